Source: an optimization exercise on an open RTL-to-GDS flow (aim: small area). Production flows keep margins and buffers that such runs may drop. The RTL was checked by simulation tests, not by an equivalence proof against the original design. Runs are listed by start time; runs that overlapped did not see each other's results, and the first one shown may already differ from the original design. Some runs may be left out. An edit can pass the tests and still lose a function that they never use. Power figures rest on the tool's default switching activity, not on a simulated workload.

## design/flow/design.v

```verilog
`timescale 1ns / 1ps
module fifo_control
    #(
        parameter ADDR_WIDTH = 3
    )
    (
        input   clk,
        input   reset,
        input   r_en,
        input   w_en,
        output  empty,
        output  full,
        output  [ADDR_WIDTH - 1: 0] w_addr,
        output  [ADDR_WIDTH - 1: 0] r_addr
    );
    reg  [ADDR_WIDTH: 0] w_ptr_reg;
    reg  [ADDR_WIDTH: 0] r_ptr_reg;
    always @(posedge clk) begin
        if (reset)
            w_ptr_reg <= 0;
        else if (w_en & !full)
            w_ptr_reg <= w_ptr_reg + 1'b1;
    end
    always @(posedge clk) begin
        if (reset)
            r_ptr_reg <= 0;
        else if (r_en & !empty)
            r_ptr_reg <= r_ptr_reg + 1'b1;
    end
    assign empty  = (r_ptr_reg == w_ptr_reg);
    assign full   = (w_ptr_reg[ADDR_WIDTH-1:0] == r_ptr_reg[ADDR_WIDTH-1:0]) &
                    (w_ptr_reg[ADDR_WIDTH] ^ r_ptr_reg[ADDR_WIDTH]);
    assign w_addr = w_ptr_reg[ADDR_WIDTH-1:0];
    assign r_addr = r_ptr_reg[ADDR_WIDTH-1:0];
endmodule
`timescale 1ns / 1ps
module fifo_dual_port_ram_simple
    #(
        parameter DATA_WIDTH = 384,
        parameter ADDR_WIDTH = 3
    )
    (
        input                        clk,
        input                        w_en,
        input                        reset,
        input   [ADDR_WIDTH - 1 : 0] w_addr,
        input   [ADDR_WIDTH - 1 : 0] r_addr,
        input   [DATA_WIDTH - 1 : 0] w_data,
        output  [DATA_WIDTH  -1 : 0] r_data
    );
    reg [DATA_WIDTH - 1: 0] mem [0: 2**ADDR_WIDTH - 1];
    assign r_data = mem[r_addr];
    integer i;
    always @(posedge clk) begin
        if (reset) begin
            for (i = 0; i < 2**ADDR_WIDTH; i = i + 1)
                mem[i] <= 'd0;
        end else if (w_en)
            mem[w_addr] <= w_data;
    end
endmodule
`timescale 1ns / 1ps
module fifo_syn_depth8
    #(
        parameter DATA_WIDTH = 384,
        parameter ADDR_WIDTH = 3
    )
    (
        input   clk,
        input   reset,
        input   w_en,
        input   r_en,
        input   [DATA_WIDTH - 1: 0] w_data,
        output  empty,
        output  full,
        output  [DATA_WIDTH -1: 0] r_data
    );
    wire [ADDR_WIDTH - 1: 0] w_addr;
    wire [ADDR_WIDTH - 1: 0] r_addr;
    fifo_dual_port_ram_simple #(
        .DATA_WIDTH(DATA_WIDTH),
        .ADDR_WIDTH(ADDR_WIDTH)
        )
    fifo_dual_port_ram_instance(
        .clk     (clk),
        .reset   (reset),
        .w_en    (w_en & ~full),
        .w_addr  (w_addr),
        .r_addr  (r_addr),
        .w_data  (w_data),
        .r_data  (r_data)
        );
    fifo_control #(
        .ADDR_WIDTH(ADDR_WIDTH)
        )
    fifo_control_instance(
        .clk     (clk),
        .reset   (reset),
        .r_en    (r_en),
        .w_en    (w_en),
        .empty   (empty),
        .full    (full),
        .w_addr  (w_addr),
        .r_addr  (r_addr)
        );
endmodule
`timescale 1ns / 1ps
module osu_gen_data(
        input           clk,
        input           rst,
        input           enable,
        output [7:0]    p1_base,     
        output          p1_hdr,      
        output          p1_zero,     
        output [7:0]    p2_base,
        output          p2_hdr,
        output          p2_zero
    );
    reg [1:0] count_packet;
    reg [7:0] payload_count_byte;
    reg       osu_valid;
    reg [1:0] gen_count;             
    always @(posedge clk) begin
        if (rst) begin
            count_packet       <= 2'd0;
            payload_count_byte <= 8'hff;
            osu_valid          <= 1'b0;
            gen_count          <= 2'd0;
        end else begin
            osu_valid <= enable;
            if (enable) begin
                count_packet       <= count_packet + 2'd1;
                payload_count_byte <= payload_count_byte + ((count_packet == 2'd0) ? 8'd41 : 8'd48);
                if (gen_count != 2'd3)
                    gen_count <= gen_count + 2'd1;
            end
        end
    end
    wire [1:0] cp1 = osu_valid ? count_packet - 2'd1 : count_packet;
    assign p1_base = osu_valid ? payload_count_byte - ((count_packet == 2'd1) ? 8'd41 : 8'd48)
                               : payload_count_byte;
    assign p1_hdr  = (cp1 == 2'd1);
    assign p2_hdr  = (cp1 == 2'd2);
    assign p2_base = p1_base - (p1_hdr ? 8'd41 : 8'd48);
    assign p1_zero = osu_valid ? (gen_count <= 2'd1) : (gen_count == 2'd0);
    assign p2_zero = osu_valid ? (gen_count <= 2'd2) : (gen_count <= 2'd1);
endmodule
`timescale 1ns / 1ps
module odu_gen_data(
        input           clk,
        input           rst,
        input           enable,
        output [30:0]   word_out,
        output          valid_gen_out,
        output [1:0]    mfas_out        
        );
    localparam [3:0]
        STATE_IDLE          = 4'd0,
        STATE_OSU_WAIT      = 4'd1,
        STATE_OVERHEAR_ROW1 = 4'd2,
        STATE_PAYLOAD_ROW1  = 4'd3,
        STATE_END_ROW1      = 4'd4,
        STATE_OVERHEAR_ROW2 = 4'd5,
        STATE_PAYLOAD_ROW2  = 4'd6,
        STATE_END_ROW2      = 4'd7,
        STATE_OVERHEAR_ROW3 = 4'd8,
        STATE_PAYLOAD_ROW3  = 4'd9,
        STATE_END_ROW3      = 4'd10;
    reg [3:0]   state_reg;
    reg [6:0]   osu_count_reg;
    reg         osu_gen_enable_reg;
    reg         valid_gen_out_reg;
    reg [3:0]   odu_row_count_reg;
    reg [30:0]  word_reg;
    wire [7:0]  p1_base, p2_base;
    wire        p1_hdr, p1_zero, p2_hdr, p2_zero;
    osu_gen_data osu_gen_data_instance(
        .clk     (clk),
        .rst     (rst),
        .enable  (osu_gen_enable_reg & enable),
        .p1_base (p1_base),
        .p1_hdr  (p1_hdr),
        .p1_zero (p1_zero),
        .p2_base (p2_base),
        .p2_hdr  (p2_hdr),
        .p2_zero (p2_zero)
    );
    function [9:0] pchunk;
        input [7:0] base;
        input       hdr;
        input       zero;
        input [1:0] c;
        begin
            pchunk[9:8] = zero ? 2'd0 : ((c == 2'd2) && hdr) ? 2'd2 : 2'd1;
            pchunk[7:0] = {base[7:4] - {2'b00, c}, base[3:0]};
        end
    endfunction
    wire [9:0] p1c1 = pchunk(p1_base, p1_hdr, p1_zero, 2'd1);
    wire [9:0] p1c2 = pchunk(p1_base, p1_hdr, p1_zero, 2'd2);
    wire [9:0] p2c0 = pchunk(p2_base, p2_hdr, p2_zero, 2'd0);
    wire [9:0] p2c1 = pchunk(p2_base, p2_hdr, p2_zero, 2'd1);
    wire [9:0] p2c2 = pchunk(p2_base, p2_hdr, p2_zero, 2'd2);
    wire [9:0] hdr  = {2'd3, 4'd0, odu_row_count_reg};
    wire [9:0] stuf = {2'd3, 8'd0};
    reg [30:0] word_next;
    reg [3:0]  state_next;
    reg [6:0]  osu_count_next;
    reg        osu_gen_enable_next;
    reg        valid_next;
    reg [3:0]  row_next;
    always @* begin
        state_next          = state_reg;
        osu_count_next      = osu_count_reg;
        osu_gen_enable_next = osu_gen_enable_reg;
        valid_next          = 1'b1;
        row_next            = odu_row_count_reg;
        word_next           = word_reg;
        case (state_reg)
            STATE_IDLE: begin
                state_next          = STATE_OSU_WAIT;
                osu_gen_enable_next = 1'b1;
                osu_count_next      = 7'd0;
                valid_next          = 1'b0;
                row_next            = 4'd0;
                word_next           = {1'b1, 30'd0};
            end
            STATE_OSU_WAIT: begin
                state_next = STATE_OVERHEAR_ROW1;
                valid_next = 1'b0;
            end
            STATE_OVERHEAR_ROW1: begin
                state_next     = STATE_PAYLOAD_ROW1;
                osu_count_next = osu_count_reg + 7'd1;
                row_next       = odu_row_count_reg + 4'd1;
                word_next      = {1'b0, hdr[9:8], p1c2[9:8], p1c1[9:8], hdr[7:0], p1c2[7:0], p1c1[7:0]};
            end
            STATE_PAYLOAD_ROW1: begin
                osu_count_next = osu_count_reg + 7'd1;
                word_next      = {1'b0, p2c0[9:8], p1c2[9:8], p1c1[9:8], p2c0[7:0], p1c2[7:0], p1c1[7:0]};
                if (osu_count_reg == 7'd78) state_next = STATE_END_ROW1;
            end
            STATE_END_ROW1: begin
                osu_count_next = 7'd0;
                state_next     = STATE_OVERHEAR_ROW2;
                word_next      = {1'b0, p2c0[9:8], p1c2[9:8], stuf[9:8], p2c0[7:0], p1c2[7:0], stuf[7:0]};
            end
            STATE_OVERHEAR_ROW2: begin
                state_next     = STATE_PAYLOAD_ROW2;
                osu_count_next = osu_count_reg + 7'd1;
                row_next       = odu_row_count_reg + 4'd1;
                word_next      = {1'b0, hdr[9:8], p2c1[9:8], p2c0[9:8], hdr[7:0], p2c1[7:0], p2c0[7:0]};
            end
            STATE_PAYLOAD_ROW2: begin
                osu_count_next = osu_count_reg + 7'd1;
                word_next      = {1'b0, p2c2[9:8], p2c1[9:8], p2c0[9:8], p2c2[7:0], p2c1[7:0], p2c0[7:0]};
                if (osu_count_reg == 7'd78) begin
                    state_next          = STATE_END_ROW2;
                    osu_gen_enable_next = 1'b1;
                end
                if (osu_count_reg == 7'd77)
                    osu_gen_enable_next = 1'b0;
            end
            STATE_END_ROW2: begin
                osu_gen_enable_next = 1'b1;
                osu_count_next      = 7'd0;
                state_next          = STATE_OVERHEAR_ROW3;
                word_next           = {1'b0, p1c2[9:8], p1c1[9:8], stuf[9:8], p1c2[7:0], p1c1[7:0], stuf[7:0]};
            end
            STATE_OVERHEAR_ROW3: begin
                state_next     = STATE_PAYLOAD_ROW3;
                osu_count_next = osu_count_reg + 7'd1;
                row_next       = odu_row_count_reg + 4'd1;
                word_next      = {1'b0, hdr[9:8], p2c0[9:8], p1c2[9:8], hdr[7:0], p2c0[7:0], p1c2[7:0]};
            end
            STATE_PAYLOAD_ROW3: begin
                osu_gen_enable_next = 1'b1;
                osu_count_next      = osu_count_reg + 7'd1;
                word_next           = {1'b0, p2c1[9:8], p2c0[9:8], p1c2[9:8], p2c1[7:0], p2c0[7:0], p1c2[7:0]};
                if (osu_count_reg == 7'd78) begin
                    state_next          = STATE_END_ROW3;
                    osu_gen_enable_next = 1'b0;
                end
            end
            STATE_END_ROW3: begin
                osu_gen_enable_next = 1'b1;
                osu_count_next      = 7'd0;
                state_next          = STATE_OVERHEAR_ROW1;
                word_next           = {1'b0, p2c1[9:8], p2c0[9:8], stuf[9:8], p2c1[7:0], p2c0[7:0], stuf[7:0]};
            end
            default: begin
                state_next = STATE_IDLE;
                valid_next = valid_gen_out_reg;
            end
        endcase
    end
    always @(posedge clk) begin
        if (rst) begin
            word_reg           <= 31'd0;
            valid_gen_out_reg  <= 1'b0;
            state_reg          <= STATE_IDLE;
            osu_count_reg      <= 7'd0;
            osu_gen_enable_reg <= 1'b0;
            odu_row_count_reg  <= 4'd0;
        end else if (enable) begin
            word_reg           <= word_next;
            valid_gen_out_reg  <= valid_next;
            state_reg          <= state_next;
            osu_count_reg      <= osu_count_next;
            osu_gen_enable_reg <= osu_gen_enable_next;
            odu_row_count_reg  <= (odu_row_count_reg == 4'd12) ? 4'd0 : row_next;
        end else
            valid_gen_out_reg  <= 1'b0;
    end
    wire [3:0] row_sub_1 = odu_row_count_reg - 4'd1;
    assign mfas_out      = {row_sub_1[3], ~row_sub_1[3] & row_sub_1[2]};
    assign word_out      = word_reg;
    assign valid_gen_out = valid_gen_out_reg;
endmodule
module odu_word_decode(
        input  [30:0]  word,
        output [383:0] data,
        output         frame_start,
        output         row_start
        );
    wire       ones = word[30];
    wire [1:0] m2 = word[29:28], m1 = word[27:26], m0 = word[25:24];
    wire [7:0] b2 = word[23:16], b1 = word[15:8], b0 = word[7:0];
    function [7:0] mfas_of;
        input [1:0] r;
        case (r)
            2'd0: mfas_of = 8'h00;
            2'd1: mfas_of = 8'h40;
            2'd2: mfas_of = 8'h80;
            default: mfas_of = 8'hff;
        endcase
    endfunction
    genvar j;
    generate
        for (j = 0; j < 16; j = j + 1) begin : g_byte
            wire [7:0] v2 = b2 - j;
            wire [7:0] v1 = b1 - j;
            wire [7:0] v0 = b0 - j;
            wire [3:0] n2 = {2'b00, b2[1:0]} + 4'd1;
            wire [7:0] h2 = (j == 1 && b2[1:0] == 2'd0) ? mfas_of(b2[3:2]) : {n2, n2};
            assign data[256 + 8*j +: 8] = ones ? 8'hff :
                                          (m2 == 2'd1 || (m2 == 2'd2 && j < 9)) ? v2 :
                                          (m2 == 2'd3) ? h2 : 8'h00;
            assign data[128 + 8*j +: 8] = ones ? 8'hff :
                                          (m1 == 2'd1 || (m1 == 2'd2 && j < 9)) ? v1 : 8'h00;
            assign data[8*j +: 8]       = ones ? 8'hff :
                                          (m0 == 2'd1 || (m0 == 2'd2 && j < 9)) ? v0 :
                                          (m0 == 2'd3) ? 8'h99 : 8'h00;
        end
    endgenerate
    assign row_start   = ~ones & (m2 == 2'd3);
    assign frame_start = row_start & (b2[1:0] == 2'd0);
endmodule
`timescale 1ns / 1ps
module odu_count_reg(
        input   clk,
        input   rst,
        input   enable_chid,
        input   chid_type,
        output  enable_gen_data
    );
    reg [16:0] value_count_reg;
    assign enable_gen_data = chid_type ? (value_count_reg >= 17'd9373)
                                       : (value_count_reg >= 17'd74984);
    always @(posedge clk) begin
        if (rst)
            value_count_reg <= 17'd0;
        else if (enable_chid) begin
            if (enable_gen_data)
                value_count_reg <= value_count_reg - (chid_type ? 17'd9373 : 17'd74984);
            else
                value_count_reg <= value_count_reg + (chid_type ? 17'd7 : 17'd9);
        end
    end
endmodule
`timescale 1ns / 1ps
module odu_count_gen_fifo(
    input           clk,
    input           rst,
    input           enable_chid,
    input           type_chid,
    input           fifo_read_enable,
    output          fifo_empty,
    output [394:0]  fifo_data_out,
    output [383:0]  data_chid,
    output          data_valid_chid
    );
    wire         enable_gen_data;
    wire [30:0]  word;
    wire         valid;
    wire [1:0]   mfas;
    wire [33:0]  fifo_entry;        
    wire         empty;
    odu_count_reg odu_count_reg_instance(
        .clk             (clk),
        .rst             (rst),
        .enable_chid     (enable_chid),
        .chid_type       (type_chid),
        .enable_gen_data (enable_gen_data)
    );
    odu_gen_data odu_gen_data_instance(
        .clk           (clk),
        .rst           (rst),
        .enable        (enable_gen_data),
        .word_out      (word),
        .valid_gen_out (valid),
        .mfas_out      (mfas)
    );
    fifo_syn_depth8 #(
        .DATA_WIDTH(34),
        .ADDR_WIDTH(1)
        )
    fifo_syn_depth8_instace (
        .clk    (clk),
        .reset  (rst),
        .w_en   (valid),
        .r_en   (fifo_read_enable & ~empty),
        .w_data ({valid, mfas, word}),
        .empty  (empty),
        .full   (),
        .r_data (fifo_entry)
        );
    wire fifo_frame_start, fifo_row_start;
    odu_word_decode data_decode(
        .word        (word),
        .data        (data_chid),
        .frame_start (),
        .row_start   ()
    );
    odu_word_decode fifo_decode(
        .word        (fifo_entry[30:0]),
        .data        (fifo_data_out[393:10]),
        .frame_start (fifo_frame_start),
        .row_start   (fifo_row_start)
    );
    assign fifo_data_out[394]   = fifo_entry[33];
    assign fifo_data_out[9]     = fifo_frame_start;
    assign fifo_data_out[8]     = fifo_row_start;
    assign fifo_data_out[7:0]   = {fifo_entry[32:31], 6'd0};
    assign fifo_empty           = empty;
    assign data_valid_chid      = valid;
endmodule
```

## design/flow/run.sh

```bash
#!/bin/bash
# synth_recipe.tcl (not shown) runs the flow's synth.tcl, then flattens the netlist and writes it again
# the make line also repeats each setting of config.mk as NAME=value (left out here)
make -C /OpenROAD-flow-scripts/flow DESIGN_CONFIG=/design/flow/config.mk WORK_HOME=/design/flow/orfs CLKGATE_MAP_FILE= SYNTH_SCRIPT=/design/flow/synth_recipe.tcl finish
```

## design/flow/config.mk

```make
export PLATFORM = sky130hd
export DESIGN_NAME = odu_count_gen_fifo
export DESIGN_NICKNAME = odu_count_gen_fifo
export VERILOG_FILES = /design/flow/design.v
export SDC_FILE = /design/flow/constraint.sdc
export NUM_CORES = 4
export LEC_CHECK = 0
export CAP_MARGIN = 20
export CORE_MARGIN = 2
export CORE_UTILIZATION = 40
export PLACE_DENSITY = 0.6
export SLEW_MARGIN = 20
```

## design/flow/constraint.sdc

```tcl
create_clock -name core_clock -period 6.0 [get_ports {clk}]
set_input_delay 1.2000 -clock core_clock [delete_from_list [all_inputs] [get_ports {clk}]]
set_output_delay 1.2000 -clock core_clock [all_outputs]
set_load 0.01 [all_outputs]
```

==> results of run 1 <==
## worst max-delay path by stage
stage / start / cells after the start / to / slack, ns
after floorplan: flop / 12 / fifo_data_out[282] / 1.51
after global placement: flop / 7 / fifo_data_out[219] / 0.77
after detailed placement: flop / 7 / fifo_data_out[219] / 0.75
after CTS: flop / 7 / fifo_data_out[219] / 0.28
after global routing: flop / 9 / fifo_data_out[65] / 0.09
final: flop / 9 / fifo_data_out[65] / 0.07
## power groups by stage
| stage | sequential, mW | combinational, mW | clock, mW |
|---|---|---|---|
| after floorplan | 1.15 | 1.43 | 0 |
| after global placement | 1.16 | 3.03 | 0 |
| after detailed placement | 1.16 | 3.03 | 0 |
| after CTS | 1.14 | 3.04 | 1.10 |
| after global routing | 1.14 | 3.22 | 1.14 |
| final | 1.14 | 3.09 | 1.09 |
## worst reg2reg max path, delay by kind of cell, from the launching register on
family                   cells  cell delay [ns]
adder cells (fa/ha/maj)      4             1.40
AO/OA/AOI/OAI                4             0.92
XOR/XNOR                     2             0.57
AND/OR/NAND/NOR              4             0.52
multiplexers                 1             0.50
flip-flops                   1             0.42
buffers and inverters        2             0.21
## through the flow
step / util, % / worst slack (ns)
after detailed placement: 54.61 / 0.7515
after floorplan: - / 1.507
after global placement: 54.58 / 0.7733
after global routing: 55.72 / 0.09024
final: 55.75 / 0.07448
after CTS: 55.72 / 0.2839
## per-layer routing
metal  GRT usage (%)  up-vias  share of wire [%]
li1                -    11300                  -
met1           52.65    12330                 42
met2           57.41     1574                 42
met3           13.57      197                 13
met4           10.64        4                3.0
met5               0        -              0.018
## final cells by class
type | instances | area (um2)
Clock inverter | 15 | 162.7
Tap cell | 688 | 860.8
Antenna cell | 6 | 15.01
Sequential cell | 151 | 3705
Multi-Input combinational cell | 2425 | 15380
Clock buffer | 17 | 425.4
Inverter | 111 | 419.2
Fill cell | 5034 | 23390
Timing Repair Buffer | 872 | 8503
## cell families after synthesis
family	synth area share, %
compound gates	25.56
xor+xnor	17.90
fa+ha+maj	7.841
buf+inv	11.59
mux	2.633
simple gates	17.22
flops	17.24
other cells	0.01746
## cell usage in the layout, fill, tap and decap left out, drive strengths merged, types with 94 or more instances in the layout
cell type	n
clkdlybuf4s50	778
o21ai	603
nand2	367
xnor2	323
a21oi	198
nor2	182
ha	133
xor2	116
inv	113
buf	94
==> results.toml, run 1 <==
[routing]
drc = 0
ant_nets = 0
vias = 25400
drtIter0Drc = 3114
drt-wirelength-per-cell_um = 26.53
drt_pre_antenna_iters = 8
wl_um = 113700
vias_per_cell = 5.928

[timing]
hold_slack_ns = 0.5037
worstMarginPinSlew_ns = 1.266
period_share_pct = 98.76
fin_crit_ns = 5.926
hold_violations = 0
relSlewSlack_pct = 15.60
fmax_mhz = 168.8
rsz0062_at_grt = "no"
final.setup_skew_ns = 0.01416
finalSetupViolCount = 0
timing.setup.tns_ns = 0
slew_viol_final = 0

[die]
die_w_um = 235.7
io_pins = 786
dieHeight_um = 235.7
die_area_um2 = 55570
coreArea_um2 = 52870
rows = 84
initial_core_util_pct = 40.63

[clocking]
clkTransAtPathRegs_ns = 0.06
insertion_delay_ns = 0.44
cts.htree.levels = 4
cts_made_buffers = 17
ctsLongestPathBuffers = 2
clock-sinks = 151
post_cts_buffers = 0
clockRootBuffer = "clkbuf_16"
cts_tree = "yes"
cts.repair.resized = 0
cts_hold_buf = 0

[layout]
layout.nets = 3717
largest_reg_flops = 68
instances_no_fill = 4285
final_layout_size_suffix_gt1_share_pct = 5.402
area_delta_synth_final_pct = 37.21
finish.instance_area_um2 = 29470

[worst_setup_path]
critPathMaxFanout = 17
critPathBufInv = 3
crit_family = "buffers and inverters"
crit_chain = "buf_4, mux2_2, inv_2, ha_1, and3_1, nand2b_1, xnor2_1, o21ai_0, clkdlybuf4s50_1"
crit_required_ns = 4.80
startpoint_type = "flop"
r2r_end = "odu_gen_data_instance.word_reg[14]"
worstPathArrival_ns = 4.73
worstSetupPathType = "reg2out"
worstSetupEndpointType = "primary output"
cpPeakStageDelay_ns = 0.83
reg2regPathDepth = 17
cp_slowest_cell = "o21ai_0"
reg2reg_setup_slack_ns = 1.35

[synth]
ys_ff_latch = 151
yosys.area.top_type = "o21ai_0"
avgSynthCellArea_um2 = 6.949
synth_edf_count = 68
yosys.area.top_type_share_pct = 13.75
synth-main-ff-cell = "dfxtp_1"
ys_warn_count = 6
seq_area_frac_synth_pct = 17.24
synthCells = 3091
synth.area.top_cells = "o21ai_0, xnor2_1, edfxtp_1"
ys_top_cells_by_count = "o21ai_0, nand2_1, xnor2_1"
async_reset_ff_share_pct = 0
synth_cell_types = 87
syn_area_um2 = 21480
synth.most_common_cell = "o21ai_0"

[place]
gp_congestion = 1.041
dpl_cell_area_um2 = 28870
dp_hpwl_um = 89240
dp_cells = 4247
port_buffers = 779

[grt]
grt_pass1_wl_um = 161900
antenna_found_initial = 14
grt_pass1_vias = 23190
grt_max_degree = 200
overflow = 0
grt_usage_pct = 38.65

[power]
seq_power_share_pct = 21.5
power_leakage_nw = 12.17
pwr-share-clk_pct = 20.5
swShare_pct = 41.84
p_comb_share_pct = 58.1
totalPowerFinal_mw = 5.319
internal-power_mw = 3.093
ir_worst_vdd_mv = 0.1869
p_per_area_nw_per_um2 = 180.5
p_sw_mw = 2.225

[min_path]
hold_end = "odu_gen_data_instance.word_reg[23]"
hold_depth = 2
worstHoldStart = "odu_gen_data_instance.word_reg[23]"
min_path_type = "reg2reg"

[run_status]
outcome = "timing/DRC/antenna clean"

[job]
cap_viol_max_count = 0
==> inputs of run 2 (changes only) <==
--- a/design/flow/design.v
+++ b/design/flow/design.v
@@ -325,34 +325,79 @@
     wire       ones = word[30];
     wire [1:0] m2 = word[29:28], m1 = word[27:26], m0 = word[25:24];
-    wire [7:0] b2 = word[23:16], b1 = word[15:8], b0 = word[7:0];
-    function [7:0] mfas_of;
-        input [1:0] r;
-        case (r)
-            2'd0: mfas_of = 8'h00;
-            2'd1: mfas_of = 8'h40;
-            2'd2: mfas_of = 8'h80;
-            default: mfas_of = 8'hff;
-        endcase
+    odu_chunk_decode #(.KIND(2)) chunk2 (
+        .b(word[23:16]), .ones(ones), .en_lo(m2[0] ^ m2[1]), .en_hi(m2[0] & ~m2[1]),
+        .spec(m2[0] & m2[1]), .d(data[383:256]));
+    odu_chunk_decode #(.KIND(0)) chunk1 (
+        .b(word[15:8]), .ones(ones), .en_lo(m1[0] ^ m1[1]), .en_hi(m1[0] & ~m1[1]),
+        .spec(1'b0), .d(data[255:128]));
+    odu_chunk_decode #(.KIND(1)) chunk0 (
+        .b(word[7:0]), .ones(ones), .en_lo(m0[0] ^ m0[1]), .en_hi(m0[0] & ~m0[1]),
+        .spec(m0[0] & m0[1]), .d(data[127:0]));
+    assign row_start   = ~ones & m2[0] & m2[1];
+    assign frame_start = row_start & ~word[17] & ~word[16];
+endmodule
+module odu_chunk_decode #(parameter KIND = 0) (
+        input  [7:0]   b,
+        input          ones,
+        input          en_lo,
+        input          en_hi,
+        input          spec,
+        output [127:0] d
+        );
+    function lt;
+        input [3:0] x;
+        input [3:0] c;
+        input integer n;
+        integer i;
+        begin
+            lt = 1'b0;
+            for (i = 0; i < n; i = i + 1)
+                lt = c[i] ? (~x[i] | lt) : (~x[i] & lt);
+        end
+    endfunction
+    function cbit;
+        input [7:0] bb;
+        input integer j;
+        input integer p;
+        reg   [3:0] n;
+        reg   [7:0] mf;
+        begin
+            if (KIND == 1)
+                cbit = (p == 0 || p == 3 || p == 4 || p == 7);
+            else if (KIND == 2) begin
+                n  = {1'b0, bb[1] & bb[0], bb[1] ^ bb[0], ~bb[0]};
+                mf = {bb[3], bb[2], {6{bb[3] & bb[2]}}};
+                if (j == 1)
+                    cbit = (~bb[1] & ~bb[0]) ? mf[p] : n[p % 4];
+                else
+                    cbit = n[p % 4];
+            end else
+                cbit = 1'b0;
+        end
     endfunction
-    genvar j;
+    wire [3:0] h   = b[7:4];
+    wire [3:0] hm1 = {h[3] ^ ~(h[2] | h[1] | h[0]), h[2] ^ ~(h[1] | h[0]), h[1] ^ ~h[0], ~h[0]};
+    genvar j, p;
     generate
         for (j = 0; j < 16; j = j + 1) begin : g_byte
-            wire [7:0] v2 = b2 - j;
-            wire [7:0] v1 = b1 - j;
-            wire [7:0] v0 = b0 - j;
-            wire [3:0] n2 = {2'b00, b2[1:0]} + 4'd1;
-            wire [7:0] h2 = (j == 1 && b2[1:0] == 2'd0) ? mfas_of(b2[3:2]) : {n2, n2};
-            assign data[256 + 8*j +: 8] = ones ? 8'hff :
-                                          (m2 == 2'd1 || (m2 == 2'd2 && j < 9)) ? v2 :
-                                          (m2 == 2'd3) ? h2 : 8'h00;
-            assign data[128 + 8*j +: 8] = ones ? 8'hff :
-                                          (m1 == 2'd1 || (m1 == 2'd2 && j < 9)) ? v1 : 8'h00;
-            assign data[8*j +: 8]       = ones ? 8'hff :
-                                          (m0 == 2'd1 || (m0 == 2'd2 && j < 9)) ? v0 :
-                                          (m0 == 2'd3) ? 8'h99 : 8'h00;
+            wire en = (j < 9) ? en_lo : en_hi;
+            for (p = 0; p < 8; p = p + 1) begin : g_bit
+                wire raw0, raw1, sel;
+                if (p >= 4) begin : g_hi
+                    assign raw0 = h[p - 4];
+                    assign raw1 = hm1[p - 4];
+                    assign sel  = lt(b[3:0], j, 4);
+                end else begin : g_lo
+                    assign raw0 = b[p] ^ ((j >> p) & 1);
+                    assign raw1 = ~b[p] ^ ((j >> p) & 1);
+                    assign sel  = lt(b[3:0], j, p);
+                end
+                wire c  = cbit(b, j, p);
+                wire g0 = ones | (en & raw0) | (spec & c);
+                wire g1 = ones | (en & raw1) | (spec & c);
+                assign d[8*j + p] = sel ? g1 : g0;
+            end
         end
     endgenerate
-    assign row_start   = ~ones & (m2 == 2'd3);
-    assign frame_start = row_start & (b2[1:0] == 2'd0);
 endmodule
 `timescale 1ns / 1ps
==> design/flow/flow/run.sh (new file) <==
#!/bin/bash
cp standard.sh standard_sh_copy.txt
export BUFFER_PORTS_ARGS="-buffer_cell sky130_fd_sc_hd__buf_1"
bash standard.sh > standard_flow.log 2>&1
==> design/flow/standard.sh (new file) <==
#!/bin/bash
# synth_recipe.tcl (not shown) runs the flow's synth.tcl, then flattens the netlist and writes it again
# the make line also repeats each setting of config.mk as NAME=value (left out here)
make -C /OpenROAD-flow-scripts/flow DESIGN_CONFIG=/design/flow/config.mk WORK_HOME=/design/flow/orfs CLKGATE_MAP_FILE= SYNTH_SCRIPT=/design/flow/synth_recipe.tcl "${@:-finish}"
removed: design/flow/run.sh
==> results.toml, run 2 <==
[routing]
drc = 0
ant_nets = 0
drt_pre_antenna_iters = 6
drt-wirelength-per-cell_um = 24.55
drtIter0Drc = 2658
vias = 22730
wl_um = 97500
vias_per_cell = 5.724

[clocking]
cts_hold_buf = 0
cts.htree.levels = 4
cts_made_buffers = 17
clock-sinks = 151
cts_tree = "yes"
clkTransAtPathRegs_ns = 0.07
ctsLongestPathBuffers = 2
cts.repair.resized = 0
post_cts_buffers = 0
clockRootBuffer = "clkbuf_16"
insertion_delay_ns = 0.44

[synth]
syn_area_um2 = 20380
ys_top_cells_by_count = "nor2_1, o21ai_0, a21oi_1"
synth.area.top_cells = "mux2i_1, edfxtp_1, buf_4"
synth_edf_count = 68
synth.most_common_cell = "nor2_1"
ys_ff_latch = 151
async_reset_ff_share_pct = 0
synthCells = 2861
yosys.area.top_type_share_pct = 10.41
yosys.area.top_type = "mux2i_1"
synth-main-ff-cell = "dfxtp_1"
avgSynthCellArea_um2 = 7.124
ys_warn_count = 8
synth_cell_types = 79
seq_area_frac_synth_pct = 18.17

[worst_setup_path]
reg2reg_setup_slack_ns = 1.28
worstSetupEndpointType = "primary output"
crit_required_ns = 4.80
worstSetupPathType = "reg2out"
worstPathArrival_ns = 4.16
r2r_end = "odu_gen_data_instance.word_reg[15]"
crit_end = "fifo_data_out[284]"
startpoint_type = "flop"
critPathMaxFanout = 18
reg2regPathDepth = 17

[place]
dpl_cell_area_um2 = 22200
gp_congestion = 1.054
dp_hpwl_um = 76140
port_buffers = 779

[layout]
final_util_pct = 45.45
layout.nets = 3353
final_layout_size_suffix_gt1_share_pct = 5.217
area_delta_synth_final_pct = 12.12
layout_commonest_cell = "buf_1"
mostFrequentLayoutCells = "buf_1, nor2_1, o21ai_0"
largest_reg_flops = 68
finish.instance_area_um2 = 22850

[min_path]
min_path_type = "reg2reg"

[die]
die_area_um2 = 52770
coreArea_um2 = 50270
die_w_um = 229.7
rows = 82
initial_core_util_pct = 40.54
dieHeight_um = 229.7
io_pins = 786

[timing]
slew_viol_final = 0
relSlewSlack_pct = 19.05
rsz0062_at_grt = "no"
fmax_mhz = 186.5
timing.setup.tns_ns = 0
hold_slack_ns = 0.4682
fin_crit_ns = 5.362
worstMarginPinSlew_ns = 1.214
period_share_pct = 89.37
hold_violations = 0
final.setup_skew_ns = 0.01298
finalSetupViolCount = 0

[power]
ir_worst_vdd_mv = 0.2089
power_leakage_nw = 9.548
p_per_area_nw_per_um2 = 255.4

[grt]
overflow = 0
grt_usage_pct = 34.68
antenna_found_initial = 4
grt_pass1_vias = 20000
grt_pass1_wl_um = 138000
grt_max_degree = 87

[run_status]
outcome = "timing/DRC/antenna clean"

[job]
cap_viol_max_count = 0
run 2: per-stage QoR:
stage | instances | power (mW) | setup WS, ns
detailed placement | 3936 | 4.623 | 1.283
CTS | 3968 | 5.779 | 0.8053
floorplan | 2866 | 3.614 | 1.962
global route | 3969 | 6.125 | 0.4898
global placement | 3936 | 4.625 | 1.305
finish | 3971 | 5.835 | 0.6378
run 2: logic make-up after synthesis:
kind of cell               share of synthesized area [%]
xor gates and xnor gates                           10.35
and+or+nand+nor                                    18.10
DFF                                                18.17
other                                            0.01840
AOI/OAI and AO/OA                                  22.74
muxes                                              11.68
adders and majority gates                          3.966
buffers and inverters                              14.97
run 2: how the worst min path moves through the flow:
stage,startpoint,to,cells past startpoint
floorplan,flop,flop,2
global placement,flop,flop,2
detailed placement,flop,flop,2
CTS,flop,flop,2
global route,flop,flop,2
finish,flop,flop,2
run 2: layout make-up:
type                            instances  area (um2)
Antenna cell                            2       5.005
Clock buffer                           17       425.4
Clock inverter                         15       188.9
Fill cell                            5411       27420
Inverter                              129       484.2
Multi-Input combinational cell       2141       13720
Sequential cell                       151        3711
Tap cell                              672       840.8
Timing Repair Buffer                  844        3472
run 2: critical path, stage by stage (launching register included):
cell	delay (ns)
dfxtp_2	0.60
mux2i_2	0.26
buf_4	0.29
inv_1	0.21
ha_1	0.53
a21oi_2	0.97
o21ai_0	0.48
nor2_1	0.20
nor2_1	0.06
buf_1	0.12
run 2: routing by layer:
| layer | GRT usage, % | vias up | wire [um] |
|---|---|---|---|
| met5 | 0 | - | 13 |
| met4 | 7.802 | 2 | 2003 |
| met3 | 14.20 | 102 | 12560 |
| met2 | 51.52 | 1195 | 41980 |
| met1 | 46.73 | 10950 | 40940 |
| li1 | - | 10480 | - |
run 2: power breakdown:
| group | internal (mW) | switching [mW] | leakage, nW |
|---|---|---|---|
| logic | 1.09 | 2.34 | 7.87 |
| clock network | 0.665 | 0.492 | 0.296 |
| registers | 1.13 | 0.120 | 1.38 |
==> inputs of run 3 (changes only) <==
--- a/design/flow/design.v
+++ b/design/flow/design.v
@@ -151,5 +151,5 @@
         input           rst,
         input           enable,
-        output [30:0]   word_out,
+        output [29:0]   word_out,
         output          valid_gen_out,
         output [1:0]    mfas_out        
@@ -172,5 +172,5 @@
     reg         valid_gen_out_reg;
     reg [3:0]   odu_row_count_reg;
-    reg [30:0]  word_reg;
+    reg [29:0]  word_reg;
     wire [7:0]  p1_base, p2_base;
     wire        p1_hdr, p1_zero, p2_hdr, p2_zero;
@@ -203,5 +203,5 @@
     wire [9:0] hdr  = {2'd3, 4'd0, odu_row_count_reg};
     wire [9:0] stuf = {2'd3, 8'd0};
-    reg [30:0] word_next;
+    reg [29:0] word_next;
     reg [3:0]  state_next;
     reg [6:0]  osu_count_next;
@@ -223,5 +223,5 @@
                 valid_next          = 1'b0;
                 row_next            = 4'd0;
-                word_next           = {1'b1, 30'd0};
+                word_next           = {2'd0, 2'd3, 26'd0};
             end
             STATE_OSU_WAIT: begin
@@ -233,9 +233,9 @@
                 osu_count_next = osu_count_reg + 7'd1;
                 row_next       = odu_row_count_reg + 4'd1;
-                word_next      = {1'b0, hdr[9:8], p1c2[9:8], p1c1[9:8], hdr[7:0], p1c2[7:0], p1c1[7:0]};
+                word_next      = {hdr[9:8], p1c2[9:8], p1c1[9:8], hdr[7:0], p1c2[7:0], p1c1[7:0]};
             end
             STATE_PAYLOAD_ROW1: begin
                 osu_count_next = osu_count_reg + 7'd1;
-                word_next      = {1'b0, p2c0[9:8], p1c2[9:8], p1c1[9:8], p2c0[7:0], p1c2[7:0], p1c1[7:0]};
+                word_next      = {p2c0[9:8], p1c2[9:8], p1c1[9:8], p2c0[7:0], p1c2[7:0], p1c1[7:0]};
                 if (osu_count_reg == 7'd78) state_next = STATE_END_ROW1;
             end
@@ -243,5 +243,5 @@
                 osu_count_next = 7'd0;
                 state_next     = STATE_OVERHEAR_ROW2;
-                word_next      = {1'b0, p2c0[9:8], p1c2[9:8], stuf[9:8], p2c0[7:0], p1c2[7:0], stuf[7:0]};
+                word_next      = {p2c0[9:8], p1c2[9:8], stuf[9:8], p2c0[7:0], p1c2[7:0], stuf[7:0]};
             end
             STATE_OVERHEAR_ROW2: begin
@@ -249,9 +249,9 @@
                 osu_count_next = osu_count_reg + 7'd1;
                 row_next       = odu_row_count_reg + 4'd1;
-                word_next      = {1'b0, hdr[9:8], p2c1[9:8], p2c0[9:8], hdr[7:0], p2c1[7:0], p2c0[7:0]};
+                word_next      = {hdr[9:8], p2c1[9:8], p2c0[9:8], hdr[7:0], p2c1[7:0], p2c0[7:0]};
             end
             STATE_PAYLOAD_ROW2: begin
                 osu_count_next = osu_count_reg + 7'd1;
-                word_next      = {1'b0, p2c2[9:8], p2c1[9:8], p2c0[9:8], p2c2[7:0], p2c1[7:0], p2c0[7:0]};
+                word_next      = {p2c2[9:8], p2c1[9:8], p2c0[9:8], p2c2[7:0], p2c1[7:0], p2c0[7:0]};
                 if (osu_count_reg == 7'd78) begin
                     state_next          = STATE_END_ROW2;
@@ -265,5 +265,5 @@
                 osu_count_next      = 7'd0;
                 state_next          = STATE_OVERHEAR_ROW3;
-                word_next           = {1'b0, p1c2[9:8], p1c1[9:8], stuf[9:8], p1c2[7:0], p1c1[7:0], stuf[7:0]};
+                word_next           = {p1c2[9:8], p1c1[9:8], stuf[9:8], p1c2[7:0], p1c1[7:0], stuf[7:0]};
             end
             STATE_OVERHEAR_ROW3: begin
@@ -271,10 +271,10 @@
                 osu_count_next = osu_count_reg + 7'd1;
                 row_next       = odu_row_count_reg + 4'd1;
-                word_next      = {1'b0, hdr[9:8], p2c0[9:8], p1c2[9:8], hdr[7:0], p2c0[7:0], p1c2[7:0]};
+                word_next      = {hdr[9:8], p2c0[9:8], p1c2[9:8], hdr[7:0], p2c0[7:0], p1c2[7:0]};
             end
             STATE_PAYLOAD_ROW3: begin
                 osu_gen_enable_next = 1'b1;
                 osu_count_next      = osu_count_reg + 7'd1;
-                word_next           = {1'b0, p2c1[9:8], p2c0[9:8], p1c2[9:8], p2c1[7:0], p2c0[7:0], p1c2[7:0]};
+                word_next           = {p2c1[9:8], p2c0[9:8], p1c2[9:8], p2c1[7:0], p2c0[7:0], p1c2[7:0]};
                 if (osu_count_reg == 7'd78) begin
                     state_next          = STATE_END_ROW3;
@@ -286,5 +286,5 @@
                 osu_count_next      = 7'd0;
                 state_next          = STATE_OVERHEAR_ROW1;
-                word_next           = {1'b0, p2c1[9:8], p2c0[9:8], stuf[9:8], p2c1[7:0], p2c0[7:0], stuf[7:0]};
+                word_next           = {p2c1[9:8], p2c0[9:8], stuf[9:8], p2c1[7:0], p2c0[7:0], stuf[7:0]};
             end
             default: begin
@@ -296,5 +296,5 @@
     always @(posedge clk) begin
         if (rst) begin
-            word_reg           <= 31'd0;
+            word_reg           <= 30'd0;
             valid_gen_out_reg  <= 1'b0;
             state_reg          <= STATE_IDLE;
@@ -317,12 +317,12 @@
     assign valid_gen_out = valid_gen_out_reg;
 endmodule
-module odu_word_decode(
-        input  [30:0]  word,
+module odu_word_decode #(parameter HAS_ONES = 1) (
+        input  [29:0]  word,
         output [383:0] data,
         output         frame_start,
         output         row_start
         );
-    wire       ones = word[30];
     wire [1:0] m2 = word[29:28], m1 = word[27:26], m0 = word[25:24];
+    wire       ones = HAS_ONES ? (m1 == 2'd3) : 1'b0;
     odu_chunk_decode #(.KIND(2)) chunk2 (
         .b(word[23:16]), .ones(ones), .en_lo(m2[0] ^ m2[1]), .en_hi(m2[0] & ~m2[1]),
@@ -366,5 +366,5 @@
                 cbit = (p == 0 || p == 3 || p == 4 || p == 7);
             else if (KIND == 2) begin
-                n  = {1'b0, bb[1] & bb[0], bb[1] ^ bb[0], ~bb[0]};
+                n  = {bb[1] & bb[0], bb[1] ^ bb[0], ~bb[0]};
                 mf = {bb[3], bb[2], {6{bb[3] & bb[2]}}};
                 if (j == 1)
@@ -436,8 +436,8 @@
     );
     wire         enable_gen_data;
-    wire [30:0]  word;
+    wire [29:0]  word;
     wire         valid;
     wire [1:0]   mfas;
-    wire [33:0]  fifo_entry;        
+    wire [31:0]  fifo_entry;        
     wire         empty;
     odu_count_reg odu_count_reg_instance(
@@ -457,5 +457,5 @@
     );
     fifo_syn_depth8 #(
-        .DATA_WIDTH(34),
+        .DATA_WIDTH(32),
         .ADDR_WIDTH(1)
         )
@@ -465,5 +465,5 @@
         .w_en   (valid),
         .r_en   (fifo_read_enable & ~empty),
-        .w_data ({valid, mfas, word}),
+        .w_data ({mfas, word}),
         .empty  (empty),
         .full   (),
@@ -477,14 +477,14 @@
         .row_start   ()
     );
-    odu_word_decode fifo_decode(
-        .word        (fifo_entry[30:0]),
+    odu_word_decode #(.HAS_ONES(0)) fifo_decode(
+        .word        (fifo_entry[29:0]),
         .data        (fifo_data_out[393:10]),
         .frame_start (fifo_frame_start),
         .row_start   (fifo_row_start)
     );
-    assign fifo_data_out[394]   = fifo_entry[33];
+    assign fifo_data_out[394]   = |fifo_entry[29:24];
     assign fifo_data_out[9]     = fifo_frame_start;
     assign fifo_data_out[8]     = fifo_row_start;
-    assign fifo_data_out[7:0]   = {fifo_entry[32:31], 6'd0};
+    assign fifo_data_out[7:0]   = {fifo_entry[31:30], 6'd0};
     assign fifo_empty           = empty;
     assign data_valid_chid      = valid;
--- a/design/flow/config.mk
+++ b/design/flow/config.mk
@@ -6,4 +6,5 @@
 export NUM_CORES = 4
 export LEC_CHECK = 0
+export ABC_AREA = 1
 export CAP_MARGIN = 20
 export CORE_MARGIN = 2
==> results.toml, run 3 <==
[run_status]
outcome = "stopped before the end"
failing_step = "I/O pin placement"
firstError = "[ERROR PPL-0024] Number of IO pins (786) exceeds maximum number of available positions (776). Increase the die perimeter from 865.32um to 1068.96um."

[die]
initial_core_util_pct = 40.69
rows = 77
dieHeight_um = 216.3
die_w_um = 216.3

[synth]
syn_area_um2 = 18030
synth_cell_types = 62
synth-main-ff-cell = "dfxtp_1"
seq_area_frac_synth_pct = 19.76
ys_ff_latch = 146
synth.area.top_cells = "o21ai_0, nand2_1, edfxtp_1"
ys_warn_count = 8
synthCells = 2984
yosys.area.top_type_share_pct = 14.65
async_reset_ff_share_pct = 0
avgSynthCellArea_um2 = 6.043
ys_top_cells_by_count = "nand2_1, o21ai_0, inv_1"
synth_edf_count = 64
yosys.area.top_type = "o21ai_0"
synth.most_common_cell = "nand2_1"
==> run 3: cell types whose count changed after synthesis, sizes merged, moves of 39 or more <==
| cell | before | now |
|---|---|---|
| nor4 | 41 | 2 |
| a21oi | 240 | 152 |
| nand3 | 28 | 67 |
| o21ai | 268 | 596 |
| mux2i | 212 | 7 |
| a21o | 90 | 2 |
| clkbuf | 180 | 61 |
| xnor2 | 197 | 15 |
| nand2 | 216 | 707 |
| inv | 121 | 361 |
==> run 3: logic make-up after synthesis <==
family	share of synthesized area, %
xor+xnor	1.887
compound gates	25.14
buf+inv	19.70
simple gates	28.42
flops	19.76
fa+ha+maj	4.690
mux	0.3886
other cells	0.02079
==> inputs of run 4 (changes only) <==
==> design/flow/flow/run.sh (replaced) <==
#!/bin/bash
# The standard flow with two changes:
#  - after the standard synthesis, the combinational cells are re-mapped for
#    area (remap.sh); the flip-flops are left exactly as synthesis made them;
#  - the port buffers use the smallest buffer cell (sky130_fd_sc_hd__buf_1).
set -euo pipefail
export BUFFER_PORTS_ARGS="-buffer_cell sky130_fd_sc_hd__buf_1"
RES=orfs/results/${FLOW_PLATFORM:-sky130hd}/odu_count_gen_fifo/base
bash standard.sh synth > log_1_standard_synth.txt 2>&1
cp $RES/1_2_yosys.v 1_2_yosys_standard.v
bash flow/remap.sh 1_2_yosys_standard.v 1_2_yosys_remap.v log_2_remap_yosys.txt
cp 1_2_yosys_remap.v $RES/1_2_yosys.v
touch $RES/1_2_yosys.v
bash standard.sh > log_3_standard_finish.txt 2>&1
==> design/flow/flow/remap.sh (new file) <==
#!/bin/bash
# remap.sh IN.v OUT.v LOG
# Re-maps the combinational cells of the standard synthesis netlist IN.v for
# area with ABC's area mapper, keeping every flip-flop instance (name, cell
# type, connections and the names of the nets its Q pin drives) unchanged.
set -euo pipefail
IN=$1; OUT=$2; LOG=$3
FLOW=${FLOW_HOME:-/OpenROAD-flow-scripts/flow}
LIB=$FLOW/platforms/sky130hd/lib/sky130_fd_sc_hd__tt_025C_1v80.lib
YOSYS=$(command -v yosys || echo /OpenROAD-flow-scripts/tools/install/yosys/bin/yosys)
SEQ=$(grep -o 'sky130_fd_sc_hd__[a-z0-9_]*' $IN | sort -u | grep -E '__(e?s?df|dl|sdl|edf)' | tr '\n' ' ')
DU=""
for c in $(grep -o 'sky130_fd_sc_hd__\(lpflow_[a-z0-9_]*\|probe[a-z_0-9]*\)' $LIB | sort -u); do DU="$DU -dont_use $c"; done
A="strash;dch,-f;amap;topo"
cat > ${OUT%.v}.ys <<EOY
read_liberty -ignore_miss_func $LIB
read_verilog $IN
hierarchy -top odu_count_gen_fifo
blackbox $SEQ
flatten
rename -hide w:_*_.*
opt_clean
stat -liberty $LIB
abc -liberty $LIB $DU -script +$A;$A;$A;$A
read_liberty -lib -overwrite $LIB
splitnets
opt_clean -purge
hilomap -singleton -hicell sky130_fd_sc_hd__conb_1 HI -locell sky130_fd_sc_hd__conb_1 LO
insbuf -buf sky130_fd_sc_hd__buf_4 A X
check -assert
stat -liberty $LIB
write_verilog -noattr -nohex -nodec $OUT
EOY
$YOSYS -s ${OUT%.v}.ys > $LOG 2>&1
--- a/design/flow/config.mk
+++ b/design/flow/config.mk
@@ -8,6 +8,6 @@
 export ABC_AREA = 1
 export CAP_MARGIN = 20
-export CORE_MARGIN = 2
-export CORE_UTILIZATION = 40
+export CORE_AREA = 4 4 276 276
+export DIE_AREA = 0 0 280 280
 export PLACE_DENSITY = 0.6
 export SLEW_MARGIN = 20
==> results.toml, run 4 <==
[run_status]
outcome = "timing/DRC/antenna clean"

[timing]
finalSetupViolCount = 0
worstMarginPinSlew_ns = 1.126
relSlewSlack_pct = 24.12
hold_violations = 0
rsz0062_at_grt = "no"
fin_crit_ns = 5.782
slew_viol_final = 0
fmax_mhz = 172.9
period_share_pct = 96.37
timing.setup.tns_ns = 0
final.setup_skew_ns = 0.01373

[die]
io_pins = 786
rows = 99
die_area_um2 = 78400
dieHeight_um = 280
coreArea_um2 = 73210
initial_core_util_pct = 20.10
die_w_um = 280

[routing]
wl_um = 93510
drt_pre_antenna_iters = 8
drtIter0Drc = 2233
ant_nets = 0
vias_per_cell = 5.256
drc = 0
vias = 20330
drt-wirelength-per-cell_um = 24.18

[worst_setup_path]
worstSetupPathType = "reg2out"
cp_slowest_cell = "o21ai_0"
startpoint_type = "flop"
crit_chain = "clkinv_1, nor2_1, clkinv_1, o21ai_0, clkinv_1, o21ai_0, clkinv_1, o22ai_1, buf_1"
critPathMaxFanout = 14
crit_required_ns = 4.80
cpPeakStageDelay_ns = 0.78
crit_top_cell = "clkinv_1"
worstSetupEndpointType = "primary output"
worstPathArrival_ns = 4.58

[place]
dp_hpwl_um = 75970
dp_cells = 3836
port_buffers = 779
gp_congestion = 1.019
dpl_cell_area_um2 = 17640

[grt]
grt_max_degree = 49
grt_usage_pct = 22.07
antenna_found_initial = 0
overflow = 0
grt_pass1_wl_um = 130100
grt_pass1_vias = 18270

[layout]
instances_no_fill = 3868
final_layout_size_suffix_gt1_share_pct = 3.747
antenna_cells = 0
layout.nets = 2901
finish.instance_area_um2 = 18220
layout_commonest_cell = "buf_1"
area_delta_synth_final_pct = 23.83
largest_reg_flops = 64
mostFrequentLayoutCells = "buf_1, nor2_1, o22ai_1"

[power]
p_per_area_nw_per_um2 = 305.6
totalPowerFinal_mw = 5.568
ir_worst_vdd_mv = 0.2079
power_leakage_nw = 5.760

[clocking]
ctsLongestPathBuffers = 2
insertion_delay_ns = 0.44
clkTransAtPathRegs_ns = 0.07
cts_made_buffers = 17
clockRootBuffer = "clkbuf_16"
cts.htree.levels = 4
post_cts_buffers = 0
cts.repair.resized = 0
cts_tree = "yes"
cts_hold_buf = 0
clock-sinks = 146

[synth]
avgSynthCellArea_um2 = 6.485
syn_area_um2 = 14720
synthCells = 2269
ys_warn_count = 8

[job]
cap_viol_max_count = 0

[min_path]
min_path_type = "reg2reg"
==> run 4: final timing paths <==
| kind | from | to | slack (ns) | cells past startpoint |
|---|---|---|---|---|
| worst max-delay path | odu_gen_data_instance.word_reg[17] | data_chid[318] | 0.22 | 9 |
| worst min-delay path | odu_gen_data_instance.odu_row_count_reg[3] | odu_gen_data_instance.odu_row_count_reg[3] | 0.46 | 1 |
| worst max register to register | odu_count_reg_instance.value_count_reg[0] | odu_count_reg_instance.value_count_reg[16] | 1.18 | 27 |
| worst min register to register | odu_gen_data_instance.odu_row_count_reg[3] | odu_gen_data_instance.odu_row_count_reg[3] | 0.46 | 1 |
==> run 4: layout make-up <==
type / count / area [um2]
Fill cell: 8440 / 54980
Multi-Input combinational cell: 1585 / 8272
Sequential cell: 146 / 3565
Timing Repair Buffer: 838 / 3451
Tap cell: 959 / 1200
Inverter: 308 / 1156
Clock buffer: 19 / 464.2
Clock inverter: 13 / 115.1
==> run 4: per-layer routing <==
metal | vias up | wire length (um) | global-route usage [%]
li1 | 9255 | - | -
met1 | 9769 | 38010 | 28.51
met2 | 1138 | 42550 | 35.38
met3 | 168 | 8938 | 6.157
met4 | 0 | 4016 | 7.836
met5 | - | 0 | 0
==> run 4: critical path, delay by kind of cell, from the launching register on <==
family	cells	cell delay, ns
AOI/OAI and AO/OA	3	1.44
buffers and inverters	5	1.84
DFF	1	0.46
and+or+nand+nor	1	0.39
==> run 4: metrics by stage <==
stage               util [%]  hold slack [ns]  setup slack [ns]
finish                 24.89           0.4610            0.2179
floorplan                  -           0.4363           0.06862
global placement       24.10           0.4522            0.5834
global route           24.89           0.4949            0.1912
detailed placement     24.10           0.4528            0.5871
CTS                    24.89           0.4653            0.2990
==> run 4: power by group <==
group	total, mW	internal [mW]	switching (mW)
clock network	1.06	0.579	0.477
logic	3.34	0.897	2.44
registers	1.17	1.10	0.0721
==> inputs of run 5 (changes only) <==
--- a/design/flow/design.v
+++ b/design/flow/design.v
@@ -47,16 +47,21 @@
         input   [ADDR_WIDTH - 1 : 0] r_addr,
         input   [DATA_WIDTH - 1 : 0] w_data,
-        output  [DATA_WIDTH  -1 : 0] r_data
+        output  [DATA_WIDTH  -1 : 0] r_data,
+        output                       r_filled    
     );
     reg [DATA_WIDTH - 1: 0] mem [0: 2**ADDR_WIDTH - 1];
-    assign r_data = mem[r_addr];
-    integer i;
+    reg [2**ADDR_WIDTH - 1: 0] filled;
+    assign r_data   = mem[r_addr];
+    assign r_filled = filled[r_addr];
     always @(posedge clk) begin
-        if (reset) begin
-            for (i = 0; i < 2**ADDR_WIDTH; i = i + 1)
-                mem[i] <= 'd0;
-        end else if (w_en)
+        if (w_en)
             mem[w_addr] <= w_data;
     end
+    always @(posedge clk) begin
+        if (reset)
+            filled <= 'd0;
+        else if (w_en)
+            filled[w_addr] <= 1'b1;
+    end
 endmodule
 `timescale 1ns / 1ps
@@ -74,5 +79,6 @@
         output  empty,
         output  full,
-        output  [DATA_WIDTH -1: 0] r_data
+        output  [DATA_WIDTH -1: 0] r_data,
+        output  r_filled
     );
     wire [ADDR_WIDTH - 1: 0] w_addr;
@@ -89,5 +95,6 @@
         .r_addr  (r_addr),
         .w_data  (w_data),
-        .r_data  (r_data)
+        .r_data  (r_data),
+        .r_filled(r_filled)
         );
     fifo_control #(
@@ -173,4 +180,5 @@
     reg [3:0]   odu_row_count_reg;
     reg [29:0]  word_reg;
+    reg         word_set;        
     wire [7:0]  p1_base, p2_base;
     wire        p1_hdr, p1_zero, p2_hdr, p2_zero;
@@ -295,6 +303,15 @@
     end
     always @(posedge clk) begin
+        if (enable)
+            word_reg <= word_next;
+    end
+    always @(posedge clk) begin
+        if (rst)
+            word_set <= 1'b0;
+        else if (enable)
+            word_set <= 1'b1;
+    end
+    always @(posedge clk) begin
         if (rst) begin
-            word_reg           <= 30'd0;
             valid_gen_out_reg  <= 1'b0;
             state_reg          <= STATE_IDLE;
@@ -303,5 +320,4 @@
             odu_row_count_reg  <= 4'd0;
         end else if (enable) begin
-            word_reg           <= word_next;
             valid_gen_out_reg  <= valid_next;
             state_reg          <= state_next;
@@ -314,5 +330,5 @@
     wire [3:0] row_sub_1 = odu_row_count_reg - 4'd1;
     assign mfas_out      = {row_sub_1[3], ~row_sub_1[3] & row_sub_1[2]};
-    assign word_out      = word_reg;
+    assign word_out      = {word_reg[29:24] & {6{word_set}}, word_reg[23:0]};
     assign valid_gen_out = valid_gen_out_reg;
 endmodule
@@ -441,4 +457,6 @@
     wire [31:0]  fifo_entry;        
     wire         empty;
+    wire         fifo_filled;
+    wire [31:0]  fifo_word;         
     odu_count_reg odu_count_reg_instance(
         .clk             (clk),
@@ -468,6 +486,8 @@
         .empty  (empty),
         .full   (),
-        .r_data (fifo_entry)
+        .r_data (fifo_entry),
+        .r_filled(fifo_filled)
         );
+    assign fifo_word = {fifo_entry[31:24] & {8{fifo_filled}}, fifo_entry[23:0]};
     wire fifo_frame_start, fifo_row_start;
     odu_word_decode data_decode(
@@ -478,13 +498,13 @@
     );
     odu_word_decode #(.HAS_ONES(0)) fifo_decode(
-        .word        (fifo_entry[29:0]),
+        .word        (fifo_word[29:0]),
         .data        (fifo_data_out[393:10]),
         .frame_start (fifo_frame_start),
         .row_start   (fifo_row_start)
     );
-    assign fifo_data_out[394]   = |fifo_entry[29:24];
+    assign fifo_data_out[394]   = |fifo_word[29:24];
     assign fifo_data_out[9]     = fifo_frame_start;
     assign fifo_data_out[8]     = fifo_row_start;
-    assign fifo_data_out[7:0]   = {fifo_entry[31:30], 6'd0};
+    assign fifo_data_out[7:0]   = {fifo_word[31:30], 6'd0};
     assign fifo_empty           = empty;
     assign data_valid_chid      = valid;
==> results.toml, run 5 <==
[worst_setup_path]
reg2regPathDepth = 29
cpPeakStageDelay_ns = 0.77
worstSetupPathType = "reg2out"
reg2reg_setup_slack_ns = 1.17
cp_slowest_cell = "nor2_1"
crit_top_cell = "clkinv_1"
crit_chain = "clkinv_1, buf_4, o22ai_1, buf_4, clkinv_1, nor2_1, clkinv_1, o22ai_1, buf_1"
worstPathArrival_ns = 4.17
startpoint_type = "flop"
worstSetupPathDepth = 9
crit_family = "buffers and inverters"
crit_required_ns = 4.80
critPathBufInv = 6
critPathMaxFanout = 22
worstSetupEndpointType = "primary output"

[die]
rows = 99
die_area_um2 = 78400
initial_core_util_pct = 19.85
io_pins = 786
die_w_um = 280
coreArea_um2 = 73210
dieHeight_um = 280

[power]
pwr-share-clk_pct = 20.9
p_comb_share_pct = 53.3
power_leakage_nw = 5.581
p_sw_mw = 2.627
seq_power_share_pct = 25.8
p_per_area_nw_per_um2 = 283.6
internal-power_mw = 2.457
ir_worst_vdd_mv = 0.1629
swShare_pct = 51.68
totalPowerFinal_mw = 5.084

[clocking]
cts_made_buffers = 17
cts_hold_buf = 0
ctsLongestPathBuffers = 2
post_cts_buffers = 0
cts.htree.levels = 4
cts_tree = "yes"
cts.repair.resized = 0
clockRootBuffer = "clkbuf_16"
insertion_delay_ns = 0.43
clkTransAtPathRegs_ns = 0.08
clock-sinks = 149

[layout]
instances_no_fill = 3768
layout.nets = 2799
final_util_pct = 24.49
final_layout_size_suffix_gt1_share_pct = 3.099
mostFrequentLayoutCells = "buf_1, nor2_1, o22ai_1"
layout_commonest_cell = "buf_1"
largest_reg_flops = 64
finish.instance_area_um2 = 17930
area_delta_synth_final_pct = 23.36

[routing]
drt-wirelength-per-cell_um = 22.75
drc = 0
vias = 19520
ant_nets = 0
drtIter0Drc = 1680
drt_pre_antenna_iters = 6
wl_um = 85720
vias_per_cell = 5.182

[timing]
rsz0062_at_grt = "no"
final.setup_skew_ns = 0.01464
worstMarginPinSlew_ns = 1.106
slew_viol_final = 0
finalSetupViolCount = 0
fin_crit_ns = 5.374
timing.setup.tns_ns = 0
period_share_pct = 89.57
relSlewSlack_pct = 26.01
hold_violations = 0
fmax_mhz = 186.1

[place]
gp_congestion = 1.030
dpl_cell_area_um2 = 17310
dp_cells = 3734
port_buffers = 779
dp_hpwl_um = 69500

[synth]
syn_area_um2 = 14530
ys_warn_count = 8
avgSynthCellArea_um2 = 6.658
synthCells = 2183

[grt]
antenna_found_initial = 3
grt_usage_pct = 20.07
grt_pass1_wl_um = 120100
grt_pass1_vias = 17320
grt_max_degree = 67
overflow = 0

[job]
cap_viol_max_count = 0

[run_status]
outcome = "timing/DRC/antenna clean"

[min_path]
min_path_type = "reg2reg"
hold_depth = 1
## run 5: layer usage
layer	global-route usage, %	vias up	wire, um
met5	0	-	16
met1	26.27	9225	35300
met4	6.134	2	3026
met2	31.88	1162	38500
met3	6.049	181	8883
li1	-	8954	-
## run 5: power by group through the flow
stage / logic [mW] / clock network, mW / registers [mW]
after CTS: 2.65 / 1.10 / 1.32
after floorplan: 1.74 / 0 / 1.28
after global routing: 2.91 / 1.13 / 1.33
after global placement: 2.66 / 0 / 1.34
after detailed placement: 2.64 / 0 / 1.34
final: 2.71 / 1.06 / 1.31
## run 5: area by class of cell
class	instances	area (um2)
Clock buffer	17	425.4
Inverter	304	1141
Multi-Input combinational cell	1500	7780
Sequential cell	149	3924
Fill cell	8392	55280
Tap cell	959	1200
Timing Repair Buffer	822	3271
Antenna cell	2	5.005
Clock inverter	15	182.7
## run 5: worst paths after layout
path                                         startpoint                                    endpoint
max                                                flop                          fifo_data_out[303]
min reg2reg      odu_gen_data_instance.osu_count_reg[3]      odu_gen_data_instance.osu_count_reg[3]
max reg2reg  odu_count_reg_instance.value_count_reg[10]  odu_count_reg_instance.value_count_reg[15]
min              odu_gen_data_instance.osu_count_reg[3]      odu_gen_data_instance.osu_count_reg[3]
## run 5: stage by stage
stage / hold slack [ns] / worst slack [ns]
floorplan: 0.4408 / 0.3956
detailed placement: 0.4552 / 0.8699
CTS: 0.4733 / 0.8583
global route: 0.5076 / 0.3653
finish: 0.4698 / 0.6258
global placement: 0.4533 / 0.9047
==> inputs of run 6 (changes only) <==
--- a/design/flow/config.mk
+++ b/design/flow/config.mk
@@ -9,4 +9,6 @@
 export CAP_MARGIN = 20
 export CORE_AREA = 4 4 276 276
+export CTS_BUF_LIST = sky130_fd_sc_hd__clkbuf_8
+export CTS_CLUSTER_SIZE = 30
 export DIE_AREA = 0 0 280 280
 export PLACE_DENSITY = 0.6
==> results.toml, run 6 <==
[run_status]
outcome = "timing/DRC/antenna clean"

[worst_setup_path]
r2r_end = "odu_count_reg_instance.value_count_reg[15]"
startpoint_type = "flop"
worstReg2RegStart = "odu_count_reg_instance.value_count_reg[10]"
reg2reg_setup_slack_ns = 1.16
crit_required_ns = 4.80
critPathMaxFanout = 22
worstPathArrival_ns = 4.21
reg2regPathDepth = 29
worstSetupPathType = "reg2out"
worstSetupEndpointType = "primary output"

[synth]
synthCells = 2183
syn_area_um2 = 14530
ys_warn_count = 8
avgSynthCellArea_um2 = 6.658

[power]
p_per_area_nw_per_um2 = 271.1
ir_worst_vdd_mv = 0.1113
power_leakage_nw = 5.494
totalPowerFinal_mw = 4.809

[timing]
timing.setup.tns_ns = 0
rsz0062_at_grt = "no"
fmax_mhz = 184.8
hold_slack_ns = 0.4758
worstMarginPinSlew_ns = 1.096
relSlewSlack_pct = 26.65
period_share_pct = 90.19
slew_viol_final = 0
hold_violations = 0
finalSetupViolCount = 0
final.setup_skew_ns = 0.01934
fin_crit_ns = 5.412

[layout]
largest_reg_flops = 64
fillCellCount = 8412
layout_commonest_cell = "buf_1"
layout.nets = 2799
area_delta_synth_final_pct = 22.04
final_util_pct = 24.23
seq_area_um2 = 3924
multi_input_area_um2 = 7780
final_layout_size_suffix_gt1_share_pct = 3.099
mostFrequentLayoutCells = "buf_1, nor2_1, o22ai_1"

[clocking]
cts.repair.resized = 0
clockRootBuffer = "clkbuf_8"
clock-sinks = 149
cts.htree.levels = 4
cts_tree = "yes"
cts_hold_buf = 0
insertion_delay_ns = 0.46
post_cts_buffers = 0
clkTransAtPathRegs_ns = 0.10
cts_made_buffers = 17
ctsLongestPathBuffers = 2

[grt]
grt_max_degree = 67
antenna_found_initial = 4
grt_usage_pct = 20.03
grt_pass1_wl_um = 120000
overflow = 0
grt_pass1_vias = 17300

[die]
dieHeight_um = 280
io_pins = 786
initial_core_util_pct = 19.85
rows = 99
die_w_um = 280
die_area_um2 = 78400
coreArea_um2 = 73210

[place]
port_buffers = 779
dp_hpwl_um = 69500
gp_congestion = 1.030

[min_path]
hold_end = "odu_gen_data_instance.osu_count_reg[3]"
min_path_type = "reg2reg"
hold_depth = 1
worstHoldStart = "odu_gen_data_instance.osu_count_reg[3]"

[routing]
vias = 19580
drtIter0Drc = 1862
vias_per_cell = 5.197
drt-wirelength-per-cell_um = 22.79
drt_pre_antenna_iters = 7
wl_um = 85860
ant_nets = 0
drc = 0

[job]
cap_viol_max_count = 0
run 6: cell types whose count changed in the layout (fill, tap and decap cells not counted):
| cell | previous run | this run |
|---|---|---|
| clkbuf_16 | 17 | 0 |
| clkbuf_8 | 0 | 17 |
run 6: power by group:
part	internal (mW)	switching (mW)
registers	1.20	0.115
logic	0.697	2.02
clock network	0.319	0.463
total	2.21	2.60
run 6: critical path: stages, from the launching register on:
cell      delay (ns)
dfxtp_1         0.34
clkinv_1        0.10
buf_4           0.23
o22ai_1         0.25
buf_4           0.28
clkinv_1        0.45
nor2_1          0.79
clkinv_1        0.50
o22ai_1         0.58
buf_1           0.21
run 6: cell type report:
| type | instances | area share [%] |
|---|---|---|
| Inverter | 304 | 6.433 |
| Antenna cell | 2 | 0.02822 |
| Clock inverter | 15 | 1.030 |
| Timing Repair Buffer | 822 | 18.44 |
| Tap cell | 959 | 6.765 |
| Multi-Input combinational cell | 1500 | 43.86 |
| Sequential cell | 149 | 22.12 |
| Clock buffer | 17 | 1.319 |
run 6: how the worst max path moves through the flow:
stage / startpoint / end / slack (ns) / depth (start not counted)
finish: flop / fifo_data_out[303] / 0.59 / 9
floorplan: odu_gen_data_instance.word_set / data_chid[0] / 0.40 / 7
global route: flop / fifo_data_out[303] / 0.31 / 9
detailed placement: type_chid / odu_count_reg_instance.value_count_reg[15] / 0.87 / 28
CTS: odu_gen_data_instance.word_set / data_chid[318] / 0.82 / 11
global placement: type_chid / odu_count_reg_instance.value_count_reg[15] / 0.90 / 28
run 6: metrics by stage:
step	setup WS (ns)	area [um2]	instances
floorplan	0.3956	14560	2188
global placement	0.9047	17310	3734
detailed placement	0.8699	17310	3734
CTS	0.8175	17720	3766
global route	0.3129	17730	3767
finish	0.5884	17740	3768
run 6: routing by layer:
layer,vias up,GRT usage [%],wire length (um)
met5,-,0,16
met4,2,5.614,2731
met3,160,6.091,9092
met2,1173,31.95,38740
met1,9266,26.27,35280
li1,8983,-,-
==> inputs of run 7 (changes only) <==
--- a/design/flow/design.v
+++ b/design/flow/design.v
@@ -117,8 +117,11 @@
         input           rst,
         input           enable,
-        output [7:0]    p1_base,     
+        output          osu_valid,
+        input           step_gen,
+        input           prev_valid,
+        input  [1:0]    rsel,        
+        output [7:0]    r_base,
         output          p1_hdr,      
         output          p1_zero,     
-        output [7:0]    p2_base,
         output          p2_hdr,
         output          p2_zero
@@ -126,30 +129,38 @@
     reg [1:0] count_packet;
     reg [7:0] payload_count_byte;
-    reg       osu_valid;
-    reg [1:0] gen_count;             
+    reg       osu_valid_reg;
+    reg [2:0] gen_count;             
     always @(posedge clk) begin
         if (rst) begin
             count_packet       <= 2'd0;
             payload_count_byte <= 8'hff;
-            osu_valid          <= 1'b0;
-            gen_count          <= 2'd0;
+            osu_valid_reg      <= 1'b0;
+            gen_count          <= 3'd0;
         end else begin
-            osu_valid <= enable;
+            osu_valid_reg <= enable;
             if (enable) begin
                 count_packet       <= count_packet + 2'd1;
                 payload_count_byte <= payload_count_byte + ((count_packet == 2'd0) ? 8'd41 : 8'd48);
-                if (gen_count != 2'd3)
-                    gen_count <= gen_count + 2'd1;
+                if (gen_count != 3'd4)
+                    gen_count <= gen_count + 3'd1;
             end
         end
     end
-    wire [1:0] cp1 = osu_valid ? count_packet - 2'd1 : count_packet;
-    assign p1_base = osu_valid ? payload_count_byte - ((count_packet == 2'd1) ? 8'd41 : 8'd48)
-                               : payload_count_byte;
+    assign osu_valid = osu_valid_reg;
+    wire [1:0] cp_p = count_packet - {1'b0, step_gen};
+    wire [2:0] g_p  = gen_count - {2'b00, step_gen};
+    wire [1:0] cp1  = cp_p - {1'b0, prev_valid};
+    function [7:0] stp;
+        input [1:0] cp_before;
+        stp = (cp_before == 2'd0) ? 8'd41 : 8'd48;
+    endfunction
+    wire [7:0] k = (step_gen ? stp(cp_p) : 8'd0)
+                 + (prev_valid ? stp(cp1) : 8'd0)
+                 + ((rsel == 2'd0) ? 8'd16 : (rsel == 2'd1) ? 8'd32 : stp(cp1 - 2'd1));
+    assign r_base  = payload_count_byte - k;
     assign p1_hdr  = (cp1 == 2'd1);
     assign p2_hdr  = (cp1 == 2'd2);
-    assign p2_base = p1_base - (p1_hdr ? 8'd41 : 8'd48);
-    assign p1_zero = osu_valid ? (gen_count <= 2'd1) : (gen_count == 2'd0);
-    assign p2_zero = osu_valid ? (gen_count <= 2'd2) : (gen_count <= 2'd1);
+    assign p1_zero = prev_valid ? (g_p <= 3'd1) : (g_p == 3'd0);
+    assign p2_zero = prev_valid ? (g_p <= 3'd2) : (g_p <= 3'd1);
 endmodule
 `timescale 1ns / 1ps
@@ -158,7 +169,8 @@
         input           rst,
         input           enable,
-        output [29:0]   word_out,
+        output [13:0]   word_out,
         output          valid_gen_out,
-        output [1:0]    mfas_out        
+        output [1:0]    mfas_out,       
+        output [3:0]    hdr_row         
         );
     localparam [3:0]
@@ -173,5 +185,6 @@
         STATE_OVERHEAR_ROW3 = 4'd8,
         STATE_PAYLOAD_ROW3  = 4'd9,
-        STATE_END_ROW3      = 4'd10;
+        STATE_END_ROW3      = 4'd10,
+        STATE_OVERHEAR_ROW1_FIRST = 4'd11;    
     reg [3:0]   state_reg;
     reg [6:0]   osu_count_reg;
@@ -179,37 +192,5 @@
     reg         valid_gen_out_reg;
     reg [3:0]   odu_row_count_reg;
-    reg [29:0]  word_reg;
-    reg         word_set;        
-    wire [7:0]  p1_base, p2_base;
-    wire        p1_hdr, p1_zero, p2_hdr, p2_zero;
-    osu_gen_data osu_gen_data_instance(
-        .clk     (clk),
-        .rst     (rst),
-        .enable  (osu_gen_enable_reg & enable),
-        .p1_base (p1_base),
-        .p1_hdr  (p1_hdr),
-        .p1_zero (p1_zero),
-        .p2_base (p2_base),
-        .p2_hdr  (p2_hdr),
-        .p2_zero (p2_zero)
-    );
-    function [9:0] pchunk;
-        input [7:0] base;
-        input       hdr;
-        input       zero;
-        input [1:0] c;
-        begin
-            pchunk[9:8] = zero ? 2'd0 : ((c == 2'd2) && hdr) ? 2'd2 : 2'd1;
-            pchunk[7:0] = {base[7:4] - {2'b00, c}, base[3:0]};
-        end
-    endfunction
-    wire [9:0] p1c1 = pchunk(p1_base, p1_hdr, p1_zero, 2'd1);
-    wire [9:0] p1c2 = pchunk(p1_base, p1_hdr, p1_zero, 2'd2);
-    wire [9:0] p2c0 = pchunk(p2_base, p2_hdr, p2_zero, 2'd0);
-    wire [9:0] p2c1 = pchunk(p2_base, p2_hdr, p2_zero, 2'd1);
-    wire [9:0] p2c2 = pchunk(p2_base, p2_hdr, p2_zero, 2'd2);
-    wire [9:0] hdr  = {2'd3, 4'd0, odu_row_count_reg};
-    wire [9:0] stuf = {2'd3, 8'd0};
-    reg [29:0] word_next;
+    reg         prev_osu_valid;      
     reg [3:0]  state_next;
     reg [6:0]  osu_count_next;
@@ -223,5 +204,4 @@
         valid_next          = 1'b1;
         row_next            = odu_row_count_reg;
-        word_next           = word_reg;
         case (state_reg)
             STATE_IDLE: begin
@@ -231,19 +211,16 @@
                 valid_next          = 1'b0;
                 row_next            = 4'd0;
-                word_next           = {2'd0, 2'd3, 26'd0};
             end
             STATE_OSU_WAIT: begin
-                state_next = STATE_OVERHEAR_ROW1;
+                state_next = STATE_OVERHEAR_ROW1_FIRST;
                 valid_next = 1'b0;
             end
-            STATE_OVERHEAR_ROW1: begin
+            STATE_OVERHEAR_ROW1, STATE_OVERHEAR_ROW1_FIRST: begin
                 state_next     = STATE_PAYLOAD_ROW1;
                 osu_count_next = osu_count_reg + 7'd1;
                 row_next       = odu_row_count_reg + 4'd1;
-                word_next      = {hdr[9:8], p1c2[9:8], p1c1[9:8], hdr[7:0], p1c2[7:0], p1c1[7:0]};
             end
             STATE_PAYLOAD_ROW1: begin
                 osu_count_next = osu_count_reg + 7'd1;
-                word_next      = {p2c0[9:8], p1c2[9:8], p1c1[9:8], p2c0[7:0], p1c2[7:0], p1c1[7:0]};
                 if (osu_count_reg == 7'd78) state_next = STATE_END_ROW1;
             end
@@ -251,5 +228,4 @@
                 osu_count_next = 7'd0;
                 state_next     = STATE_OVERHEAR_ROW2;
-                word_next      = {p2c0[9:8], p1c2[9:8], stuf[9:8], p2c0[7:0], p1c2[7:0], stuf[7:0]};
             end
             STATE_OVERHEAR_ROW2: begin
@@ -257,9 +233,7 @@
                 osu_count_next = osu_count_reg + 7'd1;
                 row_next       = odu_row_count_reg + 4'd1;
-                word_next      = {hdr[9:8], p2c1[9:8], p2c0[9:8], hdr[7:0], p2c1[7:0], p2c0[7:0]};
             end
             STATE_PAYLOAD_ROW2: begin
                 osu_count_next = osu_count_reg + 7'd1;
-                word_next      = {p2c2[9:8], p2c1[9:8], p2c0[9:8], p2c2[7:0], p2c1[7:0], p2c0[7:0]};
                 if (osu_count_reg == 7'd78) begin
                     state_next          = STATE_END_ROW2;
@@ -273,5 +247,4 @@
                 osu_count_next      = 7'd0;
                 state_next          = STATE_OVERHEAR_ROW3;
-                word_next           = {p1c2[9:8], p1c1[9:8], stuf[9:8], p1c2[7:0], p1c1[7:0], stuf[7:0]};
             end
             STATE_OVERHEAR_ROW3: begin
@@ -279,10 +252,8 @@
                 osu_count_next = osu_count_reg + 7'd1;
                 row_next       = odu_row_count_reg + 4'd1;
-                word_next      = {hdr[9:8], p2c0[9:8], p1c2[9:8], hdr[7:0], p2c0[7:0], p1c2[7:0]};
             end
             STATE_PAYLOAD_ROW3: begin
                 osu_gen_enable_next = 1'b1;
                 osu_count_next      = osu_count_reg + 7'd1;
-                word_next           = {p2c1[9:8], p2c0[9:8], p1c2[9:8], p2c1[7:0], p2c0[7:0], p1c2[7:0]};
                 if (osu_count_reg == 7'd78) begin
                     state_next          = STATE_END_ROW3;
@@ -294,5 +265,4 @@
                 osu_count_next      = 7'd0;
                 state_next          = STATE_OVERHEAR_ROW1;
-                word_next           = {p2c1[9:8], p2c0[9:8], stuf[9:8], p2c1[7:0], p2c0[7:0], stuf[7:0]};
             end
             default: begin
@@ -302,14 +272,5 @@
         endcase
     end
-    always @(posedge clk) begin
-        if (enable)
-            word_reg <= word_next;
-    end
-    always @(posedge clk) begin
-        if (rst)
-            word_set <= 1'b0;
-        else if (enable)
-            word_set <= 1'b1;
-    end
+    wire osu_valid;
     always @(posedge clk) begin
         if (rst) begin
@@ -328,31 +289,98 @@
             valid_gen_out_reg  <= 1'b0;
     end
+    always @(posedge clk) begin
+        if (enable)
+            prev_osu_valid <= osu_valid;
+    end
+    wire step_gen = ~(state_reg == STATE_OSU_WAIT || state_reg == STATE_END_ROW2 ||
+                      state_reg == STATE_OVERHEAR_ROW1);
+    wire first    = (osu_count_reg == 7'd1);    
+    wire [7:0]  r_base;
+    reg  [1:0]  rsel;
+    wire        p1_hdr, p1_zero, p2_hdr, p2_zero;
+    osu_gen_data osu_gen_data_instance(
+        .clk       (clk),
+        .rst       (rst),
+        .enable    (osu_gen_enable_reg & enable),
+        .osu_valid (osu_valid),
+        .step_gen  (step_gen),
+        .prev_valid(prev_osu_valid),
+        .rsel      (rsel),
+        .r_base    (r_base),
+        .p1_hdr    (p1_hdr),
+        .p1_zero   (p1_zero),
+        .p2_hdr    (p2_hdr),
+        .p2_zero   (p2_zero)
+    );
+    function [1:0] pmode;
+        input       hdr;
+        input       zero;
+        input [1:0] c;
+        pmode = zero ? 2'd0 : ((c == 2'd2) && hdr) ? 2'd2 : 2'd1;
+    endfunction
+    wire [1:0] p1c1 = pmode(p1_hdr, p1_zero, 2'd1);
+    wire [1:0] p1c2 = pmode(p1_hdr, p1_zero, 2'd2);
+    wire [1:0] p2c0 = pmode(p2_hdr, p2_zero, 2'd0);
+    wire [1:0] p2c1 = pmode(p2_hdr, p2_zero, 2'd1);
+    wire [1:0] p2c2 = pmode(p2_hdr, p2_zero, 2'd2);
+    localparam [1:0] SPEC = 2'd3;
+    reg [5:0] modes;
+    always @* begin
+        modes = 6'd0;
+        rsel  = 2'd0;
+        case (state_reg)
+            STATE_OSU_WAIT, STATE_OVERHEAR_ROW1_FIRST:           
+                modes = {2'd0, 2'd3, 2'd0};
+            STATE_PAYLOAD_ROW1:
+                if (first) begin modes = {SPEC, p1c2, p1c1}; rsel = 2'd0; end    
+                else       begin modes = {p2c0, p1c2, p1c1}; rsel = 2'd0; end    
+            STATE_END_ROW1:      begin modes = {p2c0, p1c2, p1c1}; rsel = 2'd0; end
+            STATE_OVERHEAR_ROW2: begin modes = {p2c0, p1c2, SPEC}; rsel = 2'd1; end    
+            STATE_PAYLOAD_ROW2:
+                if (first) begin modes = {SPEC, p2c1, p2c0}; rsel = 2'd2; end
+                else       begin modes = {p2c2, p2c1, p2c0}; rsel = 2'd2; end
+            STATE_END_ROW2:      begin modes = {p2c2, p2c1, p2c0}; rsel = 2'd2; end
+            STATE_OVERHEAR_ROW3: begin modes = {p1c2, p1c1, SPEC}; rsel = 2'd0; end    
+            STATE_PAYLOAD_ROW3:
+                if (first) begin modes = {SPEC, p2c0, p1c2}; rsel = 2'd1; end
+                else       begin modes = {p2c1, p2c0, p1c2}; rsel = 2'd1; end
+            STATE_END_ROW3:      begin modes = {p2c1, p2c0, p1c2}; rsel = 2'd1; end
+            STATE_OVERHEAR_ROW1: begin modes = {p2c1, p2c0, SPEC}; rsel = 2'd2; end    
+            default:             modes = 6'd0;                      
+        endcase
+    end
     wire [3:0] row_sub_1 = odu_row_count_reg - 4'd1;
     assign mfas_out      = {row_sub_1[3], ~row_sub_1[3] & row_sub_1[2]};
-    assign word_out      = {word_reg[29:24] & {6{word_set}}, word_reg[23:0]};
+    assign hdr_row       = row_sub_1;
+    assign word_out      = {modes, r_base};
     assign valid_gen_out = valid_gen_out_reg;
 endmodule
 module odu_word_decode #(parameter HAS_ONES = 1) (
-        input  [29:0]  word,
+        input  [13:0]  word,
+        input  [3:0]   hdr_row,       
         output [383:0] data,
         output         frame_start,
         output         row_start
         );
-    wire [1:0] m2 = word[29:28], m1 = word[27:26], m0 = word[25:24];
+    wire [1:0] m2 = word[13:12], m1 = word[11:10], m0 = word[9:8];
     wire       ones = HAS_ONES ? (m1 == 2'd3) : 1'b0;
+    wire [7:0] b0 = word[7:0];
+    wire [7:0] b1 = (m0[0] ^ m0[1]) ? b0 - ((m0 == 2'd2) ? 8'd9 : 8'd16) : b0;
+    wire [7:0] b2 = b1 - ((m1 == 2'd2) ? 8'd9 : 8'd16);
     odu_chunk_decode #(.KIND(2)) chunk2 (
-        .b(word[23:16]), .ones(ones), .en_lo(m2[0] ^ m2[1]), .en_hi(m2[0] & ~m2[1]),
+        .b(b2), .row(hdr_row), .ones(ones), .en_lo(m2[0] ^ m2[1]), .en_hi(m2[0] & ~m2[1]),
         .spec(m2[0] & m2[1]), .d(data[383:256]));
     odu_chunk_decode #(.KIND(0)) chunk1 (
-        .b(word[15:8]), .ones(ones), .en_lo(m1[0] ^ m1[1]), .en_hi(m1[0] & ~m1[1]),
+        .b(b1), .row(4'd0), .ones(ones), .en_lo(m1[0] ^ m1[1]), .en_hi(m1[0] & ~m1[1]),
         .spec(1'b0), .d(data[255:128]));
     odu_chunk_decode #(.KIND(1)) chunk0 (
-        .b(word[7:0]), .ones(ones), .en_lo(m0[0] ^ m0[1]), .en_hi(m0[0] & ~m0[1]),
+        .b(b0), .row(4'd0), .ones(ones), .en_lo(m0[0] ^ m0[1]), .en_hi(m0[0] & ~m0[1]),
         .spec(m0[0] & m0[1]), .d(data[127:0]));
-    assign row_start   = ~ones & m2[0] & m2[1];
-    assign frame_start = row_start & ~word[17] & ~word[16];
+    assign row_start   = m2[0] & m2[1];
+    assign frame_start = row_start & ~hdr_row[1] & ~hdr_row[0];
 endmodule
 module odu_chunk_decode #(parameter KIND = 0) (
         input  [7:0]   b,
+        input  [3:0]   row,
         input          ones,
         input          en_lo,
@@ -373,5 +401,5 @@
     endfunction
     function cbit;
-        input [7:0] bb;
+        input [3:0] bb;
         input integer j;
         input integer p;
@@ -409,5 +437,5 @@
                     assign sel  = lt(b[3:0], j, p);
                 end
-                wire c  = cbit(b, j, p);
+                wire c  = cbit(row, j, p);
                 wire g0 = ones | (en & raw0) | (spec & c);
                 wire g1 = ones | (en & raw1) | (spec & c);
@@ -452,11 +480,12 @@
     );
     wire         enable_gen_data;
-    wire [29:0]  word;
+    wire [13:0]  word;
+    wire [3:0]   hdr_row;
     wire         valid;
     wire [1:0]   mfas;
-    wire [31:0]  fifo_entry;        
+    wire [17:0]  fifo_entry;        
     wire         empty;
     wire         fifo_filled;
-    wire [31:0]  fifo_word;         
+    wire [17:0]  fifo_word;         
     odu_count_reg odu_count_reg_instance(
         .clk             (clk),
@@ -472,8 +501,9 @@
         .word_out      (word),
         .valid_gen_out (valid),
-        .mfas_out      (mfas)
+        .mfas_out      (mfas),
+        .hdr_row       (hdr_row)
     );
     fifo_syn_depth8 #(
-        .DATA_WIDTH(32),
+        .DATA_WIDTH(18),
         .ADDR_WIDTH(1)
         )
@@ -483,5 +513,5 @@
         .w_en   (valid),
         .r_en   (fifo_read_enable & ~empty),
-        .w_data ({mfas, word}),
+        .w_data ({mfas, hdr_row[1:0], word}),
         .empty  (empty),
         .full   (),
@@ -489,8 +519,10 @@
         .r_filled(fifo_filled)
         );
-    assign fifo_word = {fifo_entry[31:24] & {8{fifo_filled}}, fifo_entry[23:0]};
+    assign fifo_word = {fifo_entry[17:16] & {2{fifo_filled}}, fifo_entry[15:14],
+                        fifo_entry[13:8] & {6{fifo_filled}}, fifo_entry[7:0]};
     wire fifo_frame_start, fifo_row_start;
     odu_word_decode data_decode(
         .word        (word),
+        .hdr_row     (hdr_row),
         .data        (data_chid),
         .frame_start (),
@@ -498,13 +530,14 @@
     );
     odu_word_decode #(.HAS_ONES(0)) fifo_decode(
-        .word        (fifo_word[29:0]),
+        .word        (fifo_word[13:0]),
+        .hdr_row     (fifo_word[17:14]),
         .data        (fifo_data_out[393:10]),
         .frame_start (fifo_frame_start),
         .row_start   (fifo_row_start)
     );
-    assign fifo_data_out[394]   = |fifo_word[29:24];
+    assign fifo_data_out[394]   = |fifo_word[13:8];
     assign fifo_data_out[9]     = fifo_frame_start;
     assign fifo_data_out[8]     = fifo_row_start;
-    assign fifo_data_out[7:0]   = {fifo_word[31:30], 6'd0};
+    assign fifo_data_out[7:0]   = {fifo_word[17:16], 6'd0};
     assign fifo_empty           = empty;
     assign data_valid_chid      = valid;
--- a/design/flow/config.mk
+++ b/design/flow/config.mk
@@ -9,5 +9,6 @@
 export CAP_MARGIN = 20
 export CORE_AREA = 4 4 276 276
-export CTS_BUF_LIST = sky130_fd_sc_hd__clkbuf_8
+export CTS_BUF_LIST = sky130_fd_sc_hd__clkbuf_4 sky130_fd_sc_hd__clkbuf_8
+export CTS_CLUSTER_DIAMETER = 100
 export CTS_CLUSTER_SIZE = 30
 export DIE_AREA = 0 0 280 280
==> results.toml, run 7 <==
[routing]
vias_per_cell = 5.028
vias = 20320
ant_nets = 0
wl_um = 91690
drt_pre_antenna_iters = 6
drtIter0Drc = 1506
drt-wirelength-per-cell_um = 22.69
drc = 0

[clocking]
insertion_delay_ns = 0.39
clockRootBuffer = "clkbuf_8"
ctsLongestPathBuffers = 2
clock-sinks = 92
cts_hold_buf = 0
cts.htree.levels = 3
clkTransAtPathRegs_ns = 0.09
cts_tree = "yes"
cts_made_buffers = 9

[die]
initial_core_util_pct = 17.52
die_area_um2 = 78400
io_pins = 786
coreArea_um2 = 73210
die_w_um = 280
dieHeight_um = 280
rows = 99

[grt]
antenna_found_initial = 1
grt_pass1_wl_um = 126700
grt_usage_pct = 21.20
grt_max_degree = 41
overflow = 0
grt_pass1_vias = 18780

[layout]
largest_reg_flops = 36
fillCellCount = 7997
layout_commonest_cell = "buf_1"
multi_input_area_um2 = 10290
antenna_cells = 0
mostFrequentLayoutCells = "buf_1, nor2_1, buf_4"
area_delta_synth_final_pct = 75.49
final_layout_size_suffix_gt1_share_pct = 35.27
seq_area_um2 = 2225
layout.nets = 3082

[synth]
ys_warn_count = 8
avgSynthCellArea_um2 = 6.071
syn_area_um2 = 12830
synthCells = 2113

[place]
gp_congestion = 1.002
port_buffers = 779
dp_hpwl_um = 73460

[timing]
fmax_mhz = 155.3
rsz0062_at_grt = "yes"
worst_slack_ns = -0.4399
period_share_pct = 107.3
relSlewSlack_pct = 18.33
slew_viol_final = 0
fin_crit_ns = 6.440
timing.setup.tns_ns = -37.03
final.setup_skew_ns = 0.01839
finalSetupViolCount = 162
hold_violations = 0
worstMarginPinSlew_ns = 1.212

[worst_setup_path]
reg2regPathDepth = 32
crit_top_cell = "nor2_4"
worstSetupPathType = "reg2out"
reg2reg_setup_slack_ns = 0.64
crit_required_ns = 4.80
worstPathArrival_ns = 5.24
cp_slowest_cell = "dfxtp_4"
worstSetupEndpointType = "primary output"
critPathMaxFanout = 7
startpoint_type = "flop"
r2r_end = "odu_count_reg_instance.value_count_reg[16]"
cpPeakStageDelay_ns = 0.37
worstReg2RegStart = "odu_count_reg_instance.value_count_reg[4]"

[run_status]
outcome = "finished with violations"
so_faults = "setup timing"

[job]
cap_viol_max_count = 0

[min_path]
hold_depth = 0
hold_end = "odu_gen_data_instance.prev_osu_valid"
min_path_type = "reg2reg"

[power]
ir_worst_vdd_mv = 0.3973
totalPowerFinal_mw = 11.91
p_per_area_nw_per_um2 = 529.0
power_leakage_nw = 8.506
==> run 7: cell types whose count changed in the layout (fill, tap and decap cells not counted), sizes merged, moves of 21 or more <==
cell    before   now
a21oi      124    82
buf        822  1155
clkinv     311   233
edfxtp      94    37
inv          7    50
nand2      113   139
o21ai      182   227
o22a        17    38
o22ai      400   366
==> run 7: per-layer routing <==
| layer | vias to the layer above | global-route usage (%) | part of all wire [%] |
|---|---|---|---|
| met4 | 2 | 7.122 | 4.6 |
| met3 | 199 | 5.051 | 8.4 |
| li1 | 9385 | - | - |
| met5 | - | 0 | 0.014 |
| met2 | 1089 | 37.20 | 48 |
| met1 | 9644 | 25.45 | 39 |
==> run 7: final cells by class <==
class | instances | share of cell area, %
clock inverter | 7 | 0.4336
tap | 959 | 5.330
sequential | 92 | 9.883
clock buffer | 9 | 0.5503
multi-input combinational | 1504 | 45.72
timing repair buffer | 1183 | 32.05
inverter | 287 | 6.031
==> run 7: worst max-delay path by stage <==
stage                                 to                          startpoint  slack [ns]  cells after the start
after floorplan           data_chid[271]  odu_gen_data_instance.state_reg[2]       -0.24                     34
after global placement    data_chid[295]  odu_gen_data_instance.state_reg[2]       -0.35                     39
after detailed placement  data_chid[381]  odu_gen_data_instance.state_reg[1]       -0.30                     37
after CTS                 data_chid[294]  odu_gen_data_instance.state_reg[2]       -0.36                     39
after global routing      data_chid[359]  odu_gen_data_instance.state_reg[1]       -0.72                     40
final                     data_chid[359]  odu_gen_data_instance.state_reg[1]       -0.44                     38
==> run 7: worst max-delay path: cells and delay by family, from the launching register on <==
family / cells / cell delay (ns)
compound gates: 8 / 1.39
buf+inv: 11 / 1.04
flops: 1 / 0.37
simple gates: 19 / 2.03
==> run 7: stage by stage <==
stage	utilization, %	hold WS (ns)	area [um2]	std cells	setup WS (ns)
after floorplan	-	0.3855	13380	2118	-0.2423
after CTS	28.44	0.4185	20820	4009	-0.3580
final	30.75	0.4146	22510	4041	-0.4399
after detailed placement	25.04	0.3966	18330	3928	-0.3022
after global routing	30.75	0.4325	22510	4041	-0.7166
after global placement	25.03	0.3983	18330	3928	-0.3493
==> run 7: what timing repair did <==
action                                  in CTS  in global routing
gates resized for setup                    555                454
setup buffers                               70                 47
endpoints found under the setup margin     317                399
pin swaps                                  116                121
==> run 7: power by group <==
part | switching [mW] | internal, mW | leakage, nW | total (mW)
clock network | 0.255 | 0.237 | 0.102 | 0.491
registers | 0.0407 | 0.719 | 0.785 | 0.759
logic | 6.39 | 4.26 | 7.62 | 10.7
total | 6.69 | 5.22 | 8.51 | 11.9
==> inputs of run 8 (changes only) <==
--- a/design/flow/config.mk
+++ b/design/flow/config.mk
@@ -9,6 +9,5 @@
 export CAP_MARGIN = 20
 export CORE_AREA = 4 4 276 276
-export CTS_BUF_LIST = sky130_fd_sc_hd__clkbuf_4 sky130_fd_sc_hd__clkbuf_8
-export CTS_CLUSTER_DIAMETER = 100
+export CTS_BUF_LIST = sky130_fd_sc_hd__clkbuf_8
 export CTS_CLUSTER_SIZE = 30
 export DIE_AREA = 0 0 280 280
==> results.toml, run 8 <==
[worst_setup_path]
critPathLaunch = "odu_gen_data_instance.state_reg[1]"
cp_slowest_cell = "dfxtp_4"
worstSetupEndpointType = "primary output"
reg2regPathDepth = 32
crit_top_cell = "nor2_4"
critPathMaxFanout = 7
startpoint_type = "flop"
crit_required_ns = 4.80
cpPeakStageDelay_ns = 0.37
worstReg2RegStart = "odu_count_reg_instance.value_count_reg[4]"
worstPathArrival_ns = 5.24
reg2reg_setup_slack_ns = 0.64
r2r_end = "odu_count_reg_instance.value_count_reg[16]"
worstSetupPathType = "reg2out"

[grt]
antenna_found_initial = 1
grt_pass1_vias = 18780
grt_usage_pct = 21.20
overflow = 0
grt_pass1_wl_um = 126700
grt_max_degree = 41

[place]
gp_congestion = 1.002
dp_cells = 3928
port_buffers = 779
dp_hpwl_um = 73460

[routing]
vias_per_cell = 5.028
wl_um = 91690
drt_pre_antenna_iters = 6
ant_nets = 0
drt-wirelength-per-cell_um = 22.69
vias = 20320
drtIter0Drc = 1506
drc = 0

[layout]
layout.nets = 3082
final_layout_size_suffix_gt1_share_pct = 35.27
area_delta_synth_final_pct = 75.49
seq_area_um2 = 2225
mostFrequentLayoutCells = "buf_1, nor2_1, buf_4"
layout_commonest_cell = "buf_1"
multi_input_area_um2 = 10290
fillCellCount = 7997
instances_no_fill = 4041
antenna_cells = 0
largest_reg_flops = 36

[min_path]
hold_depth = 0
hold_end = "odu_gen_data_instance.prev_osu_valid"
min_path_type = "reg2reg"

[power]
p_per_area_nw_per_um2 = 529.0
ir_worst_vdd_mv = 0.3973
power_leakage_nw = 8.506

[timing]
final.setup_skew_ns = 0.01839
period_share_pct = 107.3
worst_slack_ns = -0.4399
finalSetupViolCount = 162
rsz0062_at_grt = "yes"
slew_viol_final = 0
worstMarginPinSlew_ns = 1.212
fmax_mhz = 155.3
hold_slack_ns = 0.4146
hold_violations = 0
fin_crit_ns = 6.440
relSlewSlack_pct = 18.33

[clocking]
clock-sinks = 92
clkTransAtPathRegs_ns = 0.09
cts_hold_buf = 0
ctsLongestPathBuffers = 2
clockRootBuffer = "clkbuf_8"
cts.htree.levels = 3
cts_made_buffers = 9
insertion_delay_ns = 0.39
cts_tree = "yes"

[job]
cap_viol_max_count = 0

[die]
rows = 99
die_w_um = 280
io_pins = 786
initial_core_util_pct = 17.52
die_area_um2 = 78400
coreArea_um2 = 73210
dieHeight_um = 280

[synth]
avgSynthCellArea_um2 = 6.071
synthCells = 2113
ys_warn_count = 8
syn_area_um2 = 12830

[run_status]
outcome = "finished with violations"
so_faults = "setup timing"
run 8: what timing repair did:
item                       CTS  global route
pin swaps                  116           121
setup endpoints to repair  317           399
buffers inserted            70            47
resized for setup          555           454
run 8: area by class of cell:
class	count	share of cell area, %
multi-input combinational	1504	45.72
clock inverter	7	0.4336
clock buffer	9	0.5503
timing repair buffer	1183	32.05
inverter	287	6.031
sequential	92	9.883
tap	959	5.330
run 8: per-layer routing:
layer	vias to the layer above	GRT usage, %	share of wire [%]
li1	9385	-	-
met1	9644	25.45	39
met2	1089	37.20	48
met3	199	5.051	8.4
met4	2	7.122	4.6
met5	-	0	0.014
run 8: how the worst max path moves through the flow:
stage,end,slack (ns),cells after the start
finish,data_chid[359],-0.44,38
global route,data_chid[359],-0.72,40
CTS,data_chid[294],-0.36,39
detailed placement,data_chid[381],-0.30,37
global placement,data_chid[295],-0.35,39
floorplan,data_chid[271],-0.24,34
run 8: worst max-delay path: cells and delay by family (launching register included):
kind / cells / cell delay (ns)
buffers and inverters: 11 / 1.04
AO/OA/AOI/OAI: 8 / 1.39
AND/OR/NAND/NOR: 19 / 2.03
flip-flops: 1 / 0.37
run 8: stage by stage:
step / utilization (%) / power (mW) / cell area, um2 / TNS [ns] / setup slack [ns]
floorplan: - / 5.305 / 13380 / -4.672 / -0.2423
global placement: 25.03 / 8.724 / 18330 / -12.38 / -0.3493
detailed placement: 25.04 / 8.686 / 18330 / -13.16 / -0.3022
CTS: 28.44 / 10.65 / 20820 / -25.09 / -0.3580
global route: 30.75 / 12.54 / 22510 / -91.45 / -0.7166
finish: 30.75 / 11.91 / 22510 / -37.03 / -0.4399
run 8: report_power, final:
group          leakage [nW]  internal (mW)  switching [mW]  total, mW
clock                 0.102          0.237           0.255      0.491
sequential            0.785          0.719          0.0407      0.759
combinational          7.62           4.26            6.39       10.7
total                  8.51           5.22            6.69       11.9
==> inputs of run 9 (changes only) <==
--- a/design/flow/design.v
+++ b/design/flow/design.v
@@ -117,9 +117,6 @@
         input           rst,
         input           enable,
-        output          osu_valid,
-        input           step_gen,
-        input           prev_valid,
         input  [1:0]    rsel,        
-        output [7:0]    r_base,
+        output [7:0]    r_base,      
         output          p1_hdr,      
         output          p1_zero,     
@@ -129,38 +126,65 @@
     reg [1:0] count_packet;
     reg [7:0] payload_count_byte;
-    reg       osu_valid_reg;
-    reg [2:0] gen_count;             
+    reg       osu_valid;
+    reg [1:0] gen_count;             
     always @(posedge clk) begin
         if (rst) begin
             count_packet       <= 2'd0;
             payload_count_byte <= 8'hff;
-            osu_valid_reg      <= 1'b0;
-            gen_count          <= 3'd0;
+            osu_valid          <= 1'b0;
+            gen_count          <= 2'd0;
         end else begin
-            osu_valid_reg <= enable;
+            osu_valid <= enable;
             if (enable) begin
                 count_packet       <= count_packet + 2'd1;
                 payload_count_byte <= payload_count_byte + ((count_packet == 2'd0) ? 8'd41 : 8'd48);
-                if (gen_count != 3'd4)
-                    gen_count <= gen_count + 3'd1;
+                if (gen_count != 2'd3)
+                    gen_count <= gen_count + 2'd1;
             end
         end
     end
-    assign osu_valid = osu_valid_reg;
-    wire [1:0] cp_p = count_packet - {1'b0, step_gen};
-    wire [2:0] g_p  = gen_count - {2'b00, step_gen};
-    wire [1:0] cp1  = cp_p - {1'b0, prev_valid};
-    function [7:0] stp;
-        input [1:0] cp_before;
-        stp = (cp_before == 2'd0) ? 8'd41 : 8'd48;
-    endfunction
-    wire [7:0] k = (step_gen ? stp(cp_p) : 8'd0)
-                 + (prev_valid ? stp(cp1) : 8'd0)
-                 + ((rsel == 2'd0) ? 8'd16 : (rsel == 2'd1) ? 8'd32 : stp(cp1 - 2'd1));
+    wire [1:0] cp1 = osu_valid ? count_packet - 2'd1 : count_packet;
+    reg [7:0] k;
+    always @*
+        case ({rsel, osu_valid, count_packet})
+            5'b00_0_00: k = 8'd16;
+            5'b00_0_01: k = 8'd16;
+            5'b00_0_10: k = 8'd16;
+            5'b00_0_11: k = 8'd16;
+            5'b00_1_00: k = 8'd64;
+            5'b00_1_01: k = 8'd57;
+            5'b00_1_10: k = 8'd64;
+            5'b00_1_11: k = 8'd64;
+            5'b01_0_00: k = 8'd32;
+            5'b01_0_01: k = 8'd32;
+            5'b01_0_10: k = 8'd32;
+            5'b01_0_11: k = 8'd32;
+            5'b01_1_00: k = 8'd80;
+            5'b01_1_01: k = 8'd73;
+            5'b01_1_10: k = 8'd80;
+            5'b01_1_11: k = 8'd80;
+            5'b10_0_00: k = 8'd48;
+            5'b10_0_01: k = 8'd41;
+            5'b10_0_10: k = 8'd48;
+            5'b10_0_11: k = 8'd48;
+            5'b10_1_00: k = 8'd96;
+            5'b10_1_01: k = 8'd89;
+            5'b10_1_10: k = 8'd89;
+            5'b10_1_11: k = 8'd96;
+            5'b11_0_00: k = 8'd64;
+            5'b11_0_01: k = 8'd57;
+            5'b11_0_10: k = 8'd64;
+            5'b11_0_11: k = 8'd64;
+            5'b11_1_00: k = 8'd112;
+            5'b11_1_01: k = 8'd105;
+            5'b11_1_10: k = 8'd105;
+            5'b11_1_11: k = 8'd112;
+            default: k = 8'd0;
+        endcase
     assign r_base  = payload_count_byte - k;
     assign p1_hdr  = (cp1 == 2'd1);
     assign p2_hdr  = (cp1 == 2'd2);
-    assign p1_zero = prev_valid ? (g_p <= 3'd1) : (g_p == 3'd0);
-    assign p2_zero = prev_valid ? (g_p <= 3'd2) : (g_p <= 3'd1);
+    assign p1_zero = osu_valid ? (gen_count <= 2'd1) : (gen_count == 2'd0);
+    assign p2_zero = osu_valid ? (gen_count <= 2'd2) : (gen_count <= 2'd1);
 endmodule
 `timescale 1ns / 1ps
@@ -185,15 +209,43 @@
         STATE_OVERHEAR_ROW3 = 4'd8,
         STATE_PAYLOAD_ROW3  = 4'd9,
-        STATE_END_ROW3      = 4'd10,
-        STATE_OVERHEAR_ROW1_FIRST = 4'd11;    
+        STATE_END_ROW3      = 4'd10;
     reg [3:0]   state_reg;
     reg [6:0]   osu_count_reg;
-    reg         osu_gen_enable_reg;
+    wire        osu_gen_enable_reg;
     reg         valid_gen_out_reg;
     reg [3:0]   odu_row_count_reg;
-    reg         prev_osu_valid;      
+    reg [13:0]  word_reg;
+    reg         word_set;        
+    wire [7:0]  r_base;
+    reg  [1:0]  rsel;
+    wire        p1_hdr, p1_zero, p2_hdr, p2_zero;
+    assign osu_gen_enable_reg = ~(state_reg == STATE_IDLE || state_reg == STATE_END_ROW3 ||
+                                  (state_reg == STATE_PAYLOAD_ROW2 && osu_count_reg == 7'd78));
+    osu_gen_data osu_gen_data_instance(
+        .clk     (clk),
+        .rst     (rst),
+        .enable  (osu_gen_enable_reg & enable),
+        .rsel    (rsel),
+        .r_base  (r_base),
+        .p1_hdr  (p1_hdr),
+        .p1_zero (p1_zero),
+        .p2_hdr  (p2_hdr),
+        .p2_zero (p2_zero)
+    );
+    function [1:0] pmode;
+        input       hdr;
+        input       zero;
+        input [1:0] c;
+        pmode = zero ? 2'd0 : ((c == 2'd2) && hdr) ? 2'd2 : 2'd1;
+    endfunction
+    wire [1:0] p1c1 = pmode(p1_hdr, p1_zero, 2'd1);
+    wire [1:0] p1c2 = pmode(p1_hdr, p1_zero, 2'd2);
+    wire [1:0] p2c0 = pmode(p2_hdr, p2_zero, 2'd0);
+    wire [1:0] p2c1 = pmode(p2_hdr, p2_zero, 2'd1);
+    wire [1:0] p2c2 = pmode(p2_hdr, p2_zero, 2'd2);
+    localparam [1:0] SPEC = 2'd3;
+    reg [13:0] word_next;
     reg [3:0]  state_next;
     reg [6:0]  osu_count_next;
-    reg        osu_gen_enable_next;
     reg        valid_next;
     reg [3:0]  row_next;
@@ -201,26 +253,29 @@
         state_next          = state_reg;
         osu_count_next      = osu_count_reg;
-        osu_gen_enable_next = osu_gen_enable_reg;
         valid_next          = 1'b1;
         row_next            = odu_row_count_reg;
+        word_next           = word_reg;
+        rsel                = 2'd0;
         case (state_reg)
             STATE_IDLE: begin
                 state_next          = STATE_OSU_WAIT;
-                osu_gen_enable_next = 1'b1;
                 osu_count_next      = 7'd0;
                 valid_next          = 1'b0;
                 row_next            = 4'd0;
+                word_next           = {2'd0, 2'd3, 10'd0};
             end
             STATE_OSU_WAIT: begin
-                state_next = STATE_OVERHEAR_ROW1_FIRST;
+                state_next = STATE_OVERHEAR_ROW1;
                 valid_next = 1'b0;
             end
-            STATE_OVERHEAR_ROW1, STATE_OVERHEAR_ROW1_FIRST: begin
+            STATE_OVERHEAR_ROW1: begin
                 state_next     = STATE_PAYLOAD_ROW1;
                 osu_count_next = osu_count_reg + 7'd1;
                 row_next       = odu_row_count_reg + 4'd1;
+                word_next      = {SPEC, p1c2, p1c1, 8'd0}; rsel = 2'd1;
             end
             STATE_PAYLOAD_ROW1: begin
                 osu_count_next = osu_count_reg + 7'd1;
+                word_next      = {p2c0, p1c2, p1c1, 8'd0}; rsel = 2'd1;
                 if (osu_count_reg == 7'd78) state_next = STATE_END_ROW1;
             end
@@ -228,4 +283,5 @@
                 osu_count_next = 7'd0;
                 state_next     = STATE_OVERHEAR_ROW2;
+                word_next      = {p2c0, p1c2, SPEC, 8'd0}; rsel = 2'd1;
             end
             STATE_OVERHEAR_ROW2: begin
@@ -233,18 +289,16 @@
                 osu_count_next = osu_count_reg + 7'd1;
                 row_next       = odu_row_count_reg + 4'd1;
+                word_next      = {SPEC, p2c1, p2c0, 8'd0}; rsel = 2'd3;
             end
             STATE_PAYLOAD_ROW2: begin
                 osu_count_next = osu_count_reg + 7'd1;
-                if (osu_count_reg == 7'd78) begin
-                    state_next          = STATE_END_ROW2;
-                    osu_gen_enable_next = 1'b1;
-                end
-                if (osu_count_reg == 7'd77)
-                    osu_gen_enable_next = 1'b0;
+                word_next      = {p2c2, p2c1, p2c0, 8'd0}; rsel = 2'd3;
+                if (osu_count_reg == 7'd78)
+                    state_next = STATE_END_ROW2;
             end
             STATE_END_ROW2: begin
-                osu_gen_enable_next = 1'b1;
                 osu_count_next      = 7'd0;
                 state_next          = STATE_OVERHEAR_ROW3;
+                word_next           = {p1c2, p1c1, SPEC, 8'd0}; rsel = 2'd0;
             end
             STATE_OVERHEAR_ROW3: begin
@@ -252,17 +306,16 @@
                 osu_count_next = osu_count_reg + 7'd1;
                 row_next       = odu_row_count_reg + 4'd1;
+                word_next      = {SPEC, p2c0, p1c2, 8'd0}; rsel = 2'd2;
             end
             STATE_PAYLOAD_ROW3: begin
-                osu_gen_enable_next = 1'b1;
                 osu_count_next      = osu_count_reg + 7'd1;
-                if (osu_count_reg == 7'd78) begin
-                    state_next          = STATE_END_ROW3;
-                    osu_gen_enable_next = 1'b0;
-                end
+                word_next           = {p2c1, p2c0, p1c2, 8'd0}; rsel = 2'd2;
+                if (osu_count_reg == 7'd78)
+                    state_next = STATE_END_ROW3;
             end
             STATE_END_ROW3: begin
-                osu_gen_enable_next = 1'b1;
                 osu_count_next      = 7'd0;
                 state_next          = STATE_OVERHEAR_ROW1;
+                word_next           = {p2c1, p2c0, SPEC, 8'd0}; rsel = 2'd2;
             end
             default: begin
@@ -272,5 +325,14 @@
         endcase
     end
-    wire osu_valid;
+    always @(posedge clk) begin
+        if (enable)
+            word_reg <= {word_next[13:8], r_base};    
+    end
+    always @(posedge clk) begin
+        if (rst)
+            word_set <= 1'b0;
+        else if (enable)
+            word_set <= 1'b1;
+    end
     always @(posedge clk) begin
         if (rst) begin
@@ -278,5 +340,4 @@
             state_reg          <= STATE_IDLE;
             osu_count_reg      <= 7'd0;
-            osu_gen_enable_reg <= 1'b0;
             odu_row_count_reg  <= 4'd0;
         end else if (enable) begin
@@ -284,74 +345,12 @@
             state_reg          <= state_next;
             osu_count_reg      <= osu_count_next;
-            osu_gen_enable_reg <= osu_gen_enable_next;
             odu_row_count_reg  <= (odu_row_count_reg == 4'd12) ? 4'd0 : row_next;
         end else
             valid_gen_out_reg  <= 1'b0;
     end
-    always @(posedge clk) begin
-        if (enable)
-            prev_osu_valid <= osu_valid;
-    end
-    wire step_gen = ~(state_reg == STATE_OSU_WAIT || state_reg == STATE_END_ROW2 ||
-                      state_reg == STATE_OVERHEAR_ROW1);
-    wire first    = (osu_count_reg == 7'd1);    
-    wire [7:0]  r_base;
-    reg  [1:0]  rsel;
-    wire        p1_hdr, p1_zero, p2_hdr, p2_zero;
-    osu_gen_data osu_gen_data_instance(
-        .clk       (clk),
-        .rst       (rst),
-        .enable    (osu_gen_enable_reg & enable),
-        .osu_valid (osu_valid),
-        .step_gen  (step_gen),
-        .prev_valid(prev_osu_valid),
-        .rsel      (rsel),
-        .r_base    (r_base),
-        .p1_hdr    (p1_hdr),
-        .p1_zero   (p1_zero),
-        .p2_hdr    (p2_hdr),
-        .p2_zero   (p2_zero)
-    );
-    function [1:0] pmode;
-        input       hdr;
-        input       zero;
-        input [1:0] c;
-        pmode = zero ? 2'd0 : ((c == 2'd2) && hdr) ? 2'd2 : 2'd1;
-    endfunction
-    wire [1:0] p1c1 = pmode(p1_hdr, p1_zero, 2'd1);
-    wire [1:0] p1c2 = pmode(p1_hdr, p1_zero, 2'd2);
-    wire [1:0] p2c0 = pmode(p2_hdr, p2_zero, 2'd0);
-    wire [1:0] p2c1 = pmode(p2_hdr, p2_zero, 2'd1);
-    wire [1:0] p2c2 = pmode(p2_hdr, p2_zero, 2'd2);
-    localparam [1:0] SPEC = 2'd3;
-    reg [5:0] modes;
-    always @* begin
-        modes = 6'd0;
-        rsel  = 2'd0;
-        case (state_reg)
-            STATE_OSU_WAIT, STATE_OVERHEAR_ROW1_FIRST:           
-                modes = {2'd0, 2'd3, 2'd0};
-            STATE_PAYLOAD_ROW1:
-                if (first) begin modes = {SPEC, p1c2, p1c1}; rsel = 2'd0; end    
-                else       begin modes = {p2c0, p1c2, p1c1}; rsel = 2'd0; end    
-            STATE_END_ROW1:      begin modes = {p2c0, p1c2, p1c1}; rsel = 2'd0; end
-            STATE_OVERHEAR_ROW2: begin modes = {p2c0, p1c2, SPEC}; rsel = 2'd1; end    
-            STATE_PAYLOAD_ROW2:
-                if (first) begin modes = {SPEC, p2c1, p2c0}; rsel = 2'd2; end
-                else       begin modes = {p2c2, p2c1, p2c0}; rsel = 2'd2; end
-            STATE_END_ROW2:      begin modes = {p2c2, p2c1, p2c0}; rsel = 2'd2; end
-            STATE_OVERHEAR_ROW3: begin modes = {p1c2, p1c1, SPEC}; rsel = 2'd0; end    
-            STATE_PAYLOAD_ROW3:
-                if (first) begin modes = {SPEC, p2c0, p1c2}; rsel = 2'd1; end
-                else       begin modes = {p2c1, p2c0, p1c2}; rsel = 2'd1; end
-            STATE_END_ROW3:      begin modes = {p2c1, p2c0, p1c2}; rsel = 2'd1; end
-            STATE_OVERHEAR_ROW1: begin modes = {p2c1, p2c0, SPEC}; rsel = 2'd2; end    
-            default:             modes = 6'd0;                      
-        endcase
-    end
     wire [3:0] row_sub_1 = odu_row_count_reg - 4'd1;
     assign mfas_out      = {row_sub_1[3], ~row_sub_1[3] & row_sub_1[2]};
     assign hdr_row       = row_sub_1;
-    assign word_out      = {modes, r_base};
+    assign word_out      = {word_reg[13:8] & {6{word_set}}, word_reg[7:0]};
     assign valid_gen_out = valid_gen_out_reg;
 endmodule
@@ -365,6 +364,6 @@
     wire [1:0] m2 = word[13:12], m1 = word[11:10], m0 = word[9:8];
     wire       ones = HAS_ONES ? (m1 == 2'd3) : 1'b0;
-    wire [7:0] b0 = word[7:0];
-    wire [7:0] b1 = (m0[0] ^ m0[1]) ? b0 - ((m0 == 2'd2) ? 8'd9 : 8'd16) : b0;
+    wire [7:0] b1 = word[7:0];
+    wire [7:0] b0 = b1 + ((m0 == 2'd2) ? 8'd9 : 8'd16);
     wire [7:0] b2 = b1 - ((m1 == 2'd2) ? 8'd9 : 8'd16);
     odu_chunk_decode #(.KIND(2)) chunk2 (
@@ -454,6 +453,6 @@
     );
     reg [16:0] value_count_reg;
-    assign enable_gen_data = chid_type ? (value_count_reg >= 17'd9373)
-                                       : (value_count_reg >= 17'd74984);
+    wire [17:0] value_sub_y = {1'b0, value_count_reg} - (chid_type ? 18'd9373 : 18'd74984);
+    assign enable_gen_data = ~value_sub_y[17];
     always @(posedge clk) begin
         if (rst)
@@ -461,5 +460,5 @@
         else if (enable_chid) begin
             if (enable_gen_data)
-                value_count_reg <= value_count_reg - (chid_type ? 17'd9373 : 17'd74984);
+                value_count_reg <= value_sub_y[16:0];
             else
                 value_count_reg <= value_count_reg + (chid_type ? 17'd7 : 17'd9);
==> results.toml, run 9 <==
[synth]
avgSynthCellArea_um2 = 6.190
syn_area_um2 = 13030
synthCells = 2105
ys_warn_count = 8

[grt]
antenna_found_initial = 3
grt_pass1_vias = 17080
grt_max_degree = 33
grt_pass1_wl_um = 125900
grt_usage_pct = 21.71
overflow = 0

[timing]
finalSetupViolCount = 0
relSlewSlack_pct = 19.33
hold_violations = 0
slew_viol_final = 0
fin_crit_ns = 5.748
final.setup_skew_ns = 0.01679
period_share_pct = 95.80
fmax_mhz = 174.0
worst_slack_ns = 0.2520
worstMarginPinSlew_ns = 1.210

[min_path]
hold_depth = 1
hold_end = "odu_gen_data_instance.osu_count_reg[6]"
min_path_type = "reg2reg"
worstHoldStart = "odu_gen_data_instance.osu_count_reg[6]"

[die]
die_w_um = 280
die_area_um2 = 78400
initial_core_util_pct = 17.80
rows = 99
dieHeight_um = 280
io_pins = 786
coreArea_um2 = 73210

[worst_setup_path]
reg2regPathDepth = 20
worstPathArrival_ns = 4.55
cp_slowest_cell = "o22ai_1"
reg2reg_setup_slack_ns = 1.67
crit_family = "simple AND/OR/NAND/NOR gates"
worstReg2RegStart = "odu_count_reg_instance.value_count_reg[0]"
worstSetupEndpointType = "primary output"
cpPeakStageDelay_ns = 0.48
crit_top_cell = "nor2_1"
worstSetupPathType = "reg2out"
crit_chain = "clkinv_1, o22ai_1, nor2_1, buf_4, nor2_1, clkinv_1, nor2_1, nand2_1, o21ai_0, clkinv_1, nor2b_1, nand2_1, a21oi_1, nor2_1, nor2_2, buf_4, o22ai_1, buf_4"
startpoint_type = "flop"
crit_required_ns = 4.80
critPathMaxFanout = 6
critPathBufInv = 6

[layout]
antenna_cells = 0
final_layout_size_suffix_gt1_share_pct = 6.494
largest_reg_flops = 36
layout_commonest_cell = "buf_1"
final_util_pct = 22.69
mostFrequentLayoutCells = "buf_1, nor2_1, o22ai_1"
area_delta_synth_final_pct = 27.49
layout.nets = 2741

[clocking]
clock-sinks = 104
cts_made_buffers = 9
cts_tree = "yes"
clockRootBuffer = "clkbuf_8"
insertion_delay_ns = 0.39
ctsLongestPathBuffers = 2
clkTransAtPathRegs_ns = 0.11
cts_hold_buf = 0
cts.htree.levels = 3

[place]
dp_hpwl_um = 76750
gp_congestion = 1.037
post-place-ws_ns = 0.6113
port_buffers = 779

[routing]
drtIter0Drc = 1970
vias_per_cell = 5.194
vias = 19220
drt_pre_antenna_iters = 5
drc = 0
wl_um = 92420
ant_nets = 0
drt-wirelength-per-cell_um = 24.98

[job]
cap_viol_max_count = 0

[run_status]
outcome = "timing/DRC/antenna clean"
## run 9: what timing repair did
item / CTS / global route
gates resized for setup: 0 / 10
endpoints found under the hold margin: 0 / 0
setup buffers: 0 / 0
endpoints found under the setup margin: 0 / 28
## run 9: per-layer routing
metal	vias to the layer above	share of wire [%]	wire, um	global-route usage (%)
li1	8656	-	-	-
met1	8959	39	36060	26.63
met2	1355	44	40230	34.12
met3	247	10	9702	6.557
met4	0	6.9	6422	11.83
met5	-	0	0	0
## run 9: metrics by stage
stage               hold WS [ns]  setup TNS, ns  area [um2]  instances
floorplan                 0.4332              0       13060       2110
global placement          0.4450              0       16360       3683
detailed placement        0.4541              0       16360       3683
CTS                       0.4711              0       16560       3699
global route              0.4942       -0.02838       16610       3700
finish                    0.4692              0       16610       3700
## run 9: cell type report
type | instances | area, um2
Clock inverter | 7 | 78.83
Timing Repair Buffer | 850 | 3829
Multi-Input combinational cell | 1472 | 7672
Tap cell | 959 | 1200
Fill cell | 8560 | 56590
Inverter | 299 | 1126
Sequential cell | 104 | 2582
Clock buffer | 9 | 123.9
## run 9: worst max path at each step
stage	from	end	slack [ns]	depth (start not counted)
final	flop	fifo_data_out[57]	0.25	18
after global routing	odu_gen_data_instance.word_set	data_chid[15]	-0.02	19
after CTS	flop	fifo_data_out[57]	0.14	18
after detailed placement	flop	fifo_data_out[57]	0.61	18
after global placement	odu_gen_data_instance.word_set	data_chid[31]	0.70	16
after floorplan	flop	fifo_data_out[285]	0.13	10
Power of run 9 is not shown: the default activity estimate is doubtful for this run.
==> inputs of run 10 (changes only) <==
--- a/design/flow/design.v
+++ b/design/flow/design.v
@@ -51,7 +51,7 @@
     );
     reg [DATA_WIDTH - 1: 0] mem [0: 2**ADDR_WIDTH - 1];
-    reg [2**ADDR_WIDTH - 1: 0] filled;
+    reg word_all_filled;
     assign r_data   = mem[r_addr];
-    assign r_filled = filled[r_addr];
+    assign r_filled = word_all_filled | (r_addr < w_addr);
     always @(posedge clk) begin
         if (w_en)
@@ -60,7 +60,7 @@
     always @(posedge clk) begin
         if (reset)
-            filled <= 'd0;
-        else if (w_en)
-            filled[w_addr] <= 1'b1;
+            word_all_filled <= 1'b0;
+        else if (w_en && w_addr == {ADDR_WIDTH{1'b1}})
+            word_all_filled <= 1'b1;
     end
 endmodule
@@ -364,15 +364,25 @@
     wire [1:0] m2 = word[13:12], m1 = word[11:10], m0 = word[9:8];
     wire       ones = HAS_ONES ? (m1 == 2'd3) : 1'b0;
-    wire [7:0] b1 = word[7:0];
-    wire [7:0] b0 = b1 + ((m0 == 2'd2) ? 8'd9 : 8'd16);
-    wire [7:0] b2 = b1 - ((m1 == 2'd2) ? 8'd9 : 8'd16);
+    wire [3:0] l1 = word[3:0];
+    wire [3:0] h  = word[7:4];
+    wire [3:0] hp1 = h + 4'd1, hm1 = h - 4'd1, hm2 = h - 4'd2;
+    wire       z0 = (m0 == 2'd2);
+    wire [3:0] l0 = z0 ? l1 + 4'd9 : l1;
+    wire       c0 = z0 & (l1 >= 4'd7);       
+    wire [3:0] h0    = (z0 & ~c0) ? h   : hp1;
+    wire [3:0] h0_m1 = (z0 & ~c0) ? hm1 : h;
+    wire       z1 = (m1 == 2'd2);
+    wire [3:0] l2 = z1 ? l1 - 4'd9 : l1;
+    wire       b2c = z1 & (l1 >= 4'd9);      
+    wire [3:0] h2    = b2c ? h   : hm1;
+    wire [3:0] h2_m1 = b2c ? hm1 : hm2;
     odu_chunk_decode #(.KIND(2)) chunk2 (
-        .b(b2), .row(hdr_row), .ones(ones), .en_lo(m2[0] ^ m2[1]), .en_hi(m2[0] & ~m2[1]),
+        .l(l2), .h(h2), .hm1(h2_m1), .row(hdr_row), .ones(ones), .en_lo(m2[0] ^ m2[1]), .en_hi(m2[0] & ~m2[1]),
         .spec(m2[0] & m2[1]), .d(data[383:256]));
     odu_chunk_decode #(.KIND(0)) chunk1 (
-        .b(b1), .row(4'd0), .ones(ones), .en_lo(m1[0] ^ m1[1]), .en_hi(m1[0] & ~m1[1]),
+        .l(l1), .h(h), .hm1(hm1), .row(4'd0), .ones(ones), .en_lo(m1[0] ^ m1[1]), .en_hi(m1[0] & ~m1[1]),
         .spec(1'b0), .d(data[255:128]));
     odu_chunk_decode #(.KIND(1)) chunk0 (
-        .b(b0), .row(4'd0), .ones(ones), .en_lo(m0[0] ^ m0[1]), .en_hi(m0[0] & ~m0[1]),
+        .l(l0), .h(h0), .hm1(h0_m1), .row(4'd0), .ones(ones), .en_lo(m0[0] ^ m0[1]), .en_hi(m0[0] & ~m0[1]),
         .spec(m0[0] & m0[1]), .d(data[127:0]));
     assign row_start   = m2[0] & m2[1];
@@ -380,5 +390,7 @@
 endmodule
 module odu_chunk_decode #(parameter KIND = 0) (
-        input  [7:0]   b,
+        input  [3:0]   l,        
+        input  [3:0]   h,        
+        input  [3:0]   hm1,      
         input  [3:0]   row,
         input          ones,
@@ -419,6 +431,5 @@
         end
     endfunction
-    wire [3:0] h   = b[7:4];
-    wire [3:0] hm1 = {h[3] ^ ~(h[2] | h[1] | h[0]), h[2] ^ ~(h[1] | h[0]), h[1] ^ ~h[0], ~h[0]};
+    wire [7:0] b = {h, l};
     genvar j, p;
     generate
--- a/design/flow/flow/run.sh
+++ b/design/flow/flow/run.sh
@@ -1,9 +1,11 @@
 #!/bin/bash
-# The standard flow with two changes:
+# The standard flow with these changes:
 #  - after the standard synthesis, the combinational cells are re-mapped for
 #    area (remap.sh); the flip-flops are left exactly as synthesis made them;
-#  - the port buffers use the smallest buffer cell (sky130_fd_sc_hd__buf_1).
+#  - the port buffers use the smallest buffer cell (sky130_fd_sc_hd__buf_1);
+#  - clock tree synthesis inserts no dummy loads.
 set -euo pipefail
 export BUFFER_PORTS_ARGS="-buffer_cell sky130_fd_sc_hd__buf_1"
+export CTS_ARGS="-sink_clustering_enable -repair_clock_nets -buf_list sky130_fd_sc_hd__clkbuf_16 -dont_use_dummy_load"
 RES=orfs/results/${FLOW_PLATFORM:-sky130hd}/odu_count_gen_fifo/base
 bash standard.sh synth > log_1_standard_synth.txt 2>&1
--- a/design/flow/flow/remap.sh
+++ b/design/flow/flow/remap.sh
@@ -12,5 +12,5 @@
 DU=""
 for c in $(grep -o 'sky130_fd_sc_hd__\(lpflow_[a-z0-9_]*\|probe[a-z_0-9]*\)' $LIB | sort -u); do DU="$DU -dont_use $c"; done
-A="strash;dch,-f;amap;topo"
+A="strash;dch,-f;amap,-F,10,-A,10;topo"
 cat > ${OUT%.v}.ys <<EOY
 read_liberty -ignore_miss_func $LIB
--- a/design/flow/config.mk
+++ b/design/flow/config.mk
@@ -9,7 +9,7 @@
 export CAP_MARGIN = 20
 export CORE_AREA = 4 4 276 276
-export CTS_BUF_LIST = sky130_fd_sc_hd__clkbuf_8
-export CTS_CLUSTER_SIZE = 30
+export CTS_BUF_LIST = sky130_fd_sc_hd__clkbuf_16
 export DIE_AREA = 0 0 280 280
+export GPL_TIMING_DRIVEN = 0
 export PLACE_DENSITY = 0.6
 export SLEW_MARGIN = 20
==> results.toml, run 10 <==
[layout]
fillCellCount = 8505
area_delta_synth_final_pct = 41.22
mostFrequentLayoutCells = "buf_1, o22ai_1, nor2_1"
multi_input_area_um2 = 7846
final_layout_size_suffix_gt1_share_pct = 13.94
seq_area_um2 = 2566
instances_no_fill = 3829
layout_commonest_cell = "buf_1"
layout.nets = 2876
largest_reg_flops = 36
final_util_pct = 24.66

[grt]
grt_pass1_wl_um = 126000
grt_pass1_vias = 17390
overflow = 0
grt_usage_pct = 21.55
grt_max_degree = 72
antenna_found_initial = 5

[worst_setup_path]
worstSetupEndpointType = "primary output"
startpoint_type = "flop"
reg2regPathDepth = 21
cpPeakStageDelay_ns = 0.78
r2r_end = "odu_gen_data_instance.osu_count_reg[6]"
reg2reg_setup_slack_ns = 1.38
crit_top_cell = "clkinv_1"
crit_required_ns = 4.80
cp_slowest_cell = "o21ai_0"
crit_chain = "clkinv_4, o221ai_4, clkinv_1, nor2_4, clkinv_1, nor2_1, nand2_1, o21ai_0, a21oi_4, a21boi_2, o32ai_1, buf_1"
worstPathArrival_ns = 4.58
critPathMaxFanout = 18
worstReg2RegStart = "odu_count_reg_instance.value_count_reg[2]"
worstSetupPathType = "reg2out"

[place]
dp_cells = 3797
post-place-ws_ns = -3.334
gp_congestion = 0.9771
port_buffers = 779
dp_hpwl_um = 74490

[clocking]
cts_hold_buf = 0
ctsLongestPathBuffers = 2
cts_tree = "yes"
clockRootBuffer = "clkbuf_16"
cts.htree.levels = 3
clock-sinks = 103
clkTransAtPathRegs_ns = 0.06
cts_made_buffers = 9
insertion_delay_ns = 0.35

[timing]
slew_viol_final = 0
fin_crit_ns = 5.780
finalSetupViolCount = 0
final.setup_skew_ns = 0.01601
hold_slack_ns = 0.4556
relSlewSlack_pct = 24.60
worst_slack_ns = 0.2200
hold_violations = 0
fmax_mhz = 173.0
period_share_pct = 96.33
worstMarginPinSlew_ns = 1.119

[die]
rows = 99
io_pins = 786
initial_core_util_pct = 17.46
die_w_um = 280
dieHeight_um = 280
die_area_um2 = 78400
coreArea_um2 = 73210

[routing]
vias_per_cell = 5.151
drt-wirelength-per-cell_um = 24.01
drt_pre_antenna_iters = 8
ant_nets = 0
vias = 19730
drc = 0
wl_um = 91950
drtIter0Drc = 2537

[job]
cap_viol_max_count = 0

[run_status]
outcome = "timing/DRC/antenna clean"

[min_path]
hold_depth = 1
worstHoldStart = "odu_gen_data_instance.osu_count_reg[6]"
min_path_type = "reg2reg"
hold_end = "odu_gen_data_instance.osu_count_reg[6]"

[synth]
synthCells = 2041
ys_warn_count = 8
avgSynthCellArea_um2 = 6.264
syn_area_um2 = 12780
run 10: worst max-delay path, delay by kind of cell, from the launching register on:
kind                   cells  cell delay, ns
AND/OR/NAND/NOR            3            0.78
buffers and inverters      4            0.96
flip-flops                 1            0.38
AO/OA/AOI/OAI              5            2.12
run 10: worst max path at each step:
| stage | end | slack (ns) | depth (start not counted) |
|---|---|---|---|
| 2_1_floorplan | fifo_data_out[296] | 0.09 | 16 |
| 3_3_place_gp | fifo_data_out[389] | -4.54 | 13 |
| 3_5_place_dp | fifo_data_out[288] | -3.33 | 17 |
| 4_1_cts | data_chid[119] | 0.05 | 13 |
| 5_1_grt | fifo_data_out[78] | -0.02 | 15 |
| 6_report | fifo_data_out[46] | 0.22 | 12 |
run 10: layout make-up:
type                            count  area share (%)
Multi-Input combinational cell   1417           43.46
Timing Repair Buffer              813           18.30
Sequential cell                   103           14.21
Buffer                            235           9.751
Tap cell                          959           6.646
Inverter                          292           6.369
Clock buffer                        9           1.247
Antenna cell                        1         0.01386
run 10: repair_timing:
action                                  CTS  global route
setup buffers                            14             7
cloned                                    1             0
resized for setup                       102            42
pin swaps                                 5             4
endpoints found under the setup margin  509           156
run 10: routing by layer:
layer | vias up | global-route usage [%] | wire (um)
li1 | 8960 | - | -
met1 | 9269 | 27.90 | 36800
met2 | 1309 | 33.41 | 40370
met3 | 185 | 7.189 | 11080
met4 | 2 | 7.875 | 3681
met5 | - | 0 | 15
run 10: through the flow:
| stage | cell area [um2] | TNS (ns) |
|---|---|---|
| 6_report | 18050 | 0 |
| 3_5_place_dp | 17210 | -481.25 |
| 3_3_place_gp | 16930 | -1305.14 |
| 4_1_cts | 17860 | 0 |
| 2_1_floorplan | 12810 | 0 |
| 5_1_grt | 18050 | -0.02507 |
Power of run 10 is not shown: the default activity estimate is doubtful for this run.
==> inputs of run 11 (changes only) <==
--- a/design/flow/config.mk
+++ b/design/flow/config.mk
@@ -11,5 +11,5 @@
 export CTS_BUF_LIST = sky130_fd_sc_hd__clkbuf_16
 export DIE_AREA = 0 0 280 280
-export GPL_TIMING_DRIVEN = 0
 export PLACE_DENSITY = 0.6
+export SETUP_SLACK_MARGIN = 0.1
 export SLEW_MARGIN = 20
==> results.toml, run 11 <==
[place]
port_buffers = 779
gp_congestion = 1.044
dp_hpwl_um = 75480

[worst_setup_path]
worstReg2RegStart = "odu_count_reg_instance.value_count_reg[2]"
crit_top_cell = "nor2_1"
worstSetupEndpointType = "primary output"
reg2regPathDepth = 22
crit_family = "compound AO/OA/AOI/OAI gates"
cp_slowest_cell = "o21ai_0"
startpoint_type = "flop"
worstPathArrival_ns = 4.58
worstSetupPathDepth = 13
crit_required_ns = 4.80
critPathMaxFanout = 12
critPathBufInv = 4
crit_chain = "clkinv_2, buf_4, o22ai_1, clkinv_1, nor2_1, nand2_1, nor2_1, a21oi_1, o22ai_1, nor2_1, o21ai_0, o21ai_0, buf_1"
cpPeakStageDelay_ns = 0.95
worstSetupPathType = "reg2out"

[routing]
drc = 0
ant_nets = 0
vias = 19210
vias_per_cell = 5.278
wl_um = 92140
drtIter0Drc = 2340
drt_pre_antenna_iters = 6
drt-wirelength-per-cell_um = 25.32

[synth]
synthCells = 2041
syn_area_um2 = 12780
ys_warn_count = 8
avgSynthCellArea_um2 = 6.264

[timing]
rsz0062_at_grt = "yes"
period_share_pct = 96.35
fmax_mhz = 173.0
hold_violations = 0
fin_crit_ns = 5.781
final.setup_skew_ns = 0.02600
slew_viol_final = 0
finalSetupViolCount = 0
relSlewSlack_pct = 16.12
worstMarginPinSlew_ns = 1.245
timing.setup.tns_ns = 0
hold_slack_ns = 0.4346

[clocking]
clockRootBuffer = "clkbuf_16"
ctsLongestPathBuffers = 2
cts_made_buffers = 9
clkTransAtPathRegs_ns = 0.06
cts_tree = "yes"
cts.htree.levels = 3
insertion_delay_ns = 0.36
clock-sinks = 103

[job]
cap_viol_max_count = 0

[die]
io_pins = 786
coreArea_um2 = 73210
initial_core_util_pct = 17.46
dieHeight_um = 280
rows = 99
die_w_um = 280
die_area_um2 = 78400

[layout]
largest_reg_flops = 36
antenna_cells = 0
area_delta_synth_final_pct = 29.19
final_layout_size_suffix_gt1_share_pct = 6.530
layout.nets = 2687
mostFrequentLayoutCells = "buf_1, o22ai_1, nor2_1"
layout_commonest_cell = "buf_1"

[grt]
overflow = 0
grt_usage_pct = 21.64
grt_max_degree = 51
grt_pass1_wl_um = 125400
grt_pass1_vias = 17020
antenna_found_initial = 4

[min_path]
min_path_type = "reg2reg"
hold_depth = 2

[run_status]
outcome = "timing/DRC/antenna clean"
[run 11: through the flow]
step           utilization (%)  instances  setup slack (ns)  cell area [um2]
6_report                 22.56       3639            0.2192            16520
5_1_grt                  22.56       3639           0.06805            16520
4_1_cts                  22.32       3637            0.1277            16340
3_5_place_dp             21.99       3627            0.1080            16100
3_3_place_gp             21.99       3627            0.2377            16100
2_1_floorplan                -       2046            0.2699            12810
[run 11: timing repair]
| action | in CTS | in global routing |
|---|---|---|
| hold buffers | 0 | 0 |
| pin swaps | 0 | 1 |
| resized for setup | 5 | 49 |
| endpoints found under the setup margin | 45 | 145 |
| buffers inserted | 1 | 1 |
[run 11: path summary, 6_finish.rpt]
path | to | slack, ns
worst max-delay path | fifo_data_out[81] | 0.22
worst min-delay path | flop | 0.43
worst max register to register | flop | 1.91
worst min register to register | flop | 0.43
[run 11: per-layer routing]
layer  GRT usage (%)  wire, um
met1           28.17     36950
met2           32.68     39420
met3           8.238     11890
met4           7.719      3891
met5               0         0
[run 11: worst register-to-register path: stages (launching register included)]
cell and delay [ns]:
dfxtp_1 0.37, clkinv_1 0.12, a21oi_1 0.20, nand2_1 0.11
nor2_1 0.15, a21oi_1 0.09, o22ai_1 0.23, a21oi_1 0.07
a21oi_1 0.18, nand2_1 0.13, and3_1 0.23, nor2_1 0.23
nor3_1 0.12, nor4_1 0.26, a21oi_2 0.11, clkinv_1 0.08
buf_4 0.20, o2111ai_1 0.43, nor2_1 0.31, nand2_1 0.09
nor2_1 0.16, a21oi_1 0.09, o21ai_0 0.07
[run 11: layout make-up]
cell class,instances,area (um2)
Fill cell,8497,56690
Multi-Input combinational cell,1416,7575
Timing Repair Buffer,860,3845
Sequential cell,103,2562
Tap cell,959,1200
Inverter,292,1110
Clock buffer,9,225.2
Power of run 11 is not shown: the default activity estimate is doubtful for this run.
==> inputs of run 12 (changes only) <==
--- a/design/flow/config.mk
+++ b/design/flow/config.mk
@@ -7,5 +7,5 @@
 export LEC_CHECK = 0
 export ABC_AREA = 1
-export CAP_MARGIN = 20
+export CAP_MARGIN = 5
 export CORE_AREA = 4 4 276 276
 export CTS_BUF_LIST = sky130_fd_sc_hd__clkbuf_16
@@ -13,3 +13,3 @@
 export PLACE_DENSITY = 0.6
 export SETUP_SLACK_MARGIN = 0.1
-export SLEW_MARGIN = 20
+export SLEW_MARGIN = 5
==> results.toml, run 12 <==
[routing]
vias = 19220
drtIter0Drc = 2289
vias_per_cell = 5.282
wl_um = 92130
drt_pre_antenna_iters = 7
drt-wirelength-per-cell_um = 25.32
drc = 0
ant_nets = 0

[clocking]
cts_tree = "yes"
clkTransAtPathRegs_ns = 0.05
cts_made_buffers = 9
clockRootBuffer = "clkbuf_16"
ctsLongestPathBuffers = 2
clock-sinks = 103
cts_hold_buf = 0
insertion_delay_ns = 0.35
cts.htree.levels = 3

[layout]
instances_no_fill = 3639
largest_reg_flops = 36
mostFrequentLayoutCells = "buf_1, o22ai_1, nor2_1"
layout.nets = 2687
layout_commonest_cell = "buf_1"
antenna_cells = 0
finish.instance_area_um2 = 16500
final_layout_size_suffix_gt1_share_pct = 6.418
area_delta_synth_final_pct = 29.03

[place]
port_buffers = 779
dp_hpwl_um = 75420
dp_cells = 3627
post-place-ws_ns = 0.09434
gp_congestion = 1.044
dpl_cell_area_um2 = 16100

[grt]
grt_usage_pct = 21.51
overflow = 0
antenna_found_initial = 4
grt_max_degree = 51
grt_pass1_vias = 17090
grt_pass1_wl_um = 125400

[die]
coreArea_um2 = 73210
initial_core_util_pct = 17.46
io_pins = 786
die_area_um2 = 78400
rows = 99
dieHeight_um = 280
die_w_um = 280

[timing]
period_share_pct = 95.63
timing.setup.tns_ns = 0
relSlewSlack_pct = 10.07
rsz0062_at_grt = "yes"
fmax_mhz = 174.3
hold_violations = 0
finalSetupViolCount = 0
slew_viol_final = 0
worstMarginPinSlew_ns = 1.335
fin_crit_ns = 5.738
worst_slack_ns = 0.2620
final.setup_skew_ns = 0.02572

[worst_setup_path]
worstPathArrival_ns = 4.54
startpoint_type = "flop"
crit_required_ns = 4.80
worstSetupEndpointType = "primary output"
critPathMaxFanout = 12
worstSetupPathType = "reg2out"

[synth]
synthCells = 2041
syn_area_um2 = 12780
avgSynthCellArea_um2 = 6.264
ys_warn_count = 8

[min_path]
min_path_type = "reg2reg"

[run_status]
outcome = "timing/DRC/antenna clean"

[job]
cap_viol_max_count = 0
[run 12: area by class of cell]
cell class | instances | area, um2
repair buffers | 860 | 3841
flip-flops and latches | 103 | 2562
fillers | 8485 | 56710
multi-input cells | 1416 | 7561
well taps | 959 | 1200
clock buffers | 9 | 225.2
inverters | 292 | 1106
[run 12: repair_timing]
item	4_1_cts	5_1_grt
buffers inserted	2	1
setup endpoints to repair	44	146
pin swaps	0	1
hold endpoints to repair	0	0
gates resized for setup	7	42
[run 12: worst max-delay path: stages (launching register included)]
cell      delay, ns
dfxtp_1        0.34
clkinv_2       0.12
buf_4          0.20
o22ai_1        0.54
clkinv_1       0.42
nor2_1         0.24
nand2_1        0.11
nor2_1         0.13
a21oi_1        0.12
o22ai_1        0.27
nor2_1         0.07
o21ai_0        0.95
o21ai_0        0.43
buf_1          0.24
[run 12: stage by stage]
stage / utilization (%) / hold slack [ns]
final: 22.53 / 0.4326
after global routing: 22.53 / 0.4611
after CTS: 22.34 / 0.4377
after detailed placement: 21.99 / 0.4299
after global placement: 21.99 / 0.4271
after floorplan: - / 0.4102
[run 12: layer usage]
metal	vias up	global-route usage [%]	wire length [um]
li1	8579	-	-
met1	9021	27.61	36650
met2	1401	32.20	39170
met3	217	8.537	12170
met4	2	8.759	4123
met5	-	0	17
[run 12: path summary, 6_finish.rpt]
kind	startpoint	slack (ns)	to	cells past startpoint
max	flop	0.26	fifo_data_out[81]	13
min	flop	0.43	flop	2
max reg2reg	odu_count_reg_instance.value_count_reg[2]	1.88	flop	21
min reg2reg	flop	0.43	flop	2
Power of run 12 is not shown: the default activity estimate is doubtful for this run.
==> inputs of run 13 (changes only) <==
--- a/design/flow/flow/run.sh
+++ b/design/flow/flow/run.sh
@@ -4,6 +4,10 @@
 #    area (remap.sh); the flip-flops are left exactly as synthesis made them;
 #  - the port buffers use the smallest buffer cell (sky130_fd_sc_hd__buf_1);
-#  - clock tree synthesis inserts no dummy loads.
+#  - clock tree synthesis inserts no dummy loads;
+#  - global placement is not timing driven (GPL_TIMING_DRIVEN 0), and the
+#    synthesis buffers it would have removed are removed before it
+#    (pre_global_place.tcl).
 set -euo pipefail
+export PRE_GLOBAL_PLACE_TCL=$(pwd)/flow/pre_global_place.tcl
 export BUFFER_PORTS_ARGS="-buffer_cell sky130_fd_sc_hd__buf_1"
 export CTS_ARGS="-sink_clustering_enable -repair_clock_nets -buf_list sky130_fd_sc_hd__clkbuf_16 -dont_use_dummy_load"
==> design/flow/flow/pre_global_place.tcl (new file) <==
# remove the buffers synthesis inserted, as global placement does when it is
# timing driven
remove_buffers
--- a/design/flow/config.mk
+++ b/design/flow/config.mk
@@ -7,9 +7,10 @@
 export LEC_CHECK = 0
 export ABC_AREA = 1
-export CAP_MARGIN = 5
+export CAP_MARGIN = 20
 export CORE_AREA = 4 4 276 276
 export CTS_BUF_LIST = sky130_fd_sc_hd__clkbuf_16
 export DIE_AREA = 0 0 280 280
+export GPL_TIMING_DRIVEN = 0
 export PLACE_DENSITY = 0.6
 export SETUP_SLACK_MARGIN = 0.1
-export SLEW_MARGIN = 5
+export SLEW_MARGIN = 20
==> results.toml, run 13 <==
[layout]
fillCellCount = 8477
area_delta_synth_final_pct = 28.49
final_layout_size_suffix_gt1_share_pct = 6.959
layout.nets = 2651
layout_commonest_cell = "buf_1"
multi_input_area_um2 = 7894
antenna_cells = 0
mostFrequentLayoutCells = "buf_1, o22ai_1, nor2_1"
largest_reg_flops = 36
seq_area_um2 = 2566

[worst_setup_path]
worstSetupPathType = "reg2out"
crit_family = "simple AND/OR/NAND/NOR gates"
worstReg2RegStart = "odu_count_reg_instance.value_count_reg[2]"
crit_chain = "buf_4, nor2_1, nor2_1, o22ai_4, nor2_1, clkinv_1, o21ai_0, clkinv_1, nor2_1, nand2_1, nand2_1, buf_1"
reg2reg_setup_slack_ns = 1.50
crit_required_ns = 4.80
worstSetupPathDepth = 12
critPathMaxFanout = 10
cpPeakStageDelay_ns = 0.59
worstSetupEndpointType = "primary output"
startpoint_type = "flop"
reg2regPathDepth = 21
critPathBufInv = 4
crit_top_cell = "nor2_1"
cp_slowest_cell = "nor2_1"
critPathLaunch = "odu_gen_data_instance.word_reg[1]"
worstPathArrival_ns = 4.52
crit_end = "data_chid[123]"

[grt]
grt_pass1_wl_um = 124500
grt_usage_pct = 21.45
grt_pass1_vias = 16940
overflow = 0
antenna_found_initial = 1
grt_max_degree = 72

[synth]
avgSynthCellArea_um2 = 6.264
syn_area_um2 = 12780
ys_warn_count = 8
synthCells = 2041

[min_path]
min_path_type = "reg2reg"
hold_depth = 2

[clocking]
clockRootBuffer = "clkbuf_16"
ctsLongestPathBuffers = 2
clock-sinks = 103
insertion_delay_ns = 0.35
cts_tree = "yes"
clkTransAtPathRegs_ns = 0.07
cts.htree.levels = 3
cts_made_buffers = 9

[run_status]
outcome = "timing/DRC/antenna clean"

[timing]
timing.setup.tns_ns = 0
period_share_pct = 95.33
relSlewSlack_pct = 18.82
rsz0062_at_grt = "yes"
finalSetupViolCount = 0
fin_crit_ns = 5.720
slew_viol_final = 0
final.setup_skew_ns = 0.02316
worstMarginPinSlew_ns = 1.205
fmax_mhz = 174.8
hold_violations = 0

[place]
gp_congestion = 0.9949
dp_hpwl_um = 73880
port_buffers = 779

[routing]
vias_per_cell = 5.303
drc = 0
ant_nets = 0
wl_um = 91710
drtIter0Drc = 2152
drt-wirelength-per-cell_um = 25.45
vias = 19110
drt_pre_antenna_iters = 6

[job]
cap_viol_max_count = 0

[die]
io_pins = 786
die_w_um = 280
dieHeight_um = 280
initial_core_util_pct = 17.46
rows = 99
die_area_um2 = 78400
coreArea_um2 = 73210
run 13: worst min path at each step:
stage                                           startpoint                                     end  slack [ns]
CTS                                                   flop                                    flop        0.46
global placement                                      flop                                    flop        0.43
floorplan                                             flop                                    flop        0.41
finish              odu_gen_data_instance.osu_count_reg[1]  odu_gen_data_instance.osu_count_reg[1]        0.47
global route                                          flop                                    flop        0.49
detailed placement                                    flop                                    flop        0.43
run 13: area by class of cell:
| class | count | area share [%] |
|---|---|---|
| inverter | 292 | 7.084 |
| tap | 959 | 7.304 |
| multi-input combinational | 1417 | 48.05 |
| timing repair buffer | 823 | 20.57 |
| clock buffer | 9 | 1.371 |
| sequential | 103 | 15.62 |
run 13: stage by stage:
step / std cells / utilization [%] / area, um2 / setup slack, ns / hold slack, ns
2_1_floorplan: 2046 / - / 12810 / 0.2699 / 0.4102
3_3_place_gp: 3549 / 20.73 / 15170 / -4.495 / 0.4264
3_5_place_dp: 3562 / 21.11 / 15450 / -3.295 / 0.4316
4_1_cts: 3587 / 22.05 / 16150 / 0.1056 / 0.4576
5_1_grt: 3603 / 22.44 / 16430 / 0.01076 / 0.4939
6_report: 3603 / 22.44 / 16430 / 0.2801 / 0.4707
run 13: timing repair:
item                                    in CTS  in global routing
cloned                                       1                  0
endpoints found under the hold margin        0                  0
buffers inserted                            15                 16
pin swaps                                    6                  6
endpoints found under the setup margin     479                214
resized for setup                          109                 51
hold buffers                                 0                  0
run 13: worst reg2reg max path, delay by kind of cell (launching register included):
kind                   cells  cell delay (ns)
AND/OR/NAND/NOR           10             2.08
buffers and inverters      2             0.36
flip-flops                 1             0.38
AO/OA/AOI/OAI              9             1.60
run 13: per-layer routing:
| metal | routed length (um) | track usage (%) | part of all wire [%] |
|---|---|---|---|
| met4 | 4409 | 8.837 | 4.8 |
| met1 | 36920 | 27.78 | 40 |
| met2 | 39110 | 32.03 | 43 |
| met3 | 11270 | 8.121 | 12 |
| met5 | 0 | 0 | 0 |
Power of run 13 is not shown: the default activity estimate is doubtful for this run.
==> inputs of run 14 (changes only) <==
--- a/design/flow/config.mk
+++ b/design/flow/config.mk
@@ -13,4 +13,4 @@
 export GPL_TIMING_DRIVEN = 0
 export PLACE_DENSITY = 0.6
-export SETUP_SLACK_MARGIN = 0.1
+export SETUP_SLACK_MARGIN = 0.05
 export SLEW_MARGIN = 20
==> results.toml, run 14 <==
[run_status]
outcome = "timing/DRC/antenna clean"

[clocking]
cts_tree = "yes"
clockRootBuffer = "clkbuf_16"
cts_made_buffers = 9
cts.htree.levels = 3
ctsLongestPathBuffers = 2
insertion_delay_ns = 0.36
clock-sinks = 103
clkTransAtPathRegs_ns = 0.08
cts_hold_buf = 0

[grt]
grt_usage_pct = 21.12
use_met1_pct = 27.19
overflow = 0
busiest_layer = "met2"
grt_util_met2_pct = 31.77
grt_pass1_wl_um = 122700
grt_max_degree = 72
grt_use_met3_pct = 8.005
antenna_found_initial = 2
grt_pass1_vias = 16740

[place]
gp_congestion = 0.9825
dp_hpwl_um = 72770
port_buffers = 779
dp_cells = 3564
post-place-ws_ns = -3.495

[timing]
timing.setup.tns_ns = 0
worstMarginPinSlew_ns = 1.137
rsz0062_at_grt = "yes"
hold_violations = 0
period_share_pct = 97.79
slew_viol_final = 0
finalSetupViolCount = 0
worst_slack_ns = 0.1326
hold_slack_ns = 0.4575
fin_crit_ns = 5.867
fmax_mhz = 170.4
final.setup_skew_ns = 0.02671
relSlewSlack_pct = 23.60

[routing]
drt-wirelength-per-cell_um = 25.18
vias = 19070
drc = 0
drt_pre_antenna_iters = 6
vias_per_cell = 5.302
wl_um = 90560
ant_nets = 0
drtIter0Drc = 2188

[worst_setup_path]
worstSetupEndpointType = "primary output"
critPathBufInv = 3
worstPathArrival_ns = 4.67
crit_required_ns = 4.80
cp_slowest_cell = "nor2_1"
worstSetupPathType = "reg2out"
crit_chain = "clkinv_1, o21ai_4, o221ai_2, nor2_1, clkinvlp_4, or2_0, o22ai_1, buf_1"
cpPeakStageDelay_ns = 0.78
critPathMaxFanout = 21
startpoint_type = "flop"
crit_family = "simple AND/OR/NAND/NOR gates"

[die]
io_pins = 786
dieHeight_um = 280
initial_core_util_pct = 17.46
die_w_um = 280
rows = 99
die_area_um2 = 78400
coreArea_um2 = 73210

[synth]
ys_warn_count = 8
synthCells = 2041
syn_area_um2 = 12780
avgSynthCellArea_um2 = 6.264

[layout]
mostFrequentLayoutCells = "buf_1, o22ai_1, nor2_1"
largest_reg_flops = 36
layout_commonest_cell = "buf_1"
final_layout_size_suffix_gt1_share_pct = 6.520
layout.nets = 2645
instances_no_fill = 3597
antenna_cells = 0
fillCellCount = 8457
area_delta_synth_final_pct = 28.20

[job]
cap_viol_max_count = 0

[min_path]
min_path_type = "reg2reg"
[run 14: cell count changes in the layout (fill, tap and decap cells not counted), moves of 3 or more]
cell and change:
buf_1 +5, buf_2 -4, buf_4 -4, buf_6 -4, clkinv_1 +3, clkinvlp_4 -3, inv_4 -3, o22ai_1 -4
[run 14: stage by stage]
stage          util [%]  area, um2
2_1_floorplan         -      12810
6_report          22.39      16390
4_1_cts           22.09      16170
3_3_place_gp      20.72      15170
5_1_grt           22.39      16390
3_5_place_dp      21.12      15460
[run 14: cell type report]
class	count	area [um2]	area share [%]
tap	959	1200	7.321
inverter	292	1161	7.084
sequential	103	2566	15.66
timing repair buffer	817	3319	20.25
multi-input combinational	1417	7918	48.31
clock buffer	9	225.2	1.374
[run 14: timing repair]
item	4_1_cts	5_1_grt
pin swaps	7	4
resized for setup	105	48
cloned	1	0
buffers inserted	17	6
hold endpoints to repair	0	0
setup endpoints to repair	516	141
[run 14: per-layer routing]
layer  wire length, um  part of all wire (%)
met5                 0                     0
met4              4121                   4.6
met3             11230                    12
met2             38610                    43
met1             36600                    40
[run 14: final timing paths]
check | start | to | slack (ns) | cells past startpoint
worst max-delay path | flop | fifo_data_out[239] | 0.13 | 8
worst min-delay path | odu_gen_data_instance.osu_count_reg[6] | odu_gen_data_instance.osu_count_reg[6] | 0.46 | 1
worst max register to register | odu_count_reg_instance.value_count_reg[2] | flop | 1.67 | 21
worst min register to register | odu_gen_data_instance.osu_count_reg[6] | odu_gen_data_instance.osu_count_reg[6] | 0.46 | 1
Power of run 14 is not shown: the default activity estimate is doubtful for this run.
==> inputs of run 15 (changes only) <==
--- a/design/flow/config.mk
+++ b/design/flow/config.mk
@@ -8,9 +8,9 @@
 export ABC_AREA = 1
 export CAP_MARGIN = 20
-export CORE_AREA = 4 4 276 276
+export CORE_AREA = 4 4 266 266
 export CTS_BUF_LIST = sky130_fd_sc_hd__clkbuf_16
-export DIE_AREA = 0 0 280 280
+export DIE_AREA = 0 0 270 270
 export GPL_TIMING_DRIVEN = 0
 export PLACE_DENSITY = 0.6
-export SETUP_SLACK_MARGIN = 0.05
+export SETUP_SLACK_MARGIN = 0.1
 export SLEW_MARGIN = 20
==> results.toml, run 15 <==
[run_status]
outcome = "timing/DRC/antenna clean"

[routing]
vias = 19020
dr.max_layer_used = "met4"
drtIter0Drc = 2337
drc = 0
ant_nets = 0
drt-wirelength-per-cell_um = 25.37
wl_met1_um = 35890
drt_pre_antenna_iters = 7
vias_per_cell = 5.414
wl_um = 89130
wl_met2_um = 38460
wl_met3_um = 11150

[layout]
final_layout_size_suffix_gt1_share_pct = 6.439
multi_input_area_um2 = 7879
antenna_cells = 0
instances_no_fill = 3513
area_delta_synth_final_pct = 26.94
layout_commonest_cell = "buf_1"
largest_reg_flops = 36
fillCellCount = 7861
seq_area_um2 = 2566
layout.nets = 2647
mostFrequentLayoutCells = "buf_1, o22ai_1, nor2_1"

[clocking]
clock-sinks = 103
cts_hold_buf = 0
cts.htree.levels = 3
clkTransAtPathRegs_ns = 0.07
cts_made_buffers = 9
cts_tree = "yes"
clockRootBuffer = "clkbuf_16"
insertion_delay_ns = 0.35
ctsLongestPathBuffers = 2

[worst_setup_path]
critPathMaxFanout = 12
startpoint_type = "flop"
worstPathArrival_ns = 4.63
crit_top_cell = "clkinv_1"
cpPeakStageDelay_ns = 0.36
crit_chain = "buf_4, o22ai_4, buf_4, nor2_1, nand2_1, clkinv_1, nor2_1, clkinv_1, o22ai_4, clkinv_2, nor2_4, clkinv_1, nor2_2, clkinv_1, o22ai_1, buf_1"
critPathBufInv = 8
worstSetupEndpointType = "primary output"
cp_slowest_cell = "dfxtp_4"
crit_required_ns = 4.80
worstSetupPathType = "reg2out"
crit_family = "buffers and inverters"

[grt]
grt_pass1_wl_um = 125400
grt_max_degree = 72
antenna_found_initial = 0
overflow = 0
grt_usage_pct = 22.60
grt_pass1_vias = 17240

[place]
post-place-ws_ns = -2.910
port_buffers = 779
dp_hpwl_um = 72540
dp_cells = 3475
gp_congestion = 1.009

[synth]
ys_warn_count = 8
syn_area_um2 = 12780
avgSynthCellArea_um2 = 6.264
synthCells = 2041

[die]
die_w_um = 270
io_pins = 786
dieHeight_um = 270
coreArea_um2 = 67630
die_area_um2 = 72900
rows = 95
initial_core_util_pct = 18.90

[timing]
worstMarginPinSlew_ns = 1.188
fmax_mhz = 171.4
rsz0062_at_grt = "yes"
hold_slack_ns = 0.4561
final.setup_skew_ns = 0.01460
finalSetupViolCount = 0
timing.setup.tns_ns = 0
period_share_pct = 97.22
slew_viol_final = 0
fin_crit_ns = 5.833
relSlewSlack_pct = 19.95
hold_violations = 0
worst_slack_ns = 0.1667

[job]
cap_viol_max_count = 0

[min_path]
min_path_type = "reg2reg"
## run 15: area by class of cell
cell class	count	area share [%]
flip-flops and latches	103	15.81
clock buffers	9	1.388
inverters	292	7.162
well taps	873	6.730
repair buffers	818	20.36
multi-input cells	1418	48.55
## run 15: worst register-to-register path, stage by stage (launching register included)
cell,delay [ns]
dfxtp_1,0.37
clkinv_1,0.12
a21oi_1,0.19
nand2_1,0.11
nor2_1,0.15
a21oi_1,0.09
o22ai_1,0.24
a21oi_1,0.07
a21oi_1,0.16
nand2_1,0.12
and3_1,0.23
nor2_1,0.25
nor3_2,0.10
nor4_1,0.53
a21oi_4,0.17
clkinv_4,0.21
o2111ai_1,0.51
nor2_1,0.36
nand2_1,0.10
nor2_1,0.16
o21ai_0,0.11
## run 15: path summary, 6_finish.rpt
| path | startpoint | endpoint | slack (ns) | cells after the start |
|---|---|---|---|---|
| worst max register to register | odu_count_reg_instance.value_count_reg[2] | flop | 1.49 | 20 |
| worst min register to register | odu_gen_data_instance.osu_count_reg[6] | odu_gen_data_instance.osu_count_reg[6] | 0.46 | 1 |
| worst min-delay path | odu_gen_data_instance.osu_count_reg[6] | odu_gen_data_instance.osu_count_reg[6] | 0.46 | 1 |
| worst max-delay path | flop | fifo_data_out[136] | 0.17 | 16 |
## run 15: what timing repair did
| action | in CTS | in global routing |
|---|---|---|
| gates cloned | 2 | 0 |
| pin swaps | 8 | 5 |
| hold endpoints to repair | 0 | 0 |
| setup buffers | 11 | 16 |
| gates resized for setup | 103 | 48 |
| setup endpoints to repair | 472 | 191 |
## run 15: per-stage QoR
stage / utilization, % / instance area, um2
3_3_place_gp: 22.28 / 15070
6_report: 24.00 / 16230
5_1_grt: 24.00 / 16230
4_1_cts: 23.57 / 15940
2_1_floorplan: - / 12810
3_5_place_dp: 22.62 / 15300
## run 15: per-layer routing
metal,vias up,GRT usage [%]
met5,-,0.3947
met4,0,8.228
met3,179,7.995
met2,1341,34.90
met1,8986,29.04
li1,8514,-
Power of run 15 is not shown: the default activity estimate is doubtful for this run.
==> inputs of run 16 (changes only) <==
--- a/design/flow/config.mk
+++ b/design/flow/config.mk
@@ -12,5 +12,5 @@
 export DIE_AREA = 0 0 270 270
 export GPL_TIMING_DRIVEN = 0
-export PLACE_DENSITY = 0.6
+export PLACE_DENSITY = 0.75
 export SETUP_SLACK_MARGIN = 0.1
 export SLEW_MARGIN = 20
==> results.toml, run 16 <==
[worst_setup_path]
startpoint_type = "flop"
worstSetupPathType = "reg2out"
worstSetupEndpointType = "primary output"
crit_chain = "nand2_4, nor2_4, buf_16, clkinv_4, o21ai_2, clkinv_1, o21ai_0, clkinv_1, o22ai_1, buf_1"
crit_top_cell = "clkinv_1"
crit_required_ns = 4.80
cp_slowest_cell = "clkinv_1"
critPathBufInv = 5
crit_family = "buffers and inverters"
worstPathArrival_ns = 4.59
cpPeakStageDelay_ns = 0.60
critPathMaxFanout = 71

[timing]
slew_viol_final = 0
worstMarginPinSlew_ns = 1.223
period_share_pct = 96.44
fmax_mhz = 172.8
rsz0062_at_grt = "no"
relSlewSlack_pct = 17.62
fin_crit_ns = 5.786
finalSetupViolCount = 0
timing.setup.tns_ns = 0
final.setup_skew_ns = 0.01546
worst_slack_ns = 0.2138
hold_violations = 0

[job]
cap_viol_max_count = 0

[synth]
synthCells = 2041
avgSynthCellArea_um2 = 6.264
syn_area_um2 = 12780
ys_warn_count = 8

[routing]
vias = 19530
drtIter0Drc = 2604
drt-wirelength-per-cell_um = 26.30
ant_nets = 0
vias_per_cell = 5.547
drc = 0
drt_pre_antenna_iters = 9
wl_um = 92620

[grt]
grt_pass1_wl_um = 129000
antenna_found_initial = 2
grt_max_degree = 72
overflow = 0
grt_pass1_vias = 17510
grt_usage_pct = 23.53

[die]
rows = 95
die_area_um2 = 72900
coreArea_um2 = 67630
die_w_um = 270
dieHeight_um = 270
initial_core_util_pct = 18.90
io_pins = 786

[place]
port_buffers = 779
dp_hpwl_um = 75270
dpl_cell_area_um2 = 15320
gp_congestion = 1.017
post-place-ws_ns = -2.995

[layout]
multi_input_area_um2 = 7881
final_layout_size_suffix_gt1_share_pct = 6.614
largest_reg_flops = 36
layout_commonest_cell = "buf_1"
fillCellCount = 7775
area_delta_synth_final_pct = 27.58
seq_area_um2 = 2566
layout.nets = 2653
mostFrequentLayoutCells = "buf_1, o22ai_1, nor2_1"
finish.instance_area_um2 = 16310

[clocking]
cts.htree.levels = 3
cts_tree = "yes"
cts_made_buffers = 9
insertion_delay_ns = 0.35
ctsLongestPathBuffers = 2
clock-sinks = 103
clkTransAtPathRegs_ns = 0.07
clockRootBuffer = "clkbuf_16"

[run_status]
outcome = "timing/DRC/antenna clean"

[min_path]
min_path_type = "reg2reg"
[run 16: worst paths after layout]
check | cells past startpoint | start | slack, ns | end
min | 1 | odu_gen_data_instance.osu_count_reg[6] | 0.46 | odu_gen_data_instance.osu_count_reg[6]
min reg2reg | 1 | odu_gen_data_instance.osu_count_reg[6] | 0.46 | odu_gen_data_instance.osu_count_reg[6]
max reg2reg | 21 | odu_count_reg_instance.value_count_reg[2] | 1.42 | odu_gen_data_instance.osu_count_reg[6]
max | 10 | odu_gen_data_instance.word_set | 0.21 | data_chid[23]
[run 16: repair_timing]
action	4_1_cts	5_1_grt
setup endpoints to repair	453	170
hold buffers	0	0
gates resized for setup	104	48
cloned	1	0
buffers inserted	16	16
pin swaps	7	7
[run 16: final cells by class]
type | instances | area share, %
diodes | 2 | 0.03068
clock buffers | 9 | 1.381
inverters | 292 | 7.211
multi-input cells | 1417 | 48.32
flip-flops and latches | 103 | 15.73
well taps | 873 | 6.697
repair buffers | 825 | 20.63
[run 16: per-layer routing]
| layer | wire length, um | GRT usage (%) |
|---|---|---|
| met4 | 4569 | 9.031 |
| met3 | 12530 | 9.443 |
| met2 | 39500 | 36.28 |
| met5 | 0 | 0.5263 |
| met1 | 36020 | 29.39 |
[run 16: stage by stage]
step                      hold slack, ns  utilization [%]  cells
after floorplan                   0.4102                -   2046
after global placement            0.4263            22.28   3463
after detailed placement          0.4373            22.66   3477
after CTS                         0.4576            23.68   3503
after global routing              0.5003            24.11   3519
final                             0.4559            24.12   3521
[run 16: worst reg2reg max path, delay by kind of cell, from the launching register on]
family                 cells  cell delay [ns]
buffers and inverters      3             0.56
flip-flops                 1             0.38
AO/OA/AOI/OAI              8             1.44
AND/OR/NAND/NOR           10             2.11
Power of run 16 is not shown: the default activity estimate is doubtful for this run.
==> inputs of run 17 (changes only) <==
--- a/design/flow/config.mk
+++ b/design/flow/config.mk
@@ -12,5 +12,5 @@
 export DIE_AREA = 0 0 270 270
 export GPL_TIMING_DRIVEN = 0
-export PLACE_DENSITY = 0.75
-export SETUP_SLACK_MARGIN = 0.1
+export PLACE_DENSITY = 0.6
+export SETUP_SLACK_MARGIN = 0.05
 export SLEW_MARGIN = 20
==> results.toml, run 17 <==
[grt]
overflow = 0
grt_pass1_vias = 17130
grt_max_degree = 72
antenna_found_initial = 1
grt_usage_pct = 22.49
grt_pass1_wl_um = 124600

[clocking]
cts_tree = "yes"
clkTransAtPathRegs_ns = 0.06
ctsLongestPathBuffers = 2
cts_made_buffers = 9
cts.htree.levels = 3
clockRootBuffer = "clkbuf_16"
insertion_delay_ns = 0.35
cts_hold_buf = 0
clock-sinks = 103

[place]
port_buffers = 779
dp_hpwl_um = 72520
post-place-ws_ns = -2.952
gp_congestion = 0.9832

[routing]
drt-wirelength-per-cell_um = 25.37
drc = 0
ant_nets = 0
wl_um = 89060
drt_pre_antenna_iters = 8
vias = 19130
drtIter0Drc = 2139
vias_per_cell = 5.451

[timing]
relSlewSlack_pct = 13.89
fmax_mhz = 170.6
rsz0062_at_grt = "yes"
hold_slack_ns = 0.4611
worstMarginPinSlew_ns = 1.278
final.setup_skew_ns = 0.01604
period_share_pct = 97.68
worst_slack_ns = 0.1392
finalSetupViolCount = 0
hold_violations = 0
fin_crit_ns = 5.861
slew_viol_final = 0
timing.setup.tns_ns = 0

[synth]
avgSynthCellArea_um2 = 6.264
syn_area_um2 = 12780
ys_warn_count = 8
synthCells = 2041

[layout]
fillCellCount = 7839
antenna_cells = 0
final_util_pct = 23.94
mostFrequentLayoutCells = "buf_1, o22ai_1, nor2_1"
seq_area_um2 = 2566
largest_reg_flops = 36
layout.nets = 2644
area_delta_synth_final_pct = 26.64
layout_commonest_cell = "buf_1"
final_layout_size_suffix_gt1_share_pct = 6.181
multi_input_area_um2 = 7829

[run_status]
outcome = "timing/DRC/antenna clean"

[worst_setup_path]
crit_required_ns = 4.80
worstPathArrival_ns = 4.66
worstSetupEndpointType = "primary output"
startpoint_type = "flop"
worstSetupPathType = "reg2out"
critPathMaxFanout = 18

[die]
die_area_um2 = 72900
initial_core_util_pct = 18.90
dieHeight_um = 270
rows = 95
io_pins = 786
die_w_um = 270
coreArea_um2 = 67630

[min_path]
min_path_type = "reg2reg"

[job]
cap_viol_max_count = 0
## run 17: cell types whose count changed in the layout (fill, tap and decap cells not counted), sizes merged
cell,delta
clkinvlp,-2
diode,-2
buf,-10
clkinv,+2
nor2,+1
## run 17: what timing repair did
action,in CTS,in global routing
pin swaps,6,3
gates cloned,1,1
resized for setup,91,48
setup endpoints to repair,485,180
setup buffers,15,7
hold endpoints to repair,0,0
## run 17: final timing paths
kind / startpoint / endpoint / slack, ns / cells past startpoint
hold reg to reg: odu_gen_data_instance.osu_count_reg[6] / odu_gen_data_instance.osu_count_reg[6] / 0.46 / 1
setup / recovery: flop / fifo_data_out[53] / 0.14 / 16
hold / removal: odu_gen_data_instance.osu_count_reg[6] / odu_gen_data_instance.osu_count_reg[6] / 0.46 / 1
setup reg to reg: odu_count_reg_instance.value_count_reg[2] / flop / 1.59 / 20
## run 17: cell type report
class | count | share of cell area [%]
Clock buffer | 9 | 1.391
Multi-Input combinational cell | 1418 | 48.35
Sequential cell | 103 | 15.85
Timing Repair Buffer | 815 | 20.46
Tap cell | 873 | 6.747
Inverter | 292 | 7.202
## run 17: metal layers
layer	GRT usage, %	part of all wire (%)	vias up
met1	29.27	41	9036
met2	34.52	43	1400
met5	0	0.011	-
met3	7.746	12	185
met4	8.076	3.8	2
li1	-	-	8510
## run 17: worst max-delay path, cell delays in order, from the launching register on
cell,delay (ns)
dfxtp_4,0.37
clkinv_4,0.16
o22ai_2,0.18
buf_6,0.23
clkinv_2,0.29
nand2_1,0.18
clkinv_1,0.21
nor2_1,0.30
clkinv_1,0.20
o22ai_4,0.39
clkinvlp_4,0.31
nor2_2,0.35
nand2_1,0.31
clkinv_1,0.27
nor2_1,0.11
o21ai_0,0.20
buf_1,0.23
## run 17: metrics by stage
step           instances  instance area, um2
6_report            3510               16190
5_1_grt             3510               16190
4_1_cts             3502               15980
3_5_place_dp        3477               15340
3_3_place_gp        3463               15060
2_1_floorplan       2046               12810
Power of run 17 is not shown: the default activity estimate is doubtful for this run.
==> inputs of run 18 (changes only) <==
--- a/design/flow/config.mk
+++ b/design/flow/config.mk
@@ -12,5 +12,5 @@
 export DIE_AREA = 0 0 270 270
 export GPL_TIMING_DRIVEN = 0
-export PLACE_DENSITY = 0.6
+export PLACE_DENSITY = 0.5
 export SETUP_SLACK_MARGIN = 0.05
 export SLEW_MARGIN = 20
==> results.toml, run 18 <==
[worst_setup_path]
critPathMaxFanout = 18
crit_required_ns = 4.80
reg2regPathDepth = 21
worstSetupPathType = "reg2out"
r2r_end = "odu_gen_data_instance.osu_count_reg[6]"
reg2reg_setup_slack_ns = 1.37
startpoint_type = "flop"
worstReg2RegStart = "odu_count_reg_instance.value_count_reg[2]"
worstSetupEndpointType = "primary output"
worstPathArrival_ns = 4.62

[min_path]
min_path_type = "reg2reg"
hold_end = "odu_gen_data_instance.osu_count_reg[6]"
hold_depth = 1
worstHoldStart = "odu_gen_data_instance.osu_count_reg[6]"

[place]
gp_congestion = 0.9826
port_buffers = 779
dp_hpwl_um = 72640
dpl_cell_area_um2 = 15290

[clocking]
cts_made_buffers = 9
clockRootBuffer = "clkbuf_16"
cts_hold_buf = 0
clock-sinks = 103
insertion_delay_ns = 0.35
clkTransAtPathRegs_ns = 0.07
cts.htree.levels = 3
cts_tree = "yes"
ctsLongestPathBuffers = 2

[timing]
slew_viol_final = 0
final.setup_skew_ns = 0.02205
worstMarginPinSlew_ns = 1.203
rsz0062_at_grt = "yes"
fmax_mhz = 171.9
relSlewSlack_pct = 19.78
finalSetupViolCount = 0
hold_violations = 0
period_share_pct = 96.95
fin_crit_ns = 5.817

[grt]
grt_pass1_vias = 17260
overflow = 0
grt_pass1_wl_um = 126600
antenna_found_initial = 1
grt_usage_pct = 22.86
grt_max_degree = 72

[routing]
ant_nets = 0
drt-wirelength-per-cell_um = 25.58
wl_um = 89650
drtIter0Drc = 2251
drc = 0
vias_per_cell = 5.433
vias = 19040
drt_pre_antenna_iters = 6

[die]
rows = 95
initial_core_util_pct = 18.90
coreArea_um2 = 67630
die_area_um2 = 72900
dieHeight_um = 270
io_pins = 786
die_w_um = 270

[layout]
mostFrequentLayoutCells = "buf_1, o22ai_1, nor2_1"
layout_commonest_cell = "buf_1"
area_delta_synth_final_pct = 26.34
final_layout_size_suffix_gt1_share_pct = 5.929
largest_reg_flops = 36
layout.nets = 2638
finish.instance_area_um2 = 16150
antenna_cells = 0

[synth]
ys_warn_count = 8
avgSynthCellArea_um2 = 6.264
syn_area_um2 = 12780
synthCells = 2041

[job]
cap_viol_max_count = 0

[run_status]
outcome = "timing/DRC/antenna clean"
## run 18: routing by layer
metal / routed length, um / GRT usage [%] / up-vias
met3: 11590 / 9.292 / 207
met4: 3953 / 9.003 / 0
met2: 38140 / 34.43 / 1312
li1: - / - / 8496
met1: 35970 / 29.09 / 9023
met5: 0 / 0 / -
## run 18: how the worst max path moves through the flow
stage                     slack, ns  depth (start not counted)                               from                  to
after detailed placement      -3.04                         17                               flop  fifo_data_out[296]
after floorplan                0.09                         16                               flop  fifo_data_out[296]
after CTS                      0.07                         13     odu_gen_data_instance.word_set      data_chid[379]
after global routing           0.02                         13  odu_gen_data_instance.word_reg[1]      data_chid[118]
after global placement        -4.25                         13                               flop  fifo_data_out[358]
final                          0.18                         11                               flop  fifo_data_out[329]
## run 18: critical path, stage by stage (launching register included)
cell and delay (ns):
dfxtp_4 0.35, buf_4 0.22, o22ai_1 0.94, clkinv_1 0.38, nor2_1 0.25, nand2_1 0.11
a21oi_1 0.41, o22ai_1 0.18, nor2_1 0.32, clkinv_1 0.41, o22ai_1 0.48, buf_1 0.21
## run 18: cell type report
| type | instances | area (um2) |
|---|---|---|
| Fill cell | 7944 | 51480 |
| Multi-Input combinational cell | 1418 | 7866 |
| Timing Repair Buffer | 809 | 3251 |
| Sequential cell | 103 | 2566 |
| Inverter | 292 | 1151 |
| Tap cell | 873 | 1092 |
| Clock buffer | 9 | 225.2 |
## run 18: metrics by stage
step	setup WS, ns	hold slack (ns)	utilization, %	cells	TNS, ns
2_1_floorplan	0.09165	0.4102	-	2046	0
3_3_place_gp	-4.254	0.4293	22.27	3463	-1166.86
3_5_place_dp	-3.041	0.4309	22.61	3473	-454.02
4_1_cts	0.06515	0.4557	23.52	3498	0
5_1_grt	0.01524	0.4952	23.88	3504	0
6_report	0.1832	0.4588	23.88	3504	0
## run 18: repair_timing
action | in CTS | in global routing
pin swaps | 8 | 0
setup endpoints to repair | 511 | 192
gates resized for setup | 87 | 55
cloned | 2 | 0
setup buffers | 14 | 5
Power of run 18 is not shown: the default activity estimate is doubtful for this run.
==> inputs of run 19 (changes only) <==
--- a/design/flow/config.mk
+++ b/design/flow/config.mk
@@ -12,5 +12,5 @@
 export DIE_AREA = 0 0 270 270
 export GPL_TIMING_DRIVEN = 0
-export PLACE_DENSITY = 0.5
+export PLACE_DENSITY = 0.65
 export SETUP_SLACK_MARGIN = 0.05
 export SLEW_MARGIN = 20
==> results.toml, run 19 <==
[run_status]
outcome = "timing/DRC/antenna clean"

[timing]
hold_slack_ns = 0.4526
fin_crit_ns = 5.800
timing.setup.tns_ns = 0
rsz0062_at_grt = "yes"
slew_viol_final = 0
period_share_pct = 96.67
hold_violations = 0
finalSetupViolCount = 0
relSlewSlack_pct = 14.36
final.setup_skew_ns = 0.01483
worstMarginPinSlew_ns = 1.271
fmax_mhz = 172.4

[layout]
seq_area_um2 = 2566
fillCellCount = 7888
area_delta_synth_final_pct = 27.04
largest_reg_flops = 36
final_layout_size_suffix_gt1_share_pct = 6.553
antenna_cells = 0
layout_commonest_cell = "buf_1"
layout.nets = 2647
mostFrequentLayoutCells = "buf_1, o22ai_1, nor2_1"
multi_input_area_um2 = 7876

[clocking]
cts_tree = "yes"
clock-sinks = 103
cts.htree.levels = 3
insertion_delay_ns = 0.35
clockRootBuffer = "clkbuf_16"
cts_made_buffers = 9
ctsLongestPathBuffers = 2
clkTransAtPathRegs_ns = 0.07
cts_hold_buf = 0

[worst_setup_path]
crit_end = "data_chid[83]"
critPathLaunch = "odu_gen_data_instance.word_reg[1]"
cpPeakStageDelay_ns = 0.71
worstSetupEndpointType = "primary output"
r2r_end = "odu_gen_data_instance.osu_count_reg[6]"
worstPathArrival_ns = 4.60
startpoint_type = "flop"
crit_required_ns = 4.80
reg2regPathDepth = 21
critPathMaxFanout = 9
worstReg2RegStart = "odu_count_reg_instance.value_count_reg[2]"
crit_chain = "clkinv_1, nor2_4, nand2_1, o21ai_0, clkinv_1, o22ai_4, clkinvlp_4, o21ai_0, clkinv_1, nor2_1, nand2_1, nand2_1, buf_1"
worstSetupPathType = "reg2out"
cp_slowest_cell = "o21ai_0"
reg2reg_setup_slack_ns = 1.44

[grt]
grt_max_degree = 72
grt_pass1_wl_um = 126100
antenna_found_initial = 1
grt_pass1_vias = 17140
overflow = 0
grt_usage_pct = 22.92

[min_path]
min_path_type = "reg2reg"

[routing]
vias_per_cell = 5.478
wl_um = 90600
drtIter0Drc = 2224
ant_nets = 0
drc = 0
drt-wirelength-per-cell_um = 25.79
drt_pre_antenna_iters = 5
vias = 19240

[die]
rows = 95
die_w_um = 270
io_pins = 786
coreArea_um2 = 67630
initial_core_util_pct = 18.90
die_area_um2 = 72900
dieHeight_um = 270

[job]
cap_viol_max_count = 0

[place]
dp_hpwl_um = 73390
gp_congestion = 0.9992
port_buffers = 779

[synth]
synthCells = 2041
avgSynthCellArea_um2 = 6.264
ys_warn_count = 8
syn_area_um2 = 12780
run 19: final cells by class:
type,instances,area share (%)
Timing Repair Buffer,818,20.47
Tap cell,873,6.725
Clock buffer,9,1.387
Inverter,292,7.126
Multi-Input combinational cell,1418,48.49
Sequential cell,103,15.80
run 19: per-stage QoR:
step	cells	instance area, um2	setup WS, ns	util [%]
6_report	3513	16240	0.1996	24.01
2_1_floorplan	2046	12810	0.09165	-
3_5_place_dp	3475	15310	-3.250	22.64
5_1_grt	3513	16240	0.01190	24.01
4_1_cts	3501	16010	0.05944	23.68
3_3_place_gp	3463	15060	-4.591	22.27
run 19: worst max-delay path, delay by kind of cell, from the launching register on:
kind	cells	cell delay (ns)
compound gates	3	1.29
buf+inv	5	1.51
simple gates	5	0.90
flops	1	0.52
run 19: timing repair:
item                       in CTS  in global routing
setup endpoints to repair     517                184
buffers inserted               15                 11
resized for setup             107                 42
pin swaps                       7                  5
gates cloned                    2                  0
run 19: worst min path at each step:
stage,start,slack [ns],cells after the start,endpoint
2_1_floorplan,flop,0.41,2,flop
3_3_place_gp,flop,0.43,2,flop
3_5_place_dp,flop,0.43,2,flop
4_1_cts,flop,0.46,2,flop
5_1_grt,odu_gen_data_instance.osu_count_reg[6],0.47,1,odu_gen_data_instance.osu_count_reg[6]
6_report,odu_gen_data_instance.osu_count_reg[6],0.45,1,odu_gen_data_instance.osu_count_reg[6]
run 19: layer usage:
| metal | part of all wire, % | GRT usage [%] | routed length (um) | up-vias |
|---|---|---|---|---|
| li1 | - | - | - | 8491 |
| met1 | 41 | 29.19 | 36820 | 9168 |
| met2 | 43 | 36.01 | 39230 | 1391 |
| met3 | 12 | 7.906 | 10840 | 193 |
| met4 | 4.1 | 8.049 | 3711 | 0 |
| met5 | 0 | 0 | 0 | - |
Power of run 19 is not shown: the default activity estimate is doubtful for this run.
==> inputs of run 20 (changes only) <==
--- a/design/flow/config.mk
+++ b/design/flow/config.mk
@@ -12,5 +12,5 @@
 export DIE_AREA = 0 0 270 270
 export GPL_TIMING_DRIVEN = 0
-export PLACE_DENSITY = 0.65
+export PLACE_DENSITY = 0.4
 export SETUP_SLACK_MARGIN = 0.05
 export SLEW_MARGIN = 20
==> results.toml, run 20 <==
[layout]
mostFrequentLayoutCells = "buf_1, o22ai_1, nor2_1"
largest_reg_flops = 36
fillCellCount = 7974
instances_no_fill = 3511
layout.nets = 2645
final_layout_size_suffix_gt1_share_pct = 6.331
finish.instance_area_um2 = 16170
area_delta_synth_final_pct = 26.48
antenna_cells = 0
layout_commonest_cell = "buf_1"

[routing]
drt_pre_antenna_iters = 5
vias = 18770
drtIter0Drc = 1945
vias_per_cell = 5.347
ant_nets = 0
wl_um = 92970
drt-wirelength-per-cell_um = 26.48
drc = 0

[worst_setup_path]
crit_required_ns = 4.80
critPathMaxFanout = 9
r2r_end = "odu_gen_data_instance.osu_count_reg[6]"
crit_top_cell = "clkinv_1"
worstSetupPathType = "reg2out"
cpPeakStageDelay_ns = 0.52
worstReg2RegStart = "odu_count_reg_instance.value_count_reg[2]"
reg2regPathDepth = 21
crit_end = "data_chid[31]"
reg2reg_setup_slack_ns = 1.55
cp_slowest_cell = "edfxtp_1"
crit_chain = "clkinvlp_4, nor2_4, nand2_1, o21ai_0, clkinv_1, o22ai_2, clkinv_1, nor2_1, clkinv_1, nor2_2, clkinv_1, o22ai_1, buf_1"
worstSetupEndpointType = "primary output"
worstPathArrival_ns = 4.58
startpoint_type = "flop"
critPathLaunch = "odu_gen_data_instance.word_reg[1]"

[clocking]
cts_tree = "yes"
clockRootBuffer = "clkbuf_16"
clock-sinks = 103
cts_made_buffers = 9
clkTransAtPathRegs_ns = 0.06
cts.htree.levels = 3
insertion_delay_ns = 0.35
ctsLongestPathBuffers = 2

[die]
die_area_um2 = 72900
coreArea_um2 = 67630
initial_core_util_pct = 18.90
io_pins = 786
die_w_um = 270
rows = 95
dieHeight_um = 270

[run_status]
outcome = "timing/DRC/antenna clean"

[timing]
final.setup_skew_ns = 0.01713
slew_viol_final = 0
relSlewSlack_pct = 19.20
fin_crit_ns = 5.782
hold_violations = 0
rsz0062_at_grt = "yes"
hold_slack_ns = 0.4641
worstMarginPinSlew_ns = 1.199
fmax_mhz = 173.0
period_share_pct = 96.36
finalSetupViolCount = 0

[min_path]
min_path_type = "reg2reg"
worstHoldStart = "odu_gen_data_instance.osu_count_reg[6]"
hold_depth = 1

[place]
dp_cells = 3475
dpl_cell_area_um2 = 15310
port_buffers = 779
dp_hpwl_um = 76130
gp_congestion = 0.9521

[synth]
ys_warn_count = 8
synthCells = 2041
syn_area_um2 = 12780
avgSynthCellArea_um2 = 6.264

[grt]
grt_max_degree = 72
grt_pass1_vias = 17140
antenna_found_initial = 4
grt_usage_pct = 23.65
grt_pass1_wl_um = 130100
overflow = 0

[job]
cap_viol_max_count = 0
-- run 20: cell type report --
| cell class | count | area, um2 | share of cell area, % |
|---|---|---|---|
| Multi-Input combinational cell | 1417 | 7833 | 48.44 |
| Sequential cell | 103 | 2566 | 15.87 |
| Clock buffer | 9 | 225.2 | 1.393 |
| Tap cell | 873 | 1092 | 6.755 |
| Timing Repair Buffer | 817 | 3309 | 20.47 |
| Inverter | 292 | 1145 | 7.080 |
-- run 20: metrics by stage --
step	TNS (ns)	util [%]	worst slack, ns
final	0	23.91	0.2182
after global routing	0	23.91	0.009512
after CTS	0	23.57	0.05696
after detailed placement	-475.62	22.64	-3.323
after global placement	-1150.45	22.27	-4.620
after floorplan	0	-	0.09165
-- run 20: metal layers --
metal  track usage, %  wire [um]  vias up
met3            9.798      11830       94
met5                0          0        -
met2            36.30      39900     1156
met1            31.58      39650     9037
met4            3.845       1581        0
li1                 -          -     8487
-- run 20: worst max-delay path, delay by kind of cell, from the launching register on --
kind	cells	cell delay (ns)
DFF	1	0.52
AOI/OAI and AO/OA	3	1.03
and+or+nand+nor	4	1.12
buffers and inverters	6	1.56
-- run 20: how the worst min path moves through the flow --
stage / endpoint
after floorplan: flop
after CTS: flop
final: odu_gen_data_instance.osu_count_reg[6]
after global routing: odu_gen_data_instance.osu_count_reg[1]
after detailed placement: flop
after global placement: flop
-- run 20: repair_timing --
action,4_1_cts,5_1_grt
buffers inserted,14,12
resized for setup,95,44
cloned,1,0
setup endpoints to repair,492,173
pin swaps,7,3
hold buffers,0,0
Power of run 20 is not shown: the default activity estimate is doubtful for this run.
==> inputs of run 21 (changes only) <==
--- a/design/flow/config.mk
+++ b/design/flow/config.mk
@@ -12,5 +12,5 @@
 export DIE_AREA = 0 0 270 270
 export GPL_TIMING_DRIVEN = 0
-export PLACE_DENSITY = 0.4
+export PLACE_DENSITY = 0.45
 export SETUP_SLACK_MARGIN = 0.05
 export SLEW_MARGIN = 20
==> results.toml, run 21 <==
[run_status]
outcome = "timing/DRC/antenna clean"

[worst_setup_path]
worstPathArrival_ns = 4.59
startpoint_type = "flop"
worstSetupEndpointType = "primary output"
crit_required_ns = 4.80
worstSetupPathType = "reg2out"
critPathMaxFanout = 18

[clocking]
clkTransAtPathRegs_ns = 0.07
cts_tree = "yes"
ctsLongestPathBuffers = 2
cts_hold_buf = 0
cts.htree.levels = 3
clockRootBuffer = "clkbuf_16"
cts_made_buffers = 9
clock-sinks = 103
insertion_delay_ns = 0.35

[grt]
grt_util_met2_pct = 35.25
grt_max_degree = 72
grt_pass1_wl_um = 130000
grt_usage_pct = 23.78
overflow = 0
use_met1_pct = 31.51
antenna_found_initial = 1
busiest_layer = "met2"
grt_use_met3_pct = 10.55
grt_pass1_vias = 16990

[routing]
drt-wirelength-per-cell_um = 26.69
vias_per_cell = 5.408
ant_nets = 0
drt_pre_antenna_iters = 8
vias = 19010
drc = 0
drtIter0Drc = 2239
wl_um = 93830

[job]
cap_viol_max_count = 0

[synth]
synthCells = 2041
avgSynthCellArea_um2 = 6.264
syn_area_um2 = 12780
ys_warn_count = 8

[layout]
fillCellCount = 7916
mostFrequentLayoutCells = "buf_1, o22ai_1, nor2_1"
largest_reg_flops = 36
layout.nets = 2649
final_layout_size_suffix_gt1_share_pct = 7.002
seq_area_um2 = 2566
layout_commonest_cell = "buf_1"
area_delta_synth_final_pct = 27.19
final_util_pct = 24.04
multi_input_area_um2 = 7870
antenna_cells = 0

[timing]
finalSetupViolCount = 0
period_share_pct = 96.55
worstMarginPinSlew_ns = 1.238
slew_viol_final = 0
relSlewSlack_pct = 16.59
hold_violations = 0
final.setup_skew_ns = 0.01985
fmax_mhz = 172.6
fin_crit_ns = 5.793
rsz0062_at_grt = "yes"

[place]
port_buffers = 779
dp_hpwl_um = 77140
gp_congestion = 0.9783

[die]
initial_core_util_pct = 18.90
die_area_um2 = 72900
coreArea_um2 = 67630
rows = 95
dieHeight_um = 270
die_w_um = 270
io_pins = 786

[min_path]
min_path_type = "reg2reg"
-- run 21: routing by layer --
metal | share of wire, % | vias to the layer above | routed length [um]
met3 | 14 | 145 | 12920
met4 | 3.1 | 0 | 2943
met2 | 41 | 1298 | 38650
met5 | 0 | - | 0
li1 | - | 8516 | -
met1 | 42 | 9051 | 39320
-- run 21: metrics by stage --
stage / hold WS [ns] / TNS, ns / cell area (um2) / instances / worst slack, ns
floorplan: 0.4102 / 0 / 12810 / 2046 / 0.09165
global placement: 0.4271 / -1120.11 / 15060 / 3463 / -4.244
detailed placement: 0.4334 / -443.43 / 15310 / 3476 / -3.267
CTS: 0.4567 / 0 / 15980 / 3501 / 0.05690
global route: 0.5008 / 0 / 16260 / 3515 / 0.01033
finish: 0.4600 / 0 / 16260 / 3515 / 0.2072
-- run 21: what timing repair did --
item	CTS	global route
gates resized for setup	105	47
buffers inserted	14	14
pin swaps	6	4
cloned	2	0
setup endpoints to repair	478	194
-- run 21: cell type report --
type / count / share of cell area (%)
timing repair buffer: 820 / 20.55
inverter: 292 / 7.164
tap: 873 / 6.717
clock buffer: 9 / 1.385
multi-input combinational: 1418 / 48.40
sequential: 103 / 15.78
-- run 21: worst max-delay path: stages, from the launching register on --
cell and delay (ns):
dfxtp_4 0.37, clkinv_4 0.17, o22ai_2 0.17, buf_6 0.21, clkinv_2 0.20, nor2_2 0.25, clkinv_1 0.19, nor2_2 0.20
clkinv_1 0.18, nor2_4 0.21, clkinv_2 0.15, o211ai_1 0.30, clkinv_2 0.24, nor2_4 0.30, clkinv_2 0.23, nor2_4 0.22
clkinv_1 0.19, a21oi_2 0.26, buf_1 0.18
-- run 21: final timing paths --
kind	from	endpoint	slack, ns	depth (start not counted)
worst max-delay path	flop	fifo_data_out[285]	0.21	18
worst min-delay path	odu_gen_data_instance.osu_count_reg[6]	odu_gen_data_instance.osu_count_reg[6]	0.46	1
worst max register to register	odu_count_reg_instance.value_count_reg[2]	odu_gen_data_instance.osu_count_reg[6]	1.66	21
worst min register to register	odu_gen_data_instance.osu_count_reg[6]	odu_gen_data_instance.osu_count_reg[6]	0.46	1
Power of run 21 is not shown: the default activity estimate is doubtful for this run.

==> port drivers added, routing unchanged <==
The results above use ideal ports. As a check the final layouts listed here were re-extracted and re-timed, cells and wires unchanged. Step 1: set_driving_cell puts a clkbuf_16 on clk and a buf_2 on each other input, an assumption about the parent block. Step 2 also shifts input and output timing later by t, the mid clock arrival at the registers, as if the neighbouring blocks saw the same clock. Slacks: ideal / step 1 / step 2; pairs: ideal / step 1.
run | t, ns | setup slack, ns | worst slew at a driven data input, ns
run 1 | 0.491 | 0.074 / 0.014 / 0.505 | 0.09
run 2 | 0.483 | 0.638 / 0.586 / 1.069 | 0.14
run 4 | 0.483 | 0.218 / 0.171 / 0.590 | 0.03
run 5 | 0.464 | 0.626 / 0.584 / 0.825 | 0.15
run 6 | 0.484 | 0.588 / 0.550 / 0.849 | 0.14
run 7 | 0.418 | -0.440 / -0.476 / -0.058 | 0.12
run 8 | 0.418 | -0.440 / -0.476 / -0.058 | 0.12
run 9 | 0.429 | 0.252 / 0.209 / 0.580 | 0.11
run 10 | 0.394 | 0.220 / 0.169 / 0.123 | 0.08
run 11 | 0.405 | 0.219 / 0.162 / 0.567 | 0.08
run 12 | 0.393 | 0.262 / 0.209 / 0.601 | 0.08
run 13 | 0.395 | 0.280 / 0.227 / 0.251 | 0.08
run 14 | 0.405 | 0.133 / 0.078 / 0.246 | 0.08
run 15 | 0.394 | 0.167 / 0.119 / 0.297 | 0.06
run 16 | 0.395 | 0.214 / 0.166 / 0.204 | 0.08
run 17 | 0.391 | 0.139 / 0.093 / 0.089 | 0.07
run 18 | 0.394 | 0.183 / 0.132 / 0.192 | 0.07
run 19 | 0.390 | 0.200 / 0.153 / 0.189 | 0.06
run 20 | 0.390 | 0.218 / 0.171 / 0.275 | 0.06
run 21 | 0.386 | 0.207 / 0.164 / 0.193 | 0.07
The setup slack of run 10, which loses most, moves by -0.051 ns with the drivers and by -0.097 ns with both steps.
